What follows belongs to an exercise in optimizing a design on an open flow for small area and a short achievable clock period; a production flow would make more cautious choices.
At most, simulation tests tie the RTL to the original design; equivalence was not proved.
Runs are listed by start time; runs that overlapped did not see each other's results, and the first one shown may already differ from the original design.
Some runs may be left out. An edit can pass the tests and still lose a function that they never use.
Only the layout flow was run in runs 6, 7, 14 and 16; the RTL was not checked for function there.

===== design/flow/config.mk =====
export PLATFORM = sky130hd
export DESIGN_NAME = sha256_pipe3
export DESIGN_NICKNAME = sha256_pipe3
export VERILOG_FILES = /design/flow/design.v
export SDC_FILE = /design/flow/constraint.sdc
export NUM_CORES = 4
export LEC_CHECK = 0
export CAP_MARGIN = 20
export CORE_MARGIN = 2
export CORE_UTILIZATION = 40
export SLEW_MARGIN = 20

===== design/flow/constraint.sdc =====
create_clock -name core_clock -period 4.2 [get_ports {clk}]
set_input_delay 0.8400 -clock core_clock [delete_from_list [all_inputs] [get_ports {clk}]]
set_output_delay 0.8400 -clock core_clock [all_outputs]
set_load 0.01 [all_outputs]

===== design/flow/design.v =====
`timescale 1ns / 1ps
module sha256_pipe2_base ( clk, i_state, i_data, out );
	parameter STAGES = 3;
	input clk;
	input [255:0] i_state;
	input [511:0] i_data;
	output [255:0] out;
	localparam Ks = {
		32'h428a2f98, 32'h71374491, 32'hb5c0fbcf, 32'he9b5dba5,
		32'h3956c25b, 32'h59f111f1, 32'h923f82a4, 32'hab1c5ed5,
		32'hd807aa98, 32'h12835b01, 32'h243185be, 32'h550c7dc3,
		32'h72be5d74, 32'h80deb1fe, 32'h9bdc06a7, 32'hc19bf174,
		32'he49b69c1, 32'hefbe4786, 32'h0fc19dc6, 32'h240ca1cc,
		32'h2de92c6f, 32'h4a7484aa, 32'h5cb0a9dc, 32'h76f988da,
		32'h983e5152, 32'ha831c66d, 32'hb00327c8, 32'hbf597fc7,
		32'hc6e00bf3, 32'hd5a79147, 32'h06ca6351, 32'h14292967,
		32'h27b70a85, 32'h2e1b2138, 32'h4d2c6dfc, 32'h53380d13,
		32'h650a7354, 32'h766a0abb, 32'h81c2c92e, 32'h92722c85,
		32'ha2bfe8a1, 32'ha81a664b, 32'hc24b8b70, 32'hc76c51a3,
		32'hd192e819, 32'hd6990624, 32'hf40e3585, 32'h106aa070,
		32'h19a4c116, 32'h1e376c08, 32'h2748774c, 32'h34b0bcb5,
		32'h391c0cb3, 32'h4ed8aa4a, 32'h5b9cca4f, 32'h682e6ff3,
		32'h748f82ee, 32'h78a5636f, 32'h84c87814, 32'h8cc70208,
		32'h90befffa, 32'ha4506ceb, 32'hbef9a3f7, 32'hc67178f2  
	};
	function [31:0] f_E0;
		input [31:0] x;
		f_E0 = ( {x[1:0],x[31:2]} ^ {x[12:0],x[31:13]} ^ {x[21:0],x[31:22]} );
	endfunction
	function [31:0] f_E1;
		input [31:0] x;
		f_E1 = ( {x[5:0],x[31:6]} ^ {x[10:0],x[31:11]} ^ {x[24:0],x[31:25]} );
	endfunction
	function [31:0] f_S0;
		input [31:0] x;
		f_S0 = ( { x[6:4] ^ x[17:15], {x[3:0], x[31:7]} ^ {x[14:0],x[31:18]} ^ x[31:3] } );
	endfunction
	function [31:0] f_S1;
		input [31:0] x;
		f_S1 = ( { x[16:7] ^ x[18:9], {x[6:0], x[31:17]} ^ {x[8:0],x[31:19]} ^ x[31:10] } );
	endfunction
	genvar i;
	wire [512*(STAGES+1)-1:0] data_all;
	wire [224*(STAGES+1)-1:0] state_all;
	wire [32*(STAGES+1)-1:0] t1_p1_all;
	wire [32*(STAGES+1)-1:0] data15_p2_all;
	generate
    	    for (i = 0; i <= STAGES; i = i + 1) begin : S
		reg [511:0] data;
		reg [223:0] state;
		reg [31:0] t1_p1;
		reg [31:0] data15_p2;
		assign data_all[512*i +: 512] = data;
		assign state_all[224*i +: 224] = state;
		assign t1_p1_all[32*i +: 32] = t1_p1;
		assign data15_p2_all[32*i +: 32] = data15_p2;
		if(i == 0) 
		begin
		    always @ (posedge clk)
		    begin
			data <= i_data;
			state <= i_state[223:0];
			t1_p1 <= i_state[(((7)+1)*(32)-1):((7)*(32))] + i_data[(((0)+1)*(32)-1):((0)*(32))] + Ks[(((63)+1)*(32)-1):((63)*(32))];
		    end
		end else
		begin
		    reg [511:0] data_buf;
		    reg [223:0] state_buf;
		    reg [31:0] data15_p1, data15_p3, t1;
		    wire [511:0] prev_data = data_all[512*(i-1) +: 512];
		    wire [223:0] prev_state = state_all[224*(i-1) +: 224];
		    always @ (posedge clk)
		    begin
			data_buf <= prev_data;
			data[479:0] <= data_buf[511:32];
			data15_p1 <= f_S1( prev_data[(((15)+1)*(32)-1):((15)*(32))] );											 
			data15_p2 <= data15_p1;														 
			data15_p3 <= ( ( i == 1 ) ? f_S1( prev_data[(((14)+1)*(32)-1):((14)*(32))] ) : data15_p2_all[32*(i-1) +: 32] ) + prev_data[(((9)+1)*(32)-1):((9)*(32))] + prev_data[(((0)+1)*(32)-1):((0)*(32))];	 
			data[(((15)+1)*(32)-1):((15)*(32))] <= f_S0( data_buf[(((1)+1)*(32)-1):((1)*(32))] ) + data15_p3;										 
    	    		state_buf <= prev_state;													 
		        t1 <= ( (prev_state[(((6)+1)*(32)-1):((6)*(32))]) ^ ((prev_state[(((4)+1)*(32)-1):((4)*(32))]) & ((prev_state[(((5)+1)*(32)-1):((5)*(32))]) ^ (prev_state[(((6)+1)*(32)-1):((6)*(32))]))) ) + f_E1( prev_state[(((4)+1)*(32)-1):((4)*(32))] ) + t1_p1_all[32*(i-1) +: 32];	 
	                state[(((0)+1)*(32)-1):((0)*(32))] <= ( ((state_buf[(((0)+1)*(32)-1):((0)*(32))]) & (state_buf[(((1)+1)*(32)-1):((1)*(32))])) | ((state_buf[(((2)+1)*(32)-1):((2)*(32))]) & ((state_buf[(((0)+1)*(32)-1):((0)*(32))]) | (state_buf[(((1)+1)*(32)-1):((1)*(32))]))) ) + f_E0( state_buf[(((0)+1)*(32)-1):((0)*(32))] ) + t1;		 
			state[(((1)+1)*(32)-1):((1)*(32))] <= state_buf[(((0)+1)*(32)-1):((0)*(32))];												 
			state[(((2)+1)*(32)-1):((2)*(32))] <= state_buf[(((1)+1)*(32)-1):((1)*(32))];												 
			state[(((3)+1)*(32)-1):((3)*(32))] <= state_buf[(((2)+1)*(32)-1):((2)*(32))];												 
			state[(((4)+1)*(32)-1):((4)*(32))] <= state_buf[(((3)+1)*(32)-1):((3)*(32))] + t1;											 
			state[(((5)+1)*(32)-1):((5)*(32))] <= state_buf[(((4)+1)*(32)-1):((4)*(32))];												 
			state[(((6)+1)*(32)-1):((6)*(32))] <= state_buf[(((5)+1)*(32)-1):((5)*(32))];												 
			t1_p1 <= state_buf[(((6)+1)*(32)-1):((6)*(32))] + data_buf[(((1)+1)*(32)-1):((1)*(32))] + Ks[((((127-i) & 63)+1)*(32)-1):(((127-i) & 63)*(32))];							 
		    end
		end
	    end
	endgenerate
	reg [31:0] state7, state7_buf;
	always @ (posedge clk)
	begin
	    state7_buf <= state_all[224*(STAGES-1) + 192 +: 32];
	    state7 <= state7_buf;
	end
 	assign out[223:0] = state_all[224*STAGES +: 224];
	assign out[255:224] = state7;
endmodule
module sha256_pipe3 ( clk, state, state2, data, hash );
	input clk;
	input [255:0] state, state2;
	input [511:0] data;
	output reg [255:0] hash;
	wire [255:0] out;	
	sha256_pipe2_base #( .STAGES(3) ) P (
	    .clk(clk),
	    .i_state(state),
	    .i_data(data),
	    .out(out)
	);
	always @ (posedge clk)
	begin
		 hash[255:0] <= out[255:0];
	end 
endmodule

===== design/flow/run.sh =====
#!/bin/bash
# synth_recipe.tcl (not shown) runs the flow's synth.tcl, then flattens the netlist and writes it again
# the make line also repeats each setting of config.mk as NAME=value (left out here)
make -C /OpenROAD-flow-scripts/flow DESIGN_CONFIG=/design/flow/config.mk WORK_HOME=/design/flow/orfs CLKGATE_MAP_FILE= SYNTH_SCRIPT=/design/flow/synth_recipe.tcl finish

==> results of run 1 <==
[stage by stage]
stage	setup slack (ns)	cell area [sq um]	cells
final	0.0887	96500	10300
after global placement	-0.399	88600	9881
after CTS	0.00132	96200	10300
after detailed placement	-0.418	88600	9881
after global routing	-0.0208	96500	10300
after floorplan	0.322	76200	6416
[layout make-up]
cell class,instances,area [sq um],share of cell area (%)
Clock buffer,279,5970,6.18
Inverter,761,2860,2.96
Multi-Input combinational cell,3345,28600,29.6
Sequential cell,2240,44900,46.5
Timing Repair Buffer,1025,9500,9.85
Antenna cell,19,47.5,0.0493
Clock inverter,111,1600,1.65
Tap cell,2511,3140,3.26
[worst max-delay path, delay by kind of cell (launching register included)]
kind,cells,cell delay [ns]
compound gates,9,2.04
buf+inv,3,0.41
flops,1,0.33
fa+ha+maj,2,0.72
xor+xnor,2,0.44
[logic make-up after synthesis]
kind of cell             after synthesis  synth area share [%]
AO/OA/AOI/OAI                       1190                  10.3
XOR/XNOR                             730                  8.39
adder cells (fa/ha/maj)              666                  12.8
buffers and inverters                831                  4.10
flip-flops                          2240                  58.8
multiplexers                         100                  1.33
AND/OR/NAND/NOR                      659                  4.23
[cells in the final DEF, fill, tap and decap left out, types with 159 or more instances in the layout]
cell / Yosys / routed
dfxtp_1: 2240 / 2232
o21ai_0: 231 / 224
buf_4: 0 / 394
a21oi_1: 335 / 327
clkdlybuf4s50_1: 0 / 608
xor2_1: 266 / 263
clkbuf_16: 0 / 213
a21o_1: 276 / 276
nand2_1: 159 / 159
nor2_1: 167 / 166
xnor2_1: 464 / 455
ha_1: 456 / 454
fa_1: 198 / 193
inv_1: 761 / 761
[worst max path at each step]
stage                                       startpoint                    end  slack (ns)
after global placement    P.S[2].genblk1.state_buf[23]       P.S[2].state[31]       -0.40
after global routing                 P.S[2].state[154]  P.S[3].genblk1.t1[31]       -0.02
after floorplan                      P.S[2].state[154]  P.S[3].genblk1.t1[31]        0.32
after CTS                  P.S[3].genblk1.state_buf[3]       P.S[3].state[31]       0.001
after detailed placement  P.S[2].genblk1.state_buf[23]       P.S[2].state[31]       -0.42
final                                P.S[1].state[155]  P.S[2].genblk1.t1[28]        0.09
[registers in the layout, indices dropped and copies added, names as in the netlist]
| signal | count |
|---|---|
| P.S.data | 96 |
| P.S.genblk1.data_buf | 96 |
| P.S.genblk1.state_buf | 640 |
| P.S.genblk1.t1 | 96 |
| P.S.state | 896 |
| P.S.t1_p1 | 96 |
| P.state7 | 32 |
| P.state7_buf | 32 |
| hash | 256 |
[timing repair]
item | CTS | global route
endpoints found under the setup margin | 21 | 37
hold buffers | 0 | 0
setup buffers | 0 | 1
pin swaps | 2 | 31
resized for setup | 13 | 53
[per-layer routing]
layer | vias up | GRT usage, % | share of wire [%]
met4 | 28 | 8.75 | 3.4
met1 | 23500 | 36.6 | 47
met5 | - | 0 | 0.069
li1 | 23500 | - | -
met2 | 1726 | 39.8 | 43
met3 | 365 | 4.85 | 6.3
==> impl_metrics.ini, run 1 <==
[route]
drc = 0
wl_microns = 256000
drt_iter0_drc = 3856
wire_per_inst_microns = 24.9
vias = 49100
drt-pass1-iter-count = 8
ant_nets = 0
viasPerCell = 4.77

[cts]
cts_max_path_buffers = 3
clock_tree.root_cell = clkbuf_16
cts_buffers = 213
tritoncts = done
cts_htree_levels = 4
cts.sinks = 2240
cts.clk_slew.worst_paths_ns = 0.06
worstSkewPairLatency_ns = 0.89

[cells_and_area]
layout-drive-gt1-share_pct = 11.5
nets = 9265
final_util_pct = 50.9
area_growth_pct = 26.6
fillCellCount = 16800

[logic_synthesis]
synth.most_common_cell = dfxtp_1
synth_edf_count = 0
synth.distinct_cells = 89
ys_top_cells_by_count = 2240 x dfxtp_1, 761 x inv_1, 464 x xnor2_1
yosysWarnings = 2
synth_ff_type = dfxtp_1
syn-cell-area_sq_um = 76200
synthCells = 6416
synth-seq-cells = 2240
synth_nets = 8095
synth_top_cell_area_share_pct = 58.8
synth_top_area_cell = dfxtp_1
synth_seq_area_share_pct = 58.8
async_reset_ff_share_pct = 0
avgSynthCellArea_sq_um = 11.9
ys_top_cells_by_area = dfxtp_1 59%, ha_1 7.5%, xnor2_1 5.3%

[placement]
gp_congestion = 0.961
dp_hpwl_microns = 216000
io_buffers = 608

[global_route]
grt_pass1_wl_microns = 352000
grt_overflow = 0
grt_antenna_before_repair = 55
grt_pass1_vias = 48800
grt.total_usage_pct = 25.9
grt_max_degree = 19

[min_path]
worstHoldStart = P.S[1].state[42]
hold_path.class = flip-flop to flip-flop
hold_depth = 0
min_to = P.S[2].genblk1.state_buf[42]

[setup_path]
arrival_ns = 4.81
crit_type = flip-flop to flip-flop
r2r_setup_slack_ns = 0.09
r2r_start = P.S[1].state[155]
cp_data_required_time_ns = 4.89
reg2reg_depth = 16
reg2reg_to = P.S[2].genblk1.t1[28]
cp_slowest_cell = fa_1
critPathMaxStageDelay_ns = 0.48
crit_path_end_kind = flip-flop
crit_chain = buf_12, xor2_2, xnor2_2, fa_1, inv_1, ha_1, a21oi_1, o21ai_0, a211oi_1, a211oi_1, a21oi_1, o211ai_1, a221o_1, buf_4, a211o_1, o311ai_0
crit_fanout = 4
worstSetupStartpointType = flip-flop

[die]
die_h_microns = 441
core_area_sq_um = 190000
die_w_microns = 441
ios = 1281
rows = 160
initial_core_util_pct = 40.2
die_area_sq_um = 194000

[sta]
slew_viol_final = 0
fin_skew_ns = 0.0735
worst_slew_pin_slew_ns = 0.950
period_share_pct = 97.9
fmax_mhz = 243
hold_violations = 0
max-slew-margin-rel_pct = 36.0
finalSetupTns_ns = 0
setup_violations = 0
hold_ws_ns = 0.256
min_period_ns = 4.11

[run]
cap_violations = 0

[run_status]
outcome = no timing/DRC/antenna violations
Power of run 1 is not shown: default switching activity piles up to over one toggle a cycle in this logic, so the estimate is an artifact.
==> inputs of run 2 (changes only) <==
==> design/flow/design.v (replaced) <==
`timescale 1ns / 1ps
module sha256_pipe3 ( clk, state, state2, data, hash );
	input clk;
	input [255:0] state, state2;
	input [511:0] data;
	output reg [255:0] hash;
	localparam [31:0] K0 = 32'h428a2f98;
	localparam [31:0] K1 = 32'h71374491;
	localparam [31:0] K2 = 32'hb5c0fbcf;
	function [31:0] f_E0;
		input [31:0] x;
		f_E0 = {x[1:0],x[31:2]} ^ {x[12:0],x[31:13]} ^ {x[21:0],x[31:22]};
	endfunction
	function [31:0] f_E1;
		input [31:0] x;
		f_E1 = {x[5:0],x[31:6]} ^ {x[10:0],x[31:11]} ^ {x[24:0],x[31:25]};
	endfunction
	function [31:0] f_ch;
		input [31:0] x, y, z;
		f_ch = z ^ (x & (y ^ z));
	endfunction
	function [31:0] f_maj;
		input [31:0] x, y, z;
		f_maj = (x & y) | (z & (x | y));
	endfunction
	function [63:0] csa;
		input [31:0] x, y, z;
		begin
			csa[31:0]  = x ^ y ^ z;
			csa[63:32] = {((x[30:0] & y[30:0]) | (z[30:0] & (x[30:0] | y[30:0]))), 1'b0};
		end
	endfunction
	wire [31:0] i_a = state[31:0];
	wire [31:0] i_b = state[63:32];
	wire [31:0] i_c = state[95:64];
	wire [31:0] i_d = state[127:96];
	wire [31:0] i_e = state[159:128];
	wire [31:0] i_f = state[191:160];
	wire [31:0] i_g = state[223:192];
	wire [31:0] i_h = state[255:224];
	wire [31:0] w0 = data[31:0];
	wire [31:0] w1 = data[63:32];
	wire [31:0] w2 = data[95:64];
	wire [63:0] r0_p = csa(i_h, w0, K0);
	wire [63:0] r0_q = csa(r0_p[31:0], r0_p[63:32], f_ch(i_e, i_f, i_g));
	wire [63:0] r0_t = csa(r0_q[31:0], r0_q[63:32], f_E1(i_e));        
	wire [63:0] r0_e = csa(r0_t[31:0], r0_t[63:32], i_d);               
	wire [63:0] r0_u = csa(r0_t[31:0], f_E0(i_a), f_maj(i_a, i_b, i_c));
	wire [63:0] r0_a = csa(r0_u[31:0], r0_u[63:32], r0_t[63:32]);      
	reg [31:0] s1_a, s1_b, s1_c, s1_e, s1_f, s1_h1, s1_h2;
	reg [63:0] s1_e1, s1_a1;
	always @(posedge clk) begin
		s1_a  <= i_a;
		s1_b  <= i_b;
		s1_c  <= i_c;
		s1_e  <= i_e;
		s1_f  <= i_f;
		s1_e1 <= r0_e;
		s1_a1 <= r0_a;
		s1_h1 <= i_g + w1 + K1;
		s1_h2 <= i_f + w2 + K2;
	end
	reg [31:0] s2_a, s2_b, s2_c, s2_e, s2_f, s2_e1, s2_a1, s2_h1, s2_h2;
	always @(posedge clk) begin
		s2_a  <= s1_a;
		s2_b  <= s1_b;
		s2_c  <= s1_c;
		s2_e  <= s1_e;
		s2_f  <= s1_f;
		s2_e1 <= s1_e1[31:0] + s1_e1[63:32];
		s2_a1 <= s1_a1[31:0] + s1_a1[63:32];
		s2_h1 <= s1_h1;
		s2_h2 <= s1_h2;
	end
	wire [31:0] r1_ch = f_ch(s2_e1, s2_e, s2_f);
	wire [63:0] r1_p  = csa(s2_h1, s2_c, r1_ch);
	wire [63:0] r1_e  = csa(r1_p[31:0], r1_p[63:32], f_E1(s2_e1));
	wire [63:0] r1_q  = csa(s2_h1, r1_ch, f_maj(s2_a1, s2_a, s2_b));
	wire [63:0] r1_u  = csa(f_E1(s2_e1), f_E0(s2_a1), r1_q[31:0]);
	wire [63:0] r1_a  = csa(r1_u[31:0], r1_u[63:32], r1_q[63:32]);
	reg [31:0] s3_a, s3_b, s3_e, s3_e1, s3_a1, s3_h2;
	reg [63:0] s3_e2, s3_a2;
	always @(posedge clk) begin
		s3_a  <= s2_a;
		s3_b  <= s2_b;
		s3_e  <= s2_e;
		s3_e1 <= s2_e1;
		s3_a1 <= s2_a1;
		s3_h2 <= s2_h2;
		s3_e2 <= r1_e;
		s3_a2 <= r1_a;
	end
	reg [31:0] s4_a, s4_b, s4_e, s4_e1, s4_a1, s4_h2, s4_e2, s4_a2;
	always @(posedge clk) begin
		s4_a  <= s3_a;
		s4_b  <= s3_b;
		s4_e  <= s3_e;
		s4_e1 <= s3_e1;
		s4_a1 <= s3_a1;
		s4_h2 <= s3_h2;
		s4_e2 <= s3_e2[31:0] + s3_e2[63:32];
		s4_a2 <= s3_a2[31:0] + s3_a2[63:32];
	end
	wire [31:0] r2_ch = f_ch(s4_e2, s4_e1, s4_e);
	wire [63:0] r2_p  = csa(s4_h2, s4_b, r2_ch);
	wire [63:0] r2_e  = csa(r2_p[31:0], r2_p[63:32], f_E1(s4_e2));
	wire [63:0] r2_q  = csa(s4_h2, r2_ch, f_maj(s4_a2, s4_a1, s4_a));
	wire [63:0] r2_u  = csa(f_E1(s4_e2), f_E0(s4_a2), r2_q[31:0]);
	wire [63:0] r2_a  = csa(r2_u[31:0], r2_u[63:32], r2_q[63:32]);
	reg [31:0] s5_a, s5_e, s5_e1, s5_a1, s5_e2, s5_a2;
	reg [63:0] s5_e3, s5_a3;
	always @(posedge clk) begin
		s5_a  <= s4_a;
		s5_e  <= s4_e;
		s5_e1 <= s4_e1;
		s5_a1 <= s4_a1;
		s5_e2 <= s4_e2;
		s5_a2 <= s4_a2;
		s5_e3 <= r2_e;
		s5_a3 <= r2_a;
	end
	reg [31:0] s6_a, s6_e, s6_e1, s6_a1, s6_e2, s6_a2, s6_e3, s6_a3;
	always @(posedge clk) begin
		s6_a  <= s5_a;
		s6_e  <= s5_e;
		s6_e1 <= s5_e1;
		s6_a1 <= s5_a1;
		s6_e2 <= s5_e2;
		s6_a2 <= s5_a2;
		s6_e3 <= s5_e3[31:0] + s5_e3[63:32];
		s6_a3 <= s5_a3[31:0] + s5_a3[63:32];
	end
	reg [255:0] s7;
	always @(posedge clk)
		s7 <= {s6_e, s6_e1, s6_e2, s6_e3, s6_a, s6_a1, s6_a2, s6_a3};
	always @(posedge clk)
		hash <= s7;
endmodule
--- a/design/flow/config.mk
+++ b/design/flow/config.mk
@@ -8,4 +8,5 @@
 export CAP_MARGIN = 20
 export CORE_MARGIN = 2
 export CORE_UTILIZATION = 40
+export SETUP_SLACK_MARGIN = 1.7
 export SLEW_MARGIN = 20
==> run 2 against run 1 <==
  * Non-clock buffer count up 63
  * Utilization up 3.1 points
  * Critical path depth is 2 higher
  * Sequential share of layout area decreased by 1.2 points
  * First-iteration DRC count down 23%
  * Die area increased by 0.73%
  * Highest routed layer unchanged
  * Worst hold slack worse by 0.12 ns
  * Still clean
==> impl_metrics.ini, run 2 <==
[run_status]
outcome = no timing/DRC/antenna violations

[route]
wl_microns = 246000
ant_nets = 0
wire_per_inst_microns = 24.6
vias = 45400
drc = 0
drt-pass1-iter-count = 5
drt_iter0_drc = 2975
viasPerCell = 4.54

[placement]
gp_congestion = 0.953
dp_hpwl_microns = 199000
io_buffers = 608

[logic_synthesis]
synth-seq-cells = 2295
yosysWarnings = 1
avgSynthCellArea_sq_um = 12.8
synth_ff_type = dfxtp_1
synth_top_cell_area_share_pct = 59.8
synth_seq_area_share_pct = 59.8
synth_top_area_cell = dfxtp_1
synth_edf_count = 0
synthCells = 5977
ys_top_cells_by_count = 2295 x dfxtp_1, 845 x inv_1, 490 x xnor2_1
synth_nets = 7746
syn-cell-area_sq_um = 76800
synth.distinct_cells = 93
ys_top_cells_by_area = dfxtp_1 60%, fa_1 11%, xnor2_1 5.6%
synth.most_common_cell = dfxtp_1
async_reset_ff_share_pct = 0

[cells_and_area]
reg_top3 = hash: 256 flops, s7: 256 flops
nets = 9037
final_cell_mix = 2094 x dfxtp_1, 720 x inv_1, 422 x buf_4, 362 x xnor2_1, 326 x fa_1
layout_commonest_cell = dfxtp_1
area_growth_pct = 33.7
layout-drive-gt1-share_pct = 28.7
final_util_pct = 53.9

[sta]
worst_slew_pin_slew_ns = 0.805
max-slew-margin-rel_pct = 45.9
min_period_ns = 2.75
rsz0062_at_grt = yes
setup_violations = 0
fin_skew_ns = 0.0607
slew_viol_final = 0
period_share_pct = 65.5
fmax_mhz = 364
hold_violations = 0

[global_route]
grt_pass1_wl_microns = 337000
grt_overflow = 0
grt_antenna_before_repair = 56
grt_pass1_vias = 46100
grt.total_usage_pct = 24.7
grt_max_degree = 19

[die]
core_area_sq_um = 190000
initial_core_util_pct = 40.3
ios = 1281
rows = 160
die_area_sq_um = 195000
die_w_microns = 442
die_h_microns = 442

[min_path]
hold_path.class = input pin to flip-flop

[setup_path]
cp_data_required_time_ns = 4.99
crit_type = input pin to flip-flop
crit_fanout = 3
arrival_ns = 3.54
crit_path_end_kind = flip-flop
worstSetupStartpointType = input pin

[cts]
worstSkewPairLatency_ns = 0.90
clock_tree.root_cell = clkbuf_16
cts_buffers = 217
cts.sinks = 2295
cts.clk_slew.worst_paths_ns = 0.06
tritoncts = done
cts_htree_levels = 4
cts_max_path_buffers = 3
postCtsHoldBufs = 0

[run]
cap_violations = 0
run 2: cell types whose count changed after synthesis, sizes merged, moves of 68 or more:
cell and change:
maj3 +112, a21oi -113, fa +211, a21o -190
mux2i -83, inv +84, mux2 +68, ha -121
o21ai -126
run 2: final timing paths:
check	start	end	slack, ns	cells after the start
worst min register to register	s1_a[15]	s2_a[15]	0.28	0
worst max-delay path	state[161]	s1_h2[27]	1.45	18
worst min-delay path	state[183]	s1_f[23]	0.14	1
worst max register to register	s5_a3[2]	s6_a3[28]	1.46	12
run 2: kinds of logic (layout without fill, tap and decap cells):
group                      after synthesis  count (layout)  synth area share (%)
DFF                                   2295            2295                  59.8
adders and majority gates              868             868                  17.7
buffers and inverters                  861            2342                  4.22
xor gates and xnor gates               730             730                  8.33
AOI/OAI and AO/OA                      630             630                  5.50
and+or+nand+nor                        508             508                  3.13
muxes                                   85              85                  1.24
other                                    0              33                     0
run 2: area by class of cell:
type / count / area [sq um]
multi-input combinational: 2821 / 32600
inverter: 845 / 3430
clock buffer: 289 / 6040
sequential: 2295 / 46500
timing repair buffer: 1088 / 9210
antenna: 33 / 82.6
tap: 2511 / 3140
clock inverter: 120 / 1770
fill: 16100 / 87700
run 2: layer usage:
layer  GRT usage, %  vias up  wire length [microns]  share of wire, %
li1               -    21600                      -                 -
met1           34.6    21800                 114000                46
met2           37.0     1543                 105000                43
met3           4.56      408                  14500               5.9
met4           11.2       14                  12300               5.0
met5              0        -                     89             0.036
run 2: worst max-delay path: stages:
cell,delay [ns]
buf_6,0.07
buf_8,0.11
inv_8,0.03
ha_4,0.24
inv_2,0.04
ha_4,0.16
fa_2,0.37
a21oi_4,0.18
nor2_2,0.06
o31a_1,0.28
o21ai_2,0.14
buf_6,0.14
o211ai_1,0.08
buf_4,0.17
a41oi_4,0.22
buf_4,0.17
buf_6,0.08
xnor2_1,0.12
run 2: stage by stage:
stage                     area (sq um)  setup slack, ns  hold WS (ns)  cells  TNS (ns)
final                           103000             1.45         0.137  10000         0
after global routing            103000             1.39        0.0959   9977         0
after detailed placement         88800          -0.0306         0.312   9204   -0.0413
after global placement           88800          -0.0253         0.310   9204   -0.0459
after CTS                       101000             1.40        0.0923   9863         0
after floorplan                  78700            0.936         0.310   5977         0
run 2: repair_timing:
action	in CTS	in global routing
gates resized for setup	1446	489
pin swaps	377	334
setup endpoints to repair	576	185
buffers inserted	250	106
Power of run 2 is not shown: the default activity estimate is doubtful for this run.
==> inputs of run 3 (changes only) <==
--- a/design/flow/config.mk
+++ b/design/flow/config.mk
@@ -8,5 +8,4 @@
 export CAP_MARGIN = 20
 export CORE_MARGIN = 2
 export CORE_UTILIZATION = 40
-export SETUP_SLACK_MARGIN = 1.7
 export SLEW_MARGIN = 20
==> run 3 against run 2 <==
  * Still clean on timing, DRC and antenna
  * Sequential share of layout area increased by 2.9 points
  * Synthesized cell count did not move
  * Die area is the same
  * Utilization fell by 3.9 points
  * Register-to-register slack got worse by 0.53 ns
  * Maximum frequency is 30% lower
  * Cell count fell by 3.0%
  * Routed wire length decreased by 3.4%
  * Sequential cell count did not move
  * Clock skew down 0.011 ns
  * Global-route usage decreased by 0.65 points
==> impl_metrics.ini, run 3 <==
[setup_path]
worstSetupStartpointType = input pin
crit_type = input pin to flip-flop
crit_path_end_kind = flip-flop
cp_slowest_cell = clkdlybuf4s50_1
reg2reg_depth = 10
cp_top_family = compound AO/OA/AOI/OAI gates
critPathMaxStageDelay_ns = 0.52
cp_num_buf_inv = 5
crit_chain = clkdlybuf4s50_1, inv_1, ha_1, inv_1, ha_1, fa_1, a21oi_1, nor2_1, o31a_1, o21ai_2, buf_4, o211ai_1, a41oi_1, buf_4, o21ai_1, a21oi_1, xnor2_1
r2r_setup_slack_ns = 0.93
reg2reg_to = s2_e1[29]
cp_data_required_time_ns = 4.99
crit_fanout = 3
r2r_start = s1_e1[1]
arrival_ns = 4.74

[cells_and_area]
layout-drive-gt1-share_pct = 9.64
final_cell_area_sq_um = 95400
area_growth_pct = 24.2
nets = 8733
layout_commonest_cell = dfxtp_1
fillCellCount = 16800
ff_latch_area_sq_um = 45900
final_cell_mix = 2295 x dfxtp_1, 845 x inv_1, 608 x clkdlybuf4s50_1, 490 x xnor2_1, 409 x fa_1
final_util_pct = 50.1
multi_input_area_sq_um = 27600
reg_top3 = hash: 256 flops, s7: 256 flops

[cts]
cts_htree_levels = 4
clock_tree.root_cell = clkbuf_16
postCtsHoldBufs = 0
cts_buffers = 215
tritoncts = done
cts.sinks = 2295
post-cts-setup-buffers = 0
cts_max_path_buffers = 3
cts.clk_slew.worst_paths_ns = 0.06
cts_resized = 0
worstSkewPairLatency_ns = 0.89

[logic_synthesis]
synth.distinct_cells = 93
syn-cell-area_sq_um = 76800
synth_nets = 7746
async_reset_ff_share_pct = 0
synthCells = 5977
ys_top_cells_by_count = 2295 x dfxtp_1, 845 x inv_1, 490 x xnor2_1
synth_top_area_cell = dfxtp_1
synth_ff_type = dfxtp_1
avgSynthCellArea_sq_um = 12.8
yosysWarnings = 1
ys_top_cells_by_area = dfxtp_1 60%, fa_1 11%, xnor2_1 5.6%
synth-seq-cells = 2295
synth_edf_count = 0
synth_top_cell_area_share_pct = 59.8
synth_seq_area_share_pct = 59.8
synth.most_common_cell = dfxtp_1

[die]
die_area_sq_um = 195000
core_area_sq_um = 190000
rows = 160
ios = 1281
initial_core_util_pct = 40.3
die_w_microns = 442
die_h_microns = 442

[min_path]
hold_depth = 0
worstHoldStart = s1_h2[14]
hold_path.class = flip-flop to flip-flop
min_to = s2_h2[14]

[sta]
period_share_pct = 94.0
fmax_mhz = 253
setup_violations = 0
slew_viol_final = 0
min_period_ns = 3.95
hold_violations = 0
max-slew-margin-rel_pct = 31.6
worst_slew_pin_slew_ns = 1.02
finalSetupTns_ns = 0
fin_skew_ns = 0.0496
rsz0062_at_grt = no

[run_status]
outcome = no timing/DRC/antenna violations

[route]
drt-pass1-iter-count = 5
ant_nets = 0
wire_per_inst_microns = 24.5
drt_iter0_drc = 3132
vias = 43800
viasPerCell = 4.51
drc = 0
wl_microns = 238000

[global_route]
grt_overflow = 0
grt_pass1_vias = 44500
grt.total_usage_pct = 24.0
grt_antenna_before_repair = 71
grt_max_degree = 20
grt_pass1_wl_microns = 328000

[run]
cap_violations = 0

[placement]
io_buffers = 608
gp_congestion = 0.948
place_area_sq_um = 87300
dp_hpwl_microns = 199000
## run 3: cell counts after synthesis
No cell type changed its count.
## run 3: cell type report
type / count / area share [%]
timing repair buffer: 786 / 7.84
inverter: 845 / 3.33
antenna: 34 / 0.0892
clock inverter: 132 / 2.08
clock buffer: 275 / 6.25
multi-input combinational: 2821 / 28.9
tap: 2511 / 3.29
sequential: 2295 / 48.2
## run 3: cell families (layout without fill, tap and decap cells)
group,Yosys count,count (layout),share of synthesized area (%)
flip-flops,2295,2295,59.8
adder cells (fa/ha/maj),868,868,17.7
buffers and inverters,861,2038,4.22
XOR/XNOR,730,730,8.33
AO/OA/AOI/OAI,630,630,5.50
AND/OR/NAND/NOR,508,508,3.13
multiplexers,85,85,1.24
other,0,34,0
## run 3: worst register-to-register path, cell delays in order (launching register included)
cell      delay [ns]
dfxtp_1         0.31
ha_1            0.24
fa_1            0.42
a21oi_1         0.20
nand4b_1        0.22
nand3_1         0.12
nand3_1         0.22
a21oi_1         0.15
o31ai_2         0.47
o21ai_0         0.27
o311ai_1        0.49
## run 3: worst max path at each step
stage                     depth (start not counted)  slack, ns         to        from
after floorplan                                  14       0.73  s1_h2[31]  state[161]
after global routing                             17       0.09  s1_h2[31]  state[161]
after detailed placement                         17      -0.85  s1_h2[29]  state[161]
after CTS                                        17       0.08  s1_h2[29]  state[161]
after global placement                           17      -0.90  s1_h2[31]  state[161]
final                                            17       0.25  s1_h2[29]  state[161]
## run 3: layer usage
layer  track usage (%)  part of all wire (%)  routed length [microns]
met5                 0                 0.034                       81
met3              4.12                   6.4                    15200
met2              35.9                    42                   100000
met1              34.8                    48                   113000
met4              8.84                   3.7                     8910
## run 3: stage by stage
stage          hold slack, ns  std cells  setup slack (ns)
2_1_floorplan           0.310       5977             0.734
3_3_place_gp            0.310       9258            -0.904
3_5_place_dp            0.312       9258            -0.849
4_1_cts                 0.286       9665            0.0764
5_1_grt                 0.295       9672            0.0862
6_report                0.298       9699             0.251
Power of run 3 is not shown: the default activity estimate is doubtful for this run.
==> inputs of run 4 (changes only) <==
--- a/design/flow/config.mk
+++ b/design/flow/config.mk
@@ -7,5 +7,7 @@
 export LEC_CHECK = 0
 export CAP_MARGIN = 20
 export CORE_MARGIN = 2
-export CORE_UTILIZATION = 40
+export CORE_UTILIZATION = 65
+export PLACE_DENSITY = 0.75
+export SETUP_SLACK_MARGIN = 1.8
 export SLEW_MARGIN = 20
==> run 4 against run 3 <==
  * The flow now stops in I/O pin placement
  * Synthesized cell count unchanged
  * Synthesized area unchanged
==> impl_metrics.ini, run 4 <==
[logic_synthesis]
avgSynthCellArea_sq_um = 12.8
synth_fa_ha_area_share_pct = 17.7
synth_nets = 7746
synthCells = 5977
synth.most_common_cell = dfxtp_1
muxShareOfSynthArea_pct = 1.24
synth_top_cell_area_share_pct = 59.8
ys_top_cells_by_area = dfxtp_1 60%, fa_1 11%, xnor2_1 5.6%
ys_top_cells_by_count = 2295 x dfxtp_1, 845 x inv_1, 490 x xnor2_1
async_reset_ff_share_pct = 0
synth_seq_area_share_pct = 59.8
synthSimpleGateAreaFrac_pct = 3.13
synth-seq-cells = 2295
synth_ff_type = dfxtp_1
syn-cell-area_sq_um = 76800
synth.distinct_cells = 93
yosysWarnings = 1
synth_edf_count = 0
synth_top_family_by_area = adder cells
synth_compound_area_share_pct = 5.50
synth_top_area_cell = dfxtp_1
synth_xor_area_share_pct = 8.33

[run_status]
error_line = [ERROR PPL-0024] Number of IO pins (1281) exceeds maximum number of available positions (1256). Increase the die perimeter from 1390.80um to 1742.16um.
outcome = stopped before the end
haltStage = I/O pin placement

[die]
die_h_microns = 348
rows = 126
die_w_microns = 348
initial_core_util_pct = 65.3
==> run 4: cell families after synthesis <==
| logic type | count (synthesis) |
|---|---|
| adder cells (fa/ha/maj) | 868 |
| buffers and inverters | 861 |
| AND/OR/NAND/NOR | 508 |
| AO/OA/AOI/OAI | 630 |
| flip-flops | 2295 |
| multiplexers | 85 |
| XOR/XNOR | 730 |
==> inputs of run 5 (changes only) <==
--- a/design/flow/config.mk
+++ b/design/flow/config.mk
@@ -8,6 +8,9 @@
 export CAP_MARGIN = 20
 export CORE_MARGIN = 2
 export CORE_UTILIZATION = 65
+export CTS_BUF_LIST = sky130_fd_sc_hd__clkbuf_8 sky130_fd_sc_hd__clkbuf_4
+export CTS_CLUSTER_DIAMETER = 60
+export CTS_CLUSTER_SIZE = 30
 export PLACE_DENSITY = 0.75
 export SETUP_SLACK_MARGIN = 1.8
 export SLEW_MARGIN = 20
==> run 5 against run 4 <==
  * The run again fails in I/O pin placement
  * Synthesized cell count did not move
  * Synthesized area did not move
==> impl_metrics.ini, run 5 <==
[run_status]
outcome = stopped before the end
haltStage = I/O pin placement
error_line = [ERROR PPL-0024] Number of IO pins (1281) exceeds maximum number of available positions (1256). Increase the die perimeter from 1390.80um to 1742.16um.

[logic_synthesis]
synth_nets = 7746
synth_top_family_by_area = adder cells
synth.most_common_cell = dfxtp_1
yosysWarnings = 1
synthSimpleGateAreaFrac_pct = 3.13
synth_top_area_cell = dfxtp_1
synthCells = 5977
synth_edf_count = 0
synth_seq_area_share_pct = 59.8
synth-seq-cells = 2295
synth_ff_type = dfxtp_1
synth_compound_area_share_pct = 5.50
synth_xor_area_share_pct = 8.33
synth_top_cell_area_share_pct = 59.8
syn-cell-area_sq_um = 76800
ys_top_cells_by_count = 2295 x dfxtp_1, 845 x inv_1, 490 x xnor2_1
ys_top_cells_by_area = dfxtp_1 60%, fa_1 11%, xnor2_1 5.6%
async_reset_ff_share_pct = 0
avgSynthCellArea_sq_um = 12.8
synth.distinct_cells = 93
synth_fa_ha_area_share_pct = 17.7
muxShareOfSynthArea_pct = 1.24

[die]
initial_core_util_pct = 65.3
rows = 126
die_h_microns = 348
die_w_microns = 348
run 5: logic make-up after synthesis:
family          count (synthesis)
fa+ha+maj                     868
buf+inv                       861
flops                        2295
mux                            85
compound gates                630
simple gates                  508
xor+xnor                      730
==> inputs of run 6 (changes only) <==
--- a/design/flow/design.v
+++ b/design/flow/design.v
@@ -41,14 +41,18 @@
 	wire [31:0] w0 = data[31:0];
 	wire [31:0] w1 = data[63:32];
 	wire [31:0] w2 = data[95:64];
-	wire [63:0] r0_p = csa(i_h, w0, K0);
-	wire [63:0] r0_q = csa(r0_p[31:0], r0_p[63:32], f_ch(i_e, i_f, i_g));
-	wire [63:0] r0_t = csa(r0_q[31:0], r0_q[63:32], f_E1(i_e));        
-	wire [63:0] r0_e = csa(r0_t[31:0], r0_t[63:32], i_d);               
-	wire [63:0] r0_u = csa(r0_t[31:0], f_E0(i_a), f_maj(i_a, i_b, i_c));
-	wire [63:0] r0_a = csa(r0_u[31:0], r0_u[63:32], r0_t[63:32]);      
-	reg [31:0] s1_a, s1_b, s1_c, s1_e, s1_f, s1_h1, s1_h2;
-	reg [63:0] s1_e1, s1_a1;
+	wire [31:0] r0_ch = f_ch(i_e, i_f, i_g);
+	wire [31:0] r0_s1 = f_E1(i_e);
+	wire [63:0] r0_p  = csa(i_h, w0, K0);                          
+	wire [63:0] r0_pd = csa(r0_p[31:0], r0_p[63:32], i_d);
+	wire [63:0] r0_q  = csa(r0_pd[31:0], r0_pd[63:32], r0_ch);
+	wire [63:0] r0_e  = csa(r0_q[31:0], r0_q[63:32], r0_s1);      
+	wire [63:0] r0_v  = csa(r0_p[31:0], r0_p[63:32], r0_ch);
+	wire [63:0] r0_w  = csa(f_maj(i_a, i_b, i_c), r0_s1, f_E0(i_a));
+	wire [63:0] r0_x  = csa(r0_v[31:0], r0_v[63:32], r0_w[31:0]);
+	wire [63:0] r0_a  = csa(r0_x[31:0], r0_x[63:32], r0_w[63:32]);  
+	reg [31:0] s1_a, s1_b, s1_c, s1_e, s1_f;
+	reg [63:0] s1_e1, s1_a1, s1_h1, s1_h2;
 	always @(posedge clk) begin
 		s1_a  <= i_a;
 		s1_b  <= i_b;
@@ -57,8 +61,8 @@
 		s1_f  <= i_f;
 		s1_e1 <= r0_e;
 		s1_a1 <= r0_a;
-		s1_h1 <= i_g + w1 + K1;
-		s1_h2 <= i_f + w2 + K2;
+		s1_h1 <= csa(i_g, w1, K1);
+		s1_h2 <= csa(i_f, w2, K2);
 	end
 	reg [31:0] s2_a, s2_b, s2_c, s2_e, s2_f, s2_e1, s2_a1, s2_h1, s2_h2;
 	always @(posedge clk) begin
@@ -69,8 +73,8 @@
 		s2_f  <= s1_f;
 		s2_e1 <= s1_e1[31:0] + s1_e1[63:32];
 		s2_a1 <= s1_a1[31:0] + s1_a1[63:32];
-		s2_h1 <= s1_h1;
-		s2_h2 <= s1_h2;
+		s2_h1 <= s1_h1[31:0] + s1_h1[63:32];
+		s2_h2 <= s1_h2[31:0] + s1_h2[63:32];
 	end
 	wire [31:0] r1_ch = f_ch(s2_e1, s2_e, s2_f);
 	wire [63:0] r1_p  = csa(s2_h1, s2_c, r1_ch);
==> design/flow/config.mk (replaced) <==
export PLATFORM = sky130hd
export DESIGN_NAME = sha256_pipe3
export DESIGN_NICKNAME = sha256_pipe3
export VERILOG_FILES = /design/flow/design.v
export SDC_FILE = /design/flow/constraint.sdc
export NUM_CORES = 4
export LEC_CHECK = 0
export CAP_MARGIN = 20
export CORE_MARGIN = 2
export CORE_UTILIZATION = 40
export SETUP_SLACK_MARGIN = 1.7
export SLEW_MARGIN = 20
==> run 6 against run 5 <==
  * Now clean on timing, DRC and antenna
  * Synthesized cell count up 7.8%
  * Synthesized area up 5.0%
==> impl_metrics.ini, run 6 <==
[global_route]
grt_pass1_wl_microns = 356000
grt_pass1_vias = 48200
grt_max_degree = 20
grt_overflow = 0
grt_antenna_before_repair = 85
grt.total_usage_pct = 25.0

[route]
vias = 47300
wire_per_inst_microns = 24.9
viasPerCell = 4.53
ant_nets = 0
drt-pass1-iter-count = 5
drc = 0
drt_iter0_drc = 3322
wl_microns = 260000

[logic_synthesis]
yosysWarnings = 1
synth_nets = 8329
ys_top_cells_by_count = 2357 x dfxtp_1, 1089 x inv_1, 525 x fa_1
synth_ff_type = dfxtp_1
ys_top_cells_by_area = dfxtp_1 59%, fa_1 13%, xnor2_1 5.5%
avgSynthCellArea_sq_um = 12.5
synth_seq_area_share_pct = 58.6
synth.distinct_cells = 84
synth-seq-cells = 2357
synth.most_common_cell = dfxtp_1
synth_top_cell_area_share_pct = 58.6
synth_edf_count = 0
synthCells = 6442
synth_top_area_cell = dfxtp_1
async_reset_ff_share_pct = 0
syn-cell-area_sq_um = 80600

[sta]
min_period_ns = 2.87
hold_violations = 0
finalSetupTns_ns = 0
max-slew-margin-rel_pct = 39.7
slew_viol_final = 0
fmax_mhz = 349
setup_violations = 0
fin_skew_ns = 0.0887
worst_slew_pin_slew_ns = 0.882
rsz0062_at_grt = yes
period_share_pct = 68.2

[setup_path]
crit_fanout = 4
critPathMaxStageDelay_ns = 0.37
cp_data_required_time_ns = 4.92
r2r_setup_slack_ns = 1.33
crit_type = flip-flop to flip-flop
arrival_ns = 3.58
cp_slowest_cell = fa_2
reg2reg_to = s2_h1[27]
crit_chain = ha_4, fa_2, a21oi_2, o21ai_2, a31o_1, a31o_4, a221oi_4, buf_6, o311ai_4, a31oi_4, o21bai_1, xor2_1
worstSetupStartpointType = flip-flop
crit_path_end_kind = flip-flop
reg2reg_depth = 12
r2r_start = s1_h1[33]

[run]
cap_violations = 0

[cts]
cts_buffers = 228
cts.clk_slew.worst_paths_ns = 0.07
clock_tree.root_cell = clkbuf_16
worstSkewPairLatency_ns = 0.91
cts.sinks = 2357
cts_htree_levels = 4
tritoncts = done
cts_max_path_buffers = 3

[cells_and_area]
area_growth_pct = 31.3
layout-drive-gt1-share_pct = 20.8
nets = 9430
final_cell_mix = 2193 x dfxtp_1, 1007 x inv_1, 441 x fa_1, 402 x xnor2_1, 309 x dlygate4sd2_1
layout_commonest_cell = dfxtp_1
reg_top3 = hash: 256 flops, s7: 256 flops

[die]
ios = 1281
initial_core_util_pct = 40.3
die_w_microns = 453
die_area_sq_um = 205000
die_h_microns = 453
rows = 164
core_area_sq_um = 200000

[min_path]
min_to = s1_b[18]
hold_depth = 1
worstHoldStart = state[50]
hold_path.class = input pin to flip-flop

[run_status]
outcome = no timing/DRC/antenna violations

[placement]
dp_hpwl_microns = 213000
io_buffers = 608
gp_congestion = 0.922
## run 6: cell count changes after synthesis, sizes merged, moves of 77 or more
cell,delta
fa,+116
xor2,-129
maj3,-118
mux2,-77
a21o,+130
inv,+244
mux2i,+77
clkbuf,+105
## run 6: how the worst max path moves through the flow
stage / startpoint / end / slack (ns) / depth (start not counted)
detailed placement: state[23] / s1_a1[21] / -0.10 / 8
floorplan: state[140] / s1_a1[1] / 1.13 / 10
CTS: s5_e3[1] / s6_e3[31] / 1.29 / 11
finish: s1_h1[33] / s2_h1[27] / 1.33 / 12
global placement: state[23] / s1_a1[21] / -0.08 / 8
global route: s1_h2[33] / s2_h2[31] / 1.24 / 12
## run 6: final cells by class
| class | instances | area (sq um) |
|---|---|---|
| Antenna cell | 24 | 60.1 |
| Clock buffer | 303 | 6410 |
| Clock inverter | 131 | 1740 |
| Fill cell | 17100 | 94300 |
| Inverter | 1090 | 4240 |
| Multi-Input combinational cell | 2876 | 33200 |
| Sequential cell | 2357 | 47500 |
| Tap cell | 2656 | 3320 |
| Timing Repair Buffer | 990 | 9300 |
## run 6: worst max-delay path, delay by kind of cell, from the launching register on
kind | cells | cell delay [ns]
XOR/XNOR | 1 | 0.15
buffers and inverters | 1 | 0.18
flip-flops | 1 | 0.33
AO/OA/AOI/OAI | 8 | 1.55
adder cells (fa/ha/maj) | 2 | 0.54
## run 6: cell families after synthesis
kind of cell	count (synthesis)	synth area share [%]
compound gates	827	6.82
xor+xnor	620	6.74
fa+ha+maj	868	18.3
buf+inv	1209	5.63
flops	2357	58.6
mux	85	1.06
simple gates	476	2.85
## run 6: routing by layer
metal | GRT usage (%) | up-vias | share of wire, %
li1 | - | 22400 | -
met1 | 35.9 | 22900 | 47
met2 | 38.0 | 1605 | 43
met3 | 4.03 | 396 | 5.7
met4 | 9.05 | 28 | 4.0
met5 | 0 | - | 0.069
## run 6: stage by stage
step	cell area, sq um	hold slack, ns	util [%]	setup slack, ns	cells
2_1_floorplan	82700	0.310	-	1.13	6442
3_3_place_gp	92300	0.310	46.2	-0.0819	9729
3_5_place_dp	92300	0.312	46.2	-0.101	9729
4_1_cts	104000	0.122	51.9	1.29	10300
5_1_grt	106000	0.120	52.9	1.24	10400
6_report	106000	0.158	52.9	1.33	10400
## run 6: what timing repair did
item,4_1_cts,5_1_grt
resized for setup,1058,351
buffers inserted,154,86
endpoints found under the hold margin,0,0
pin swaps,241,233
hold buffers,0,0
endpoints found under the setup margin,566,193
Power of run 6 is not shown: the default activity estimate is doubtful for this run.
==> inputs of run 7 (changes only) <==
--- a/design/flow/config.mk
+++ b/design/flow/config.mk
@@ -8,5 +8,8 @@
 export CAP_MARGIN = 20
 export CORE_MARGIN = 2
 export CORE_UTILIZATION = 40
+export CTS_BUF_LIST = sky130_fd_sc_hd__clkbuf_8
+export CTS_CLUSTER_DIAMETER = 45
+export CTS_CLUSTER_SIZE = 20
 export SETUP_SLACK_MARGIN = 1.7
 export SLEW_MARGIN = 20
==> run 7 against run 6 <==
  * Global-route usage shrank 0.19 points
  * Via count shrank 0.71%
  * Highest routed layer unchanged
  * Count of clock-buffer cells in the layout shrank 52
  * Cell count shrank 0.15%
==> impl_metrics.ini, run 7 <==
[run_status]
outcome = no timing/DRC/antenna violations

[route]
drt_iter0_drc = 3105
viasPerCell = 4.51
drt-pass1-iter-count = 5
wire_per_inst_microns = 24.8
vias = 46900
ant_nets = 0
wl_microns = 258000
drc = 0

[cts]
worstSkewPairLatency_ns = 1.07
cts_buffers = 239
cts_htree_levels = 4
cts.sinks = 2357
clock_tree.root_cell = clkbuf_8
cts_max_path_buffers = 3
cts.clk_slew.worst_paths_ns = 0.11
tritoncts = done

[min_path]
worstHoldStart = state[20]
min_to = s1_a[20]
hold_path.class = input pin to flip-flop
hold_depth = 1

[cells_and_area]
final_cell_area_sq_um = 103000
layout_commonest_cell = dfxtp_1
nets = 9415
stdcell_count = 10400
final_cell_mix = 2097 x dfxtp_1, 1032 x inv_1, 441 x fa_1, 409 x xnor2_1, 279 x clkdlybuf4s50_1
area_growth_pct = 27.5
reg_top3 = hash: 256 flops, s7: 256 flops
layout-drive-gt1-share_pct = 24.7

[placement]
dp_hpwl_microns = 213000
dp_cells = 9729
gp_congestion = 0.922
io_buffers = 608
place_ws_ns = -0.101
place_area_sq_um = 92300

[logic_synthesis]
synth-seq-cells = 2357
ys_top_cells_by_area = dfxtp_1 59%, fa_1 13%, xnor2_1 5.5%
yosysWarnings = 1
synth_top_cell_area_share_pct = 58.6
synth_top_family_by_area = adder cells
async_reset_ff_share_pct = 0
synth_ff_type = dfxtp_1
syn-cell-area_sq_um = 80600
synth_compound_area_share_pct = 6.82
synthSimpleGateAreaFrac_pct = 2.85
synth_top_area_cell = dfxtp_1
muxShareOfSynthArea_pct = 1.06
synth_fa_ha_area_share_pct = 18.3
synth_xor_area_share_pct = 6.74
synth_edf_count = 0
synth.most_common_cell = dfxtp_1
synthCells = 6442
synth.distinct_cells = 84
synth_seq_area_share_pct = 58.6
synth_nets = 8329
avgSynthCellArea_sq_um = 12.5
ys_top_cells_by_count = 2357 x dfxtp_1, 1089 x inv_1, 525 x fa_1

[setup_path]
cp_data_required_time_ns = 5.10
crit_fanout = 4
arrival_ns = 3.77
r2r_setup_slack_ns = 1.33
reg2reg_to = s2_h1[27]
worstSetupStartpointType = flip-flop
r2r_start = s1_h1[33]
reg2reg_depth = 12
crit_type = flip-flop to flip-flop
crit_path_end_kind = flip-flop

[sta]
worst_slack_ns = 1.33
fin_skew_ns = 0.0624
worst_slew_pin_slew_ns = 0.940
hold_ws_ns = 0.0456
fmax_mhz = 348
max-slew-margin-rel_pct = 35.7
slew_viol_final = 0
hold_violations = 0
rsz0062_at_grt = yes
period_share_pct = 68.4
min_period_ns = 2.87
setup_violations = 0

[die]
rows = 164
die_w_microns = 453
initial_core_util_pct = 40.3
core_area_sq_um = 200000
die_area_sq_um = 205000
ios = 1281
die_h_microns = 453

[global_route]
grt_antenna_before_repair = 75
grt_max_degree = 21
grt.total_usage_pct = 24.8
grt_overflow = 0
grt_pass1_vias = 47800
grt_pass1_wl_microns = 353000

[run]
cap_violations = 0
## run 7: cell counts after synthesis
No cell type changed its count.
## run 7: cell type report
cell class,instances,area (sq um)
Fill cell,17500,97300
Inverter,1090,4240
Timing Repair Buffer,964,8310
Sequential cell,2357,47700
Clock inverter,192,2630
Multi-Input combinational cell,2876,33100
Clock buffer,251,3450
Antenna cell,25,62.6
Tap cell,2656,3320
## run 7: worst max path at each step
stage                     from  slack [ns]   endpoint
detailed placement   state[23]       -0.10  s1_a1[21]
global route          s5_e3[1]        1.28  s6_e3[31]
global placement     state[23]       -0.08  s1_a1[21]
floorplan           state[140]        1.13   s1_a1[1]
CTS                   s5_e3[1]        1.28  s6_e3[31]
finish               s1_h1[33]        1.33  s2_h1[27]
## run 7: kinds of logic after synthesis
group | after synthesis
AO/OA/AOI/OAI | 827
XOR/XNOR | 620
adder cells (fa/ha/maj) | 868
buffers and inverters | 1209
flip-flops | 2357
multiplexers | 85
AND/OR/NAND/NOR | 476
## run 7: critical path, stage by stage (launching register included)
cell and delay, ns:
dfxtp_2 0.33, ha_4 0.17, fa_2 0.37, a21oi_2 0.19, o21ai_2 0.10, a31o_1 0.22
a31o_4 0.25, a221oi_4 0.23, buf_6 0.17, o311ai_4 0.12, a31oi_4 0.31, o21bai_1 0.13
xor2_1 0.15
## run 7: metrics by stage
stage	setup TNS, ns	utilization [%]
4_1_cts	0	50.3
5_1_grt	0	51.3
6_report	0	51.4
3_3_place_gp	-0.157	46.2
2_1_floorplan	0	-
3_5_place_dp	-0.162	46.2
## run 7: per-layer routing
layer | vias to the layer above | wire length, microns | GRT usage (%) | share of wire (%)
met5 | - | 141 | 0 | 0.055
met4 | 24 | 10200 | 8.81 | 4.0
met3 | 384 | 14400 | 4.17 | 5.6
met2 | 1483 | 111000 | 37.6 | 43
met1 | 22700 | 122000 | 35.6 | 47
li1 | 22400 | - | - | -
## run 7: timing repair
action | 4_1_cts | 5_1_grt
hold endpoints to repair | 0 | 1
hold buffers | 0 | 1
pin swaps | 209 | 183
setup endpoints to repair | 558 | 194
buffers inserted | 110 | 103
resized for setup | 1730 | 348
Power of run 7 is not shown: the default activity estimate is doubtful for this run.
==> inputs of run 8 (changes only) <==
--- a/design/flow/design.v
+++ b/design/flow/design.v
@@ -41,18 +41,14 @@
 	wire [31:0] w0 = data[31:0];
 	wire [31:0] w1 = data[63:32];
 	wire [31:0] w2 = data[95:64];
-	wire [31:0] r0_ch = f_ch(i_e, i_f, i_g);
-	wire [31:0] r0_s1 = f_E1(i_e);
-	wire [63:0] r0_p  = csa(i_h, w0, K0);                          
-	wire [63:0] r0_pd = csa(r0_p[31:0], r0_p[63:32], i_d);
-	wire [63:0] r0_q  = csa(r0_pd[31:0], r0_pd[63:32], r0_ch);
-	wire [63:0] r0_e  = csa(r0_q[31:0], r0_q[63:32], r0_s1);      
-	wire [63:0] r0_v  = csa(r0_p[31:0], r0_p[63:32], r0_ch);
-	wire [63:0] r0_w  = csa(f_maj(i_a, i_b, i_c), r0_s1, f_E0(i_a));
-	wire [63:0] r0_x  = csa(r0_v[31:0], r0_v[63:32], r0_w[31:0]);
-	wire [63:0] r0_a  = csa(r0_x[31:0], r0_x[63:32], r0_w[63:32]);  
-	reg [31:0] s1_a, s1_b, s1_c, s1_e, s1_f;
-	reg [63:0] s1_e1, s1_a1, s1_h1, s1_h2;
+	wire [63:0] r0_p = csa(i_h, w0, K0);
+	wire [63:0] r0_q = csa(r0_p[31:0], r0_p[63:32], f_ch(i_e, i_f, i_g));
+	wire [63:0] r0_t = csa(r0_q[31:0], r0_q[63:32], f_E1(i_e));        
+	wire [63:0] r0_e = csa(r0_t[31:0], r0_t[63:32], i_d);               
+	wire [63:0] r0_u = csa(r0_t[31:0], f_E0(i_a), f_maj(i_a, i_b, i_c));
+	wire [63:0] r0_a = csa(r0_u[31:0], r0_u[63:32], r0_t[63:32]);      
+	reg [31:0] s1_a, s1_b, s1_c, s1_e, s1_f, s1_h1, s1_h2;
+	reg [63:0] s1_e1, s1_a1;
 	always @(posedge clk) begin
 		s1_a  <= i_a;
 		s1_b  <= i_b;
@@ -61,8 +57,8 @@
 		s1_f  <= i_f;
 		s1_e1 <= r0_e;
 		s1_a1 <= r0_a;
-		s1_h1 <= csa(i_g, w1, K1);
-		s1_h2 <= csa(i_f, w2, K2);
+		s1_h1 <= i_g + w1 + K1;
+		s1_h2 <= i_f + w2 + K2;
 	end
 	reg [31:0] s2_a, s2_b, s2_c, s2_e, s2_f, s2_e1, s2_a1, s2_h1, s2_h2;
 	always @(posedge clk) begin
@@ -73,8 +69,8 @@
 		s2_f  <= s1_f;
 		s2_e1 <= s1_e1[31:0] + s1_e1[63:32];
 		s2_a1 <= s1_a1[31:0] + s1_a1[63:32];
-		s2_h1 <= s1_h1[31:0] + s1_h1[63:32];
-		s2_h2 <= s1_h2[31:0] + s1_h2[63:32];
+		s2_h1 <= s1_h1;
+		s2_h2 <= s1_h2;
 	end
 	wire [31:0] r1_ch = f_ch(s2_e1, s2_e, s2_f);
 	wire [63:0] r1_p  = csa(s2_h1, s2_c, r1_ch);
==> design/flow/flow/run.sh (new file) <==
#!/bin/bash
# Standard ORFS flow (standard.sh) with two changes:
#  - synthesis maps the logic with a delay-driven ABC script (flow/map.abc) and does not
#    pre-map adders to full/half-adder cells; registers and names are as in the standard synthesis
#  - port buffers are sky130_fd_sc_hd__buf_2
set -euo pipefail
W=$(pwd)
{
  echo 'proc abc {args} {'
  echo '  set i [lsearch $args -script]'
  echo '  if {$i >= 0} { set args [lreplace $args $i [expr {$i+1}]] }'
  echo "  yosys abc {*}\$args -script $W/flow/map.abc"
  echo '}'
  cat synth_recipe.tcl
} > my_synth.tcl
sed -e "s#SYNTH_SCRIPT=[^ ]*#SYNTH_SCRIPT=$W/my_synth.tcl ADDER_MAP_FILE=#" standard.sh > my_standard.sh
export BUFFER_PORTS_ARGS="-buffer_cell sky130_fd_sc_hd__buf_2"
bash my_standard.sh > flow_make.log 2>&1
==> design/flow/flow/map.abc (new file) <==
strash
dch
map -D 1200
buffer -p
upsize -D 1200
dnsize -D 1200
==> design/flow/standard.sh (new file) <==
#!/bin/bash
# synth_recipe.tcl (not shown) runs the flow's synth.tcl, then flattens the netlist and writes it again
# the make line also repeats each setting of config.mk as NAME=value (left out here)
make -C /OpenROAD-flow-scripts/flow DESIGN_CONFIG=/design/flow/config.mk WORK_HOME=/design/flow/orfs CLKGATE_MAP_FILE= SYNTH_SCRIPT=/design/flow/synth_recipe.tcl "${@:-finish}"
--- a/design/flow/config.mk
+++ b/design/flow/config.mk
@@ -11,5 +11,5 @@
 export CTS_BUF_LIST = sky130_fd_sc_hd__clkbuf_8
 export CTS_CLUSTER_DIAMETER = 45
 export CTS_CLUSTER_SIZE = 20
-export SETUP_SLACK_MARGIN = 1.7
+export SETUP_SLACK_MARGIN = 1.8
 export SLEW_MARGIN = 20
removed: design/flow/run.sh
==> run 8 against run 7 <==
  * Via count grew 47%
  * Sequential share of layout area shrank 0.68 points
  * Maximum frequency grew 16%
  * Non-clock buffer count shrank 192
  * Synthesized area grew 6.2%
  * Global-route usage grew 8.7 points
  * Still clean
  * Largest cell class unchanged
  * Synthesized cell count grew 53%
  * Critical path depth shrank 3
  * Utilization shrank 3.8 points
  * Cell count grew 33%
  * Clock skew grew 0.013 ns
==> impl_metrics.ini, run 8 <==
[run_status]
outcome = no timing/DRC/antenna violations

[setup_path]
cp_slowest_cell = dlygate4sd3_1
cp_num_buf_inv = 3
crit_chain = dlygate4sd3_1, buf_2, inv_1, xor2_2, nand3b_1, o2bb2ai_1, nand2_1, nand3_1, a21oi_1
crit_path_end_kind = flip-flop
r2r_start = s2_a1[0]
critPathMaxStageDelay_ns = 0.51
reg2reg_depth = 7
cp_top_family = buffers and inverters
crit_type = input pin to flip-flop
worstSetupStartpointType = input pin
r2r_setup_slack_ns = 1.78
reg2reg_to = s3_a2[43]
cp_data_required_time_ns = 5.10
arrival_ns = 3.37
crit_fanout = 4

[logic_synthesis]
async_reset_ff_share_pct = 0
synthSimpleGateAreaFrac_pct = 20.9
synth_ff_type = dfxtp_1
ys_top_cells_by_count = 2295 x dfxtp_1, 1985 x nand2_1, 1248 x nor2_1
avgSynthCellArea_sq_um = 8.70
synth_top_cell_area_share_pct = 53.7
ys_top_cells_by_area = dfxtp_1 54%, nand2_1 8.7%, nor2_1 5.5%
yosysWarnings = 1
synth.distinct_cells = 76
syn-cell-area_sq_um = 85600
synth_top_area_cell = dfxtp_1
synth.most_common_cell = dfxtp_1
synth_top_family_by_area = simple AND/OR/NAND/NOR gates
synth-seq-cells = 2295
synth_fa_ha_area_share_pct = 0.282
synth_seq_area_share_pct = 53.7
synthCells = 9834
muxShareOfSynthArea_pct = 0.0468
synth_nets = 10900
synth_edf_count = 0
synth_xor_area_share_pct = 10.7
synth_compound_area_share_pct = 10.2

[route]
drc = 0
wl_microns = 374000
drt-pass1-iter-count = 6
drt_iter0_drc = 6062
viasPerCell = 4.98
ant_nets = 0
wire_per_inst_microns = 27.0
vias = 69000

[cells_and_area]
nets = 11800
final_cell_mix = 2092 x dfxtp_1, 1978 x nand2_1, 1200 x nor2_1, 931 x inv_1, 572 x a21oi_1
final_cell_area_sq_um = 101000
layout_commonest_cell = dfxtp_1
reg_top3 = hash: 256 flops, s7: 256 flops
stdcell_count = 13900
ff_latch_area_sq_um = 46200
fillCellCount = 20400
layout-drive-gt1-share_pct = 15.9
area_growth_pct = 18.1
multi_input_area_sq_um = 37200

[global_route]
grt_pass1_wl_microns = 500000
grt_overflow = 0
grt_pass1_vias = 64500
grt_max_degree = 21
grt.total_usage_pct = 33.5
grt_antenna_before_repair = 130

[placement]
place_ws_ns = 0.736
io_buffers = 608
dp_cells = 13300
place_area_sq_um = 92400
dp_hpwl_microns = 321000
gp_congestion = 1.09

[sta]
min_period_ns = 2.47
hold_violations = 0
rsz0062_at_grt = yes
fin_skew_ns = 0.0750
worst_slew_pin_slew_ns = 1.08
period_share_pct = 58.9
fmax_mhz = 404
finalSetupTns_ns = 0
setup_violations = 0
worst_slack_ns = 1.73
max-slew-margin-rel_pct = 27.2
slew_viol_final = 0

[run]
cap_violations = 0

[min_path]
hold_depth = 1
min_to = s1_e[14]
hold_path.class = input pin to flip-flop
worstHoldStart = state[142]

[cts]
cts_htree_levels = 4
cts.sinks = 2295
tritoncts = done
cts.clk_slew.worst_paths_ns = 0.11
cts_max_path_buffers = 3
cts_buffers = 205
clock_tree.root_cell = clkbuf_8
worstSkewPairLatency_ns = 1.08

[die]
rows = 169
ios = 1281
die_w_microns = 467
die_h_microns = 467
die_area_sq_um = 218000
initial_core_util_pct = 40.3
core_area_sq_um = 213000
-- run 8: through the flow --
stage                     util [%]  hold WS (ns)
final                         47.6        0.0967
after detailed placement      43.5         0.312
after global placement        43.5         0.310
after floorplan                  -         0.310
after CTS                     47.0       0.00263
after global routing          47.5        0.0318
-- run 8: final cells by class --
class / count / area share, %
sequential: 2295 / 45.7
multi-input combinational: 6586 / 36.8
timing repair buffer: 772 / 5.42
inverter: 943 / 3.52
tap: 2821 / 3.49
clock buffer: 213 / 2.90
clock inverter: 149 / 1.96
antenna: 83 / 0.206
-- run 8: worst max-delay path by stage --
stage          slack (ns)  cells after the start       start   endpoint
3_3_place_gp         0.63                     10  state[175]  s1_h2[30]
4_1_cts              1.70                     10   s5_e3[35]  s6_e3[22]
2_1_floorplan        1.86                     12  state[143]  s1_a1[16]
6_report             1.73                      9    state[0]  s1_a1[52]
5_1_grt              1.73                     11   s1_e1[55]  s2_e1[31]
3_5_place_dp         0.74                     10  state[175]  s1_h2[30]
-- run 8: per-layer routing --
layer	vias to the layer above	part of all wire [%]	track usage [%]
met5	-	0.043	0
met4	24	7.6	22.5
met3	680	6.3	6.18
met2	2687	45	53.5
met1	32100	41	41.2
li1	33500	-	-
-- run 8: what timing repair did --
item	4_1_cts	5_1_grt
setup endpoints to repair	418	331
hold buffers	105	0
hold endpoints to repair	119	0
gates cloned	0	0
gates resized for setup	406	211
buffers inserted	15	8
pin swaps	7	5
-- run 8: logic make-up (layout without fill, tap and decap cells) --
| family | after synthesis | count (layout) |
|---|---|---|
| other | 0 | 83 |
| adder cells (fa/ha/maj) | 24 | 24 |
| AND/OR/NAND/NOR | 4214 | 4214 |
| flip-flops | 2295 | 2295 |
| buffers and inverters | 953 | 2077 |
| multiplexers | 4 | 4 |
| AO/OA/AOI/OAI | 1401 | 1401 |
| XOR/XNOR | 943 | 943 |
Power of run 8 is not shown: the default activity estimate is doubtful for this run.
==> inputs of run 9 (changes only) <==
==> design/flow/flow/map.abc (replaced) <==
strash
dch
map -D 1500
buffer -p
upsize -D 1500
dnsize -D 1500
==> run 9 against run 8 <==
  * Highest routed layer unchanged
  * Clock skew decreased by 0.0073 ns
  * Maximum frequency decreased by 3.5%
  * Sequential share of layout area increased by 0.85 points
  * Still clean
  * Die area decreased by 6.0%
  * Register-to-register slack got worse by 0.14 ns
  * Critical path depth increased by 2
  * Count of clock-buffer cells in the layout increased by 11
  * Sequential cell count unchanged
  * Utilization increased by 2.3 points
  * First-iteration DRC count decreased by 31%
  * Non-clock buffer count increased by 195
  * Cell count decreased by 6.7%
==> impl_metrics.ini, run 9 <==
[placement]
place_area_sq_um = 87700
dp_hpwl_microns = 250000
io_buffers = 608
place_ws_ns = 0.491
gp_congestion = 0.984

[route]
wl_microns = 299000
viasPerCell = 4.65
wire_per_inst_microns = 23.2
drt-pass1-iter-count = 5
ant_nets = 0
vias = 60100
drt_iter0_drc = 4162
drc = 0

[setup_path]
crit_fanout = 3
arrival_ns = 3.51
crit_type = flip-flop to flip-flop
crit_path_end_kind = flip-flop
worstSetupStartpointType = flip-flop
cp_slowest_cell = o311a_4
critPathMaxStageDelay_ns = 0.48
cp_data_required_time_ns = 5.15
cp_top_family = compound AO/OA/AOI/OAI gates
crit_chain = nand2_2, inv_1, nor2_4, nand3_2, o211ai_4, a21oi_4, o31ai_4, nand4_1, o311a_4, o41ai_4, xor2_1
cp_num_buf_inv = 1

[sta]
min_period_ns = 2.56
worst_slew_pin_slew_ns = 1.10
finalSetupTns_ns = 0
setup_violations = 0
fmax_mhz = 390
rsz0062_at_grt = yes
fin_skew_ns = 0.0677
worst_slack_ns = 1.64
period_share_pct = 61.0
hold_violations = 0
max-slew-margin-rel_pct = 26.2
slew_viol_final = 0

[cells_and_area]
layout_commonest_cell = dfxtp_1
area_growth_pct = 23.7
fillCellCount = 18600
layout-drive-gt1-share_pct = 20.9
reg_top3 = hash: 256 flops, s7: 256 flops
final_cell_mix = 2037 x dfxtp_1, 1693 x nand2_1, 931 x nor2_1, 886 x inv_1, 513 x xor2_1
nets = 11100
final_cell_area_sq_um = 99500

[cts]
worstSkewPairLatency_ns = 1.06
cts_buffers = 217
cts.clk_slew.worst_paths_ns = 0.11
clock_tree.root_cell = clkbuf_8
cts_max_path_buffers = 3
tritoncts = done
cts_htree_levels = 4
cts.sinks = 2295

[logic_synthesis]
synth_top_cell_area_share_pct = 57.1
synth_edf_count = 0
synth_ff_type = dfxtp_1
avgSynthCellArea_sq_um = 9.09
synth.most_common_cell = dfxtp_1
async_reset_ff_share_pct = 0
ys_top_cells_by_area = dfxtp_1 57%, nand2_1 8.2%, xor2_1 6.2%
synth_top_area_cell = dfxtp_1
synth.distinct_cells = 66
synth_nets = 9869
syn-cell-area_sq_um = 80400
yosysWarnings = 1
synthCells = 8844
ys_top_cells_by_count = 2295 x dfxtp_1, 1765 x nand2_1, 998 x nor2_1
synth_seq_area_share_pct = 57.1
synth-seq-cells = 2295

[global_route]
grt_pass1_vias = 57300
grt_pass1_wl_microns = 407000
grt_overflow = 0
grt_max_degree = 21
grt_antenna_before_repair = 112
grt.total_usage_pct = 28.4

[die]
core_area_sq_um = 200000
rows = 164
initial_core_util_pct = 40.3
ios = 1281
die_area_sq_um = 205000
die_h_microns = 452
die_w_microns = 452

[min_path]
hold_path.class = input pin to flip-flop

[run_status]
outcome = no timing/DRC/antenna violations

[run]
cap_violations = 0
## run 9: cell types whose count changed in the layout (fill, tap and decap cells not counted), sizes merged, moves of 46 or more
| cell | previous run | this run |
|---|---|---|
| mux2 | 0 | 51 |
| xnor2 | 371 | 523 |
| o21bai | 74 | 26 |
| xnor3 | 52 | 6 |
| buf | 666 | 796 |
| dlygate4sd3 | 105 | 166 |
| nand3 | 515 | 272 |
| nor2 | 1276 | 998 |
| a21oi | 598 | 476 |
| o21ai | 364 | 243 |
| xor2 | 511 | 571 |
| or2 | 122 | 183 |
| nand2 | 1986 | 1766 |
## run 9: through the flow
step	instances	hold slack (ns)	utilization, %
3_3_place_gp	12200	0.310	43.9
6_report	12900	0.0966	49.8
2_1_floorplan	8844	0.310	-
4_1_cts	12800	0.00212	48.7
5_1_grt	12900	0.0265	49.8
3_5_place_dp	12200	0.312	43.9
## run 9: routing by layer
| metal | GRT usage (%) | up-vias | part of all wire, % |
|---|---|---|---|
| li1 | - | 30300 | - |
| met1 | 36.9 | 27400 | 44 |
| met2 | 46.4 | 1935 | 45 |
| met3 | 4.42 | 486 | 5.8 |
| met4 | 13.5 | 30 | 5.2 |
| met5 | 0 | - | 0.064 |
## run 9: layout make-up
| cell class | instances | area (sq um) | share of cell area, % |
|---|---|---|---|
| inverter | 901 | 3410 | 3.43 |
| timing repair buffer | 967 | 7170 | 7.21 |
| clock inverter | 167 | 2240 | 2.26 |
| tap | 2656 | 3320 | 3.34 |
| antenna | 73 | 183 | 0.184 |
| sequential | 2295 | 46300 | 46.6 |
| multi-input combinational | 5647 | 33700 | 33.9 |
| clock buffer | 224 | 3080 | 3.10 |
## run 9: logic make-up after synthesis
logic type,after synthesis,synth area share [%]
DFF,2295,57.1
AOI/OAI and AO/OA,981,7.11
muxes,68,0.926
and+or+nand+nor,3429,17.6
xor gates and xnor gates,1101,12.1
buffers and inverters,902,4.21
adders and majority gates,68,0.847
## run 9: path summary, 6_finish.rpt
kind              from         to  slack, ns  cells after the start
max          s3_a2[36]  s4_a2[28]       1.64                     11
min          state[11]   s1_a[11]        0.1                      1
max reg2reg  s3_a2[36]  s4_a2[28]       1.64                     11
min reg2reg   s1_f[22]   s2_f[22]       0.28                      0
## run 9: worst reg2reg max path, delay by kind of cell (launching register included)
kind,cells,cell delay (ns)
xor+xnor,1,0.20
simple gates,4,0.57
buf+inv,1,0.08
flops,1,0.35
compound gates,5,1.27
## run 9: timing repair
item / 4_1_cts / 5_1_grt
hold buffers: 166 / 0
cloned: 0 / 0
setup buffers: 59 / 72
pin swaps: 68 / 127
hold endpoints to repair: 193 / 0
gates resized for setup: 492 / 410
endpoints found under the setup margin: 412 / 349
Power of run 9 is not shown: the default activity estimate is doubtful for this run.
==> inputs of run 10 (changes only) <==
--- a/design/flow/config.mk
+++ b/design/flow/config.mk
@@ -8,8 +8,8 @@
 export CAP_MARGIN = 20
 export CORE_MARGIN = 2
 export CORE_UTILIZATION = 40
-export CTS_BUF_LIST = sky130_fd_sc_hd__clkbuf_8
-export CTS_CLUSTER_DIAMETER = 45
-export CTS_CLUSTER_SIZE = 20
-export SETUP_SLACK_MARGIN = 1.8
+export CTS_BUF_LIST = sky130_fd_sc_hd__clkbuf_16
+export CTS_CLUSTER_DIAMETER = 50
+export CTS_CLUSTER_SIZE = 30
+export SETUP_SLACK_MARGIN = 2.0
 export SLEW_MARGIN = 20
==> run 10 against run 9 <==
  * Critical path depth up 7
  * Sequential share of layout area decreased by 1.8 points
  * Register-to-register slack is essentially flat
  * Utilization increased by 2.1 points
  * Synthesized area did not move
  * Maximum frequency down 0.44%
  * Critical endpoint is now s4_a2[4]
==> impl_metrics.ini, run 10 <==
[run_status]
outcome = no timing/DRC/antenna violations

[route]
drt-pass1-iter-count = 5
drc = 0
drt_iter0_drc = 4155
vias = 60400
ant_nets = 0
wire_per_inst_microns = 23.2
viasPerCell = 4.67
wl_microns = 300000

[sta]
min_period_ns = 2.57
worst_slew_pin_slew_ns = 0.941
finalSetupTns_ns = 0
hold_violations = 0
period_share_pct = 61.3
slew_viol_final = 0
fin_skew_ns = 0.0503
fmax_mhz = 388
max-slew-margin-rel_pct = 36.7
rsz0062_at_grt = yes
setup_violations = 0

[cts]
cts_buffers = 173
cts.sinks = 2295
clock_tree.root_cell = clkbuf_16
cts_htree_levels = 4
worstSkewPairLatency_ns = 0.87
cts.clk_slew.worst_paths_ns = 0.10
postCtsHoldBufs = 0
cts_max_path_buffers = 3
tritoncts = done

[die]
rows = 164
die_area_sq_um = 205000
initial_core_util_pct = 40.3
core_area_sq_um = 200000
die_h_microns = 452
die_w_microns = 452
ios = 1281

[logic_synthesis]
synth.most_common_cell = dfxtp_1
syn-cell-area_sq_um = 80400
synth_seq_area_share_pct = 57.1
async_reset_ff_share_pct = 0
synthCells = 8844
synth_ff_type = dfxtp_1
synth-seq-cells = 2295
ys_top_cells_by_area = dfxtp_1 57%, nand2_1 8.2%, xor2_1 6.2%
avgSynthCellArea_sq_um = 9.09
synth_nets = 9869
synth_edf_count = 0
synth.distinct_cells = 66
synth_top_area_cell = dfxtp_1
ys_top_cells_by_count = 2295 x dfxtp_1, 1765 x nand2_1, 998 x nor2_1
synth_top_cell_area_share_pct = 57.1
yosysWarnings = 1

[global_route]
grt_max_degree = 31
grt.total_usage_pct = 28.3
grt_pass1_wl_microns = 405000
grt_antenna_before_repair = 150
grt_pass1_vias = 56700
grt_overflow = 0

[placement]
gp_congestion = 0.989
dp_hpwl_microns = 250000
io_buffers = 608

[cells_and_area]
layout_commonest_cell = dfxtp_1
fillCellCount = 17900
final_cell_mix = 2046 x dfxtp_1, 1599 x nand2_1, 867 x inv_1, 840 x nor2_1, 477 x xnor2_1
nets = 11000
layout-drive-gt1-share_pct = 26.5
area_growth_pct = 29.0
reg_top3 = hash: 256 flops, s7: 256 flops

[setup_path]
crit_path_end_kind = flip-flop
crit_type = flip-flop to flip-flop
crit_fanout = 2
worstSetupStartpointType = flip-flop
cp_data_required_time_ns = 4.97
arrival_ns = 3.35

[run]
cap_violations = 0

[min_path]
hold_path.class = input pin to flip-flop
==> run 10: cell families (layout without fill, tap and decap cells) <==
| kind of cell | Yosys count | count (layout) | synth area share (%) |
|---|---|---|---|
| other | 0 | 103 | 0 |
| and+or+nand+nor | 3429 | 3429 | 17.6 |
| AOI/OAI and AO/OA | 981 | 981 | 7.11 |
| buffers and inverters | 902 | 2224 | 4.21 |
| DFF | 2295 | 2295 | 57.1 |
| xor gates and xnor gates | 1101 | 1101 | 12.1 |
| adders and majority gates | 68 | 68 | 0.847 |
| muxes | 68 | 68 | 0.926 |
==> run 10: path summary, 6_finish.rpt <==
check | endpoint | from | cells after the start | slack [ns]
worst max-delay path | s4_a2[4] | s3_a2[35] | 18 | 1.63
worst min-delay path | s1_b[4] | state[36] | 1 | 0.09
worst max register to register | s4_a2[4] | s3_a2[35] | 18 | 1.63
worst min register to register | s2_a[31] | s1_a[31] | 0 | 0.29
==> run 10: critical path: stages (launching register included) <==
cell and delay, ns:
dfxtp_4 0.37, nor2_4 0.16, o21ai_4 0.09, buf_4 0.14, buf_6 0.10, buf_6 0.10, buf_4 0.12, buf_6 0.11
buf_6 0.10, buf_4 0.12, buf_4 0.13, buf_4 0.12, buf_4 0.13, buf_6 0.11, buf_6 0.11, buf_6 0.11
buf_6 0.11, buf_6 0.11, xor2_1 0.14
==> run 10: through the flow <==
step | setup WS, ns | area, sq um | instances | hold slack [ns] | util, %
6_report | 1.63 | 104000 | 12900 | 0.0900 | 52.0
5_1_grt | 1.55 | 104000 | 12900 | 0.0455 | 51.9
4_1_cts | 1.71 | 99600 | 12700 | 0.0249 | 49.9
3_5_place_dp | 0.505 | 88000 | 12200 | 0.312 | 44.1
3_3_place_gp | 0.469 | 88000 | 12200 | 0.310 | 44.1
2_1_floorplan | 1.64 | 81200 | 8844 | 0.310 | -
==> run 10: timing repair <==
action,CTS,global route
endpoints found under the setup margin,478,363
endpoints found under the hold margin,0,0
setup buffers,181,149
gates resized for setup,867,664
pin swaps,173,238
==> run 10: layout make-up <==
cell class | instances | area (sq um) | area share, %
repair buffers | 1001 | 7310 | 7.05
clock inverters | 147 | 2230 | 2.15
diodes | 103 | 258 | 0.248
well taps | 2656 | 3320 | 3.20
multi-input cells | 5647 | 36400 | 35.1
inverters | 901 | 3430 | 3.31
clock buffers | 175 | 4380 | 4.22
flip-flops and latches | 2295 | 46400 | 44.7
==> run 10: per-layer routing <==
metal	up-vias	GRT usage, %	wire [microns]
met2	1881	45.5	135000
met4	66	15.1	18800
met1	27600	36.4	128000
met5	-	0	433
li1	30200	-	-
met3	593	4.76	18200
Power of run 10 is not shown: the default activity estimate is doubtful for this run.
==> inputs of run 11 (changes only) <==
--- a/design/flow/flow/run.sh
+++ b/design/flow/flow/run.sh
@@ -13,6 +13,6 @@
   echo '}'
   cat synth_recipe.tcl
 } > my_synth.tcl
-sed -e "s#SYNTH_SCRIPT=[^ ]*#SYNTH_SCRIPT=$W/my_synth.tcl ADDER_MAP_FILE=#" standard.sh > my_standard.sh
+sed -e "s#SYNTH_SCRIPT=[^ ]*#SYNTH_SCRIPT=$W/my_synth.tcl ADDER_MAP_FILE= MATCH_CELL_FOOTPRINT=0#" standard.sh > my_standard.sh
 export BUFFER_PORTS_ARGS="-buffer_cell sky130_fd_sc_hd__buf_2"
 bash my_standard.sh > flow_make.log 2>&1
--- a/design/flow/config.mk
+++ b/design/flow/config.mk
@@ -8,8 +8,8 @@
 export CAP_MARGIN = 20
 export CORE_MARGIN = 2
 export CORE_UTILIZATION = 40
-export CTS_BUF_LIST = sky130_fd_sc_hd__clkbuf_16
-export CTS_CLUSTER_DIAMETER = 50
-export CTS_CLUSTER_SIZE = 30
-export SETUP_SLACK_MARGIN = 2.0
+export CTS_BUF_LIST = sky130_fd_sc_hd__clkbuf_8
+export CTS_CLUSTER_DIAMETER = 45
+export CTS_CLUSTER_SIZE = 20
+export SETUP_SLACK_MARGIN = 1.9
 export SLEW_MARGIN = 20
==> run 11 against run 10 <==
  * Still clean
  * Non-clock buffer count rose by 9
  * Global-route usage fell by 0.31 points
  * First-iteration DRC count rose by 6.8%
  * Count of clock-buffer cells in the layout rose by 55
  * Sequential share of layout area rose by 1.3 points
==> impl_metrics.ini, run 11 <==
[run_status]
outcome = no timing/DRC/antenna violations

[cts]
worstSkewPairLatency_ns = 1.04
cts_buffers = 220
clock_tree.root_cell = clkbuf_8
tritoncts = done
cts_htree_levels = 4
cts.sinks = 2295
cts_max_path_buffers = 3
cts.clk_slew.worst_paths_ns = 0.11

[placement]
io_buffers = 608
gp_congestion = 0.970
dp_hpwl_microns = 246000
dp_cells = 12200

[sta]
period_share_pct = 59.7
fin_skew_ns = 0.0663
finalSetupTns_ns = 0
min_period_ns = 2.51
slew_viol_final = 0
setup_violations = 0
max-slew-margin-rel_pct = 33.1
worst_slew_pin_slew_ns = 0.996
hold_violations = 0
fmax_mhz = 399
rsz0062_at_grt = yes

[global_route]
grt.total_usage_pct = 28.0
grt_pass1_wl_microns = 402000
grt_overflow = 0
grt_max_degree = 21
grt_pass1_vias = 56900
grt_antenna_before_repair = 129

[logic_synthesis]
synth.distinct_cells = 66
async_reset_ff_share_pct = 0
ys_top_cells_by_area = dfxtp_1 57%, nand2_1 8.2%, xor2_1 6.2%
avgSynthCellArea_sq_um = 9.09
synth-seq-cells = 2295
yosysWarnings = 1
synth_ff_type = dfxtp_1
synth_edf_count = 0
synth_seq_area_share_pct = 57.1
synthCells = 8844
syn-cell-area_sq_um = 80400
ys_top_cells_by_count = 2295 x dfxtp_1, 1765 x nand2_1, 998 x nor2_1
synth_nets = 9869
synth_top_cell_area_share_pct = 57.1
synth.most_common_cell = dfxtp_1
synth_top_area_cell = dfxtp_1

[setup_path]
crit_fanout = 3
worstSetupStartpointType = flip-flop
arrival_ns = 3.40
crit_type = flip-flop to flip-flop
cp_data_required_time_ns = 5.09
crit_path_end_kind = flip-flop

[route]
drt-pass1-iter-count = 6
vias = 60400
ant_nets = 0
drt_iter0_drc = 4439
viasPerCell = 4.66
wl_microns = 295000
drc = 0
wire_per_inst_microns = 22.8

[cells_and_area]
layout_commonest_cell = dfxtp_1
stdcell_count = 13000
layout-drive-gt1-share_pct = 22.9
nets = 11100
area_growth_pct = 25.3
final_cell_mix = 2023 x dfxtp_1, 1666 x nand2_1, 907 x nor2_1, 884 x inv_1, 495 x xor2_1
reg_top3 = hash: 256 flops, s7: 256 flops

[run]
cap_violations = 0

[die]
core_area_sq_um = 200000
die_area_sq_um = 205000
initial_core_util_pct = 40.3
ios = 1281
rows = 164
die_w_microns = 452
die_h_microns = 452

[min_path]
hold_path.class = input pin to flip-flop
run 11: metrics by stage:
stage                     worst slack (ns)  util [%]  instance area, sq um  hold slack [ns]
after floorplan                       1.64         -                 81100            0.310
after global placement               0.550      44.0                 87900            0.310
after detailed placement             0.578      44.0                 87900            0.312
after CTS                             1.66      49.1                 98100         0.000569
after global routing                  1.54      50.4                101000           0.0402
final                                 1.69      50.4                101000           0.0938
run 11: metal layers:
metal  track usage, %  wire, microns  part of all wire [%]  vias up
met5                0            199                 0.067        -
met4             12.4          15000                   5.1       30
met3             4.36          18200                   6.2      508
met2             45.4         133000                    45     2107
met1             36.8         129000                    44    27400
li1                 -              -                     -    30400
run 11: kinds of logic after synthesis:
| group | count (synthesis) | share of synthesized area [%] |
|---|---|---|
| xor+xnor | 1101 | 12.1 |
| simple gates | 3429 | 17.6 |
| mux | 68 | 0.926 |
| fa+ha+maj | 68 | 0.847 |
| buf+inv | 902 | 4.21 |
| flops | 2295 | 57.1 |
| compound gates | 981 | 7.11 |
run 11: worst paths after layout:
| check | endpoint | cells after the start | startpoint | slack, ns |
|---|---|---|---|---|
| max | s6_a3[29] | 13 | s5_a3[35] | 1.69 |
| min | s1_a[29] | 1 | state[29] | 0.09 |
| max reg2reg | s6_a3[29] | 13 | s5_a3[35] | 1.69 |
| min reg2reg | s2_f[31] | 0 | s1_f[31] | 0.28 |
run 11: final cells by class:
class,count,area (sq um)
clock inverter,173,2070
sequential,2295,46400
antenna,53,133
multi-input combinational,5647,34700
fill,18400,99000
timing repair buffer,1010,7550
clock buffer,230,3170
inverter,901,3440
tap,2656,3320
run 11: repair_timing:
action | in CTS | in global routing
pin swaps | 130 | 149
buffers inserted | 110 | 88
hold endpoints to repair | 177 | 0
hold buffers | 154 | 0
setup endpoints to repair | 471 | 446
gates resized for setup | 657 | 433
run 11: critical path, cell delays in order (launching register included):
cell and delay [ns]:
dfxtp_2 0.36, nand2_2 0.10, inv_2 0.05, nor3_2 0.15, nand2_1 0.07, o211ai_1 0.16
a21oi_2 0.15, o31ai_2 0.29, nand2_1 0.10, o211ai_1 0.21, nand2_2 0.21, a21oi_4 0.24
a31oi_1 0.11, xnor2_1 0.16
Power of run 11 is not shown: the default activity estimate is doubtful for this run.
==> inputs of run 12 (changes only) <==
==> design/flow/flow/map.abc (replaced) <==
strash
dch
map -D 1200
buffer -p
upsize -D 1200
dnsize -D 1200
==> run 12 against run 11 <==
  * Still clean
  * Routed wire length increased by 26%
  * Worst hold slack better by 0.020 ns
  * Clock skew is 0.00089 ns higher
  * Synthesized cell count is 11% higher
  * Largest cell class unchanged
  * Highest routed layer unchanged
==> impl_metrics.ini, run 12 <==
[setup_path]
crit_path_end_kind = flip-flop
worstSetupStartpointType = input pin
critPathMaxStageDelay_ns = 0.52
crit_fanout = 4
crit_chain = buf_2, nor2_1, or2_2, nand2_1, nand2_1, nand2_1, o21bai_1, a21oi_1, nor2_1, nor2_1, nand2_1, o21ai_0, nand2_1
cp_data_required_time_ns = 5.11
cp_slowest_cell = a21oi_1
crit_type = input pin to flip-flop
cp_num_buf_inv = 1
cp_top_family = simple AND/OR/NAND/NOR gates
arrival_ns = 3.47
crit_top_cell = nand2_1

[min_path]
hold_path.class = input pin to flip-flop

[route]
drt-pass1-iter-count = 6
wire_per_inst_microns = 26.6
vias = 69200
ant_nets = 0
drt_iter0_drc = 5604
viasPerCell = 4.96
wl_microns = 372000
drc = 0

[global_route]
grt_antenna_before_repair = 142
grt_max_degree = 21
grt_overflow = 0
grt.total_usage_pct = 33.3
grt_pass1_vias = 65000
grt_pass1_wl_microns = 497000

[die]
die_area_sq_um = 218000
die_w_microns = 467
initial_core_util_pct = 40.3
rows = 169
die_h_microns = 467
ios = 1281
core_area_sq_um = 213000

[logic_synthesis]
ys_top_cells_by_area = dfxtp_1 54%, nand2_1 8.7%, nor2_1 5.5%
async_reset_ff_share_pct = 0
synth_nets = 10900
synth.distinct_cells = 76
yosysWarnings = 1
synth_ff_type = dfxtp_1
synth_seq_area_share_pct = 53.7
syn-cell-area_sq_um = 85600
synth-seq-cells = 2295
ys_top_cells_by_count = 2295 x dfxtp_1, 1985 x nand2_1, 1248 x nor2_1
synth_top_cell_area_share_pct = 53.7
synth_top_area_cell = dfxtp_1
avgSynthCellArea_sq_um = 8.70
synth_edf_count = 0
synth.most_common_cell = dfxtp_1
synthCells = 9834

[run]
cap_violations = 0

[cells_and_area]
layout-drive-gt1-share_pct = 17.4
area_growth_pct = 19.7
nets = 11900
layout_commonest_cell = dfxtp_1
final_cell_mix = 2079 x dfxtp_1, 1971 x nand2_1, 1166 x nor2_1, 933 x inv_1, 553 x a21oi_1
reg_top3 = hash: 256 flops, s7: 256 flops

[cts]
tritoncts = done
clock_tree.root_cell = clkbuf_8
cts.sinks = 2295
cts_buffers = 220
worstSkewPairLatency_ns = 1.07
cts_max_path_buffers = 3
cts.clk_slew.worst_paths_ns = 0.09
cts_htree_levels = 4

[run_status]
outcome = no timing/DRC/antenna violations

[sta]
setup_violations = 0
min_period_ns = 2.56
slew_viol_final = 0
rsz0062_at_grt = yes
fin_skew_ns = 0.0672
period_share_pct = 61.0
hold_violations = 0
max-slew-margin-rel_pct = 31.2
worst_slew_pin_slew_ns = 1.02
fmax_mhz = 390
finalSetupTns_ns = 0

[placement]
dp_hpwl_microns = 317000
gp_congestion = 1.07
io_buffers = 608
==> run 12: metrics by stage <==
stage / hold WS [ns] / setup slack [ns] / cell area [sq um] / utilization (%) / std cells
after detailed placement: 0.312 / 0.700 / 92500 / 43.5 / 13300
after CTS: 0.00705 / 1.63 / 101000 / 47.5 / 13800
after floorplan: 0.310 / 1.88 / 85700 / - / 9834
final: 0.114 / 1.64 / 103000 / 48.2 / 14000
after global routing: 0.0362 / 1.69 / 102000 / 48.2 / 13900
after global placement: 0.310 / 0.718 / 92500 / 43.5 / 13300
==> run 12: cell type report <==
type	instances	area, sq um
fill	20400	110000
sequential	2295	46200
multi-input combinational	6586	37700
timing repair buffer	823	6050
inverter	943	3560
tap	2821	3530
clock buffer	227	3120
clock inverter	174	2090
antenna	95	238
==> run 12: cell families after synthesis <==
| family | synth area share (%) |
|---|---|
| XOR/XNOR | 10.7 |
| buffers and inverters | 4.22 |
| AO/OA/AOI/OAI | 10.2 |
| AND/OR/NAND/NOR | 20.9 |
| multiplexers | 0.0468 |
| flip-flops | 53.7 |
| adder cells (fa/ha/maj) | 0.282 |
==> run 12: worst paths after layout <==
kind | end | cells after the start | from | slack, ns
setup reg to reg | s3_a2[26] | 8 | s2_e1[25] | 1.88
hold / removal | s1_e[7] | 1 | state[135] | 0.11
setup / recovery | s1_h2[29] | 13 | state[179] | 1.64
hold reg to reg | s2_a[22] | 0 | s1_a[22] | 0.30
==> run 12: layer usage <==
metal,vias to the layer above,track usage (%),wire length [microns],part of all wire (%)
met5,-,0.176,237,0.064
met3,719,5.75,22700,6.1
met4,38,25.6,32800,8.8
li1,33700,-,-,-
met1,32100,40.4,152000,41
met2,2621,52.6,164000,44
==> run 12: worst register-to-register path, stage by stage (launching register included) <==
cell,delay (ns)
dfxtp_2,0.52
inv_1,0.21
nor2_1,0.19
nor2_1,0.07
nand2_1,0.17
nand2_1,0.13
xor2_1,0.18
a21boi_1,0.30
xnor3_1,0.43
==> run 12: repair_timing <==
action                                  4_1_cts  5_1_grt
hold endpoints to repair                    146        0
buffers inserted                             28       23
hold buffers                                127        0
gates resized for setup                     401      330
endpoints found under the setup margin      451      436
pin swaps                                    17       28
Power of run 12 is not shown: the default activity estimate is doubtful for this run.
==> inputs of run 13 (changes only) <==
--- a/design/flow/design.v
+++ b/design/flow/design.v
@@ -30,6 +30,25 @@
 			csa[63:32] = {((x[30:0] & y[30:0]) | (z[30:0] & (x[30:0] | y[30:0]))), 1'b0};
 		end
 	endfunction
+	function [63:0] to_pg;
+		input [63:0] cs;
+		to_pg = {cs[31:0] & cs[63:32], cs[31:0] ^ cs[63:32]};
+	endfunction
+	function [31:0] add_pg;
+		input [63:0] pg;
+		reg [31:0] G, P;
+		integer i, l;
+		begin
+			P = pg[31:0];
+			G = pg[63:32];
+			for (l = 1; l < 32; l = l * 2)
+				for (i = 31; i >= l; i = i - 1) begin
+					G[i] = G[i] | (P[i] & G[i-l]);
+					P[i] = P[i] & P[i-l];
+				end
+			add_pg = pg[31:0] ^ {G[30:0], 1'b0};
+		end
+	endfunction
 	wire [31:0] i_a = state[31:0];
 	wire [31:0] i_b = state[63:32];
 	wire [31:0] i_c = state[95:64];
@@ -41,12 +60,16 @@
 	wire [31:0] w0 = data[31:0];
 	wire [31:0] w1 = data[63:32];
 	wire [31:0] w2 = data[95:64];
-	wire [63:0] r0_p = csa(i_h, w0, K0);
-	wire [63:0] r0_q = csa(r0_p[31:0], r0_p[63:32], f_ch(i_e, i_f, i_g));
-	wire [63:0] r0_t = csa(r0_q[31:0], r0_q[63:32], f_E1(i_e));        
-	wire [63:0] r0_e = csa(r0_t[31:0], r0_t[63:32], i_d);               
-	wire [63:0] r0_u = csa(r0_t[31:0], f_E0(i_a), f_maj(i_a, i_b, i_c));
-	wire [63:0] r0_a = csa(r0_u[31:0], r0_u[63:32], r0_t[63:32]);      
+	wire [31:0] r0_ch = f_ch(i_e, i_f, i_g);
+	wire [31:0] r0_s1 = f_E1(i_e);
+	wire [63:0] r0_p  = csa(i_h, w0, K0);                           
+	wire [63:0] r0_pd = csa(r0_p[31:0], r0_p[63:32], i_d);
+	wire [63:0] r0_q  = csa(r0_pd[31:0], r0_pd[63:32], r0_ch);
+	wire [63:0] r0_e  = csa(r0_q[31:0], r0_q[63:32], r0_s1);       
+	wire [63:0] r0_v  = csa(r0_p[31:0], r0_p[63:32], r0_ch);
+	wire [63:0] r0_w  = csa(f_maj(i_a, i_b, i_c), r0_s1, f_E0(i_a));
+	wire [63:0] r0_x  = csa(r0_v[31:0], r0_v[63:32], r0_w[31:0]);
+	wire [63:0] r0_a  = csa(r0_x[31:0], r0_x[63:32], r0_w[63:32]);  
 	reg [31:0] s1_a, s1_b, s1_c, s1_e, s1_f, s1_h1, s1_h2;
 	reg [63:0] s1_e1, s1_a1;
 	always @(posedge clk) begin
@@ -55,7 +78,7 @@
 		s1_c  <= i_c;
 		s1_e  <= i_e;
 		s1_f  <= i_f;
-		s1_e1 <= r0_e;
+		s1_e1 <= to_pg(r0_e);
 		s1_a1 <= r0_a;
 		s1_h1 <= i_g + w1 + K1;
 		s1_h2 <= i_f + w2 + K2;
@@ -67,7 +90,7 @@
 		s2_c  <= s1_c;
 		s2_e  <= s1_e;
 		s2_f  <= s1_f;
-		s2_e1 <= s1_e1[31:0] + s1_e1[63:32];
+		s2_e1 <= add_pg(s1_e1);
 		s2_a1 <= s1_a1[31:0] + s1_a1[63:32];
 		s2_h1 <= s1_h1;
 		s2_h2 <= s1_h2;
@@ -87,7 +110,7 @@
 		s3_e1 <= s2_e1;
 		s3_a1 <= s2_a1;
 		s3_h2 <= s2_h2;
-		s3_e2 <= r1_e;
+		s3_e2 <= to_pg(r1_e);
 		s3_a2 <= r1_a;
 	end
 	reg [31:0] s4_a, s4_b, s4_e, s4_e1, s4_a1, s4_h2, s4_e2, s4_a2;
@@ -98,7 +121,7 @@
 		s4_e1 <= s3_e1;
 		s4_a1 <= s3_a1;
 		s4_h2 <= s3_h2;
-		s4_e2 <= s3_e2[31:0] + s3_e2[63:32];
+		s4_e2 <= add_pg(s3_e2);
 		s4_a2 <= s3_a2[31:0] + s3_a2[63:32];
 	end
 	wire [31:0] r2_ch = f_ch(s4_e2, s4_e1, s4_e);
@@ -119,7 +142,11 @@
 		s5_e3 <= r2_e;
 		s5_a3 <= r2_a;
 	end
-	reg [31:0] s6_a, s6_e, s6_e1, s6_a1, s6_e2, s6_a2, s6_e3, s6_a3;
+	wire [16:0] r2_elo = s5_e3[15:0] + s5_e3[47:32];
+	wire [16:0] r2_alo = s5_a3[15:0] + s5_a3[47:32];
+	reg [31:0] s6_a, s6_e, s6_e1, s6_a1, s6_e2, s6_a2;
+	reg [16:0] s6_e3lo, s6_a3lo;
+	reg [31:0] s6_e3hi, s6_a3hi;
 	always @(posedge clk) begin
 		s6_a  <= s5_a;
 		s6_e  <= s5_e;
@@ -127,12 +154,16 @@
 		s6_a1 <= s5_a1;
 		s6_e2 <= s5_e2;
 		s6_a2 <= s5_a2;
-		s6_e3 <= s5_e3[31:0] + s5_e3[63:32];
-		s6_a3 <= s5_a3[31:0] + s5_a3[63:32];
+		s6_e3lo <= r2_elo;
+		s6_a3lo <= r2_alo;
+		s6_e3hi <= {s5_e3[63:48], s5_e3[31:16]};
+		s6_a3hi <= {s5_a3[63:48], s5_a3[31:16]};
 	end
+	wire [15:0] r2_ehi = s6_e3hi[15:0] + s6_e3hi[31:16] + s6_e3lo[16];
+	wire [15:0] r2_ahi = s6_a3hi[15:0] + s6_a3hi[31:16] + s6_a3lo[16];
 	reg [255:0] s7;
 	always @(posedge clk)
-		s7 <= {s6_e, s6_e1, s6_e2, s6_e3, s6_a, s6_a1, s6_a2, s6_a3};
+		s7 <= {s6_e, s6_e1, s6_e2, r2_ehi, s6_e3lo[15:0], s6_a, s6_a1, s6_a2, r2_ahi, s6_a3lo[15:0]};
 	always @(posedge clk)
 		hash <= s7;
 endmodule
==> design/flow/flow/map.abc (replaced) <==
strash
dch
map -D 1500
buffer -p
upsize -D 1500
dnsize -D 1500
==> run 13 against run 12 <==
  * Count of clock-buffer cells in the layout increased by 8
  * Largest cell class unchanged
  * Still clean
  * Highest routed layer unchanged
  * Non-clock buffer count rose by 51
  * Clock skew fell by 0.0087 ns
  * Critical path type is now flip-flop to primary output
  * Sequential cell count grew 32
  * Setup slack improved by 0.16 ns
  * Design area fell by 2.1%
==> impl_metrics.ini, run 13 <==
[setup_path]
reg2reg_depth = 6
cp_num_buf_inv = 1
r2r_setup_slack_ns = 1.85
worstSetupStartpointType = flip-flop
crit_type = flip-flop to primary output
cp_data_required_time_ns = 3.36
crit_chain = buf_6
critPathMaxStageDelay_ns = 0.40
cp_slowest_cell = dfxtp_4
crit_path_end_kind = primary output
arrival_ns = 1.56
cp_top_family = flip-flops
crit_fanout = 1
worst-path-stages = 1

[cells_and_area]
fillCellCount = 18900
nets = 10800
area_growth_pct = 22.5
reg_top3 = hash: 256 flops, s7: 256 flops, s5_e3: 63 flops
final_cell_mix = 2063 x dfxtp_1, 1688 x nand2_1, 823 x nor2_1, 712 x xor2_1, 675 x inv_1
layout_commonest_cell = dfxtp_1
layout-drive-gt1-share_pct = 21.8
final_util_pct = 49.2

[logic_synthesis]
synth.most_common_cell = dfxtp_1
synth_nets = 9739
synth-seq-cells = 2327
synth_ff_type = dfxtp_1
async_reset_ff_share_pct = 0
synthCells = 8714
yosysWarnings = 1
synth.distinct_cells = 71
ys_top_cells_by_count = 2327 x dfxtp_1, 1763 x nand2_1, 890 x nor2_1
synth_seq_area_share_pct = 56.9
synth_top_cell_area_share_pct = 56.9
avgSynthCellArea_sq_um = 9.39
synth_edf_count = 0
synth_top_area_cell = dfxtp_1
ys_top_cells_by_area = dfxtp_1 57%, xor2_1 8.5%, nand2_1 8.1%
syn-cell-area_sq_um = 81900

[die]
core_area_sq_um = 204000
rows = 166
initial_core_util_pct = 40.1
ios = 1281
die_h_microns = 456
die_w_microns = 456
die_area_sq_um = 208000

[global_route]
grtUsageMet2_pct = 45.6
grt.total_usage_pct = 27.9
grt_overflow = 0
use_met1_pct = 37.1
grt_antenna_before_repair = 112
grt_pass1_vias = 56200
grt_max_degree = 21
top_usage_layer = met2
grt_util_met3_pct = 4.27
grt_pass1_wl_microns = 406000

[route]
drt-pass1-iter-count = 8
wire_per_inst_microns = 23.5
drc = 0
wl_microns = 299000
ant_nets = 0
drt_iter0_drc = 4019
vias = 59200
viasPerCell = 4.64

[placement]
dp_hpwl_microns = 250000
gp_congestion = 0.980
io_buffers = 608

[sta]
fin_skew_ns = 0.0585
min_period_ns = 2.40
worst_slew_pin_slew_ns = 0.918
max-slew-margin-rel_pct = 38.3
finalSetupTns_ns = 0
setup_violations = 0
hold_violations = 0
period_share_pct = 57.1
slew_viol_final = 0
fmax_mhz = 417
rsz0062_at_grt = yes

[run_status]
outcome = no timing/DRC/antenna violations

[cts]
cts.clk_slew.worst_paths_ns = 0.10
cts_buffers = 227
cts_max_path_buffers = 3
cts.sinks = 2327
cts_htree_levels = 4
clock_tree.root_cell = clkbuf_8
worstSkewPairLatency_ns = 1.04
tritoncts = done

[min_path]
hold_depth = 1
hold_path.class = input pin to flip-flop

[run]
cap_violations = 0
run 13: repair_timing:
item | CTS | global route
setup endpoints to repair | 468 | 452
gates resized for setup | 472 | 408
endpoints found under the hold margin | 102 | 0
hold buffers | 103 | 0
pin swaps | 45 | 81
setup buffers | 36 | 60
run 13: area by class of cell:
| type | count | area [sq um] | area share, % |
|---|---|---|---|
| clock inverter | 181 | 2290 | 2.28 |
| multi-input combinational | 5692 | 35300 | 35.2 |
| inverter | 692 | 2610 | 2.60 |
| tap | 2688 | 3360 | 3.35 |
| clock buffer | 235 | 3230 | 3.22 |
| timing repair buffer | 874 | 6340 | 6.32 |
| antenna | 63 | 158 | 0.157 |
| sequential | 2327 | 47000 | 46.9 |
run 13: worst paths after layout:
check,start,to
max,hash[192],hash[192]
min,state[184],s1_f[24]
max reg2reg,s2_a1[29],s3_a2[27]
min reg2reg,s3_a1[22],s4_a1[22]
run 13: stage by stage:
| step | hold slack (ns) | instance area, sq um | setup WS, ns | instances |
|---|---|---|---|---|
| 2_1_floorplan | 0.310 | 82400 | 1.80 | 8714 |
| 3_3_place_gp | 0.310 | 89300 | 0.687 | 12100 |
| 3_5_place_dp | 0.312 | 89300 | 0.672 | 12100 |
| 4_1_cts | 0.000312 | 98000 | 1.69 | 12600 |
| 5_1_grt | 0.0274 | 100000 | 1.74 | 12700 |
| 6_report | 0.0896 | 100000 | 1.80 | 12800 |
run 13: per-layer routing:
| metal | wire (microns) | vias to the layer above |
|---|---|---|
| met5 | 249 | - |
| met4 | 13100 | 42 |
| met3 | 17000 | 459 |
| met2 | 136000 | 1779 |
| met1 | 132000 | 27200 |
| li1 | - | 29700 |
run 13: cells by family after synthesis:
kind of cell | share of synthesized area, %
adders and majority gates | 0.874
DFF | 56.9
AOI/OAI and AO/OA | 6.80
buffers and inverters | 3.20
xor gates and xnor gates | 15.0
and+or+nand+nor | 16.4
muxes | 0.777
Power of run 13 is not shown: the default activity estimate is doubtful for this run.
==> inputs of run 14 (changes only) <==
--- a/design/flow/design.v
+++ b/design/flow/design.v
@@ -42,10 +42,11 @@
 			P = pg[31:0];
 			G = pg[63:32];
 			for (l = 1; l < 32; l = l * 2)
-				for (i = 31; i >= l; i = i - 1) begin
-					G[i] = G[i] | (P[i] & G[i-l]);
-					P[i] = P[i] & P[i-l];
-				end
+				for (i = 31; i >= 0; i = i - 1)
+					if ((i / l) % 2 == 1) begin
+						G[i] = G[i] | (P[i] & G[(i / l) * l - 1]);
+						P[i] = P[i] & P[(i / l) * l - 1];
+					end
 			add_pg = pg[31:0] ^ {G[30:0], 1'b0};
 		end
 	endfunction
@@ -91,7 +92,7 @@
 		s2_e  <= s1_e;
 		s2_f  <= s1_f;
 		s2_e1 <= add_pg(s1_e1);
-		s2_a1 <= s1_a1[31:0] + s1_a1[63:32];
+		s2_a1 <= add_pg(to_pg(s1_a1));
 		s2_h1 <= s1_h1;
 		s2_h2 <= s1_h2;
 	end
@@ -122,7 +123,7 @@
 		s4_a1 <= s3_a1;
 		s4_h2 <= s3_h2;
 		s4_e2 <= add_pg(s3_e2);
-		s4_a2 <= s3_a2[31:0] + s3_a2[63:32];
+		s4_a2 <= add_pg(to_pg(s3_a2));
 	end
 	wire [31:0] r2_ch = f_ch(s4_e2, s4_e1, s4_e);
 	wire [63:0] r2_p  = csa(s4_h2, s4_b, r2_ch);
--- a/design/flow/config.mk
+++ b/design/flow/config.mk
@@ -8,8 +8,8 @@
 export CAP_MARGIN = 20
 export CORE_MARGIN = 2
 export CORE_UTILIZATION = 40
-export CTS_BUF_LIST = sky130_fd_sc_hd__clkbuf_8
-export CTS_CLUSTER_DIAMETER = 45
-export CTS_CLUSTER_SIZE = 20
+export CTS_BUF_LIST = sky130_fd_sc_hd__clkbuf_16
+export CTS_CLUSTER_DIAMETER = 50
+export CTS_CLUSTER_SIZE = 32
 export SETUP_SLACK_MARGIN = 1.9
 export SLEW_MARGIN = 20
==> run 14 against run 13 <==
  * Still clean on timing, DRC and antenna
  * Synthesized area decreased by 1.6%
  * Count of clock-buffer cells in the layout decreased by 56
  * Cell count decreased by 4.3%
  * Critical path depth increased by 14
  * Sequential cell count unchanged
  * Die area decreased by 1.6%
  * Maximum frequency increased by 2.6%
  * Critical path type is now input pin to flip-flop
  * Largest cell class unchanged
  * Highest routed layer unchanged
==> impl_metrics.ini, run 14 <==
[run_status]
outcome = no timing/DRC/antenna violations

[route]
ant_nets = 0
drc = 0
drt-pass1-iter-count = 6
vias = 56000
wl_microns = 268000
wire_per_inst_microns = 21.9
drt_iter0_drc = 3712
viasPerCell = 4.59

[cells_and_area]
layout-drive-gt1-share_pct = 19.4
nets = 10400
area_growth_pct = 20.9
final_cell_mix = 2209 x dfxtp_1, 1617 x nand2_1, 754 x nor2_1, 747 x xor2_1, 676 x inv_1
multi_input_area_sq_um = 33700
reg_top3 = hash: 256 flops, s7: 256 flops, s5_e3: 63 flops
layout_commonest_cell = dfxtp_1
fillCellCount = 18400
ff_latch_area_sq_um = 46800

[global_route]
grt_max_degree = 33
grt.total_usage_pct = 25.4
grt_pass1_vias = 52100
grt_antenna_before_repair = 158
grt_overflow = 0
grt_pass1_wl_microns = 365000

[cts]
worstSkewPairLatency_ns = 0.86
tritoncts = done
postCtsHoldBufs = 0
cts_max_path_buffers = 3
clock_tree.root_cell = clkbuf_16
cts_htree_levels = 4
cts.clk_slew.worst_paths_ns = 0.08
cts_buffers = 177
cts.sinks = 2327

[setup_path]
crit_type = input pin to flip-flop
cp_data_required_time_ns = 4.92
arrival_ns = 3.06
crit_fanout = 4
worstSetupStartpointType = input pin
crit_path_end_kind = flip-flop

[logic_synthesis]
avgSynthCellArea_sq_um = 9.54
ys_top_cells_by_area = dfxtp_1 58%, xor2_1 8.8%, nand2_1 7.9%
synth_nets = 9468
synth-seq-cells = 2327
synth_top_cell_area_share_pct = 57.8
async_reset_ff_share_pct = 0
synth.distinct_cells = 70
yosysWarnings = 1
syn-cell-area_sq_um = 80600
ys_top_cells_by_count = 2327 x dfxtp_1, 1686 x nand2_1, 827 x nor2_1
synth_ff_type = dfxtp_1
synth.most_common_cell = dfxtp_1
synthCells = 8443
synth_seq_area_share_pct = 57.8
synth_edf_count = 0
synth_top_area_cell = dfxtp_1

[die]
core_area_sq_um = 200000
ios = 1281
rows = 164
die_w_microns = 453
initial_core_util_pct = 40.3
die_h_microns = 453
die_area_sq_um = 205000

[sta]
period_share_pct = 55.7
worst_slew_pin_slew_ns = 0.876
hold_violations = 0
max-slew-margin-rel_pct = 41.0
fin_skew_ns = 0.0635
min_period_ns = 2.34
slew_viol_final = 0
setup_violations = 0
rsz0062_at_grt = yes
finalSetupTns_ns = 0
fmax_mhz = 428

[placement]
gp_congestion = 0.957
io_buffers = 608
dp_hpwl_microns = 224000

[min_path]
hold_path.class = input pin to flip-flop

[run]
cap_violations = 0
==> run 14: cell types whose count changed after synthesis, moves of 11 or more <==
cell	previous run	this run
xor2_2	17	1
xnor2_1	532	544
o211ai_1	17	5
or2_1	58	21
a21oi_1	440	393
nor3_1	67	56
xor2_1	792	808
nand2_1	1763	1686
o21ai_1	37	20
nor2_1	890	827
or2_2	161	198
nand3_1	140	129
==> run 14: kinds of logic (layout without fill, tap and decap cells) <==
kind of cell | after synthesis | after routing | share of synthesized area [%]
and+or+nand+nor | 3040 | 3040 | 15.6
DFF | 2327 | 2327 | 57.8
xor gates and xnor gates | 1374 | 1374 | 15.3
AOI/OAI and AO/OA | 873 | 873 | 6.30
buffers and inverters | 696 | 1735 | 3.25
adders and majority gates | 72 | 72 | 0.898
muxes | 61 | 61 | 0.800
other | 0 | 61 | 0
==> run 14: final cells by class <==
type | count | share of cell area [%]
inverters | 691 | 2.68
multi-input cells | 5420 | 34.5
well taps | 2656 | 3.41
clock inverters | 155 | 2.55
repair buffers | 710 | 4.05
diodes | 61 | 0.157
flip-flops and latches | 2327 | 48.0
clock buffers | 179 | 4.60
==> run 14: critical path, stage by stage <==
cell	delay, ns
buf_2	0.24
nand2_2	0.13
inv_2	0.13
nor2_1	0.06
nor2_1	0.12
nor2_2	0.11
a21oi_2	0.25
buf_4	0.17
o21ai_1	0.08
a21oi_1	0.13
buf_4	0.18
o211ai_1	0.10
a211oi_1	0.19
o21ai_1	0.14
xor2_1	0.16
==> run 14: final timing paths <==
kind	startpoint	endpoint	slack, ns	cells after the start
setup / recovery	state[181]	s1_h2[30]	1.86	15
hold reg to reg	s3_a1[24]	s4_a1[24]	0.29	0
hold / removal	state[94]	s1_c[30]	0.11	1
setup reg to reg	s4_e2[28]	s5_a3[28]	1.92	7
==> run 14: through the flow <==
stage | cell area, sq um | hold WS, ns | cells | setup slack [ns] | util, %
finish | 97400 | 0.106 | 12200 | 1.86 | 48.7
global route | 97300 | 0.0688 | 12200 | 1.78 | 48.7
CTS | 96100 | 0.0419 | 12100 | 1.84 | 48.1
detailed placement | 88000 | 0.312 | 11700 | 0.519 | 44.0
global placement | 88000 | 0.311 | 11700 | 0.580 | 44.0
floorplan | 81400 | 0.310 | 8443 | 1.79 | -
==> run 14: metal layers <==
| layer | GRT usage [%] | share of wire [%] | up-vias |
|---|---|---|---|
| li1 | - | - | 28300 |
| met1 | 34.6 | 46 | 25300 |
| met2 | 38.7 | 42 | 1783 |
| met3 | 4.95 | 6.3 | 549 |
| met4 | 11.8 | 5.3 | 68 |
| met5 | 0 | 0.16 | - |
==> run 14: timing repair <==
action                     in CTS  in global routing
setup endpoints to repair     211                179
hold endpoints to repair        0                  0
gates cloned                    0                  0
setup buffers                  32                 34
gates resized for setup       240                222
pin swaps                      27                 49
Power of run 14 is not shown: the default activity estimate is doubtful for this run.
==> inputs of run 15 (changes only) <==
--- a/design/flow/design.v
+++ b/design/flow/design.v
@@ -42,11 +42,10 @@
 			P = pg[31:0];
 			G = pg[63:32];
 			for (l = 1; l < 32; l = l * 2)
-				for (i = 31; i >= 0; i = i - 1)
-					if ((i / l) % 2 == 1) begin
-						G[i] = G[i] | (P[i] & G[(i / l) * l - 1]);
-						P[i] = P[i] & P[(i / l) * l - 1];
-					end
+				for (i = 31; i >= l; i = i - 1) begin
+					G[i] = G[i] | (P[i] & G[i-l]);
+					P[i] = P[i] & P[i-l];
+				end
 			add_pg = pg[31:0] ^ {G[30:0], 1'b0};
 		end
 	endfunction
@@ -92,7 +91,7 @@
 		s2_e  <= s1_e;
 		s2_f  <= s1_f;
 		s2_e1 <= add_pg(s1_e1);
-		s2_a1 <= add_pg(to_pg(s1_a1));
+		s2_a1 <= s1_a1[31:0] + s1_a1[63:32];
 		s2_h1 <= s1_h1;
 		s2_h2 <= s1_h2;
 	end
@@ -123,7 +122,7 @@
 		s4_a1 <= s3_a1;
 		s4_h2 <= s3_h2;
 		s4_e2 <= add_pg(s3_e2);
-		s4_a2 <= add_pg(to_pg(s3_a2));
+		s4_a2 <= s3_a2[31:0] + s3_a2[63:32];
 	end
 	wire [31:0] r2_ch = f_ch(s4_e2, s4_e1, s4_e);
 	wire [63:0] r2_p  = csa(s4_h2, s4_b, r2_ch);
==> run 15 against run 14 <==
  * Still clean on timing, DRC and antenna
  * Worst hold slack worse by 0.016 ns
  * Register-to-register slack worse by 0.03 ns
  * Routed wire length is 11% higher
==> impl_metrics.ini, run 15 <==
[run]
cap_violations = 0

[route]
wl_microns = 296000
wire_per_inst_microns = 23.6
ant_nets = 0
viasPerCell = 4.65
vias = 58500
drt_iter0_drc = 3853
drt-pass1-iter-count = 5
drc = 0

[sta]
slew_viol_final = 0
fin_skew_ns = 0.0486
fmax_mhz = 432
worst_slew_pin_slew_ns = 0.828
max-slew-margin-rel_pct = 44.6
rsz0062_at_grt = yes
finalSetupTns_ns = 0
hold_violations = 0
min_period_ns = 2.31
period_share_pct = 55.1
setup_violations = 0

[logic_synthesis]
synthCells = 8714
synth_nets = 9739
synth_xor_area_share_pct = 15.0
synth_edf_count = 0
ys_top_cells_by_count = 2327 x dfxtp_1, 1763 x nand2_1, 890 x nor2_1
synth_top_family_by_area = simple AND/OR/NAND/NOR gates
synth_top_area_cell = dfxtp_1
synth.distinct_cells = 71
synth-seq-cells = 2327
synth_top_cell_area_share_pct = 56.9
muxShareOfSynthArea_pct = 0.777
synth_ff_type = dfxtp_1
yosysWarnings = 1
syn-cell-area_sq_um = 81900
async_reset_ff_share_pct = 0
synth.most_common_cell = dfxtp_1
ys_top_cells_by_area = dfxtp_1 57%, xor2_1 8.5%, nand2_1 8.1%
synth_compound_area_share_pct = 6.80
avgSynthCellArea_sq_um = 9.39
synthSimpleGateAreaFrac_pct = 16.4
synth_seq_area_share_pct = 56.9
synth_fa_ha_area_share_pct = 0.874

[setup_path]
cp_data_required_time_ns = 4.97
arrival_ns = 3.09
reg2reg_depth = 9
crit_path_end_kind = flip-flop
crit_type = input pin to flip-flop
worstSetupStartpointType = input pin
reg2reg_to = s4_a2[30]
crit_fanout = 4
r2r_setup_slack_ns = 1.89
r2r_start = s3_a2[15]

[cells_and_area]
final_cell_mix = 2198 x dfxtp_1, 1682 x nand2_1, 803 x nor2_1, 703 x xor2_1, 675 x inv_1
reg_top3 = hash: 256 flops, s7: 256 flops, s5_e3: 63 flops
layout-drive-gt1-share_pct = 20.5
area_growth_pct = 21.8
layout_commonest_cell = dfxtp_1
nets = 10700
fillCellCount = 18900

[die]
die_w_microns = 456
die_h_microns = 456
die_area_sq_um = 208000
rows = 166
ios = 1281
core_area_sq_um = 204000
initial_core_util_pct = 40.1

[cts]
cts_htree_levels = 4
cts.sinks = 2327
postCtsHoldBufs = 0
tritoncts = done
cts_max_path_buffers = 3
cts_buffers = 181
clock_tree.root_cell = clkbuf_16
worstSkewPairLatency_ns = 0.87
cts.clk_slew.worst_paths_ns = 0.10

[placement]
gp_congestion = 0.980
dp_hpwl_microns = 250000
io_buffers = 608

[global_route]
grt_overflow = 0
grt_pass1_vias = 55400
grt_max_degree = 33
grt.total_usage_pct = 27.7
grt_antenna_before_repair = 119
grt_pass1_wl_microns = 402000

[min_path]
worstHoldStart = state[88]
min_to = s1_c[24]
hold_depth = 1
hold_path.class = input pin to flip-flop

[run_status]
outcome = no timing/DRC/antenna violations
run 15: changes by cell type in the layout (fill, tap and decap cells not counted), moves of 18 or more:
cell | before | now
nor2_1 | 754 | 803
nand2_2 | 68 | 86
a21oi_2 | 31 | 59
or2_1 | 16 | 52
xor2_1 | 747 | 703
buf_4 | 90 | 150
xor2_2 | 58 | 94
or2_4 | 34 | 13
nand2_1 | 1617 | 1682
a21oi_1 | 359 | 380
run 15: worst max-delay path by stage:
stage,startpoint,endpoint,slack [ns],depth (start not counted)
after floorplan,state[225],s1_e1[1],1.80,10
after global placement,state[169],s1_h2[24],0.69,13
after detailed placement,state[169],s1_h2[24],0.67,13
after CTS,s2_a1[20],s3_a2[30],1.73,8
after global routing,s1_a1[3],s2_a1[29],1.77,14
final,state[167],s1_h2[30],1.89,15
run 15: kinds of logic (layout without fill, tap and decap cells):
logic type,Yosys count,count (layout)
mux,60,60
flops,2327,2327
compound gates,962,962
fa+ha+maj,71,71
other cells,0,50
xor+xnor,1360,1360
buf+inv,695,1803
simple gates,3239,3239
run 15: routing by layer:
metal | track usage [%] | vias to the layer above | wire length (microns)
met4 | 11.1 | 56 | 14300
met2 | 45.3 | 1727 | 134000
met1 | 36.6 | 26800 | 131000
li1 | - | 29400 | -
met5 | 0 | - | 314
met3 | 4.36 | 504 | 16800
run 15: cell type report:
class                           instances  area (sq um)  share of cell area, %
Sequential cell                      2327         46800                   46.9
Antenna cell                           50           125                  0.125
Inverter                              692          2610                   2.62
Timing Repair Buffer                  771          4410                   4.42
Clock inverter                        154          2160                   2.17
Multi-Input combinational cell       5692         35600                   35.7
Clock buffer                          186          4650                   4.67
Tap cell                             2688          3360                   3.37
run 15: what timing repair did:
item,in CTS,in global routing
gates cloned,0,0
endpoints found under the setup margin,243,199
buffers inserted,37,59
resized for setup,334,321
pin swaps,47,91
run 15: through the flow:
stage	std cells	hold WS [ns]	utilization (%)	setup slack, ns	instance area [sq um]
3_3_place_gp	12100	0.310	43.8	0.687	89300
4_1_cts	12500	0.0247	48.0	1.73	97900
2_1_floorplan	8714	0.310	-	1.80	82400
6_report	12600	0.0897	48.9	1.89	99700
3_5_place_dp	12100	0.312	43.8	0.672	89300
5_1_grt	12500	0.0526	48.9	1.77	99600
run 15: critical path: stages:
cell	delay, ns
clkbuf_4	0.18
nor2_4	0.14
inv_2	0.07
nand2_1	0.07
nor3_2	0.04
nor2_2	0.16
buf_4	0.13
nand2_1	0.06
inv_1	0.14
nand3_1	0.15
o41ai_2	0.32
buf_4	0.20
nand3_2	0.16
o21ai_2	0.21
xor2_1	0.18
Power of run 15 is not shown: the default activity estimate is doubtful for this run.
==> inputs of run 16 (changes only) <==
--- a/design/flow/design.v
+++ b/design/flow/design.v
@@ -42,10 +42,11 @@
 			P = pg[31:0];
 			G = pg[63:32];
 			for (l = 1; l < 32; l = l * 2)
-				for (i = 31; i >= l; i = i - 1) begin
-					G[i] = G[i] | (P[i] & G[i-l]);
-					P[i] = P[i] & P[i-l];
-				end
+				for (i = 31; i >= 0; i = i - 1)
+					if ((i / l) % 2 == 1) begin
+						G[i] = G[i] | (P[i] & G[(i / l) * l - 1]);
+						P[i] = P[i] & P[(i / l) * l - 1];
+					end
 			add_pg = pg[31:0] ^ {G[30:0], 1'b0};
 		end
 	endfunction
@@ -91,7 +92,7 @@
 		s2_e  <= s1_e;
 		s2_f  <= s1_f;
 		s2_e1 <= add_pg(s1_e1);
-		s2_a1 <= s1_a1[31:0] + s1_a1[63:32];
+		s2_a1 <= add_pg(to_pg(s1_a1));
 		s2_h1 <= s1_h1;
 		s2_h2 <= s1_h2;
 	end
@@ -122,7 +123,7 @@
 		s4_a1 <= s3_a1;
 		s4_h2 <= s3_h2;
 		s4_e2 <= add_pg(s3_e2);
-		s4_a2 <= s3_a2[31:0] + s3_a2[63:32];
+		s4_a2 <= add_pg(to_pg(s3_a2));
 	end
 	wire [31:0] r2_ch = f_ch(s4_e2, s4_e1, s4_e);
 	wire [63:0] r2_p  = csa(s4_h2, s4_b, r2_ch);
==> design/flow/flow/map.abc (replaced) <==
strash
&get -n
&dch
&nf -D 1500
&put
buffer -p
upsize -D 1500
dnsize -D 1500
==> run 16 against run 15 <==
  * Still clean
  * Cell count shrank 14%
  * Setup slack lost 0.096 ns
  * Global-route usage shrank 2.6 points
  * Non-clock buffer count grew 6
  * Die area shrank 3.8%
  * Critical path depth shrank 5
  * Largest cell class unchanged
==> impl_metrics.ini, run 16 <==
[global_route]
grt_antenna_before_repair = 126
grt_overflow = 0
grt_pass1_wl_microns = 348000
grt_max_degree = 33
grt.total_usage_pct = 25.2
grt_pass1_vias = 47300

[cells_and_area]
stdcell_count = 10800
layout_commonest_cell = dfxtp_1
ff_latch_area_sq_um = 46800
layout-drive-gt1-share_pct = 23.0
final_cell_mix = 2206 x dfxtp_1, 891 x xnor2_1, 605 x buf_2, 602 x nor2_1, 522 x xor2_1
multi_input_area_sq_um = 35600
nets = 8998
reg_top3 = hash: 256 flops, s7: 256 flops, s5_e3: 63 flops
fillCellCount = 17300
area_growth_pct = 23.6
final_util_pct = 49.8

[cts]
clock_tree.root_cell = clkbuf_16
cts.sinks = 2327
worstSkewPairLatency_ns = 0.85
cts_buffers = 165
cts_max_path_buffers = 3
postCtsHoldBufs = 0
tritoncts = done
cts_htree_levels = 4
cts.clk_slew.worst_paths_ns = 0.10

[min_path]
hold_depth = 1
hold_path.class = input pin to flip-flop

[sta]
worst_slew_pin_slew_ns = 0.818
finalSetupTns_ns = 0
slew_viol_final = 0
min_period_ns = 2.41
hold_violations = 0
rsz0062_at_grt = yes
period_share_pct = 57.3
fin_skew_ns = 0.0477
fmax_mhz = 415
max-slew-margin-rel_pct = 45.1
setup_violations = 0

[route]
wire_per_inst_microns = 24.0
drc = 0
drt_iter0_drc = 2960
viasPerCell = 4.62
ant_nets = 0
drt-pass1-iter-count = 5
vias = 49800
wl_microns = 258000

[logic_synthesis]
synth_ff_type = dfxtp_1
synth-seq-cells = 2327
syn-cell-area_sq_um = 78700
ys_top_cells_by_count = 2327 x dfxtp_1, 1047 x xnor2_1, 635 x nor2_1
synth.distinct_cells = 76
avgSynthCellArea_sq_um = 11.2
synth.most_common_cell = dfxtp_1
async_reset_ff_share_pct = 0
synth_nets = 8069
synthCells = 7044
synth_seq_area_share_pct = 59.2
yosysWarnings = 1
synth_top_cell_area_share_pct = 59.2
synth_top_area_cell = dfxtp_1
synth_edf_count = 0
ys_top_cells_by_area = dfxtp_1 59%, xnor2_1 12%, xor2_1 7.0%

[setup_path]
worstSetupStartpointType = flip-flop
reg2reg_depth = 10
worst-path-stages = 10
cp_slowest_cell = a221o_2
cp_top_family = compound AO/OA/AOI/OAI gates
cp_data_required_time_ns = 4.95
crit_type = flip-flop to flip-flop
crit_chain = xnor2_4, o21ai_2, a211o_1, a221o_2, a31oi_4, buf_12, nor4_4, buf_6, o31ai_4, xnor2_2
crit_fanout = 6
crit_path_end_kind = flip-flop
arrival_ns = 3.16
critPathMaxStageDelay_ns = 0.41
cp_num_buf_inv = 2

[placement]
gp_congestion = 0.928
dp_hpwl_microns = 216000
dp_cells = 10300
io_buffers = 608

[die]
die_area_sq_um = 200000
initial_core_util_pct = 40.3
die_w_microns = 448
core_area_sq_um = 195000
ios = 1281
rows = 162
die_h_microns = 448

[run]
cap_violations = 0

[run_status]
outcome = no timing/DRC/antenna violations
==> run 16: final timing paths <==
| kind | to | start | slack, ns |
|---|---|---|---|
| max reg2reg | s2_a1[26] | s1_a1[39] | 1.79 |
| min | s1_b[27] | state[59] | 0.11 |
| max | s2_a1[26] | s1_a1[39] | 1.79 |
| min reg2reg | s4_e2[0] | s3_e2[0] | 0.30 |
==> run 16: stage by stage <==
step           setup slack (ns)  cell area (sq um)  hold WS [ns]
3_3_place_gp              0.474              87600         0.311
3_5_place_dp              0.629              87600         0.312
5_1_grt                    1.71              97200        0.0739
6_report                   1.79              97300         0.113
2_1_floorplan              1.65              80900         0.310
4_1_cts                    1.71              95600        0.0395
==> run 16: kinds of logic after synthesis <==
logic type / share of synthesized area [%]
compound gates: 5.94
fa+ha+maj: 3.85
buf+inv: 1.01
flops: 59.2
simple gates: 9.28
mux: 1.22
xor+xnor: 19.5
==> run 16: area by class of cell <==
class                   count  area share, %
inverters                 196          0.756
clock buffers             173           4.45
repair buffers            777           4.59
diodes                     46          0.118
flip-flops and latches   2327           48.1
multi-input cells        4506           36.6
clock inverters           134           2.00
well taps                2624           3.37
==> run 16: timing repair <==
| item | CTS | global route |
|---|---|---|
| setup buffers | 51 | 54 |
| endpoints found under the setup margin | 256 | 201 |
| pin swaps | 68 | 87 |
| gates resized for setup | 322 | 278 |
==> run 16: metal layers <==
metal / vias to the layer above / wire length, microns / track usage [%]
met4: 42 / 13500 / 12.1
met2: 1495 / 110000 / 38.1
met1: 23000 / 121000 / 34.9
met3: 469 / 14000 / 4.13
li1: 24800 / - / -
met5: - / 251 / 0
Power of run 16 is not shown: the default activity estimate is doubtful for this run.
==> inputs of run 17 (changes only) <==
--- a/design/flow/design.v
+++ b/design/flow/design.v
@@ -71,8 +71,8 @@
 	wire [63:0] r0_w  = csa(f_maj(i_a, i_b, i_c), r0_s1, f_E0(i_a));
 	wire [63:0] r0_x  = csa(r0_v[31:0], r0_v[63:32], r0_w[31:0]);
 	wire [63:0] r0_a  = csa(r0_x[31:0], r0_x[63:32], r0_w[63:32]);  
-	reg [31:0] s1_a, s1_b, s1_c, s1_e, s1_f, s1_h1, s1_h2;
-	reg [63:0] s1_e1, s1_a1;
+	reg [31:0] s1_a, s1_b, s1_c, s1_e, s1_f, s1_w2;
+	reg [63:0] s1_e1, s1_a1, s1_h1;
 	always @(posedge clk) begin
 		s1_a  <= i_a;
 		s1_b  <= i_b;
@@ -81,10 +81,11 @@
 		s1_f  <= i_f;
 		s1_e1 <= to_pg(r0_e);
 		s1_a1 <= r0_a;
-		s1_h1 <= i_g + w1 + K1;
-		s1_h2 <= i_f + w2 + K2;
+		s1_h1 <= csa(i_g, w1, K1);
+		s1_w2 <= w2;
 	end
-	reg [31:0] s2_a, s2_b, s2_c, s2_e, s2_f, s2_e1, s2_a1, s2_h1, s2_h2;
+	reg [31:0] s2_a, s2_b, s2_c, s2_e, s2_f, s2_e1, s2_a1, s2_h1;
+	reg [63:0] s2_h2;
 	always @(posedge clk) begin
 		s2_a  <= s1_a;
 		s2_b  <= s1_b;
@@ -93,8 +94,8 @@
 		s2_f  <= s1_f;
 		s2_e1 <= add_pg(s1_e1);
 		s2_a1 <= add_pg(to_pg(s1_a1));
-		s2_h1 <= s1_h1;
-		s2_h2 <= s1_h2;
+		s2_h1 <= add_pg(to_pg(s1_h1));
+		s2_h2 <= csa(s1_f, s1_w2, K2);
 	end
 	wire [31:0] r1_ch = f_ch(s2_e1, s2_e, s2_f);
 	wire [63:0] r1_p  = csa(s2_h1, s2_c, r1_ch);
@@ -110,7 +111,7 @@
 		s3_e  <= s2_e;
 		s3_e1 <= s2_e1;
 		s3_a1 <= s2_a1;
-		s3_h2 <= s2_h2;
+		s3_h2 <= add_pg(to_pg(s2_h2));
 		s3_e2 <= to_pg(r1_e);
 		s3_a2 <= r1_a;
 	end
==> design/flow/flow/map.abc (replaced) <==
strash
dch
map -D 1500
buffer -p
upsize -D 1500
dnsize -D 1500
==> run 17 against run 16 <==
  * Clock skew is 0.012 ns higher
  * Setup slack better by 0.092 ns
  * Synthesized cell count is 21% higher
  * Non-clock buffer count is 42 lower
  * Sequential share of layout area is 0.19 points higher
  * Still clean
  * Die area is 3.5% higher
  * Highest routed layer unchanged
  * First-iteration DRC count is 36% higher
==> impl_metrics.ini, run 17 <==
[cts]
tritoncts = done
cts.clk_slew.worst_paths_ns = 0.08
cts.sinks = 2389
cts_max_path_buffers = 3
cts_htree_levels = 4
worstSkewPairLatency_ns = 0.89
cts_buffers = 186
clock_tree.root_cell = clkbuf_16

[sta]
period_share_pct = 55.2
rsz0062_at_grt = yes
max-slew-margin-rel_pct = 47.2
fin_skew_ns = 0.0600
slew_viol_final = 0
finalSetupTns_ns = 0
min_period_ns = 2.32
fmax_mhz = 432
setup_violations = 0
hold_violations = 0
worst_slew_pin_slew_ns = 0.783

[die]
initial_core_util_pct = 40.3
ios = 1281
die_h_microns = 456
die_w_microns = 456
rows = 165
die_area_sq_um = 207000
core_area_sq_um = 202000

[global_route]
grt_pass1_vias = 51400
grt_pass1_wl_microns = 358000
grt.total_usage_pct = 24.3
grt_overflow = 0
grt_max_degree = 33
grt_antenna_before_repair = 102

[route]
wl_microns = 258000
ant_nets = 0
drc = 0
wire_per_inst_microns = 20.9
drt-pass1-iter-count = 5
vias = 55100
viasPerCell = 4.47
drt_iter0_drc = 4038

[setup_path]
crit_type = flip-flop to flip-flop
arrival_ns = 3.09
cp_slowest_cell = dfxtp_1
r2r_start = s1_h1[18]
crit_path_end_kind = flip-flop
cp_data_required_time_ns = 4.98
critPathMaxStageDelay_ns = 0.33
crit_chain = and2_4, nor2_2, a21oi_2, a21oi_4, a221oi_2, nor2_1, or2_4, a221o_1, a31oi_2, xnor2_2
worstSetupStartpointType = flip-flop
crit_fanout = 6
crit_start = s1_h1[18]

[logic_synthesis]
synth-seq-cells = 2389
yosysWarnings = 1
synth_top_cell_area_share_pct = 58.6
ys_top_cells_by_count = 2389 x dfxtp_1, 1860 x nand2_1, 841 x nor2_1
syn-cell-area_sq_um = 81500
ys_top_cells_by_area = dfxtp_1 59%, xor2_1 8.9%, nand2_1 8.6%
synth_nets = 9564
async_reset_ff_share_pct = 0
synth_seq_area_share_pct = 58.6
synth.distinct_cells = 75
synthCells = 8539
synth.most_common_cell = dfxtp_1
avgSynthCellArea_sq_um = 9.55
synth_edf_count = 0
synth_ff_type = dfxtp_1
synth_top_area_cell = dfxtp_1

[placement]
dp_cells = 11800
dp_hpwl_microns = 213000
gp_congestion = 0.960
io_buffers = 608

[cells_and_area]
layout-drive-gt1-share_pct = 20.5
area_growth_pct = 22.1
nets = 10500
reg_top3 = hash: 256 flops, s7: 256 flops
layout_commonest_cell = dfxtp_1
fillCellCount = 18500
multi_input_area_sq_um = 33700
stdcell_count = 12300
final_cell_mix = 2243 x dfxtp_1, 1802 x nand2_1, 797 x nor2_1, 733 x xor2_1, 682 x inv_1
final_util_pct = 49.2
ff_latch_area_sq_um = 48100

[run_status]
outcome = no timing/DRC/antenna violations

[min_path]
hold_path.class = input pin to flip-flop
worstHoldStart = data[88]

[run]
cap_violations = 0
-- run 17: cell types whose count changed after synthesis, moves of 54 or more --
cell / delta
xnor2_1: -582
or2_2: +201
xor2_1: +197
maj3_1: -269
dfxtp_1: +62
a21oi_1: +54
inv_1: +499
nor2b_1: -223
nand2_1: +1447
o21ai_0: -125
mux2i_1: -80
nor2_1: +206
-- run 17: repair_timing --
item,CTS,global route
hold endpoints to repair,0,0
endpoints found under the setup margin,296,235
hold buffers,0,0
resized for setup,307,286
cloned,1,0
pin swaps,48,81
buffers inserted,48,53
-- run 17: cell type report --
cell class              count  share of cell area (%)
diodes                     49                   0.123
clock buffers             188                    4.72
clock inverters           163                    2.68
inverters                 699                    2.66
multi-input cells        5444                    33.9
flip-flops and latches   2389                    48.3
well taps                2672                    3.36
repair buffers            735                    4.26
-- run 17: logic make-up after synthesis --
logic type                 synth area share [%]
and+or+nand+nor                            16.7
xor gates and xnor gates                   14.5
DFF                                        58.6
buffers and inverters                      3.28
AOI/OAI and AO/OA                          5.71
muxes                                     0.654
adders and majority gates                 0.473
-- run 17: stage by stage --
step           area [sq um]  setup slack (ns)  hold slack (ns)
2_1_floorplan         82200              1.76            0.310
3_3_place_gp          88800             0.950            0.311
3_5_place_dp          88800             0.871            0.312
4_1_cts               97800              1.74           0.0178
5_1_grt               99500              1.73           0.0398
6_report              99600              1.88           0.0875
-- run 17: critical path, delay by kind of cell, from the launching register on --
| kind | cells | cell delay (ns) |
|---|---|---|
| AND/OR/NAND/NOR | 4 | 0.62 |
| flip-flops | 1 | 0.33 |
| AO/OA/AOI/OAI | 5 | 1.14 |
| XOR/XNOR | 1 | 0.14 |
-- run 17: layer usage --
metal,routed length (microns),vias up,GRT usage [%]
met5,221,-,0
met4,11900,34,9.72
met3,14600,422,3.71
met2,106000,1622,36.3
met1,125000,24600,35.1
li1,-,28400,-
-- run 17: path summary, 6_finish.rpt --
path	slack, ns	to	cells after the start
setup / recovery	1.88	s2_h1[29]	10
hold / removal	0.09	s1_w2[24]	1
setup reg to reg	1.88	s2_h1[29]	10
hold reg to reg	0.29	s4_e1[30]	0
Power of run 17 is not shown: the default activity estimate is doubtful for this run.
==> inputs of run 18 (changes only) <==
--- a/design/flow/config.mk
+++ b/design/flow/config.mk
@@ -7,9 +7,9 @@
 export LEC_CHECK = 0
 export CAP_MARGIN = 20
 export CORE_MARGIN = 2
-export CORE_UTILIZATION = 40
+export CORE_UTILIZATION = 42
 export CTS_BUF_LIST = sky130_fd_sc_hd__clkbuf_16
-export CTS_CLUSTER_DIAMETER = 50
-export CTS_CLUSTER_SIZE = 32
+export CTS_CLUSTER_DIAMETER = 55
+export CTS_CLUSTER_SIZE = 36
 export SETUP_SLACK_MARGIN = 1.9
 export SLEW_MARGIN = 20
==> run 18 against run 17 <==
  * Still clean
  * Clock skew is 0.0025 ns lower
  * Sequential cell count unchanged
  * Synthesized area did not move
  * Critical path depth decreased by 1
  * Setup slack got worse by 0.050 ns
  * Count of clock-buffer cells in the layout fell by 23
  * Cell count decreased by 1.3%
  * Non-clock buffer count up 16
  * Sequential share of layout area rose by 0.57 points
  * Design area shrank 1.2%
  * Synthesized cell count is the same
  * First-iteration DRC count fell by 8.3%
  * Largest cell class unchanged
==> impl_metrics.ini, run 18 <==
[run_status]
outcome = no timing/DRC/antenna violations

[route]
drc = 0
ant_nets = 0
wl_microns = 254000
vias = 54800
wire_per_inst_microns = 20.8
drt_iter0_drc = 3701
viasPerCell = 4.50
drt-pass1-iter-count = 5

[die]
initial_core_util_pct = 42.3
die_area_sq_um = 198000
ios = 1281
core_area_sq_um = 193000
rows = 161
die_w_microns = 445
die_h_microns = 445

[placement]
dp_hpwl_microns = 209000
io_buffers = 608
gp_congestion = 1.00
place_ws_ns = 0.968
place_area_sq_um = 88600

[logic_synthesis]
synth.distinct_cells = 75
synthCells = 8539
synth.most_common_cell = dfxtp_1
synth_top_area_cell = dfxtp_1
avgSynthCellArea_sq_um = 9.55
synth_ff_type = dfxtp_1
synth_edf_count = 0
synth_top_cell_area_share_pct = 58.6
yosysWarnings = 1
synth_nets = 9564
synth_seq_area_share_pct = 58.6
async_reset_ff_share_pct = 0
syn-cell-area_sq_um = 81500
synth-seq-cells = 2389
ys_top_cells_by_area = dfxtp_1 59%, xor2_1 8.9%, nand2_1 8.6%
ys_top_cells_by_count = 2389 x dfxtp_1, 1860 x nand2_1, 841 x nor2_1

[global_route]
grt_antenna_before_repair = 112
grt_pass1_vias = 50700
grt.total_usage_pct = 25.0
grt_max_degree = 37
grt_overflow = 0
grt_pass1_wl_microns = 349000

[sta]
worst_slew_pin_slew_ns = 0.855
min_period_ns = 2.37
setup_violations = 0
finalSetupTns_ns = 0
max-slew-margin-rel_pct = 42.6
fmax_mhz = 423
hold_violations = 0
worst_slack_ns = 1.83
slew_viol_final = 0
fin_skew_ns = 0.0575
period_share_pct = 56.4
rsz0062_at_grt = yes

[setup_path]
crit_type = flip-flop to flip-flop
cp_data_required_time_ns = 4.88
arrival_ns = 3.04
worstSetupStartpointType = flip-flop
r2r_setup_slack_ns = 1.83
crit_fanout = 4
crit_path_end_kind = flip-flop

[min_path]
hold_path.class = input pin to flip-flop

[run]
cap_violations = 0

[cells_and_area]
layout_commonest_cell = dfxtp_1
area_growth_pct = 20.6
multi_input_area_sq_um = 33700
final_cell_mix = 2250 x dfxtp_1, 1808 x nand2_1, 796 x nor2_1, 731 x xor2_1, 682 x inv_1
reg_top3 = hash: 256 flops, s7: 256 flops
fillCellCount = 17400
ff_latch_area_sq_um = 48100
final_cell_area_sq_um = 98400
nets = 10500
layout-drive-gt1-share_pct = 20.1

[cts]
cts.clk_slew.worst_paths_ns = 0.10
cts_buffers = 160
clock_tree.root_cell = clkbuf_16
cts.sinks = 2389
cts_max_path_buffers = 3
postCtsHoldBufs = 0
worstSkewPairLatency_ns = 0.86
tritoncts = done
cts_htree_levels = 4
==> run 18: layout make-up <==
| cell class | instances | share of cell area (%) |
|---|---|---|
| flip-flops and latches | 2389 | 48.9 |
| well taps | 2526 | 3.21 |
| inverters | 699 | 2.70 |
| clock inverters | 133 | 2.14 |
| diodes | 70 | 0.178 |
| repair buffers | 751 | 4.44 |
| multi-input cells | 5444 | 34.3 |
| clock buffers | 165 | 4.20 |
==> run 18: logic make-up after synthesis <==
logic type                 Yosys count  share of synthesized area, %
muxes                               48                         0.654
AOI/OAI and AO/OA                  765                          5.71
adders and majority gates           38                         0.473
xor gates and xnor gates          1318                          14.5
and+or+nand+nor                   3274                          16.7
DFF                               2389                          58.6
buffers and inverters              707                          3.28
==> run 18: worst paths after layout <==
kind | from | to | depth (start not counted)
min reg2reg | s1_c[6] | s2_c[6] | 0
max reg2reg | s1_h1[2] | s2_h1[13] | 9
max | s1_h1[2] | s2_h1[13] | 9
min | data[88] | s1_w2[24] | 1
==> run 18: per-layer routing <==
layer	vias up	share of wire [%]	track usage, %	routed length [microns]
met5	-	0.069	0	174
met4	30	4.2	10.6	10700
met3	387	5.9	4.07	15000
met2	1541	42	36.9	105000
met1	24500	48	35.9	122000
li1	28400	-	-	-
==> run 18: timing repair <==
item,in CTS,in global routing
gates cloned,2,0
setup buffers,58,58
endpoints found under the setup margin,285,212
resized for setup,329,243
pin swaps,75,82
hold endpoints to repair,0,0
==> run 18: metrics by stage <==
step / std cells / hold WS (ns) / utilization [%]
global route: 12100 / 0.0672 / 51.0
detailed placement: 11700 / 0.312 / 45.9
floorplan: 8539 / 0.310 / -
finish: 12200 / 0.108 / 51.0
global placement: 11700 / 0.311 / 45.9
CTS: 12000 / 0.0431 / 50.1
==> run 18: critical path, cell delays in order, from the launching register on <==
cell,delay [ns]
dfxtp_2,0.35
nor2_4,0.11
o21ai_2,0.08
maj3_2,0.40
a21oi_4,0.19
o21ai_4,0.09
buf_4,0.15
a21oi_2,0.21
a21oi_1,0.14
xor2_2,0.47
Power of run 18 is not shown: the default activity estimate is doubtful for this run.
==> inputs of run 19 (changes only) <==
==> design/flow/flow/map.abc (replaced) <==
strash
dch
map -D 1700
buffer -p
upsize -D 1700
dnsize -D 1700
--- a/design/flow/config.mk
+++ b/design/flow/config.mk
@@ -7,9 +7,9 @@
 export LEC_CHECK = 0
 export CAP_MARGIN = 20
 export CORE_MARGIN = 2
-export CORE_UTILIZATION = 42
+export CORE_UTILIZATION = 40
 export CTS_BUF_LIST = sky130_fd_sc_hd__clkbuf_16
-export CTS_CLUSTER_DIAMETER = 55
-export CTS_CLUSTER_SIZE = 36
+export CTS_CLUSTER_DIAMETER = 50
+export CTS_CLUSTER_SIZE = 32
 export SETUP_SLACK_MARGIN = 1.9
 export SLEW_MARGIN = 20
==> run 19 against run 18 <==
  * Sequential share of layout area shrank 0.23 points
  * Register-to-register slack hardly changed
  * First-iteration DRC count increased by 0.49%
  * Maximum frequency shrank 0.21%
  * Die area up 3.4%
  * Critical endpoint is now s4_a2[29]
  * Non-clock buffer count is 43 higher
  * Largest cell class unchanged
  * Synthesized cell count is 2.0% lower
  * Global-route usage down 0.96 points
  * Critical path depth is 4 higher
  * Utilization shrank 1.4 points
==> impl_metrics.ini, run 19 <==
[run_status]
outcome = no timing/DRC/antenna violations

[global_route]
grt_antenna_before_repair = 120
grt_max_degree = 33
grt_pass1_wl_microns = 348000
grt.total_usage_pct = 24.0
grt_overflow = 0
grt_pass1_vias = 50900

[placement]
dp_hpwl_microns = 207000
io_buffers = 608
gp_congestion = 0.930
dp_cells = 11700
place_ws_ns = 0.969

[die]
rows = 164
core_area_sq_um = 200000
initial_core_util_pct = 40.2
die_area_sq_um = 204000
die_h_microns = 452
die_w_microns = 452
ios = 1281

[logic_synthesis]
synth_top_area_cell = dfxtp_1
yosysWarnings = 1
ys_top_cells_by_area = dfxtp_1 60%, xor2_1 8.7%, nand2_1 6.6%
synth_nets = 9389
avgSynthCellArea_sq_um = 9.60
synthCells = 8364
async_reset_ff_share_pct = 0
synth_ff_type = dfxtp_1
synth.distinct_cells = 69
synth_seq_area_share_pct = 59.5
synth_edf_count = 0
synth_top_cell_area_share_pct = 59.5
ys_top_cells_by_count = 2389 x dfxtp_1, 1421 x nand2_1, 964 x nor2_1
syn-cell-area_sq_um = 80300
synth.most_common_cell = dfxtp_1
synth-seq-cells = 2389

[route]
wl_microns = 252000
ant_nets = 0
wire_per_inst_microns = 20.6
vias = 54300
drc = 0
drt-pass1-iter-count = 6
viasPerCell = 4.44
drt_iter0_drc = 3719

[sta]
min_period_ns = 2.37
max-slew-margin-rel_pct = 39.6
worst_slack_ns = 1.83
setup_violations = 0
hold_violations = 0
worst_slew_pin_slew_ns = 0.896
rsz0062_at_grt = yes
finalSetupTns_ns = 0
hold_ws_ns = 0.0772
slew_viol_final = 0
fmax_mhz = 422
fin_skew_ns = 0.0568
period_share_pct = 56.5

[cts]
cts.clk_slew.worst_paths_ns = 0.08
cts.sinks = 2389
cts_max_path_buffers = 3
cts_htree_levels = 4
worstSkewPairLatency_ns = 0.87
clock_tree.root_cell = clkbuf_16
tritoncts = done
postCtsHoldBufs = 0
cts_buffers = 189

[setup_path]
crit_path_end_kind = flip-flop
cp_data_required_time_ns = 4.96
worstSetupStartpointType = flip-flop
crit_type = flip-flop to flip-flop
crit_fanout = 5
arrival_ns = 3.13

[run]
cap_violations = 0

[min_path]
hold_path.class = input pin to flip-flop

[cells_and_area]
area_growth_pct = 23.3
layout-drive-gt1-share_pct = 21.6
layout_commonest_cell = dfxtp_1
final_cell_mix = 2229 x dfxtp_1, 1362 x nand2_1, 902 x nor2_1, 819 x inv_1, 706 x xor2_1
nets = 10400
reg_top3 = hash: 256 flops, s7: 256 flops
stdcell_count = 12200
## run 19: repair_timing
item                                    CTS  global route
cloned                                    3             0
resized for setup                       441           289
setup buffers                            96            63
endpoints found under the setup margin  272           194
pin swaps                                79            90
## run 19: routing by layer
layer	global-route usage, %	wire length [microns]	vias up
met5	0	280	-
met4	10.5	12300	50
met3	3.71	14200	444
met2	34.5	101000	1583
met1	35.4	124000	24300
li1	-	-	28000
## run 19: worst max-delay path, cell delays in order (launching register included)
cell       delay, ns
dfxtp_2         0.34
and2_4          0.16
nor2_4          0.14
nand2_2         0.08
nor3_2          0.22
nor2_2          0.10
nor3_2          0.23
a2111oi_4       0.05
buf_4           0.18
o21ai_4         0.22
buf_6           0.16
clkbuf_16       0.15
a31oi_2         0.08
xor2_1          0.14
## run 19: metrics by stage
step / util [%] / area [sq um]
after floorplan: - / 80900
after global placement: 43.8 / 87400
after detailed placement: 43.8 / 87400
after CTS: 48.7 / 97100
after global routing: 49.5 / 98900
final: 49.6 / 99000
## run 19: final cells by class
cell class	instances	area, sq um
clock inverter	168	2380
fill	18200	101000
multi-input combinational	5123	32300
clock buffer	191	4780
sequential	2389	48200
tap	2656	3320
timing repair buffer	794	4680
inverter	850	3250
antenna	56	140
## run 19: worst paths after layout
check                 from         to  slack [ns]  cells past startpoint
setup / recovery  s3_a2[5]  s4_a2[29]        1.83                     13
hold / removal    data[89]  s1_w2[25]        0.08                      1
setup reg to reg  s3_a2[5]  s4_a2[29]        1.83                     13
hold reg to reg   s1_a[30]   s2_a[30]        0.29                      0
## run 19: logic make-up after synthesis
logic type	after synthesis	share of synthesized area [%]
AO/OA/AOI/OAI	853	6.29
XOR/XNOR	1230	13.4
adder cells (fa/ha/maj)	53	0.660
buffers and inverters	853	4.01
flip-flops	2389	59.5
multiplexers	67	0.838
AND/OR/NAND/NOR	2919	15.2
Power of run 19 is not shown: the default activity estimate is doubtful for this run.
==> inputs of run 20 (changes only) <==
==> design/flow/flow/map.abc (replaced) <==
strash
dch
map -D 1500
buffer -p
upsize -D 1500
dnsize -D 1500
--- a/design/flow/config.mk
+++ b/design/flow/config.mk
@@ -11,5 +11,5 @@
 export CTS_BUF_LIST = sky130_fd_sc_hd__clkbuf_16
 export CTS_CLUSTER_DIAMETER = 50
 export CTS_CLUSTER_SIZE = 32
-export SETUP_SLACK_MARGIN = 1.9
+export SETUP_SLACK_MARGIN = 2.05
 export SLEW_MARGIN = 20
==> run 20 against run 19 <==
  * Still clean on timing, DRC and antenna
  * Clock skew down 0.0055 ns
  * First-iteration DRC count up 7.2%
  * Non-clock buffer count up 100
  * Design area up 6.1%
  * Global-route usage up 0.54 points
  * Synthesized area up 1.5%
  * Largest cell class unchanged
  * Highest routed layer unchanged
==> impl_metrics.ini, run 20 <==
[run_status]
outcome = no timing/DRC/antenna violations

[logic_synthesis]
synth_top_cell_area_share_pct = 58.6
synth.most_common_cell = dfxtp_1
ys_top_cells_by_count = 2389 x dfxtp_1, 1860 x nand2_1, 841 x nor2_1
synth-seq-cells = 2389
synth_edf_count = 0
async_reset_ff_share_pct = 0
avgSynthCellArea_sq_um = 9.55
yosysWarnings = 1
synthCells = 8539
synth_ff_type = dfxtp_1
synth_nets = 9564
synth_seq_area_share_pct = 58.6
synth.distinct_cells = 75
ys_top_cells_by_area = dfxtp_1 59%, xor2_1 8.9%, nand2_1 8.6%
syn-cell-area_sq_um = 81500
synth_top_area_cell = dfxtp_1

[setup_path]
crit_fanout = 5
critPathMaxStageDelay_ns = 0.34
arrival_ns = 3.15
r2r_setup_slack_ns = 1.83
crit_path_end_kind = flip-flop
cp_data_required_time_ns = 4.98
crit_chain = nand2_2, o21ai_2, maj3_2, a21oi_4, o21ai_4, nand4_1, nand2_4, clkinvlp_4, buf_4, o21ai_2, xor2_1, buf_4
worstSetupStartpointType = flip-flop
crit_type = flip-flop to flip-flop
cp_slowest_cell = dfxtp_2
reg2reg_depth = 12

[cells_and_area]
fillCellCount = 18000
ff_latch_area_sq_um = 48400
area_growth_pct = 28.8
multi_input_area_sq_um = 36600
final_cell_area_sq_um = 105000
layout_commonest_cell = dfxtp_1
final_cell_mix = 2084 x dfxtp_1, 1721 x nand2_1, 754 x nor2_1, 657 x inv_1, 627 x xor2_1
reg_top3 = hash: 256 flops, s7: 256 flops
nets = 10600
layout-drive-gt1-share_pct = 27.6

[global_route]
grt_pass1_wl_microns = 361000
grt_max_degree = 33
grt_pass1_vias = 51900
grt_overflow = 0
grt_antenna_before_repair = 117
grt.total_usage_pct = 24.5

[cts]
tritoncts = done
cts.clk_slew.worst_paths_ns = 0.09
postCtsHoldBufs = 0
cts.sinks = 2389
clock_tree.root_cell = clkbuf_16
cts_htree_levels = 4
cts_buffers = 188
worstSkewPairLatency_ns = 0.88
cts_max_path_buffers = 3

[route]
drt_iter0_drc = 3987
ant_nets = 0
wire_per_inst_microns = 21.1
viasPerCell = 4.49
drc = 0
drt-pass1-iter-count = 5
wl_microns = 264000
vias = 56200

[die]
die_area_sq_um = 207000
rows = 165
core_area_sq_um = 202000
die_h_microns = 456
die_w_microns = 456
initial_core_util_pct = 40.3
ios = 1281

[sta]
fmax_mhz = 422
finalSetupTns_ns = 0
max-slew-margin-rel_pct = 38.1
slew_viol_final = 0
hold_violations = 0
fin_skew_ns = 0.0513
worst_slew_pin_slew_ns = 0.926
min_period_ns = 2.37
setup_violations = 0
rsz0062_at_grt = yes
period_share_pct = 56.4

[placement]
dp_hpwl_microns = 214000
io_buffers = 608
place_area_sq_um = 89300
gp_congestion = 0.941

[min_path]
hold_path.class = input pin to flip-flop
hold_depth = 1

[run]
cap_violations = 0
==> run 20: changes by cell type in the layout (fill, tap and decap cells not counted), sizes merged, moves of 21 or more <==
cell,previous run,this run
inv,929,790
mux2i,65,6
xnor2,434,466
and2,119,87
nor2,973,843
a21boi,77,53
xor2,796,834
nand2,1428,1862
nand3b,7,28
mux2,2,42
o21ai,257,184
nand3,75,101
buf,792,881
or2,250,272
==> run 20: cells by family (layout without fill, tap and decap cells) <==
group	Yosys count	in the layout	share of synthesized area, %
AO/OA/AOI/OAI	765	765	5.71
XOR/XNOR	1318	1318	14.5
adder cells (fa/ha/maj)	38	38	0.473
buffers and inverters	707	1950	3.28
flip-flops	2389	2389	58.6
multiplexers	48	48	0.654
other	0	58	0
AND/OR/NAND/NOR	3274	3274	16.7
==> run 20: area by class of cell <==
class / count / share of cell area [%]
sequential: 2389 / 46.1
tap: 2672 / 3.18
inverter: 699 / 2.57
clock buffer: 192 / 4.57
timing repair buffer: 894 / 6.28
clock inverter: 165 / 2.36
multi-input combinational: 5443 / 34.9
antenna: 58 / 0.138
==> run 20: critical path, delay by kind of cell (launching register included) <==
kind | cells | cell delay [ns]
compound gates | 4 | 0.63
xor+xnor | 1 | 0.19
fa+ha+maj | 1 | 0.32
buf+inv | 3 | 0.40
flops | 1 | 0.34
simple gates | 3 | 0.41
==> run 20: path summary, 6_finish.rpt <==
path                to       from
max          s2_h1[19]   s1_h1[1]
min          s1_w2[30]   data[94]
max reg2reg  s2_h1[19]   s1_h1[1]
min reg2reg  s4_e1[17]  s3_e1[17]
==> run 20: repair_timing <==
item / 4_1_cts / 5_1_grt
gates resized for setup: 801 / 609
endpoints found under the setup margin: 615 / 543
pin swaps: 105 / 178
endpoints found under the hold margin: 0 / 0
setup buffers: 146 / 116
gates cloned: 1 / 0
==> run 20: layer usage <==
metal	vias to the layer above	GRT usage (%)	routed length (microns)
met5	-	0	299
met4	48	10.7	11800
met3	453	4.05	14000
met2	1636	36.4	111000
met1	25400	35.1	127000
li1	28700	-	-
==> run 20: per-stage QoR <==
step / hold slack [ns] / setup WS (ns) / utilization (%) / instances
2_1_floorplan: 0.310 / 1.76 / - / 8539
3_3_place_gp: 0.310 / 1.04 / 44.1 / 11800
3_5_place_dp: 0.312 / 1.00 / 44.1 / 11800
4_1_cts: 0.00208 / 1.81 / 50.0 / 12300
5_1_grt: 0.0366 / 1.68 / 51.9 / 12500
6_report: 0.0727 / 1.83 / 51.9 / 12500
Power of run 20 is not shown: the default activity estimate is doubtful for this run.
==> inputs of run 21 (changes only) <==
--- a/design/flow/config.mk
+++ b/design/flow/config.mk
@@ -10,6 +10,6 @@
 export CORE_UTILIZATION = 40
 export CTS_BUF_LIST = sky130_fd_sc_hd__clkbuf_16
 export CTS_CLUSTER_DIAMETER = 50
-export CTS_CLUSTER_SIZE = 32
-export SETUP_SLACK_MARGIN = 2.05
+export CTS_CLUSTER_SIZE = 36
+export SETUP_SLACK_MARGIN = 1.9
 export SLEW_MARGIN = 20
==> run 21 against run 20 <==
  * Sequential cell count is the same
  * Maximum frequency up 2.3%
  * First-iteration DRC count up 0.58%
  * Via count down 2.1%
  * Die area did not move
  * Setup slack gained 0.052 ns
  * Design area down 5.2%
==> impl_metrics.ini, run 21 <==
[setup_path]
cp_data_required_time_ns = 4.94
arrival_ns = 3.06
reg2reg_depth = 12
worstSetupStartpointType = flip-flop
r2r_setup_slack_ns = 1.88
crit_fanout = 5
r2r_start = s1_h1[1]
crit_type = flip-flop to flip-flop
crit_path_end_kind = flip-flop
reg2reg_to = s2_h1[31]

[logic_synthesis]
synth_top_area_cell = dfxtp_1
synth.most_common_cell = dfxtp_1
avgSynthCellArea_sq_um = 9.55
synth_top_cell_area_share_pct = 58.6
async_reset_ff_share_pct = 0
synth_ff_type = dfxtp_1
synth.distinct_cells = 75
ys_top_cells_by_area = dfxtp_1 59%, xor2_1 8.9%, nand2_1 8.6%
synthCells = 8539
synth_seq_area_share_pct = 58.6
synth-seq-cells = 2389
yosysWarnings = 1
synth_edf_count = 0
ys_top_cells_by_count = 2389 x dfxtp_1, 1860 x nand2_1, 841 x nor2_1
syn-cell-area_sq_um = 81500
synth_nets = 9564

[route]
viasPerCell = 4.46
wl_microns = 258000
wire_per_inst_microns = 20.9
ant_nets = 0
drt_iter0_drc = 4010
drt-pass1-iter-count = 5
vias = 55000
drc = 0

[sta]
min_period_ns = 2.32
period_share_pct = 55.1
setup_violations = 0
hold_ws_ns = 0.0875
rsz0062_at_grt = yes
fin_skew_ns = 0.0596
hold_violations = 0
finalSetupTns_ns = 0
slew_viol_final = 0
worst_slack_ns = 1.88
fmax_mhz = 432
worst_slew_pin_slew_ns = 0.787
max-slew-margin-rel_pct = 47.0

[placement]
dp_hpwl_microns = 213000
io_buffers = 608
gp_congestion = 0.960
place_ws_ns = 0.871

[cells_and_area]
layout-drive-gt1-share_pct = 20.5
nets = 10500
final_util_pct = 49.2
layout_commonest_cell = dfxtp_1
reg_top3 = hash: 256 flops, s7: 256 flops
final_cell_mix = 2243 x dfxtp_1, 1802 x nand2_1, 797 x nor2_1, 733 x xor2_1, 682 x inv_1
area_growth_pct = 22.1

[die]
die_area_sq_um = 207000
rows = 165
die_h_microns = 456
initial_core_util_pct = 40.3
core_area_sq_um = 202000
ios = 1281
die_w_microns = 456

[global_route]
grt_pass1_vias = 51400
grt_antenna_before_repair = 102
grt_overflow = 0
grt.total_usage_pct = 24.3
grt_pass1_wl_microns = 358000
grt_max_degree = 37

[run_status]
outcome = no timing/DRC/antenna violations

[cts]
cts_htree_levels = 4
worstSkewPairLatency_ns = 0.88
cts_max_path_buffers = 3
tritoncts = done
cts.clk_slew.worst_paths_ns = 0.08
cts.sinks = 2389
cts_buffers = 186
clock_tree.root_cell = clkbuf_16

[run]
cap_violations = 0

[min_path]
worstHoldStart = data[88]
min_to = s1_w2[24]
hold_path.class = input pin to flip-flop
hold_depth = 1
## run 21: cell types whose count changed in the layout (fill, tap and decap cells not counted), sizes merged
cell | previous run | this run
nand2 | 1862 | 1863
inv | 790 | 773
clkbuf | 205 | 190
buf | 881 | 733
bufinv | 4 | 9
clkinv | 53 | 71
diode | 58 | 43
clkinvlp | 17 | 10
## run 21: layout make-up
cell class / count / area [sq um]
antenna: 43 / 108
fill: 18400 / 103000
multi-input combinational: 5444 / 33700
clock inverter: 164 / 2700
inverter: 699 / 2650
clock buffer: 188 / 4700
sequential: 2389 / 48100
timing repair buffer: 735 / 4240
tap: 2672 / 3340
## run 21: worst max-delay path by stage
stage,slack [ns],endpoint,cells after the start,from
2_1_floorplan,1.76,s1_e1[19],12,data[19]
3_3_place_gp,0.95,s1_a1[5],11,state[138]
3_5_place_dp,0.87,s1_a1[4],10,state[138]
4_1_cts,1.74,s2_h1[31],11,s1_h1[34]
5_1_grt,1.73,s4_a2[31],13,s3_a2[24]
6_report,1.88,s2_h1[31],12,s1_h1[1]
## run 21: metal layers
layer	part of all wire [%]	GRT usage [%]	wire length, microns
met5	0.082	0	212
met4	4.5	9.73	11500
met3	5.8	3.71	14900
met2	41	36.3	107000
met1	48	35.1	125000
## run 21: through the flow
| step | instances | cell area [sq um] |
|---|---|---|
| after global routing | 12300 | 99500 |
| final | 12300 | 99600 |
| after global placement | 11800 | 88800 |
| after floorplan | 8539 | 82200 |
| after detailed placement | 11800 | 88800 |
| after CTS | 12200 | 97800 |
## run 21: cell families (layout without fill, tap and decap cells)
group                    after synthesis  count (layout)  synth area share (%)
flip-flops                          2389            2389                  58.6
other                                  0              43                     0
XOR/XNOR                            1318            1318                  14.5
AO/OA/AOI/OAI                        765             765                  5.71
multiplexers                          48              48                 0.654
AND/OR/NAND/NOR                     3274            3275                  16.7
buffers and inverters                707            1786                  3.28
adder cells (fa/ha/maj)               38              38                 0.473
## run 21: worst max-delay path: stages (launching register included)
cell        delay [ns]
dfxtp_2           0.36
nand2_4           0.06
o21ai_4           0.15
maj3_2            0.30
a21oi_4           0.09
o21ai_4           0.23
nand4_1           0.18
nand2_4           0.19
clkinvlp_4        0.13
buf_6             0.15
nor3_2            0.15
nor2_2            0.07
xor2_1            0.14
## run 21: what timing repair did
action | 4_1_cts | 5_1_grt
pin swaps | 48 | 81
resized for setup | 308 | 285
setup buffers | 48 | 53
hold buffers | 0 | 0
endpoints found under the setup margin | 298 | 234
hold endpoints to repair | 0 | 0
gates cloned | 1 | 0
Power of run 21 is not shown: the default activity estimate is doubtful for this run.
==> inputs of run 22 (changes only) <==
--- a/design/flow/config.mk
+++ b/design/flow/config.mk
@@ -10,6 +10,6 @@
 export CORE_UTILIZATION = 40
 export CTS_BUF_LIST = sky130_fd_sc_hd__clkbuf_16
 export CTS_CLUSTER_DIAMETER = 50
-export CTS_CLUSTER_SIZE = 36
-export SETUP_SLACK_MARGIN = 1.9
+export CTS_CLUSTER_SIZE = 32
+export SETUP_SLACK_MARGIN = 1.6
 export SLEW_MARGIN = 20
==> run 22 against run 21 <==
  * Global-route usage is 0.56 points lower
  * Non-clock buffer count fell by 88
  * Clock skew decreased by 0.013 ns
  * Largest cell class unchanged
  * Highest routed layer unchanged
==> impl_metrics.ini, run 22 <==
[die]
ios = 1281
initial_core_util_pct = 40.3
die_w_microns = 456
rows = 165
core_area_sq_um = 202000
die_area_sq_um = 207000
die_h_microns = 456

[sta]
worst_slew_pin_slew_ns = 0.928
rsz0062_at_grt = no
setup_violations = 0
hold_violations = 0
period_share_pct = 61.0
max-slew-margin-rel_pct = 37.7
slew_viol_final = 0
fmax_mhz = 391
finalSetupTns_ns = 0
fin_skew_ns = 0.0468
min_period_ns = 2.56

[route]
vias = 54700
drt_iter0_drc = 3817
drc = 0
drt-pass1-iter-count = 6
wl_microns = 253000
viasPerCell = 4.46
ant_nets = 0
wire_per_inst_microns = 20.7

[setup_path]
crit_fanout = 5
crit_path_end_kind = flip-flop
critPathMaxStageDelay_ns = 0.81
crit_top_cell = xnor2_1
cp_num_buf_inv = 0
arrival_ns = 3.35
cp_slowest_cell = dfxtp_1
cp_top_family = XOR/XNOR gates
worstSetupStartpointType = flip-flop
crit_type = flip-flop to flip-flop
cp_data_required_time_ns = 4.99
crit_chain = xnor2_1, xor2_1, or2_2, nand2_1, xnor2_1, xnor2_1, xor2_1

[logic_synthesis]
yosysWarnings = 1
synth_seq_area_share_pct = 58.6
async_reset_ff_share_pct = 0
syn-cell-area_sq_um = 81500
ys_top_cells_by_count = 2389 x dfxtp_1, 1860 x nand2_1, 841 x nor2_1
synth_ff_type = dfxtp_1
synth.most_common_cell = dfxtp_1
synth_nets = 9564
synth.distinct_cells = 75
ys_top_cells_by_area = dfxtp_1 59%, xor2_1 8.9%, nand2_1 8.6%
synth_top_area_cell = dfxtp_1
synthCells = 8539
synth_edf_count = 0
synth-seq-cells = 2389
avgSynthCellArea_sq_um = 9.55
synth_top_cell_area_share_pct = 58.6

[global_route]
grt_antenna_before_repair = 122
top_usage_layer = met2
use_met1_pct = 34.4
grt_max_degree = 33
grt_overflow = 0
grt_pass1_vias = 50200
grt_pass1_wl_microns = 350000
grtUsageMet2_pct = 34.9
grt.total_usage_pct = 23.8
grt_util_met3_pct = 3.79

[min_path]
hold_path.class = input pin to flip-flop

[cells_and_area]
area_growth_pct = 17.4
final_cell_mix = 2358 x dfxtp_1, 1859 x nand2_1, 840 x nor2_1, 812 x xor2_1, 699 x inv_1
layout_commonest_cell = dfxtp_1
fillCellCount = 18900
layout-drive-gt1-share_pct = 14.6
reg_top3 = hash: 256 flops, s7: 256 flops
nets = 10400

[cts]
cts_buffers = 185
cts.clk_slew.worst_paths_ns = 0.08
worstSkewPairLatency_ns = 0.89
cts_htree_levels = 4
clock_tree.root_cell = clkbuf_16
cts.sinks = 2389
cts_max_path_buffers = 3
postCtsHoldBufs = 0
tritoncts = done

[placement]
dp_hpwl_microns = 211000
gp_congestion = 0.941
io_buffers = 608

[run]
cap_violations = 0

[run_status]
outcome = no timing/DRC/antenna violations
-- run 22: kinds of logic (layout without fill, tap and decap cells) --
kind of cell	Yosys count	after routing	synth area share [%]
muxes	48	48	0.654
buffers and inverters	707	1698	3.28
and+or+nand+nor	3274	3274	16.7
other	0	54	0
AOI/OAI and AO/OA	765	765	5.71
xor gates and xnor gates	1318	1318	14.5
adders and majority gates	38	38	0.473
DFF	2389	2389	58.6
-- run 22: area by class of cell --
class	instances	area, sq um	area share, %
sequential	2389	47900	50.0
multi-input combinational	5443	31300	32.7
clock buffer	186	4650	4.86
timing repair buffer	647	3400	3.55
tap	2672	3340	3.49
inverter	699	2620	2.74
clock inverter	166	2430	2.53
antenna	54	135	0.141
-- run 22: per-stage QoR --
step | area, sq um | utilization [%] | setup WS (ns) | cells | hold WS, ns
5_1_grt | 95700 | 47.3 | 1.60 | 12200 | 0.0291
2_1_floorplan | 81500 | - | 1.66 | 8539 | 0.310
3_5_place_dp | 88100 | 43.5 | 0.940 | 11800 | 0.312
3_3_place_gp | 88100 | 43.5 | 1.01 | 11800 | 0.311
6_report | 95800 | 47.3 | 1.64 | 12300 | 0.0775
4_1_cts | 95400 | 47.1 | 1.60 | 12200 | 0.00746
-- run 22: path summary, 6_finish.rpt --
| check | from | endpoint | slack [ns] | cells after the start |
|---|---|---|---|---|
| hold / removal | data[94] | s1_w2[30] | 0.08 | 1 |
| hold reg to reg | s3_a1[24] | s4_a1[24] | 0.29 | 0 |
| setup reg to reg | s4_e2[10] | s5_a3[4] | 1.64 | 7 |
| setup / recovery | s4_e2[10] | s5_a3[4] | 1.64 | 7 |
-- run 22: what timing repair did --
action                                 4_1_cts  5_1_grt
gates resized for setup                     39       38
endpoints found under the hold margin        0        0
setup buffers                                2        8
setup endpoints to repair                   78       72
pin swaps                                    2        4
-- run 22: routing by layer --
layer | wire [microns] | vias to the layer above | share of wire, %
li1 | - | 28300 | -
met1 | 124000 | 24300 | 49
met2 | 103000 | 1651 | 41
met3 | 14200 | 431 | 5.6
met4 | 11200 | 44 | 4.4
met5 | 274 | - | 0.11
Power of run 22 is not shown: the default activity estimate is doubtful for this run.
==> inputs of run 23 (changes only) <==
--- a/design/flow/config.mk
+++ b/design/flow/config.mk
@@ -11,5 +11,5 @@
 export CTS_BUF_LIST = sky130_fd_sc_hd__clkbuf_16
 export CTS_CLUSTER_DIAMETER = 50
 export CTS_CLUSTER_SIZE = 32
-export SETUP_SLACK_MARGIN = 1.6
+export SETUP_SLACK_MARGIN = 1.75
 export SLEW_MARGIN = 20
==> run 23 against run 22 <==
  * Non-clock buffer count increased by 26
  * Setup slack improved by 0.11 ns
  * First-iteration DRC count increased by 0.65%
  * Worst hold slack got worse by 0.0069 ns
  * Critical path depth unchanged
  * Register-to-register slack improved by 0.11 ns
  * Via count increased by 0.82%
  * Sequential cell count unchanged
  * Global-route usage about the same
  * Routed wire length increased by 0.56%
  * Design area increased by 0.90%
  * Critical endpoint is now s5_a3[7]
  * Highest routed layer unchanged
==> impl_metrics.ini, run 23 <==
[sta]
rsz0062_at_grt = yes
fmax_mhz = 408
period_share_pct = 58.4
slew_viol_final = 0
min_period_ns = 2.45
worst_slew_pin_slew_ns = 0.935
hold_violations = 0
setup_violations = 0
finalSetupTns_ns = 0
max-slew-margin-rel_pct = 37.0
fin_skew_ns = 0.0714

[logic_synthesis]
yosysWarnings = 1
ys_top_cells_by_count = 2389 x dfxtp_1, 1860 x nand2_1, 841 x nor2_1
synth_edf_count = 0
synth-seq-cells = 2389
synth_top_area_cell = dfxtp_1
synth_nets = 9564
synthCells = 8539
avgSynthCellArea_sq_um = 9.55
synth_seq_area_share_pct = 58.6
syn-cell-area_sq_um = 81500
async_reset_ff_share_pct = 0
ys_top_cells_by_area = dfxtp_1 59%, xor2_1 8.9%, nand2_1 8.6%
synth.most_common_cell = dfxtp_1
synth.distinct_cells = 75
synth_ff_type = dfxtp_1
synth_top_cell_area_share_pct = 58.6

[cts]
cts_max_path_buffers = 3
worstSkewPairLatency_ns = 0.87
cts_htree_levels = 4
tritoncts = done
cts_buffers = 184
cts.clk_slew.worst_paths_ns = 0.08
clock_tree.root_cell = clkbuf_16
postCtsHoldBufs = 0
cts.sinks = 2389

[setup_path]
crit_type = flip-flop to flip-flop
r2r_start = s4_a2[9]
arrival_ns = 3.25
crit_chain = xnor2_1, xor2_1, or2_2, nand2_1, xnor2_1, xnor2_1, xor2_1
reg2reg_depth = 7
worstSetupStartpointType = flip-flop
crit_top_cell = xnor2_1
crit_fanout = 5
cp_slowest_cell = dfxtp_1
cp_data_required_time_ns = 5.00
crit_path_end_kind = flip-flop
reg2reg_to = s5_a3[7]
critPathMaxStageDelay_ns = 0.80
r2r_setup_slack_ns = 1.75

[min_path]
min_to = s1_w2[30]
hold_path.class = input pin to flip-flop
hold_depth = 1
worstHoldStart = data[94]

[global_route]
grt_pass1_vias = 50000
grt_pass1_wl_microns = 349000
grt_overflow = 0
grt_antenna_before_repair = 130
grt_max_degree = 32
grt.total_usage_pct = 23.7

[die]
ios = 1281
die_area_sq_um = 207000
rows = 165
core_area_sq_um = 202000
die_h_microns = 456
die_w_microns = 456
initial_core_util_pct = 40.3

[route]
drt_iter0_drc = 3842
wire_per_inst_microns = 20.8
wl_microns = 255000
drt-pass1-iter-count = 6
ant_nets = 0
vias = 55100
drc = 0
viasPerCell = 4.49

[placement]
io_buffers = 608
dp_hpwl_microns = 211000
gp_congestion = 0.931

[cells_and_area]
final_util_pct = 47.8
layout_commonest_cell = dfxtp_1
area_growth_pct = 18.5
reg_top3 = hash: 256 flops, s7: 256 flops
final_cell_mix = 2306 x dfxtp_1, 1853 x nand2_1, 825 x nor2_1, 794 x xor2_1, 694 x inv_1
layout-drive-gt1-share_pct = 16.2
nets = 10400

[run]
cap_violations = 0

[run_status]
outcome = no timing/DRC/antenna violations
run 23: worst max-delay path by stage:
stage,startpoint,to,slack [ns],depth (start not counted)
finish,s4_a2[9],s5_a3[7],1.75,7
global route,s1_h1[33],s2_h1[23],1.71,11
CTS,s2_h2[33],s3_h2[21],1.74,11
detailed placement,state[154],s1_a1[26],0.96,11
global placement,state[154],s1_a1[26],0.97,11
floorplan,state[252],s1_e1[28],1.72,12
run 23: final cells by class:
| type | instances | area, sq um |
|---|---|---|
| Clock inverter | 163 | 2540 |
| Tap cell | 2672 | 3340 |
| Inverter | 699 | 2630 |
| Sequential cell | 2389 | 48000 |
| Timing Repair Buffer | 673 | 3600 |
| Antenna cell | 44 | 110 |
| Fill cell | 18700 | 106000 |
| Clock buffer | 184 | 4600 |
| Multi-Input combinational cell | 5444 | 31800 |
run 23: what timing repair did:
| item | CTS | global route |
|---|---|---|
| setup buffers | 14 | 30 |
| pin swaps | 16 | 39 |
| setup endpoints to repair | 172 | 145 |
| gates resized for setup | 120 | 124 |
| gates cloned | 1 | 0 |
run 23: per-layer routing:
layer  vias up  wire (microns)  global-route usage (%)
li1      28300               -                       -
met1     24600          124000                    34.4
met2      1744          104000                    35.0
met3       430           16000                    4.02
met4        50           10700                    9.18
met5         -             322                       0
run 23: cell families (layout without fill, tap and decap cells):
kind of cell / Yosys count / in the layout / synth area share, %
flops: 2389 / 2389 / 58.6
mux: 48 / 48 / 0.654
compound gates: 765 / 765 / 5.71
other cells: 0 / 44 / 0
simple gates: 3274 / 3275 / 16.7
xor+xnor: 1318 / 1318 / 14.5
buf+inv: 707 / 1719 / 3.28
fa+ha+maj: 38 / 38 / 0.473
run 23: per-stage QoR:
stage          setup slack [ns]  hold WS (ns)  instance area [sq um]  instances
6_report                   1.75        0.0707                  96600      12300
2_1_floorplan              1.72         0.310                  81600       8539
3_3_place_gp              0.974         0.311                  88100      11800
4_1_cts                    1.74        0.0162                  95900      12200
5_1_grt                    1.71        0.0278                  96500      12200
3_5_place_dp              0.959         0.312                  88100      11800
run 23: critical path, delay by kind of cell (launching register included):
kind,cells,cell delay (ns)
XOR/XNOR,5,1.33
flip-flops,1,0.80
AND/OR/NAND/NOR,2,0.27
Power of run 23 is not shown: the default activity estimate is doubtful for this run.
==> inputs of run 24 (changes only) <==
==> design/flow/flow/map.abc (replaced) <==
strash
dch
map -D 1300
buffer -p
upsize -D 1300
dnsize -D 1300
--- a/design/flow/config.mk
+++ b/design/flow/config.mk
@@ -11,5 +11,5 @@
 export CTS_BUF_LIST = sky130_fd_sc_hd__clkbuf_16
 export CTS_CLUSTER_DIAMETER = 50
 export CTS_CLUSTER_SIZE = 32
-export SETUP_SLACK_MARGIN = 1.75
+export SETUP_SLACK_MARGIN = 1.9
 export SLEW_MARGIN = 20
==> run 24 against run 23 <==
  * Worst hold slack better by 0.0013 ns
  * Cell count is 5.1% higher
  * Setup slack better by 0.079 ns
  * Sequential share of layout area is 2.3 points lower
  * Synthesized cell count rose by 5.1%
  * Routed wire length rose by 16%
==> impl_metrics.ini, run 24 <==
[run_status]
outcome = no timing/DRC/antenna violations

[sta]
max-slew-margin-rel_pct = 33.6
finalSetupTns_ns = 0
worst_slack_ns = 1.83
fmax_mhz = 421
setup_violations = 0
hold_ws_ns = 0.0720
hold_violations = 0
period_share_pct = 56.5
fin_skew_ns = 0.0563
slew_viol_final = 0
min_period_ns = 2.37
rsz0062_at_grt = yes
worst_slew_pin_slew_ns = 0.993

[cts]
cts_htree_levels = 4
cts.sinks = 2389
cts_max_path_buffers = 3
cts.clk_slew.worst_paths_ns = 0.09
worstSkewPairLatency_ns = 0.88
clock_tree.root_cell = clkbuf_16
cts_buffers = 192
tritoncts = done

[cells_and_area]
final_cell_mix = 2282 x dfxtp_1, 2164 x nand2_1, 722 x xor2_1, 663 x nor2_1, 618 x inv_1
layout-drive-gt1-share_pct = 18.0
nets = 10900
area_growth_pct = 21.1
layout_commonest_cell = dfxtp_1
final_cell_area_sq_um = 101000
reg_top3 = hash: 256 flops, s7: 256 flops

[route]
wl_met2_microns = 128000
drc = 0
wl_met3_microns = 16700
wl_met1_microns = 135000
viasPerCell = 4.66
vias = 60100
highest_layer = met5
drt_iter0_drc = 4724
drt-pass1-iter-count = 8
wire_per_inst_microns = 22.8
wl_microns = 294000
ant_nets = 0

[logic_synthesis]
synth_top_area_cell = dfxtp_1
async_reset_ff_share_pct = 0
synthCells = 8977
synth_edf_count = 0
synth_ff_type = dfxtp_1
avgSynthCellArea_sq_um = 9.32
synth_top_cell_area_share_pct = 57.2
synth.most_common_cell = dfxtp_1
ys_top_cells_by_area = dfxtp_1 57%, nand2_1 9.9%, xor2_1 8.5%
synth_nets = 10000
synth.distinct_cells = 74
yosysWarnings = 1
synth_seq_area_share_pct = 57.2
ys_top_cells_by_count = 2389 x dfxtp_1, 2197 x nand2_1, 815 x xor2_1
synth-seq-cells = 2389
syn-cell-area_sq_um = 83700

[setup_path]
critPathMaxStageDelay_ns = 0.33
crit_path_end_kind = flip-flop
worst-path-stages = 10
cp_slowest_cell = xor2_2
reg2reg_depth = 10
arrival_ns = 3.11
worstSetupStartpointType = flip-flop
cp_top_family = compound AO/OA/AOI/OAI gates
cp_data_required_time_ns = 4.94
crit_fanout = 6
cp_num_buf_inv = 1
crit_chain = and2_1, nor2_1, nor2_1, a21oi_2, nor2_2, a311oi_4, buf_6, nand2_8, a221oi_4, xor2_2
crit_top_cell = nor2_1
crit_type = flip-flop to flip-flop

[global_route]
grt_pass1_wl_microns = 396000
grt_max_degree = 33
grt_antenna_before_repair = 104
grt.total_usage_pct = 26.9
grt_overflow = 0
grt_pass1_vias = 54900

[die]
rows = 167
die_h_microns = 461
core_area_sq_um = 207000
die_area_sq_um = 213000
die_w_microns = 461
ios = 1281
initial_core_util_pct = 40.3

[min_path]
hold_path.class = input pin to flip-flop
hold_depth = 1

[placement]
gp_congestion = 0.968
place_area_sq_um = 90800
place_ws_ns = 0.771
io_buffers = 608
dp_hpwl_microns = 245000

[run]
cap_violations = 0
## run 24: cell types whose count changed after synthesis, moves of 27 or more
cell	before	now
nand2_1	1860	2197
nand3_1	100	361
nor2_1	841	697
or2_2	238	141
inv_1	695	626
a21boi_0	53	99
xnor2_1	465	419
mux2_2	42	1
o21a_1	32	68
buf_2	4	33
maj3_1	34	7
## run 24: repair_timing
| item | CTS | global route |
|---|---|---|
| gates cloned | 1 | 1 |
| hold endpoints to repair | 8 | 0 |
| setup endpoints to repair | 264 | 203 |
| resized for setup | 302 | 216 |
| setup buffers | 35 | 37 |
| pin swaps | 52 | 58 |
| hold buffers | 8 | 0 |
## run 24: kinds of logic (layout without fill, tap and decap cells)
| logic type | count (synthesis) | count (layout) | share of synthesized area (%) |
|---|---|---|---|
| adders and majority gates | 13 | 13 | 0.164 |
| muxes | 5 | 5 | 0.0613 |
| other | 0 | 67 | 0 |
| xor gates and xnor gates | 1293 | 1293 | 14.2 |
| AOI/OAI and AO/OA | 920 | 920 | 6.90 |
| buffers and inverters | 678 | 1744 | 3.13 |
| and+or+nand+nor | 3679 | 3680 | 18.4 |
| DFF | 2389 | 2389 | 57.2 |
## run 24: final cells by class
class,count,area [sq um]
clock buffers,192,4800
clock inverters,168,2500
diodes,67,168
repair buffers,752,4320
well taps,2788,3490
multi-input cells,5911,35600
flip-flops and latches,2389,48000
inverters,632,2390
fillers,19200,106000
## run 24: layer usage
metal	vias to the layer above	GRT usage (%)
met5	-	0
met3	447	3.84
met1	27600	37.0
li1	30200	-
met4	26	12.7
met2	1928	41.5
## run 24: path summary, 6_finish.rpt
kind / from / slack (ns) / endpoint
hold / removal: data[79] / 0.07 / s1_w2[15]
setup / recovery: s1_h1[13] / 1.83 / s2_h1[30]
setup reg to reg: s1_h1[13] / 1.83 / s2_h1[30]
hold reg to reg: s6_a3lo[7] / 0.28 / s7[7]
## run 24: per-stage QoR
| stage | cells | util (%) |
|---|---|---|
| after floorplan | 8977 | - |
| after global placement | 12400 | 43.7 |
| after detailed placement | 12400 | 43.7 |
| after CTS | 12800 | 48.1 |
| after global routing | 12900 | 48.8 |
| final | 12900 | 48.8 |
Power of run 24 is not shown: the default activity estimate is doubtful for this run.
==> inputs of run 25 (changes only) <==
==> design/flow/flow/map.abc (replaced) <==
strash
dch
map -D 1500
buffer -p
upsize -D 1500
dnsize -D 1500
--- a/design/flow/config.mk
+++ b/design/flow/config.mk
@@ -11,5 +11,5 @@
 export CTS_BUF_LIST = sky130_fd_sc_hd__clkbuf_16
 export CTS_CLUSTER_DIAMETER = 50
 export CTS_CLUSTER_SIZE = 32
-export SETUP_SLACK_MARGIN = 1.9
+export SETUP_SLACK_MARGIN = 1.97
 export SLEW_MARGIN = 20
==> run 25 against run 24 <==
  * Now fails the layout checks on antenna violations
  * Worst hold slack got worse by 0.0011 ns
  * Setup slack gained 0.019 ns
  * Critical path depth did not move
  * Global-route usage fell by 2.5 points
  * Clock skew rose by 0.028 ns
  * Cell count fell by 3.7%
  * Synthesized cell count fell by 4.9%
  * Largest cell class unchanged
  * Highest routed layer unchanged
==> impl_metrics.ini, run 25 <==
[logic_synthesis]
synth_top_cell_area_share_pct = 58.6
syn-cell-area_sq_um = 81500
synth_top_family_by_area = simple AND/OR/NAND/NOR gates
synth_seq_area_share_pct = 58.6
yosysWarnings = 1
ys_top_cells_by_area = dfxtp_1 59%, xor2_1 8.9%, nand2_1 8.6%
avgSynthCellArea_sq_um = 9.55
synth_top_area_cell = dfxtp_1
synth_compound_area_share_pct = 5.71
muxShareOfSynthArea_pct = 0.654
synthSimpleGateAreaFrac_pct = 16.7
synth_fa_ha_area_share_pct = 0.473
synth_nets = 9564
synth.distinct_cells = 75
synth_xor_area_share_pct = 14.5
synth-seq-cells = 2389
synthCells = 8539
synth_ff_type = dfxtp_1
synth_edf_count = 0
async_reset_ff_share_pct = 0
synth.most_common_cell = dfxtp_1
ys_top_cells_by_count = 2389 x dfxtp_1, 1860 x nand2_1, 841 x nor2_1

[die]
rows = 165
die_area_sq_um = 207000
initial_core_util_pct = 40.3
die_w_microns = 456
ios = 1281
die_h_microns = 456
core_area_sq_um = 202000

[cells_and_area]
reg_top3 = hash: 256 flops, s7: 256 flops
area_growth_pct = 25.5
final_cell_mix = 2132 x dfxtp_1, 1771 x nand2_1, 776 x nor2_1, 692 x xor2_1, 672 x inv_1
layout-drive-gt1-share_pct = 24.0
nets = 10500
layout_commonest_cell = dfxtp_1

[setup_path]
crit_fanout = 7
worstSetupStartpointType = flip-flop
arrival_ns = 3.09
crit_type = flip-flop to flip-flop
cp_data_required_time_ns = 4.93
crit_path_end_kind = flip-flop

[run_status]
outcome = failed layout checks
violations = antenna violations

[route]
wl_microns = 261000
vias = 55800
drt_iter0_drc = 3984
drc = 0
viasPerCell = 4.49
wire_per_inst_microns = 21.0
drt-pass1-iter-count = 5
ant_nets = 1

[global_route]
grt_max_degree = 33
grt_antenna_before_repair = 132
grt.total_usage_pct = 24.4
grt_overflow = 0
grt_pass1_wl_microns = 358000
grt_pass1_vias = 51300

[placement]
dp_hpwl_microns = 214000
io_buffers = 608
place_ws_ns = 1.02
gp_congestion = 0.984

[cts]
worstSkewPairLatency_ns = 0.90
cts.clk_slew.worst_paths_ns = 0.09
tritoncts = done
cts_buffers = 192
cts_htree_levels = 4
cts.sinks = 2389
cts_max_path_buffers = 3
clock_tree.root_cell = clkbuf_16

[sta]
hold_ws_ns = 0.0709
setup_violations = 0
max-slew-margin-rel_pct = 50.3
min_period_ns = 2.36
period_share_pct = 56.1
fmax_mhz = 425
fin_skew_ns = 0.0840
rsz0062_at_grt = yes
hold_violations = 0
slew_viol_final = 0
worst_slew_pin_slew_ns = 0.740
worst_slack_ns = 1.84
finalSetupTns_ns = 0

[min_path]
hold_path.class = input pin to flip-flop

[run]
cap_violations = 0
-- run 25: logic make-up (layout without fill, tap and decap cells) --
| family | after synthesis | in the layout |
|---|---|---|
| xor+xnor | 1318 | 1318 |
| flops | 2389 | 2389 |
| other cells | 0 | 67 |
| buf+inv | 707 | 1853 |
| compound gates | 765 | 765 |
| simple gates | 3274 | 3275 |
| fa+ha+maj | 38 | 38 |
| mux | 48 | 48 |
-- run 25: worst max-delay path, cell delays in order, from the launching register on --
cell	delay, ns
dfxtp_2	0.35
nand2_2	0.07
o21ai_2	0.18
maj3_2	0.26
a21oi_4	0.08
o21ai_4	0.20
nand4_1	0.13
buf_6	0.17
nand2_8	0.12
a21oi_1	0.10
xnor2_1	0.55
-- run 25: repair_timing --
action,CTS,global route
gates cloned,1,0
hold buffers,2,0
setup endpoints to repair,496,353
resized for setup,641,361
endpoints found under the hold margin,2,0
pin swaps,86,103
setup buffers,83,67
-- run 25: layer usage --
layer | GRT usage, % | vias to the layer above | share of wire, %
met3 | 3.98 | 438 | 5.6
met4 | 10.3 | 52 | 4.6
met2 | 36.5 | 1634 | 42
met1 | 34.6 | 25100 | 48
li1 | - | 28500 | -
met5 | 0 | - | 0.13
-- run 25: final timing paths --
kind / to / startpoint / cells past startpoint / slack, ns
setup reg to reg: s3_h2[17] / s2_h2[33] / 10 / 1.84
hold reg to reg: s4_h2[18] / s3_h2[18] / 0 / 0.29
hold / removal: s1_w2[1] / data[65] / 1 / 0.07
setup / recovery: s3_h2[17] / s2_h2[33] / 10 / 1.84
-- run 25: area by class of cell --
type | count | area (sq um)
antenna | 67 | 168
clock buffer | 192 | 4800
clock inverter | 172 | 2620
fill | 18300 | 100000
inverter | 699 | 2680
multi-input combinational | 5444 | 34900
sequential | 2389 | 48300
tap | 2672 | 3340
timing repair buffer | 790 | 5500
-- run 25: metrics by stage --
step / cells / area (sq um) / utilization [%]
after CTS: 12300 / 99900 / 49.4
after floorplan: 8539 / 82700 / -
final: 12400 / 102000 / 50.6
after detailed placement: 11800 / 89200 / 44.1
after global placement: 11800 / 89200 / 44.1
after global routing: 12400 / 102000 / 50.5
Power of run 25 is not shown: the default activity estimate is doubtful for this run.

-- afterwards: timing with drivers on the ports --
No port has a modelled driver above. Below, the same layouts with a new extraction and two added sets of constraints. Step 1 assumes that a clkbuf_16 drives the clock port and a buf_2 every other input. Step 2 also shifts input and output timing later by t, the mid clock arrival at the registers, as if the neighbouring blocks saw the same clock. Three values: ideal, step 1, step 2; two values: the first two.
run	t, ns	setup WS [ns]	worst hold slack (ns)
run 1	0.950	0.089 / 0.089 / -0.373	0.256 / 0.256 / 0.256
run 2	0.948	1.451 / 1.459 / 0.530	0.137 / 0.098 / 0.279
run 3	0.940	0.251 / 0.303 / -0.637	0.298 / 0.298 / 0.298
run 6	0.946	1.334 / 1.334 / 0.666	0.158 / 0.142 / 0.252
run 7	1.103	1.326 / 1.326 / 0.622	0.046 / 0.018 / 0.299
run 8	1.128	1.726 / 1.663 / 0.535	0.097 / 0.024 / 0.297
run 9	1.107	1.637 / 1.637 / 0.620	0.097 / 0.051 / 0.283
run 10	0.930	1.625 / 1.625 / 1.011	0.090 / 0.035 / 0.291
run 11	1.085	1.694 / 1.694 / 0.831	0.094 / 0.048 / 0.276
run 12	1.126	1.638 / 1.697 / 0.584	0.114 / 0.049 / 0.300
run 13	1.106	1.801 / 1.713 / 0.803	0.090 / 0.030 / 0.318
run 14	0.904	1.862 / 1.883 / 0.979	0.106 / 0.060 / 0.294
run 15	0.939	1.888 / 1.863 / 0.962	0.090 / 0.051 / 0.294
run 16	0.914	1.792 / 1.792 / 0.953	0.113 / 0.073 / 0.297
run 17	0.939	1.883 / 1.883 / 1.064	0.087 / 0.028 / 0.287
run 18	0.900	1.833 / 1.833 / 1.042	0.108 / 0.059 / 0.291
run 19	0.919	1.828 / 1.828 / 1.007	0.077 / 0.021 / 0.288
run 20	0.932	1.832 / 1.832 / 1.107	0.073 / 0.013 / 0.298
run 21	0.940	1.885 / 1.881 / 1.063	0.087 / 0.025 / 0.288
run 22	0.937	1.640 / 1.640 / 0.955	0.078 / 0.021 / 0.293
run 23	0.918	1.748 / 1.748 / 0.936	0.071 / 0.014 / 0.293
run 24	0.947	1.826 / 1.826 / 0.988	0.072 / 0.012 / 0.283
run 25	0.940	1.845 / 1.845 / 1.113	0.071 / 0.022 / 0.294
Met with ideal ports but missed after step 2: setup timing in run 1 and run 3. For run 8, which loses most, drivers alone change the setup slack by -0.063 ns; drivers and shift together by -1.191 ns.
